What follows belongs to an exercise in optimizing a design on an open flow for small area; a production flow would make more cautious choices. Where RTL was checked, it was by simulation tests only, not by an equivalence proof against the original. Runs are listed by start time; runs that overlapped did not see each other's results, and the first one shown may already differ from the original design. The series may have gaps, and a smaller design here may also do less where the tests do not look. No functional check of the RTL was part of runs 5 to 8. The flow treats the clock pin as an ideal source, which a real chip does not have. Power figures rest on the tool's default switching activity, not on a simulated workload.

==> design.v <==
`timescale 1ns / 1ps
module counter16(
	input clk,
	input rst,
	input en,
	input [15:0]range,
	output reg [15:0]value
);
	always@(posedge clk or posedge rst) begin
		if(rst) value <= 0;
		else if(en) begin
			if(value == range - 1) value <= 0;
			else value <= value + 1;
		end
	end
endmodule
`timescale 1ns / 1ps
module vga(
	input clk,
	input rst,
	output vgaen,          
	output [8:0]row,
	output [9:0]column,
	input [7:0]color,
	output [2:0]vgaRed,
	output [2:0]vgaGreen,
	output [1:0]vgaBlue,
	output vgaHsync,
	output vgaVsync
);
	parameter CLKF = 25;
	parameter H_SYNC = 96;
	parameter H_BEGIN = 144;
	parameter H_END = 784;
	parameter H_PERIOD = 800;
	parameter V_SYNC = 2;
	parameter V_BEGIN = 31;
	parameter V_END = 511;
	parameter V_PERIOD = 521;
	wire [15:0]clk25;
	counter16 clk25c(clk, rst, 1'b1, 16'd2, clk25);
	assign vgaen = (CLKF == 50) ? 1'b1 : ~clk25[0];
	wire [15:0]hcount16;
	wire [9:0]hcount;
	counter16 hc(clk, rst, vgaen, H_PERIOD, hcount16);
	assign hcount = hcount16[9:0];
	assign vgaHsync = (hcount < H_SYNC) ? 0 : 1;
	assign column = hcount - H_BEGIN;
	wire [15:0]vcount16;
	wire [9:0]vcount;
	counter16 vc(clk, rst, vgaen && (hcount == H_PERIOD - 1), V_PERIOD, vcount16);
	assign vcount = vcount16[9:0];
	assign vgaVsync = (vcount < V_SYNC) ? 0 : 1;
	assign row = vcount - V_BEGIN;
	wire de;
	assign de = (vcount >= V_BEGIN) && (vcount < V_END) && (hcount >= H_BEGIN) && (hcount < H_END);
	assign vgaRed = de ? color[2:0] : 0;
	assign vgaGreen = de ? color[5:3] : 0;
	assign vgaBlue = de ? color[7:6] : 0;
endmodule
`timescale 1ns / 1ps
module mouse #(parameter IDLE_W = 8) (
	input clk,
	input rst,
	input PS2C_act,
	input PS2D,
	output reg [9:0]x,
	output reg [7:0]y,
	output btnl,
	output btnr
);
	reg PS2C;
	always@(posedge clk) PS2C <= PS2C_act;
	reg [7:0]w1;
	reg [7:0]w2;
	reg [7:0]w3;
	reg [7:0]w4;
	reg [IDLE_W-1:0]idlec;
	always@(posedge clk or posedge rst) begin
		if(rst) idlec <= 1;
		else if(~PS2C) idlec <= 1;
		else if(idlec != 0) idlec <= idlec + 1;
	end
	assign idle = (idlec == 0);
	reg oldps2c;
	always@(posedge clk) begin
		oldps2c <= PS2C;
	end
	wire [9:0]newx;
	wire [9:0]newy;
	assign newx = x + {w2[7], w2[7], w2};
	assign newy = {2'b00, y} - {w3[7], w3[7], w3};
	reg [2:0]state;
	reg [8:0]step;
	always@(posedge clk or posedge rst) begin
		if(rst) begin
			w1 <= 0;
			w2 <= 0;
			w3 <= 0;
			w4 <= 0;
			x <= 349;
			y <= 114;
			state <= 7;
			step <= 0;
		end
		else if(idle && PS2C) state <= 0;
		else if(oldps2c & ~PS2C) case(state)
			0: if(~PS2D) begin
					state <= 1;
					step <= 0;
				end
			1: begin
				if(step[3] == 0) w1[step] <= PS2D;
				if(step == 10)	state <= 2;
				if(step == 10) step <= 0;
				else step <= step + 1;
			end
			2: begin
				if(step[3] == 0) w2[step] <= PS2D;
				if(step == 10)	state <= 3;
				if(step == 10) step <= 0;
				else step <= step + 1;
			end
			3: begin
				if(step[3] == 0) w3[step] <= PS2D;
				if(step == 10)	state <= 4;
				if(step == 10) step <= 0;
				else step <= step + 1;
			end
			4: begin
				if(step[3] == 0) w4[step] <= PS2D;
				if(step == 10)	state <= 5;
				if(step == 10) step <= 0;
				else step <= step + 1;
				if(step == 0) begin
					x <= newx > 861 ? 0 : newx > 698 ? 698 : newx;
					y <= (newy > 760) || (newy < 50) ? 50 : newy > 228 ? 228 : newy;
				end
			end
			5: begin
				state <= 6;
			end
			6: begin
				state <= 6;
			end
		endcase
	end
	assign btnl = w1[0];
	assign btnr = w1[1];
endmodule
`timescale 1ns / 1ps
module display(
	input clk,
	input rst,
	input [3:0]num3,
	input [3:0]num2,
	input [3:0]num1,
	input [3:0]num0,
	output reg [3:0]an,
	output reg [6:0]seg
);
	wire [15:0]clk25000;
	counter16 dc(clk, rst, 1'b1, 16'd25000, clk25000);
	reg [1:0]c;
	wire [3:0]num;
	assign num = c[1] ? (c[0] ? num3 : num2) : (c[0] ? num1 : num0);
	always@(posedge clk or posedge rst) begin
		if(rst) begin
			an <= 4'b1110;
			c <= 0;
		end
		else if(clk25000 == 0) begin
			an<={an[2:0],an[3]};
			c<=c+1;
		end
	end
	always@(*) case(num)
		0: seg = 7'b1000000;
		1: seg = 7'b1111001;
		2: seg = 7'b0100100;
		3: seg = 7'b0110000;
		4: seg = 7'b0011001;
		5: seg = 7'b0010010;
		6: seg = 7'b0000010;
		7: seg = 7'b1111000;
		8: seg = 7'b0000000;
		9: seg = 7'b0010000;
		10:seg = 7'b0001000;
		11:seg = 7'b0000011;
		12:seg = 7'b1000110;
		13:seg = 7'b0100001;
		14:seg = 7'b0000110;
		15:seg = 7'b0001110;
	endcase
endmodule
`timescale 1ns / 1ps
module top(
	input clk,
	input rst,
	output [2:0]vgaRed,
	output [2:0]vgaGreen,
	output [1:0]vgaBlue,
	output vgaHsync,
	output vgaVsync,
	output MemOE,
	output MemWR,
	output FlashRp,
	output FlashCS,
	output reg [23:1]MemAdr,
	input [15:0]MemDB,
	input [7:0]sw,
	input [3:0]btn,
	output [7:0]led,
	input PS2C,
	input PS2D,
	output [3:0]an,
	output [6:0]seg
);
	localparam SHOOT_W = 8;    
	localparam RELOAD_W = 13;  
	localparam ENEMY_W = 13;   
	localparam HP_W = 9;       
	parameter E1L = 38;
	parameter E1R = 55;
	parameter E1T = 145;
	parameter E1B = 205;
	parameter E2L = 230;
	parameter E2R = 259;
	parameter E2T = 168;
	parameter E2B = 233;
	parameter E3L = 362;
	parameter E3R = 383;
	parameter E3T = 162;
	parameter E3B = 237;
	parameter E4L = 466;
	parameter E4R = 488;
	parameter E4T = 99;
	parameter E4B = 146;
	wire vgaen;
	wire [8:0]row;
	wire [9:0]column;
	wire [7:0]color;
	vga myvga(clk, rst, vgaen, row, column, color, vgaRed, vgaGreen, vgaBlue, vgaHsync, vgaVsync);
	wire [9:0]x;
	wire [7:0]my;
	wire btnl;
	wire btnr;
	mouse mymouse(clk, rst, PS2C, PS2D, x, my, btnl, btnr);
	reg [3:0]score3;
	reg [3:0]score2;
	reg [3:0]score1;
	reg [3:0]score0;
	display scoredisplay(clk, rst, score3, score2, score1, score0, an, seg);
	reg [6:0]yoffset;
	wire [7:0]y;
	assign y = my - yoffset;
	reg [3:0]ammo;
	assign led = 255 << (8-ammo);
	reg [6:0]hp;
	reg [3:0]enemy;
	wire [10:0]rr;
	wire [10:0]rc;
	assign rr = y - 240 + row;
	assign rc = x - 320 + column;
	assign MemOE = 0;
	assign MemWR = 0;
	assign FlashRp = 1;
	assign FlashCS = 0;
	reg [15:0]cachebg;
	wire picture;
	assign picture = rc < 130 ? enemy[0] : rc < 290 ? enemy[1] : rc < 410 ? enemy[2] : rc < 670 ? enemy[3] : enemy[0];
	always@(posedge clk or posedge rst) begin
		if(rst) begin
			cachebg <= 0;
			MemAdr <= 0;
		end
		else if(vgaen && column[0]) begin
			cachebg <= MemDB;
			MemAdr <= ({picture, 21'd0} | (((y + row) << 11) + ((column + 3) & 11'b01111111111) + x)) >> 1;
		end
	end
	wire [7:0]background;
	assign background = column[0] ? cachebg[15:8] : cachebg[7:0];
	wire [7:0]hud;
	assign hud = ((column == 320 && row >= 237 && row <= 243) || (row == 240 && column >= 317 && column <= 323)) ? 255 :
		((column == 320 && row >= 230 && row <= 250) || (row == 240 && column >= 310 && column <= 330)) ? 0 :
		192;
	wire [7:0]hpdisplay;
	assign hpdisplay = (row >= 465 && row < 475 && column > 5 && column <= 5 + (hp << 1)) ? 7 : 192;
	wire [7:0]ammodisplay;
	assign ammodisplay = (column >= 605 && column < 635 && row < 475 && row >= 475 - (ammo << 4)) ? 8'b00111111 : 192;
	wire [7:0]e1display;
	assign e1display = (enemy[0] && rc >= E1L && rc < E1R && rr >= E1T && rr < E1B) ? 7 : 192;
	wire [7:0]e2display;
	assign e2display = (enemy[1] && rc >= E2L && rc < E2R && rr >= E2T && rr < E2B) ? 7 : 192;
	wire [7:0]e3display;
	assign e3display = (enemy[2] && rc >= E3L && rc < E3R && rr >= E3T && rr < E3B) ? 7 : 192;
	wire [7:0]e4display;
	assign e4display = (enemy[3] && rc >= E4L && rc < E4R && rr >= E4T && rr < E4B) ? 7 : 192;
	wire [7:0]theend;
	assign theend = (hp == 0) ? 7 : 192;
	assign color = (theend != 192) ? theend :
		(hud != 192) ? hud :
		(hpdisplay != 192) ? hpdisplay :
		(ammodisplay != 192) ? ammodisplay :
		background;
	reg [SHOOT_W-1:0]shoot;
	reg lastshoot21;
	reg [SHOOT_W-1:0]offreset;
	reg lastors21;
	reg [RELOAD_W-1:0]reload;
	always@(posedge clk or posedge rst) begin
		if(rst) shoot <= {SHOOT_W{1'b1}};
		else if(btnl) shoot <= shoot + 1;
		else shoot <= {SHOOT_W{1'b1}};
	end
	always@(posedge clk or posedge rst) begin
		if(rst) offreset <= {SHOOT_W{1'b1}};
		else offreset <= offreset + 1;
	end
	always@(posedge clk or posedge rst) begin
		if(rst) lastshoot21 <= 0;
		else lastshoot21 <= shoot[SHOOT_W-1];
	end
	always@(posedge clk or posedge rst) begin
		if(rst) lastors21 <= 0;
		else lastors21 <= offreset[SHOOT_W-1];
	end
	always@(posedge clk or posedge rst) begin
		if(rst) begin
			ammo <= 8;
			reload <= 0;
			yoffset <= 0;
		end
		else begin
			if(&reload) ammo <= 8;
			if(|reload) reload <= reload + 1;
			else if(lastshoot21 & ~(shoot[SHOOT_W-1])) begin
				if(ammo == 1) reload <= 1;
				ammo <= ammo - 1;
			end
			if(~(|reload) && (lastshoot21 & ~(shoot[SHOOT_W-1]))) yoffset <= yoffset + 5;
			else if((lastors21 & ~(offreset[SHOOT_W-1])) && yoffset != 0) yoffset <= yoffset - 1;
		end
	end
	reg [ENEMY_W-1:0]enemytimer;
	wire [3:0]enemycount;
	assign enemycount = {3'b000, enemy[0]} + {3'b000, enemy[1]} + {3'b000, enemy[2]} + {3'b000, enemy[3]};
	always@(posedge clk or posedge rst) begin
		if(rst) enemytimer <= 0;
		else enemytimer <= enemytimer + 1;
	end
	always@(posedge clk or posedge rst) begin
		if(rst) begin
			enemy <= 0;
			hp <= 100;
			score3 <= 0;
			score2 <= 0;
			score1 <= 0;
			score0 <= 0;
		end
		else begin
			if(~(|reload) && (lastshoot21 & ~(shoot[SHOOT_W-1]))) begin
				if(enemy[0] && x >= E1L && x < E1R && y >= E1T && y < E1B) begin
					enemy[0] <= 0;
					if(score0 == 9) begin
						if(score1 == 9) begin
							if(score2 == 9) begin
								score3 <= score3 + 1;
								score2 <= 0;
							end else score2 <= score2 + 1;
							score1 <= 0;
						end else score1 <= score1 + 1;
						score0 <= 0;
					end else score0 <= score0 + 1;
				end
				else if(enemy[1] && x >= E2L && x < E2R && y >= E2T && y < E2B) begin
					enemy[1] <= 0;
					if(score0 == 9) begin
						if(score1 == 9) begin
							if(score2 == 9) begin
								score3 <= score3 + 1;
								score2 <= 0;
							end else score2 <= score2 + 1;
							score1 <= 0;
						end else score1 <= score1 + 1;
						score0 <= 0;
					end else score0 <= score0 + 1;
				end
				else if(enemy[2] && x >= E3L && x < E3R && y >= E3T && y < E3B) begin
					enemy[2] <= 0;
					if(score0 == 9) begin
						if(score1 == 9) begin
							if(score2 == 9) begin
								score3 <= score3 + 1;
								score2 <= 0;
							end else score2 <= score2 + 1;
							score1 <= 0;
						end else score1 <= score1 + 1;
						score0 <= 0;
					end else score0 <= score0 + 1;
				end
				else if(enemy[3] && x >= E4L && x < E4R && y >= E4T && y < E4B) begin
					enemy[3] <= 0;
					if(score0 == 9) begin
						if(score1 == 9) begin
							if(score2 == 9) begin
								score3 <= score3 + 1;
								score2 <= 0;
							end else score2 <= score2 + 1;
							score1 <= 0;
						end else score1 <= score1 + 1;
						score0 <= 0;
					end else score0 <= score0 + 1;
				end
			end
			else if(enemytimer == 0) enemy[{x[0]^hp[0], y[0]^ammo[0]}] <= 1;
			if(enemytimer[HP_W-1:0] == 0) begin
				if(hp < enemycount) hp <= 0;
				else if(~(sw[7]))hp <= hp - enemycount;
			end
		end
	end
endmodule
==> run.sh <==
#!/bin/bash
# synth_recipe.tcl (not shown) runs the flow's synth.tcl, then flattens the netlist and writes it again
# the make line also repeats each setting of config.mk as NAME=value (left out here)
make -C /OpenROAD-flow-scripts/flow DESIGN_CONFIG=/design/flow/config.mk WORK_HOME=/design/flow/orfs CLKGATE_MAP_FILE= SYNTH_SCRIPT=/design/flow/synth_recipe.tcl finish
==> config.mk <==
export PLATFORM = sky130hd
export DESIGN_NAME = top
export DESIGN_NICKNAME = top
export VERILOG_FILES = /design/flow/design.v
export SDC_FILE = /design/flow/constraint.sdc
export NUM_CORES = 4
export LEC_CHECK = 0
export CAP_MARGIN = 20
export CORE_MARGIN = 2
export CORE_UTILIZATION = 40
export SLEW_MARGIN = 20
==> constraint.sdc <==
create_clock -name core_clock -period 10.0 [get_ports {clk}]
set_input_delay 2.0000 -clock core_clock [delete_from_list [all_inputs] [get_ports {clk}]]
set_output_delay 2.0000 -clock core_clock [all_outputs]
set_load 0.01 [all_outputs]
==> impl_metrics.ini, run 1 <==
[setup_path]
path_buf_inv = 2
startpoint_type = flop
path_cells = inv_1 > ha_1 > nand2b_1 > nand2_1 > xor2_2 > ha_1 > nand4_1 > nor3_1 > nor3_1 > or4_1 > o211a_1 > o21a_1 > clkdlybuf4s50_1
critPathArrivalTime_ns = 4.64
cp_slowest_cell = or4_1
crit_type = flop to output port
critPathTopFamily = simple AND/OR/NAND/NOR gates
crit_fanout = 11
crit_path_end_kind = output port
critPathMaxStageDelay_ns = 0.70
required_ns = 8.00

[logic_synthesis]
ys_types = 100
ys_seq_area_share_pct = 37.1
synth_top_area_share_pct = 31.1
synth-seq-cells = 246
avgSynthCellArea_um2 = 9.16
synth_edf_count = 0
synth-warning-count = 7
synthCells = 1821
synthFlopType = dfrtp_1
ys_top_cells_by_area = dfrtp_1 (31%), ha_1 (9.4%), xnor2_1 (5.9%)
synthArstFlopShare_pct = 99.2
yosysTopAreaCell = dfrtp_1
netlist_area_um2 = 16700
synthTopCellsByCount = dfrtp_1 (207), nand2_1 (207), ha_1 (125)

[die]
die_w_um = 208
dieHeight_um = 208
start_util_pct = 40.7
ios = 88
die_area_um2 = 43300
core_um2 = 41000
rows = 74

[drt]
final_antenna_net_count = 0
drt-total-wl_um = 37100
wl_met1_um = 17500
wl_per_cell_um = 15.3
drt-initial-drc-count = 609
drcViolationCount = 0
dr_wl_met2_um = 17400
first_pass_iters = 4
vias_per_cell = 5.34
top_layer_used = met4
vias = 13000
wl_met3_um = 1350

[clocking]
clock_latency_ns = 0.57
h-tree-depth = 1
clock_sinks = 246
cts_tree = built
cts_setup_buffers = 0
cts_made_buffers = 29
cts_root_buf = clkbuf_16
cts_hold_buf = 0
cts_resized = 0
clockBufferDepth = 3
clk_pin_slew_ns = 0.06

[pwr]
p_comb_share_pct = 28.4
p_int_w = 0.00221
p_leak_nw = 8.49
swShare_pct = 32.1
clkPwrFrac_pct = 34.7
p_sw_w = 0.00105
pwr-share-seq_pct = 36.9
power.density_nw_per_um2 = 172
ir_drop_mv = 0.142

[timing]
finalSetupTns_ns = 0
finalHoldViolCount = 0
fmax_ghz = 0.151
whs_ns = 0.416
tightest_slew_ns = 0.974
setup-violations-final = 0
min_period_over_period_pct = 66.4
drv_slew = 0
rsz0062_at_grt = false
relSlewSlack_pct = 35.0
finalClockSkew_ns = 0.0182
min_period_ns = 6.64

[run]
cap_viol_max_count = 0

[placement]
place.detailed.hpwl_um = 27300
io_buffers = 70
globalplace.congestion = 0.849

[global_routing]
grt_pass1_wl_um = 63300
grt_max_degree = 90
grt-ovfl-total = 0
antenna_found_initial = 0
grt_usage_pct = 17.2
grt_pass1_vias = 12700

[status]
status = finished clean

[cells_and_area]
antenna_cells = 0
drive_gt1_share_pct = 9.23
nFillCells = 3861
areaGrowthSynthToFinish_pct = 13.4
final_nets = 2040

[hold_path]
hold_class = flop to flop
## metal layers
layer  global-route usage, %  vias up
met1                    23.3     6194
met2                    29.2      210
li1                        -     6494
met3                    2.38       61
met5                       0        -
met4                    4.27        0
## cells in the final DEF, fill, tap and decap left out, types with 25 or more instances in the layout
cell and instances:
ha_1 125, nor2_1 121, clkdlybuf4s50_1 70, nand3_1 82
xnor2_1 113, nor3_1 41, dfstp_2 37, dfrtp_1 207
xor2_1 66, a21oi_1 70, inv_1 111, nor4_1 25
mux2_2 28, nand2_1 207, and3_1 39, o21ai_0 84
nor2b_1 30, clkbuf_16 29
## state kept, by name, summed over array words and instances (netlist names), 9 cells and up
signal	count
mymouse.step	9
reload	13
cachebg	16
scoredisplay.dc.value	16
myvga.clk25c.value	16
myvga.hc.value	16
enemytimer	13
mymouse.x	10
myvga.vc.value	16
MemAdr	21
## cells by family (layout without fill, tap and decap cells)
group	after synthesis	in the layout	share of synthesized area, %
fa+ha+maj	134	134	10.5
other cells	2	6	0.0450
xor+xnor	181	181	9.60
mux	49	49	3.58
compound gates	330	330	13.4
simple gates	705	705	21.6
buf+inv	174	246	4.14
flops	246	246	37.1
## worst paths after layout
kind	startpoint	endpoint	slack (ns)	cells past startpoint
hold reg to reg	offreset[7]	lastors21	0.42	0
min in group asynchronous	rst	score1[3]	1.92	2
setup reg to reg	myvga.hc.value[4]	MemAdr[21]	5.87	16
max in group asynchronous	rst	mymouse.step[3]	6.59	3
hold / removal	offreset[7]	lastors21	0.42	0
setup / recovery	myvga.hc.value[4]	vgaGreen[1]	3.36	13
## worst reg2reg max path, stage by stage (launching register included)
cell and delay (ns):
dfrtp_1 0.50, inv_1 0.24, ha_1 0.39, xor2_1 0.40, inv_1 0.17, ha_1 0.30
inv_1 0.04, ha_1 0.29, o21ai_0 0.11, a21boi_0 0.18, o22a_1 0.18, xor2_1 0.37
o211ai_1 0.19, mux2i_1 0.18, o211ai_1 0.10, nor4_1 0.28, a21oi_1 0.07
## final cells by class
| cell class | instances | area [um^2] | area share [%] |
|---|---|---|---|
| clock inverter | 18 | 231 | 1.22 |
| multi-input combinational | 1405 | 9810 | 51.9 |
| inverter | 113 | 432 | 2.28 |
| clock buffer | 36 | 802 | 4.24 |
| tap | 532 | 666 | 3.52 |
| sequential | 246 | 6190 | 32.8 |
| timing repair buffer | 79 | 772 | 4.08 |
## power groups by stage
stage / clock [W] / combinational, W / sequential [W]
3_3_place_gp: 0 / 0.000905 / 0.00122
4_1_cts: 0.00117 / 0.000935 / 0.00120
3_5_place_dp: 0 / 0.000926 / 0.00122
5_1_grt: 0.00121 / 0.00105 / 0.00122
2_1_floorplan: 0 / 0.000687 / 0.00118
6_report: 0.00113 / 0.000926 / 0.00120
## through the flow
step	area, um^2	utilization [%]	std cells	setup WS (ns)	total power, W
after CTS	18900	46.1	2429	3.37	0.00331
final	18900	46.1	2429	3.36	0.00326
after global routing	18900	46.1	2429	3.11	0.00347
after global placement	17900	43.6	2375	4.09	0.00212
after detailed placement	17900	43.6	2375	4.00	0.00214
after floorplan	16700	-	1825	1.36	0.00187
==> run 2, diff against run 1 <==
==> design.v (replaced) <==
`timescale 1ns / 1ps
`timescale 1ns / 1ps
module vga(
	input de,
	input [7:0]color,
	output [2:0]vgaRed,
	output [2:0]vgaGreen,
	output [1:0]vgaBlue
);
	assign vgaRed = de ? color[2:0] : 3'd0;
	assign vgaGreen = de ? color[5:3] : 3'd0;
	assign vgaBlue = de ? color[7:6] : 2'd0;
endmodule
`timescale 1ns / 1ps
module mouse #(parameter IDLE_W = 8) (
	input clk,
	input rst,
	input PS2C_act,
	input PS2D,
	output reg [9:0]x,
	output reg [7:0]y,
	output reg btnl
);
	localparam WAIT = 3'd5;
	reg PS2C;
	always@(posedge clk) PS2C <= PS2C_act;
	reg oldps2c;
	always@(posedge clk) oldps2c <= PS2C;
	reg [IDLE_W-1:0]idlec;
	always@(posedge clk or posedge rst) begin
		if(rst) idlec <= 1;
		else if(~PS2C) idlec <= 1;
		else if(idlec != 0) idlec <= idlec + 1;
	end
	wire idle = (idlec == 0);
	reg [2:0]state;
	reg [3:0]step;
	reg [15:0]mv;    
	wire fall = oldps2c & ~PS2C;
	wire inbyte = (state != 0) && (state != WAIT);
	always@(posedge clk)
		if(fall && (state == 2 || state == 3) && ~step[3]) mv <= {PS2D, mv[15:1]};
	always@(posedge clk)
		if(fall && (state == 0 ? ~PS2D : inbyte))
			step <= (state == 0 || step == 10) ? 4'd0 : step + 4'd1;
	wire [10:0]sx = {1'b0, x} + {{3{mv[7]}}, mv[7:0]};
	wire [10:0]sy = {3'b000, y} - {{3{mv[15]}}, mv[15:8]};
	always@(posedge clk or posedge rst) begin
		if(rst) begin
			btnl <= 0;
			x <= 349;
			y <= 114;
			state <= WAIT;
		end
		else if(idle && PS2C) state <= 0;
		else if(fall) begin
			if(state == 0) begin
				if(~PS2D) state <= 1;
			end
			else if(inbyte) begin
				if(state == 1 && step == 0) btnl <= PS2D;
				if(step == 10) state <= state + 3'd1;
				if(state == 4 && step == 0) begin
					x <= sx[10] ? 10'd0 : sx > 698 ? 10'd698 : sx[9:0];
					y <= (sy[10] || sy < 50) ? 8'd50 : sy > 228 ? 8'd228 : sy[7:0];
				end
			end
		end
	end
endmodule
`timescale 1ns / 1ps
module display(
	input [1:0]c,
	input [3:0]num3,
	input [3:0]num2,
	input [3:0]num1,
	input [3:0]num0,
	output [3:0]an,
	output reg [6:0]seg
);
	wire [3:0]num;
	assign num = c[1] ? (c[0] ? num3 : num2) : (c[0] ? num1 : num0);
	assign an = ~(4'b0001 << c);
	always@(*) case(num)
		0: seg = 7'b1000000;
		1: seg = 7'b1111001;
		2: seg = 7'b0100100;
		3: seg = 7'b0110000;
		4: seg = 7'b0011001;
		5: seg = 7'b0010010;
		6: seg = 7'b0000010;
		7: seg = 7'b1111000;
		8: seg = 7'b0000000;
		9: seg = 7'b0010000;
		10:seg = 7'b0001000;
		11:seg = 7'b0000011;
		12:seg = 7'b1000110;
		13:seg = 7'b0100001;
		14:seg = 7'b0000110;
		15:seg = 7'b0001110;
	endcase
endmodule
`timescale 1ns / 1ps
module top(
	input clk,
	input rst,
	output [2:0]vgaRed,
	output [2:0]vgaGreen,
	output [1:0]vgaBlue,
	output vgaHsync,
	output vgaVsync,
	output MemOE,
	output MemWR,
	output FlashRp,
	output FlashCS,
	output [23:1]MemAdr,
	input [15:0]MemDB,
	input [7:0]sw,
	input [3:0]btn,
	output [7:0]led,
	input PS2C,
	input PS2D,
	output [3:0]an,
	output [6:0]seg
);
	parameter E1L = 38;
	parameter E1R = 55;
	parameter E1T = 145;
	parameter E1B = 205;
	parameter E2L = 230;
	parameter E2R = 259;
	parameter E2T = 168;
	parameter E2B = 233;
	parameter E3L = 362;
	parameter E3R = 383;
	parameter E3T = 162;
	parameter E3B = 237;
	parameter E4L = 466;
	parameter E4R = 488;
	parameter E4T = 99;
	parameter E4B = 146;
	localparam [12:0] TOFF = 13'd281;
	localparam [12:0] V_RST = 13'd0 - TOFF;
	reg [12:0]v;
	always@(posedge clk or posedge rst) begin
		if(rst) v <= V_RST;
		else v <= v + 13'd1;
	end
	wire vgaen = v[0];
	reg [4:0]hp5;
	wire [9:0]hc = {hp5, v[5:1]};
	wire lineend = vgaen && hp5 == 5'd20 && v[5:1] == 5'd18;    
	always@(posedge clk or posedge rst) begin
		if(rst) hp5 <= 5'd27;
		else if(lineend) hp5 <= 5'd27;
		else if(v[5:0] == 6'd63) hp5 <= hp5 + 5'd1;
	end
	reg [9:0]rv;
	always@(posedge clk or posedge rst) begin
		if(rst) rv <= 10'd993;
		else if(lineend) rv <= (rv == 10'd489) ? 10'd993 : rv + 10'd1;
	end
	wire [8:0]row = rv[8:0];
	assign vgaHsync = ~(hc >= 10'd883 && hc <= 10'd978);
	assign vgaVsync = ~(rv == 10'd993 || rv == 10'd994);
	wire de = (rv < 10'd480) && (hc >= 10'd3) && (hc <= 10'd642);
	localparam [12:0] V_T1 = 13'd1 - TOFF;
	localparam [12:0] V_T7 = 13'd7 - TOFF;
	wire tick_recoil = (v[7:0] == V_T1[7:0]);      
	wire tick_hp = (v[8:0] == V_RST[8:0]);         
	wire tick_enemy = (v == V_RST);                
	wire tick_digit = (v[2:0] == V_T7[2:0]);       
	wire tick_an0 = (v[2:0] == V_RST[2:0]);        
	wire [9:0]x;
	wire [7:0]my;
	wire btnl;
	mouse mymouse(clk, rst, PS2C, PS2D, x, my, btnl);
	reg [3:0]score3;
	reg [3:0]score2;
	reg [3:0]score1;
	reg [3:0]score0;
	reg [11:0]d;
	reg [1:0]c;
	always@(posedge clk or posedge rst) begin
		if(rst) d <= 0;
		else if(tick_digit) d <= (d == 12'd3124) ? 12'd0 : d + 12'd1;
	end
	always@(posedge clk or posedge rst) begin
		if(rst) c <= 0;
		else if(d == 0 && tick_an0) c <= c + 2'd1;
	end
	display scoredisplay(c, score3, score2, score1, score0, an, seg);
	reg [6:0]yoffset;
	wire [7:0]y;
	assign y = my - {1'b0, yoffset};
	reg [3:0]ammo;
	wire [15:0]ledsh = 16'hff << (4'd8 - ammo);
	assign led = ledsh[7:0];
	reg [6:0]hp4;
	reg [3:0]enemy;
	assign MemOE = 0;
	assign MemWR = 0;
	assign FlashRp = 1;
	assign FlashCS = 0;
	reg [20:1]adr;
	reg pic;
	assign MemAdr = {2'b00, pic, adr};
	reg [15:0]cachebg;
	wire fetch = vgaen && ~v[1];
	wire [9:0]ysum = {2'b00, y} + {1'b0, row};
	wire [9:0]alo = hc[9:1] + x[9:1];           
	wire [10:0]sum = {alo, x[0]};               
	wire picture = (hc[9:2] == 0) ? enemy[0] :
		(sum < 11'd453) ? enemy[0] :
		(sum < 11'd613) ? enemy[1] :
		(sum < 11'd733) ? enemy[2] :
		(sum < 11'd993) ? enemy[3] : enemy[0];
	always@(posedge clk or posedge rst) begin
		if(rst) begin
			adr <= 0;
			pic <= 0;
		end
		else if(fetch) begin
			adr <= {ysum, alo};
			pic <= picture;
		end
	end
	always@(posedge clk) if(fetch) cachebg <= MemDB;
	wire [7:0]background = hc[0] ? cachebg[7:0] : cachebg[15:8];
	wire hud_w = (hc == 10'd323 && rv >= 10'd237 && rv <= 10'd243) ||
		(rv == 10'd240 && hc >= 10'd320 && hc <= 10'd326);
	wire hud_b = (hc == 10'd323 && rv >= 10'd230 && rv <= 10'd250) ||
		(rv == 10'd240 && hc >= 10'd313 && hc <= 10'd333);
	wire hpbar = rv >= 10'd465 && rv < 10'd475 && hc >= 10'd9 && hc <= {hp4, 1'b0};
	wire ammobar = hc >= 10'd608 && hc < 10'd638 && rv < 10'd475 &&
		({1'b0, row} + {2'b00, ammo, 4'b0000}) >= 10'd475;
	wire [7:0]color = (hp4 == 7'd4) ? 8'd7 :
		hud_w ? 8'd255 :
		hud_b ? 8'd0 :
		hpbar ? 8'd7 :
		ammobar ? 8'b00111111 :
		background;
	vga myvga(de, color, vgaRed, vgaGreen, vgaBlue);
	reg [7:0]shoot;
	reg [12:0]reload;
	always@(posedge clk or posedge rst) begin
		if(rst) shoot <= 8'hff;
		else if(btnl) shoot <= shoot + 8'd1;
		else shoot <= 8'hff;
	end
	wire reloading = |reload;
	wire fire = ~reloading && (shoot == 0);
	always@(posedge clk or posedge rst) begin
		if(rst) begin
			ammo <= 8;
			reload <= 0;
			yoffset <= 0;
		end
		else begin
			if(&reload) ammo <= 8;
			if(reloading) reload <= reload + 13'd1;
			else if(shoot == 0) begin
				if(ammo == 1) reload <= 1;
				ammo <= ammo - 4'd1;
			end
			if(fire) yoffset <= yoffset + 7'd5;
			else if(tick_recoil && yoffset != 0) yoffset <= yoffset - 7'd1;
		end
	end
	wire [2:0]enemycount = {2'b00, enemy[0]} + {2'b00, enemy[1]} + {2'b00, enemy[2]} + {2'b00, enemy[3]};
	wire h1 = enemy[0] && x >= E1L && x < E1R && y >= E1T && y < E1B;
	wire h2 = enemy[1] && x >= E2L && x < E2R && y >= E2T && y < E2B;
	wire h3 = enemy[2] && x >= E3L && x < E3R && y >= E3T && y < E3B;
	wire h4 = enemy[3] && x >= E4L && x < E4R && y >= E4T && y < E4B;
	wire hit = h1 | h2 | h3 | h4;
	always@(posedge clk or posedge rst) begin
		if(rst) begin
			enemy <= 0;
			hp4 <= 104;
			score3 <= 0;
			score2 <= 0;
			score1 <= 0;
			score0 <= 0;
		end
		else begin
			if(fire) begin
				if(h1) enemy[0] <= 0;
				else if(h2) enemy[1] <= 0;
				else if(h3) enemy[2] <= 0;
				else if(h4) enemy[3] <= 0;
				if(hit) begin
					if(score0 == 9) begin
						if(score1 == 9) begin
							if(score2 == 9) begin
								score3 <= score3 + 1;
								score2 <= 0;
							end else score2 <= score2 + 1;
							score1 <= 0;
						end else score1 <= score1 + 1;
						score0 <= 0;
					end else score0 <= score0 + 1;
				end
			end
			else if(tick_enemy) enemy[{x[0]^hp4[0], y[0]^ammo[0]}] <= 1;
			if(tick_hp) begin
				if(hp4 < {4'b0000, enemycount} + 7'd4) hp4 <= 4;
				else if(~(sw[7])) hp4 <= hp4 - {4'b0000, enemycount};
			end
		end
	end
endmodule
==> run 2 against run 1 <==
Still clean. Register-to-register slack gained 0.28 ns. Cell area shrank 24%. Non-clock buffer count shrank 7. Wire length shrank 24%. Flip-flop and latch count shrank 56. Critical path type unchanged. Largest cell class unchanged.
==> impl_metrics.ini, run 2 <==
[status]
status = finished clean

[global_routing]
grt_max_degree = 91
grt-ovfl-total = 0
grt_pass1_vias = 9537
grt_pass1_wl_um = 47900
antenna_found_initial = 0
grt_usage_pct = 17.7

[logic_synthesis]
avgSynthCellArea_um2 = 9.78
yosysTopAreaCell = dfrtp_1
synth_most_common_cell = nor2_1
synth-warning-count = 3
synthArstFlopShare_pct = 80.0
synth_top_area_share_pct = 21.1
synthCells = 1297
netlist_area_um2 = 12700
synth-seq-cells = 190
synthFlopType = dfrtp_1
synth_edf_count = 36
ys_top_cells_by_area = dfrtp_1 (21%), ha_1 (10%), dfstp_2 (9.3%)
synthTopCellsByCount = nor2_1 (109), dfrtp_1 (107), ha_1 (104)
ys_seq_area_share_pct = 39.3
ys_types = 101

[timing]
drv_slew = 0
min_period_over_period_pct = 60.7
finalClockSkew_ns = 0.0156
rsz0062_at_grt = false
finalHoldViolCount = 0
finalSetupTns_ns = 0
setup-violations-final = 0
min_period_ns = 6.07
tightest_slew_ns = 0.851
relSlewSlack_pct = 42.5
fmax_ghz = 0.165

[cells_and_area]
areaGrowthSynthToFinish_pct = 12.9
antenna_cells = 0
layout_commonest_cell = nor2_1
drive_gt1_share_pct = 10.3
regMostFlops = adr
final_nets = 1496
largest_reg_flops = 20
reg_top3 = adr: 20 flops, cachebg: 16 flops, mymouse.mv: 16 flops
layout_common_cells = nor2_1 (109), dfrtp_1 (107), ha_1 (103)
layout.cells.non_filler = 1767

[die]
ios = 88
die_area_um2 = 33100
dieHeight_um = 182
die_w_um = 182
start_util_pct = 40.4
core_um2 = 31400
rows = 65

[clocking]
clock_sinks = 190
cts_tree = built
cts_made_buffers = 17
h-tree-depth = 4
cts_hold_buf = 0
clk_pin_slew_ns = 0.08
cts_resized = 0
clock_latency_ns = 0.45
cts_root_buf = clkbuf_16
clockBufferDepth = 2
cts_setup_buffers = 0

[drt]
drt-total-wl_um = 28000
drcViolationCount = 0
vias_per_cell = 5.39
wl_per_cell_um = 15.9
vias = 9517
first_pass_iters = 4
drt-initial-drc-count = 542
final_antenna_net_count = 0

[run]
cap_viol_max_count = 0

[pwr]
clkPwrFrac_pct = 37.6
p_comb_share_pct = 12.9
power.density_nw_per_um2 = 124
ir_drop_mv = 0.144
p_int_w = 0.00130
pwr-share-seq_pct = 49.5
p_leak_nw = 6.03
swShare_pct = 26.9
p_sw_w = 0.000478

[placement]
place.detailed.hpwl_um = 20800
dp_cells = 1735
globalplace.congestion = 0.842
io_buffers = 70

[setup_path]
required_ns = 8.00
crit_type = flop to output port
critPathArrivalTime_ns = 4.07
startpoint_type = flop
crit_fanout = 15
crit_path_end_kind = output port

[hold_path]
hold_class = flop to flop
[run 2: worst paths after layout]
kind | to | slack [ns] | depth (start not counted) | start
worst max-delay path | vgaRed[2] | 3.93 | 8 | rv[4]
worst min-delay path | mymouse.mv[11] | 0.45 | 0 | mymouse.mv[12]
worst max register to register | adr[20] | 6.15 | 13 | mymouse.y[1]
worst min register to register | mymouse.mv[11] | 0.45 | 0 | mymouse.mv[12]
max in group asynchronous | mymouse.state[1] | 6.58 | 3 | rst
min in group asynchronous | adr[18] | 2.10 | 2 | rst
[run 2: power by group through the flow]
stage,Clock [W],Combinational (W),Sequential [W]
2_1_floorplan,0,0.000180,0.000881
3_3_place_gp,0,0.000227,0.000892
3_5_place_dp,0,0.000230,0.000893
4_1_cts,0.000693,0.000232,0.000878
5_1_grt,0.000717,0.000262,0.000885
6_report,0.000667,0.000230,0.000878
[run 2: routing by layer]
metal  share of wire [%]  routed length [um]  vias to the layer above  GRT usage (%)
met5                   0                   0                        -              0
met4                 1.1                 318                        0           4.19
met3                 2.7                 759                       21           2.89
met2                  48               13600                      123           30.5
met1                  48               13400                     4606           23.5
li1                    -                   -                     4767              -
[run 2: logic make-up after synthesis]
group                      synth area share (%)
adders and majority gates                  11.8
and+or+nand+nor                            17.6
buffers and inverters                      4.25
DFF                                        39.3
AOI/OAI and AO/OA                          15.3
muxes                                      4.19
xor gates and xnor gates                   7.52
other                                    0.0592
[run 2: through the flow]
| stage | cell area (um^2) | utilization (%) | worst slack [ns] | hold slack [ns] | power (W) |
|---|---|---|---|---|---|
| floorplan | 12700 | - | 3.98 | 0.358 | 0.00106 |
| global placement | 13700 | 43.8 | 4.11 | 0.431 | 0.00112 |
| detailed placement | 13700 | 43.8 | 4.08 | 0.440 | 0.00112 |
| CTS | 14300 | 45.6 | 3.58 | 0.456 | 0.00180 |
| global route | 14300 | 45.6 | 3.63 | 0.472 | 0.00186 |
| finish | 14300 | 45.6 | 3.93 | 0.450 | 0.00177 |
[run 2: area by class of cell]
class | count | area, um^2
fill | 3017 | 17100
multi-input combinational | 977 | 7210
sequential | 190 | 4980
timing repair buffer | 72 | 716
tap | 402 | 503
clock buffer | 21 | 450
inverter | 94 | 358
clock inverter | 11 | 108
[run 2: worst max-delay path: stages (launching register included)]
cell and delay, ns:
dfrtp_1 0.58, ha_1 0.34, fa_1 0.48, a21oi_1 0.04
or4_1 0.56, a2111oi_2 0.70, nor3_1 0.18, a21oi_1 0.17
clkdlybuf4s50_1 0.57
==> run 3, diff against run 2 <==
--- a/design.v
+++ b/design.v
@@ -21,6 +21,27 @@
 	output reg [7:0]y,
 	output reg btnl
 );
+	function automatic [15:0] addc(input [15:0] a, input [15:0] b, input ci);
+		integer i;
+		reg c;
+		begin
+			c = ci;
+			for(i = 0; i < 16; i = i + 1) begin
+				addc[i] = a[i] ^ b[i] ^ c;
+				c = (a[i] & b[i]) | (c & (a[i] ^ b[i]));
+			end
+		end
+	endfunction
+	function automatic ltu(input [15:0] a, input [15:0] b);
+		integer i;
+		reg br;
+		begin
+			br = 0;
+			for(i = 0; i < 16; i = i + 1)
+				br = (~a[i] & b[i]) | (~(a[i] ^ b[i]) & br);
+			ltu = br;
+		end
+	endfunction
 	localparam WAIT = 3'd5;
 	reg PS2C;
 	always@(posedge clk) PS2C <= PS2C_act;
@@ -43,8 +64,8 @@
 	always@(posedge clk)
 		if(fall && (state == 0 ? ~PS2D : inbyte))
 			step <= (state == 0 || step == 10) ? 4'd0 : step + 4'd1;
-	wire [10:0]sx = {1'b0, x} + {{3{mv[7]}}, mv[7:0]};
-	wire [10:0]sy = {3'b000, y} - {{3{mv[15]}}, mv[15:8]};
+	wire [10:0]sx = addc(x, {{8{mv[7]}}, mv[7:0]}, 1'b0);
+	wire [10:0]sy = addc(y, ~{{8{mv[15]}}, mv[15:8]}, 1'b1);
 	always@(posedge clk or posedge rst) begin
 		if(rst) begin
 			btnl <= 0;
@@ -61,8 +82,8 @@
 				if(state == 1 && step == 0) btnl <= PS2D;
 				if(step == 10) state <= state + 3'd1;
 				if(state == 4 && step == 0) begin
-					x <= sx[10] ? 10'd0 : sx > 698 ? 10'd698 : sx[9:0];
-					y <= (sy[10] || sy < 50) ? 8'd50 : sy > 228 ? 8'd228 : sy[7:0];
+					x <= sx[10] ? 10'd0 : ~ltu(sx, 699) ? 10'd698 : sx[9:0];
+					y <= (sy[10] || ltu(sy, 50)) ? 8'd50 : ~ltu(sy, 229) ? 8'd228 : sy[7:0];
 				end
 			end
 		end
@@ -123,6 +144,27 @@
 	output [3:0]an,
 	output [6:0]seg
 );
+	function automatic [15:0] addc(input [15:0] a, input [15:0] b, input ci);
+		integer i;
+		reg c;
+		begin
+			c = ci;
+			for(i = 0; i < 16; i = i + 1) begin
+				addc[i] = a[i] ^ b[i] ^ c;
+				c = (a[i] & b[i]) | (c & (a[i] ^ b[i]));
+			end
+		end
+	endfunction
+	function automatic ltu(input [15:0] a, input [15:0] b);
+		integer i;
+		reg br;
+		begin
+			br = 0;
+			for(i = 0; i < 16; i = i + 1)
+				br = (~a[i] & b[i]) | (~(a[i] ^ b[i]) & br);
+			ltu = br;
+		end
+	endfunction
 	parameter E1L = 38;
 	parameter E1R = 55;
 	parameter E1T = 145;
@@ -161,9 +203,9 @@
 		else if(lineend) rv <= (rv == 10'd489) ? 10'd993 : rv + 10'd1;
 	end
 	wire [8:0]row = rv[8:0];
-	assign vgaHsync = ~(hc >= 10'd883 && hc <= 10'd978);
+	assign vgaHsync = ~(~ltu(hc, 883) && ltu(hc, 979));
 	assign vgaVsync = ~(rv == 10'd993 || rv == 10'd994);
-	wire de = (rv < 10'd480) && (hc >= 10'd3) && (hc <= 10'd642);
+	wire de = ltu(rv, 480) && ~ltu(hc, 3) && ltu(hc, 643);
 	localparam [12:0] V_T1 = 13'd1 - TOFF;
 	localparam [12:0] V_T7 = 13'd7 - TOFF;
 	wire tick_recoil = (v[7:0] == V_T1[7:0]);      
@@ -179,20 +221,21 @@
 	reg [3:0]score2;
 	reg [3:0]score1;
 	reg [3:0]score0;
-	reg [11:0]d;
+	reg [11:0]e;
 	reg [1:0]c;
+	wire [12:0]einc = addc(e, 0, tick_digit);
 	always@(posedge clk or posedge rst) begin
-		if(rst) d <= 0;
-		else if(tick_digit) d <= (d == 12'd3124) ? 12'd0 : d + 12'd1;
+		if(rst) e <= 12'd4095;
+		else e <= einc[11:0] | (einc[12] ? 12'd971 : 12'd0);
 	end
 	always@(posedge clk or posedge rst) begin
 		if(rst) c <= 0;
-		else if(d == 0 && tick_an0) c <= c + 2'd1;
+		else if((&e) && tick_an0) c <= c + 2'd1;
 	end
 	display scoredisplay(c, score3, score2, score1, score0, an, seg);
 	reg [6:0]yoffset;
 	wire [7:0]y;
-	assign y = my - {1'b0, yoffset};
+	assign y = addc(my, ~{9'd0, yoffset}, 1'b1);
 	reg [3:0]ammo;
 	wire [15:0]ledsh = 16'hff << (4'd8 - ammo);
 	assign led = ledsh[7:0];
@@ -207,14 +250,14 @@
 	assign MemAdr = {2'b00, pic, adr};
 	reg [15:0]cachebg;
 	wire fetch = vgaen && ~v[1];
-	wire [9:0]ysum = {2'b00, y} + {1'b0, row};
-	wire [9:0]alo = hc[9:1] + x[9:1];           
+	wire [9:0]ysum = addc(y, row, 1'b0);
+	wire [9:0]alo = addc(hc[9:1], x[9:1], 1'b0);           
 	wire [10:0]sum = {alo, x[0]};               
 	wire picture = (hc[9:2] == 0) ? enemy[0] :
-		(sum < 11'd453) ? enemy[0] :
-		(sum < 11'd613) ? enemy[1] :
-		(sum < 11'd733) ? enemy[2] :
-		(sum < 11'd993) ? enemy[3] : enemy[0];
+		ltu(sum, 453) ? enemy[0] :
+		ltu(sum, 613) ? enemy[1] :
+		ltu(sum, 733) ? enemy[2] :
+		ltu(sum, 993) ? enemy[3] : enemy[0];
 	always@(posedge clk or posedge rst) begin
 		if(rst) begin
 			adr <= 0;
@@ -227,13 +270,15 @@
 	end
 	always@(posedge clk) if(fetch) cachebg <= MemDB;
 	wire [7:0]background = hc[0] ? cachebg[7:0] : cachebg[15:8];
-	wire hud_w = (hc == 10'd323 && rv >= 10'd237 && rv <= 10'd243) ||
-		(rv == 10'd240 && hc >= 10'd320 && hc <= 10'd326);
-	wire hud_b = (hc == 10'd323 && rv >= 10'd230 && rv <= 10'd250) ||
-		(rv == 10'd240 && hc >= 10'd313 && hc <= 10'd333);
-	wire hpbar = rv >= 10'd465 && rv < 10'd475 && hc >= 10'd9 && hc <= {hp4, 1'b0};
-	wire ammobar = hc >= 10'd608 && hc < 10'd638 && rv < 10'd475 &&
-		({1'b0, row} + {2'b00, ammo, 4'b0000}) >= 10'd475;
+	wire hud_w = (hc == 10'd323 && ~ltu(rv, 237) && ltu(rv, 244)) ||
+		(rv == 10'd240 && ~ltu(hc, 320) && ltu(hc, 327));
+	wire hud_b = (hc == 10'd323 && ~ltu(rv, 230) && ltu(rv, 251)) ||
+		(rv == 10'd240 && ~ltu(hc, 313) && ltu(hc, 334));
+	wire hpbar = ~ltu(rv, 465) && ltu(rv, 475) && ~ltu(hc, 9) && ~ltu({hp4, 1'b0}, hc);
+	wire ammobar = ~ltu(hc, 608) && ltu(hc, 638) && ltu(rv, 475) &&
+		ammo_rows;
+	wire [5:0]ammo_sum = addc(row[8:4], ammo, ~ltu(row[3:0], 11));
+	wire ammo_rows = ammo_sum[5] | (&ammo_sum[4:1]);
 	wire [7:0]color = (hp4 == 7'd4) ? 8'd7 :
 		hud_w ? 8'd255 :
 		hud_b ? 8'd0 :
@@ -243,12 +288,16 @@
 	vga myvga(de, color, vgaRed, vgaGreen, vgaBlue);
 	reg [7:0]shoot;
 	reg [12:0]reload;
+	wire rz12 = (reload[11:0] == 0);
+	wire reloading = ~rz12 | reload[12];
+	wire reload_end = rz12 & reload[12];
+	wire reload_start = (shoot == 0) && (ammo == 1);
+	wire reload_fb = (reload[12] ^ reload[3] ^ reload[2] ^ reload[0] ^ rz12) & (reloading | reload_start);
 	always@(posedge clk or posedge rst) begin
 		if(rst) shoot <= 8'hff;
 		else if(btnl) shoot <= shoot + 8'd1;
 		else shoot <= 8'hff;
 	end
-	wire reloading = |reload;
 	wire fire = ~reloading && (shoot == 0);
 	always@(posedge clk or posedge rst) begin
 		if(rst) begin
@@ -257,22 +306,30 @@
 			yoffset <= 0;
 		end
 		else begin
-			if(&reload) ammo <= 8;
-			if(reloading) reload <= reload + 13'd1;
-			else if(shoot == 0) begin
-				if(ammo == 1) reload <= 1;
-				ammo <= ammo - 4'd1;
-			end
+			if(reload_end) ammo <= 8;
+			reload <= {reload[11:0], reload_fb};
+			if(~reloading && shoot == 0) ammo <= ammo - 4'd1;
 			if(fire) yoffset <= yoffset + 7'd5;
 			else if(tick_recoil && yoffset != 0) yoffset <= yoffset - 7'd1;
 		end
 	end
 	wire [2:0]enemycount = {2'b00, enemy[0]} + {2'b00, enemy[1]} + {2'b00, enemy[2]} + {2'b00, enemy[3]};
-	wire h1 = enemy[0] && x >= E1L && x < E1R && y >= E1T && y < E1B;
-	wire h2 = enemy[1] && x >= E2L && x < E2R && y >= E2T && y < E2B;
-	wire h3 = enemy[2] && x >= E3L && x < E3R && y >= E3T && y < E3B;
-	wire h4 = enemy[3] && x >= E4L && x < E4R && y >= E4T && y < E4B;
+	wire h1 = enemy[0] && ~ltu(x, E1L) && ltu(x, E1R) && ~ltu(y, E1T) && ltu(y, E1B);
+	wire h2 = enemy[1] && ~ltu(x, E2L) && ltu(x, E2R) && ~ltu(y, E2T) && ltu(y, E2B);
+	wire h3 = enemy[2] && ~ltu(x, E3L) && ltu(x, E3R) && ~ltu(y, E3T) && ltu(y, E3B);
+	wire h4 = enemy[3] && ~ltu(x, E4L) && ltu(x, E4R) && ~ltu(y, E4T) && ltu(y, E4B);
 	wire hit = h1 | h2 | h3 | h4;
+	function automatic [3:0] bcdtog(input [3:0] q);
+		bcdtog = {q[0] & (q[3] | (q[2] & q[1])), q[1] & q[0], q[0] & ~q[3], 1'b1};
+	endfunction
+	wire sc_c0 = fire & hit;
+	wire sc_c1 = sc_c0 & score0[3] & score0[0];
+	wire sc_c2 = sc_c1 & score1[3] & score1[0];
+	wire sc_c3 = sc_c2 & score2[3] & score2[0];
+	wire [3:0]sc_t0 = sc_c0 ? bcdtog(score0) : 4'd0;
+	wire [3:0]sc_t1 = sc_c1 ? bcdtog(score1) : 4'd0;
+	wire [3:0]sc_t2 = sc_c2 ? bcdtog(score2) : 4'd0;
+	wire [3:0]sc_t3 = sc_c3 ? {&score3[2:0], &score3[1:0], score3[0], 1'b1} : 4'd0;
 	always@(posedge clk or posedge rst) begin
 		if(rst) begin
 			enemy <= 0;
@@ -283,28 +340,20 @@
 			score0 <= 0;
 		end
 		else begin
+			score0 <= score0 ^ sc_t0;
+			score1 <= score1 ^ sc_t1;
+			score2 <= score2 ^ sc_t2;
+			score3 <= score3 ^ sc_t3;
 			if(fire) begin
 				if(h1) enemy[0] <= 0;
 				else if(h2) enemy[1] <= 0;
 				else if(h3) enemy[2] <= 0;
 				else if(h4) enemy[3] <= 0;
-				if(hit) begin
-					if(score0 == 9) begin
-						if(score1 == 9) begin
-							if(score2 == 9) begin
-								score3 <= score3 + 1;
-								score2 <= 0;
-							end else score2 <= score2 + 1;
-							score1 <= 0;
-						end else score1 <= score1 + 1;
-						score0 <= 0;
-					end else score0 <= score0 + 1;
-				end
 			end
 			else if(tick_enemy) enemy[{x[0]^hp4[0], y[0]^ammo[0]}] <= 1;
 			if(tick_hp) begin
-				if(hp4 < {4'b0000, enemycount} + 7'd4) hp4 <= 4;
-				else if(~(sw[7])) hp4 <= hp4 - {4'b0000, enemycount};
+				if(ltu(hp4, enemycount + 7'd4)) hp4 <= 4;
+				else if(~(sw[7])) hp4 <= addc(hp4, ~{13'd0, enemycount}, 1'b1);
 			end
 		end
 	end
==> run 3 against run 2 <==
Power is 14% higher. Sequential share of layout area is 3.8 points higher. Sequential power is 4.9% higher. Clock skew is 0.0073 ns lower. Non-clock buffer count stayed put. Critical path depth is 9 higher. Critical endpoint is now vgaGreen[0]. Cell area is 9.6% lower. Worst hold slack worse by 0.070 ns.
==> impl_metrics.ini, run 3 <==
[status]
status = finished clean

[timing]
fmax_ghz = 0.156
min_period_over_period_pct = 64.2
setup-violations-final = 0
relSlewSlack_pct = 32.0
finalHoldViolCount = 0
rsz0062_at_grt = false
finalSetupTns_ns = 0
tightest_slew_ns = 1.02
drv_slew = 0
whs_ns = 0.380
min_period_ns = 6.42
finalClockSkew_ns = 0.00832

[clocking]
cts_made_buffers = 17
h-tree-depth = 4
clock_sinks = 190
clock_latency_ns = 0.44
clk_pin_slew_ns = 0.07
cts_hold_buf = 0
cts_root_buf = clkbuf_16
cts_tree = built
clockBufferDepth = 2
cts_setup_buffers = 0
cts_resized = 0

[cells_and_area]
largest_reg_flops = 20
multi_input_area_um2 = 5650
reg_top3 = adr: 20 flops, cachebg: 16 flops, mymouse.mv: 16 flops
final_nets = 1265
final_util_pct = 46.6
antenna_cells = 0
layout_commonest_cell = inv_1
regMostFlops = adr
nFillCells = 2630
areaGrowthSynthToFinish_pct = 14.9
layout.cells.non_filler = 1498
layout_common_cells = inv_1 (126), dfrtp_1 (95), nand2_1 (86)
regArea_um2 = 5000
drive_gt1_share_pct = 12.0

[pwr]
ir_drop_mv = 0.126
p_total_w = 0.00202
p_leak_nw = 5.62
power.density_nw_per_um2 = 156

[logic_synthesis]
synthArstFlopShare_pct = 80.0
synth_edf_count = 36
synthTopCellsByCount = inv_1 (127), dfrtp_1 (95), nand2_1 (86)
ys_seq_area_share_pct = 44.3
yosysTopAreaCell = dfrtp_1
synth_top_area_share_pct = 21.1
synth-seq-cells = 190
netlist_area_um2 = 11300
ys_top_cells_by_area = dfrtp_1 (21%), dfstp_2 (13%), edfxtp_1 (9.6%)
synth_most_common_cell = inv_1
ys_types = 80
synthCells = 1050
synthFlopType = dfrtp_1
synth-warning-count = 3
avgSynthCellArea_um2 = 10.7

[global_routing]
grt-ovfl-total = 0
antenna_found_initial = 0
grt_pass1_vias = 7661
grt_pass1_wl_um = 39000
grt_max_degree = 83
grt_usage_pct = 16.6

[setup_path]
crit_type = flop to output port
critPathArrivalTime_ns = 4.42
required_ns = 8.00
startpoint_type = flop
rrSetupSlack_ns = 4.69
crit_fanout = 6
crit_path_end_kind = output port
r2r_end = mymouse.x[0]
cp_slowest_cell = dfstp_2
ff2ff_path_depth = 14
r2r-start = mymouse.x[0]
path_cells = ha_1 > inv_1 > ha_1 > inv_1 > a31oi_1 > fa_1 > fa_1 > inv_1 > fa_1 > ha_1 > a31oi_1 > a2111oi_2 > a211oi_1 > nor2_1 > nand2_1 > a21oi_1 > clkdlybuf4s50_1
critPathMaxStageDelay_ns = 0.60

[hold_path]
min_to = reload[7]
hold_class = flop to flop
min-delay-start = reload[6]
whs_path_depth = 0

[placement]
place.detailed.hpwl_um = 17000
dp_cells = 1466
io_buffers = 70
globalplace.congestion = 0.831

[die]
core_um2 = 27800
die_w_um = 172
rows = 61
die_area_um2 = 29500
start_util_pct = 40.6
dieHeight_um = 172
ios = 88

[drt]
drcViolationCount = 0
first_pass_iters = 5
wl_per_cell_um = 15.3
vias = 7600
drt-initial-drc-count = 566
final_antenna_net_count = 0
drt-total-wl_um = 22900
vias_per_cell = 5.07

[run]
cap_viol_max_count = 0
==> run 3: how the worst max path moves through the flow <==
stage,from,endpoint,slack (ns),cells after the start
4_1_cts,rv[0],vgaGreen[0],3.55,17
3_5_place_dp,rv[0],vgaGreen[0],4.03,17
6_report,rv[0],vgaGreen[0],3.58,17
5_1_grt,rv[1],vgaGreen[0],3.32,17
2_1_floorplan,rst,adr[10],4.00,1
3_3_place_gp,rv[0],vgaGreen[2],4.08,17
==> run 3: area by class of cell <==
class	count	share of cell area, %
Multi-Input combinational cell	697	43.6
Clock inverter	13	1.45
Sequential cell	190	38.6
Timing Repair Buffer	72	5.53
Tap cell	378	3.65
Inverter	129	3.78
Clock buffer	19	3.42
==> run 3: kinds of logic after synthesis <==
logic type	Yosys count	synth area share, %
AND/OR/NAND/NOR	302	13.9
adder cells (fa/ha/maj)	126	16.9
multiplexers	41	4.34
flip-flops	190	44.3
XOR/XNOR	61	4.74
AO/OA/AOI/OAI	161	9.86
buffers and inverters	167	5.86
other	2	0.0666
==> run 3: routing by layer <==
metal  wire length (um)  up-vias  GRT usage, %  share of wire [%]
met5                  0        -             0                  0
met2              10400       97          26.1                 45
met4                205        0          4.02               0.90
li1                   -     3718             -                  -
met3                617       15          3.14                2.7
met1              11600     3770          23.9                 51
==> run 3: through the flow <==
| step | setup slack [ns] | cell area, um^2 |
|---|---|---|
| floorplan | 4.00 | 11300 |
| global placement | 4.08 | 12300 |
| detailed placement | 4.03 | 12300 |
| CTS | 3.55 | 12900 |
| global route | 3.32 | 12900 |
| finish | 3.58 | 12900 |
==> run 3: power breakdown <==
| group | total [W] | leakage, nW | internal, W | switching [W] |
|---|---|---|---|---|
| clock network | 0.000730 | 0.302 | 0.000427 | 0.000303 |
| registers | 0.000921 | 2.19 | 0.000863 | 0.0000580 |
| logic | 0.000367 | 3.12 | 0.000165 | 0.000202 |
| total | 0.00202 | 5.62 | 0.00146 | 0.000562 |
==> run 3: worst max-delay path, delay by kind of cell, from the launching register on <==
| kind | cells | cell delay, ns |
|---|---|---|
| AND/OR/NAND/NOR | 2 | 0.18 |
| flip-flops | 1 | 0.60 |
| AO/OA/AOI/OAI | 5 | 1.06 |
| buffers and inverters | 4 | 0.76 |
| adder cells (fa/ha/maj) | 6 | 1.39 |
==> run 4, diff against run 3 <==
==> flow/run.sh (new file) <==
#!/bin/bash
# Standard ORFS layout; the only change is the cell used for the port
# buffers (buf_1 instead of the default pick).
set -euo pipefail
bash standard.sh BUFFER_PORTS_ARGS="-buffer_cell sky130_fd_sc_hd__buf_1" finish > make_finish.log 2>&1
==> standard.sh (new file) <==
#!/bin/bash
# synth_recipe.tcl (not shown) runs the flow's synth.tcl, then flattens the netlist and writes it again
# the make line also repeats each setting of config.mk as NAME=value (left out here)
make -C /OpenROAD-flow-scripts/flow DESIGN_CONFIG=/design/flow/config.mk WORK_HOME=/design/flow/orfs CLKGATE_MAP_FILE= SYNTH_SCRIPT=/design/flow/synth_recipe.tcl "${@:-finish}"
--- a/config.mk
+++ b/config.mk
@@ -8,4 +8,5 @@
 export CAP_MARGIN = 20
 export CORE_MARGIN = 2
 export CORE_UTILIZATION = 40
+export CTS_BUF_LIST = sky130_fd_sc_hd__clkbuf_8
 export SLEW_MARGIN = 20
removed: run.sh
==> run 4 against run 3 <==
Core utilization is 2.2 points lower. Synthesized area unchanged. Critical endpoint unchanged. Worst hold slack worse by 0.0052 ns. Highest routed layer unchanged.
==> impl_metrics.ini, run 4 <==
[status]
status = finished clean

[run]
cap_viol_max_count = 0

[cells_and_area]
nFillCells = 2725
layout_common_cells = inv_1 (127), dfrtp_1 (95), nand2_1 (86)
regMostFlops = adr
areaGrowthSynthToFinish_pct = 9.51
antenna_cells = 0
layout_commonest_cell = inv_1
final_nets = 1265
regArea_um2 = 5000
layout.cells.non_filler = 1498
largest_reg_flops = 20
drive_gt1_share_pct = 12.1
multi_input_area_um2 = 5650
reg_top3 = adr: 20 flops, cachebg: 16 flops, mymouse.mv: 16 flops

[die]
start_util_pct = 40.6
die_w_um = 172
dieHeight_um = 172
rows = 61
ios = 88
die_area_um2 = 29500
core_um2 = 27800

[logic_synthesis]
synth-seq-cells = 190
synthCells = 1050
synth_top_area_share_pct = 21.1
netlist_area_um2 = 11300
synth_edf_count = 36
avgSynthCellArea_um2 = 10.7
yosysTopAreaCell = dfrtp_1
synthFlopType = dfrtp_1
synth_most_common_cell = inv_1
ys_top_cells_by_area = dfrtp_1 (21%), dfstp_2 (13%), edfxtp_1 (9.6%)
synthTopCellsByCount = inv_1 (127), dfrtp_1 (95), nand2_1 (86)
synthArstFlopShare_pct = 80.0
ys_types = 80
ys_seq_area_share_pct = 44.3
synth-warning-count = 3

[timing]
relSlewSlack_pct = 29.6
whs_ns = 0.375
fmax_ghz = 0.162
rsz0062_at_grt = false
min_period_over_period_pct = 61.9
finalHoldViolCount = 0
tightest_slew_ns = 1.06
setup-violations-final = 0
drv_slew = 0
finalSetupTns_ns = 0
min_period_ns = 6.19
finalClockSkew_ns = 0.0154

[drt]
wl_per_cell_um = 15.1
final_antenna_net_count = 0
vias = 7611
drt-total-wl_um = 22600
drcViolationCount = 0
drt-initial-drc-count = 566
vias_per_cell = 5.08
first_pass_iters = 5

[setup_path]
required_ns = 8.00
path_buf_inv = 4
critPathTopFamily = adder cells
crit_type = flop to output port
path_cells = ha_1 > inv_1 > ha_1 > inv_1 > a31oi_1 > fa_1 > fa_1 > inv_1 > fa_1 > ha_1 > a31oi_1 > a2111oi_2 > a211oi_1 > nor2_1 > nand2_1 > a21oi_1 > buf_1
cp_slowest_cell = a2111oi_2
critPathMaxStageDelay_ns = 0.62
crit_path_end_kind = output port
crit_fanout = 6
startpoint_type = flop
critPathArrivalTime_ns = 4.19

[hold_path]
hold_class = flop to flop

[placement]
place.detailed.hpwl_um = 16600
dp_cells = 1466
io_buffers = 70
globalplace.congestion = 0.838

[clocking]
h-tree-depth = 4
cts_resized = 0
cts_tree = built
clock_latency_ns = 0.48
clock_sinks = 190
cts_hold_buf = 0
clockBufferDepth = 2
clk_pin_slew_ns = 0.10
cts_made_buffers = 17
cts_setup_buffers = 0
cts_root_buf = clkbuf_8

[pwr]
pwr-share-seq_pct = 49.6
ir_drop_mv = 0.151
power.density_nw_per_um2 = 150
p_leak_nw = 5.36
p_comb_share_pct = 18.9
p_sw_w = 0.000545
p_int_w = 0.00131
clkPwrFrac_pct = 31.5
swShare_pct = 29.3

[global_routing]
grt_pass1_vias = 7519
grt_pass1_wl_um = 38500
grt-ovfl-total = 0
antenna_found_initial = 0
grt_usage_pct = 16.4
grt_max_degree = 92
run 4: cell counts after synthesis:
Identical to the previous run, type by type.
run 4: final timing paths:
check / startpoint / endpoint / slack, ns / depth (start not counted)
max: rv[0] / vgaGreen[0] / 3.81 / 17
min: reload[1] / reload[2] / 0.38 / 0
max reg2reg: mymouse.x[0] / mymouse.x[8] / 4.60 / 14
min reg2reg: reload[1] / reload[2] / 0.38 / 0
max in group asynchronous: rst / adr[1] / 7.03 / 3
min in group asynchronous: rst / reload[7] / 1.65 / 2
run 4: cells by family (layout without fill, tap and decap cells):
| logic type | Yosys count | after routing | share of synthesized area (%) |
|---|---|---|---|
| muxes | 41 | 41 | 4.34 |
| buffers and inverters | 167 | 233 | 5.86 |
| xor gates and xnor gates | 61 | 61 | 4.74 |
| and+or+nand+nor | 302 | 302 | 13.9 |
| adders and majority gates | 126 | 126 | 16.9 |
| other | 2 | 6 | 0.0666 |
| DFF | 190 | 190 | 44.3 |
| AOI/OAI and AO/OA | 161 | 161 | 9.86 |
run 4: per-layer routing:
metal / up-vias / routed length (um) / track usage, %
met1: 3735 / 11200 / 23.4
met5: - / 0 / 0
met3: 22 / 815 / 2.98
met4: 0 / 303 / 4.68
met2: 141 / 10300 / 25.7
li1: 3713 / - / -
run 4: final cells by class:
| cell class | instances | share of cell area, % |
|---|---|---|
| Multi-Input combinational cell | 697 | 45.7 |
| Clock inverter | 14 | 1.75 |
| Timing Repair Buffer | 72 | 2.25 |
| Inverter | 129 | 3.96 |
| Sequential cell | 190 | 40.5 |
| Clock buffer | 18 | 2.01 |
| Tap cell | 378 | 3.83 |
run 4: worst register-to-register path, stage by stage, from the launching register on:
cell and delay (ns):
dfstp_2 0.65, ha_1 0.18, inv_1 0.06, fa_1 0.44
fa_1 0.46, fa_1 0.46, fa_1 0.46, fa_1 0.46
fa_1 0.42, inv_1 0.09, fa_1 0.21, fa_1 0.43
o21ai_0 0.49, nand2b_1 0.24, o31ai_1 0.29
run 4: per-stage QoR:
step                setup slack (ns)  total power, W  utilization, %  area (um^2)
global placement                4.38         0.00128            42.7        11900
CTS                             3.80         0.00188            44.4        12300
finish                          3.81         0.00186            44.4        12300
detailed placement              4.35         0.00129            42.7        11900
global route                    3.56         0.00197            44.4        12300
floorplan                       4.00         0.00119               -        11300
run 4: power by group through the flow:
stage,logic [W],registers [W],clock network (W)
floorplan,0.000267,0.000921,0
global placement,0.000344,0.000935,0
detailed placement,0.000351,0.000936,0
CTS,0.000356,0.000922,0.000605
global route,0.000407,0.000932,0.000635
finish,0.000351,0.000921,0.000586
==> run 5, diff against run 4 <==
--- a/design.v
+++ b/design.v
@@ -12,7 +12,7 @@
 	assign vgaBlue = de ? color[7:6] : 2'd0;
 endmodule
 `timescale 1ns / 1ps
-module mouse #(parameter IDLE_W = 8) (
+module mouse(
 	input clk,
 	input rst,
 	input PS2C_act,
@@ -47,13 +47,14 @@
 	always@(posedge clk) PS2C <= PS2C_act;
 	reg oldps2c;
 	always@(posedge clk) oldps2c <= PS2C;
-	reg [IDLE_W-1:0]idlec;
+	reg [7:0]idlec;
+	wire iz7 = (idlec[6:0] == 0);
+	wire idle = iz7 & ~idlec[7];
 	always@(posedge clk or posedge rst) begin
 		if(rst) idlec <= 1;
 		else if(~PS2C) idlec <= 1;
-		else if(idlec != 0) idlec <= idlec + 1;
+		else idlec <= {idlec[6:0], (idlec[7] ^ idlec[5] ^ idlec[4] ^ idlec[3]) & ~iz7};
 	end
-	wire idle = (idlec == 0);
 	reg [2:0]state;
 	reg [3:0]step;
 	reg [15:0]mv;    
@@ -287,18 +288,19 @@
 		background;
 	vga myvga(de, color, vgaRed, vgaGreen, vgaBlue);
 	reg [7:0]shoot;
+	wire shot = (shoot == 8'hfe);
 	reg [12:0]reload;
 	wire rz12 = (reload[11:0] == 0);
 	wire reloading = ~rz12 | reload[12];
 	wire reload_end = rz12 & reload[12];
-	wire reload_start = (shoot == 0) && (ammo == 1);
+	wire reload_start = shot && (ammo == 1);
 	wire reload_fb = (reload[12] ^ reload[3] ^ reload[2] ^ reload[0] ^ rz12) & (reloading | reload_start);
 	always@(posedge clk or posedge rst) begin
 		if(rst) shoot <= 8'hff;
-		else if(btnl) shoot <= shoot + 8'd1;
+		else if(btnl) shoot <= {shoot[6:0], shoot[7] ^ shoot[5] ^ shoot[4] ^ shoot[3] ^ (shoot[6:0] == 0)};
 		else shoot <= 8'hff;
 	end
-	wire fire = ~reloading && (shoot == 0);
+	wire fire = ~reloading && shot;
 	always@(posedge clk or posedge rst) begin
 		if(rst) begin
 			ammo <= 8;
@@ -308,7 +310,7 @@
 		else begin
 			if(reload_end) ammo <= 8;
 			reload <= {reload[11:0], reload_fb};
-			if(~reloading && shoot == 0) ammo <= ammo - 4'd1;
+			if(fire) ammo <= ammo - 4'd1;
 			if(fire) yoffset <= yoffset + 7'd5;
 			else if(tick_recoil && yoffset != 0) yoffset <= yoffset - 7'd1;
 		end
==> flow/run.sh (replaced) <==
#!/bin/bash
# Standard ORFS layout with buf_1 port buffers and a clock tree of clkbuf_8
# without dummy loads.
set -euo pipefail
bash standard.sh BUFFER_PORTS_ARGS="-buffer_cell sky130_fd_sc_hd__buf_1" \
  CTS_ARGS="-sink_clustering_enable -repair_clock_nets -buf_list sky130_fd_sc_hd__clkbuf_8 -dont_use_dummy_load" \
  finish > make_finish.log 2>&1
--- a/config.mk
+++ b/config.mk
@@ -8,5 +8,4 @@
 export CAP_MARGIN = 20
 export CORE_MARGIN = 2
 export CORE_UTILIZATION = 40
-export CTS_BUF_LIST = sky130_fd_sc_hd__clkbuf_8
 export SLEW_MARGIN = 20
==> run 5 against run 4 <==
Still clean on timing, DRC and antenna. Worst setup slack improved by 0.13 ns. Power rose by 0.67%. Clock power fell by 33%. Synthesized area fell by 1.8%. Cell count fell by 1.5%. Critical path type unchanged. Critical endpoint is now vgaRed[0]. Largest cell class unchanged.
==> impl_metrics.ini, run 5 <==
[setup_path]
r2r-start = mymouse.x[0]
critPathArrivalTime_ns = 4.05
r2r_end = mymouse.x[6]
critPathTopFamily = adder cells
rrSetupSlack_ns = 4.78
startpoint_type = flop
required_ns = 8.00
crit_type = flop to output port
ff2ff_path_depth = 14
crit_path_end_kind = output port
path_buf_inv = 4
path_depth = 16
crit_fanout = 6
cp_slowest_cell = dfstp_2
path_cells = ha_1 > inv_1 > ha_1 > inv_1 > a31oi_1 > fa_1 > fa_1 > inv_1 > fa_1 > a31oi_1 > nor2_1 > o221ai_1 > nand3_1 > a21oi_1 > a21oi_1 > buf_1
critPathMaxStageDelay_ns = 0.59

[timing]
relSlewSlack_pct = 39.8
min_period_ns = 6.05
drv_slew = 0
min_period_over_period_pct = 60.5
setup-violations-final = 0
tightest_slew_ns = 0.902
finalSetupTns_ns = 0
rsz0062_at_grt = false
finalClockSkew_ns = 0.0338
finalHoldViolCount = 0
whs_ns = 0.390
fmax_ghz = 0.165

[pwr]
power.density_nw_per_um2 = 157
p_comb_share_pct = 27.1
swShare_pct = 33.7
p_int_w = 0.00124
clkPwrFrac_pct = 21.1
p_total_w = 0.00187
p_leak_nw = 5.05
pwr-share-seq_pct = 51.8
p_sw_w = 0.000630
ir_drop_mv = 0.105

[clocking]
cts_hold_buf = 0
cts_made_buffers = 17
cts_tree = built
cts_setup_buffers = 0
clock_latency_ns = 0.48
cts_root_buf = clkbuf_8
cts_resized = 0
h-tree-depth = 4
clock_sinks = 190
clk_pin_slew_ns = 0.11
clockBufferDepth = 2

[cells_and_area]
layout_common_cells = inv_1 (109), dfrtp_1 (95), nand2_1 (92)
reg_top3 = adr: 20 flops, cachebg: 16 flops, mymouse.mv: 16 flops
final_nets = 1259
regMostFlops = adr
antenna_cells = 0
areaGrowthSynthToFinish_pct = 7.91
layout_commonest_cell = inv_1
finalInstanceArea_um2 = 11900
layout.cells.non_filler = 1475
drive_gt1_share_pct = 11.9
largest_reg_flops = 20

[logic_synthesis]
ys_seq_area_share_pct = 45.1
netlist_area_um2 = 11100
synthFlopType = dfrtp_1
ys_types = 74
synth_most_common_cell = inv_1
synthArstFlopShare_pct = 80.0
synth_edf_count = 36
synth-seq-cells = 190
avgSynthCellArea_um2 = 10.7
synth-warning-count = 3
yosysTopAreaCell = dfrtp_1
synthCells = 1039
synthTopCellsByCount = inv_1 (110), dfrtp_1 (95), nand2_1 (92)
synth_top_area_share_pct = 21.5
ys_top_cells_by_area = dfrtp_1 (21%), dfstp_2 (14%), edfxtp_1 (9.8%)

[placement]
globalplace.congestion = 0.909
place_area_um2 = 11700
dp_cells = 1458
place.detailed.hpwl_um = 17100
io_buffers = 70

[global_routing]
grt_usage_pct = 16.7
grt_pass1_vias = 7481
grt_pass1_wl_um = 38100
antenna_found_initial = 0
grt-ovfl-total = 0
grt_max_degree = 58

[run]
cap_viol_max_count = 0

[drt]
drt-total-wl_um = 22600
dr_wl_met2_um = 10700
drt-initial-drc-count = 425
top_layer_used = met4
vias_per_cell = 5.14
final_antenna_net_count = 0
drcViolationCount = 0
wl_met1_um = 10700
first_pass_iters = 4
vias = 7583
wl_per_cell_um = 15.3
wl_met3_um = 786

[status]
status = finished clean

[die]
die_area_um2 = 29000
rows = 60
start_util_pct = 40.9
core_um2 = 27100
dieHeight_um = 170
die_w_um = 170
ios = 88

[hold_path]
whs_path_depth = 0
hold_class = flop to flop
min-delay-start = reload[1]
min_to = reload[2]
==> run 5: changes by cell type after synthesis, sizes merged, moves of 6 or more <==
cell,previous run,this run
nor2,44,60
nand2,86,92
nor2b,12,6
a21oi,37,50
o21ai,28,38
mux2i,23,9
nand2b,10,17
clkbuf,28,22
inv,128,113
nor4,13,20
xnor2,46,37
mux2,13,19
a31oi,6,14
==> run 5: power groups by stage <==
stage               registers [W]  logic [W]  clock network [W]
global placement         0.000983   0.000504                  0
CTS                      0.000971   0.000515           0.000408
global route             0.000985   0.000580           0.000439
finish                   0.000969   0.000507           0.000394
floorplan                0.000964   0.000383                  0
detailed placement       0.000985   0.000513                  0
==> run 5: how the worst max path moves through the flow <==
| stage | slack [ns] | endpoint | from |
|---|---|---|---|
| finish | 3.95 | vgaRed[0] | rv[0] |
| global route | 3.68 | vgaRed[0] | rv[0] |
| CTS | 3.89 | vgaRed[0] | rv[0] |
| detailed placement | 4.40 | vgaRed[0] | rv[0] |
| global placement | 4.41 | vgaRed[0] | rv[0] |
| floorplan | 4.00 | adr[10] | rst |
==> run 5: layout make-up <==
cell class,instances,area (um^2)
flip-flops and latches,190,5000
clock buffers,17,234
fillers,2617,15200
well taps,372,465
inverters,113,429
multi-input cells,706,5510
repair buffers,77,315
==> run 5: worst reg2reg max path, delay by kind of cell, from the launching register on <==
family                   cells  cell delay [ns]
adder cells (fa/ha/maj)      9             3.51
flip-flops                   1             0.65
AO/OA/AOI/OAI                2             0.64
AND/OR/NAND/NOR              1             0.17
buffers and inverters        2             0.13
==> run 5: per-stage QoR <==
step | utilization [%] | setup slack, ns
2_1_floorplan | - | 4.00
3_3_place_gp | 43.2 | 4.41
3_5_place_dp | 43.2 | 4.40
4_1_cts | 44.1 | 3.89
5_1_grt | 44.1 | 3.68
6_report | 44.1 | 3.95
==> run 5: kinds of logic (layout without fill, tap and decap cells) <==
| kind of cell | count (synthesis) | count (layout) | share of synthesized area, % |
|---|---|---|---|
| XOR/XNOR | 53 | 53 | 4.26 |
| flip-flops | 190 | 190 | 45.1 |
| other | 2 | 6 | 0.0678 |
| multiplexers | 32 | 32 | 3.56 |
| AND/OR/NAND/NOR | 319 | 319 | 14.7 |
| adder cells (fa/ha/maj) | 122 | 122 | 16.8 |
| buffers and inverters | 147 | 207 | 5.33 |
| AO/OA/AOI/OAI | 174 | 174 | 10.2 |
==> run 5: metal layers <==
| metal | up-vias | GRT usage, % |
|---|---|---|
| met3 | 33 | 2.95 |
| met4 | 0 | 5.80 |
| li1 | 3705 | - |
| met2 | 135 | 26.8 |
| met1 | 3710 | 22.8 |
| met5 | - | 0 |
==> run 6, diff against run 5 <==
--- a/design.v
+++ b/design.v
@@ -208,12 +208,9 @@
 	assign vgaVsync = ~(rv == 10'd993 || rv == 10'd994);
 	wire de = ltu(rv, 480) && ~ltu(hc, 3) && ltu(hc, 643);
 	localparam [12:0] V_T1 = 13'd1 - TOFF;
-	localparam [12:0] V_T7 = 13'd7 - TOFF;
 	wire tick_recoil = (v[7:0] == V_T1[7:0]);      
 	wire tick_hp = (v[8:0] == V_RST[8:0]);         
 	wire tick_enemy = (v == V_RST);                
-	wire tick_digit = (v[2:0] == V_T7[2:0]);       
-	wire tick_an0 = (v[2:0] == V_RST[2:0]);        
 	wire [9:0]x;
 	wire [7:0]my;
 	wire btnl;
@@ -222,16 +219,17 @@
 	reg [3:0]score2;
 	reg [3:0]score1;
 	reg [3:0]score0;
-	reg [11:0]e;
-	reg [1:0]c;
-	wire [12:0]einc = addc(e, 0, tick_digit);
+	localparam [14:0] DL_END = 15'd21978;
+	reg [14:0]dl;
+	wire dl_end = (dl == DL_END);
 	always@(posedge clk or posedge rst) begin
-		if(rst) e <= 12'd4095;
-		else e <= einc[11:0] | (einc[12] ? 12'd971 : 12'd0);
+		if(rst) dl <= DL_END;
+		else dl <= {dl[13:0], dl[14] ^ dl[13] ^ dl_end};
 	end
+	reg [1:0]c;
 	always@(posedge clk or posedge rst) begin
 		if(rst) c <= 0;
-		else if((&e) && tick_an0) c <= c + 2'd1;
+		else if(dl_end) c <= c + 2'd1;
 	end
 	display scoredisplay(c, score3, score2, score1, score0, an, seg);
 	reg [6:0]yoffset;
==> flow/run.sh (replaced) <==
#!/bin/bash
# Standard ORFS layout with buf_1 port buffers and a clock tree without
# dummy loads.
set -euo pipefail
bash standard.sh BUFFER_PORTS_ARGS="-buffer_cell sky130_fd_sc_hd__buf_1" \
  CTS_ARGS="-sink_clustering_enable -repair_clock_nets -buf_list sky130_fd_sc_hd__clkbuf_8 -sink_clustering_size 24 -sink_clustering_max_diameter 80 -dont_use_dummy_load" \
  finish > make_finish.log 2>&1
==> run 6 against run 5 <==
Still clean on timing, DRC and antenna. Synthesized area decreased by 0.78%. Worst hold slack worse by 0.033 ns. Power is 3.1% lower. First-iteration DRC count decreased by 1.2%. Combinational power decreased by 7.3%. Via count is 4.1% lower. Sequential share of layout area increased by 1.1 points. Clock skew fell by 0.0012 ns. Core utilization shrank 0.29 points.
==> impl_metrics.ini, run 6 <==
[drt]
wl_per_cell_um = 15.9
drt-initial-drc-count = 420
vias = 7272
drt-total-wl_um = 22300
drcViolationCount = 0
vias_per_cell = 5.19
first_pass_iters = 5
final_antenna_net_count = 0

[hold_path]
whs_path_depth = 0
hold_class = flop to flop

[timing]
finalClockSkew_ns = 0.0326
min_period_ns = 6.63
drv_slew = 0
finalSetupTns_ns = 0
min_period_over_period_pct = 66.3
fmax_ghz = 0.151
setup-violations-final = 0
finalHoldViolCount = 0
tightest_slew_ns = 1.07
relSlewSlack_pct = 29.0
rsz0062_at_grt = false

[clocking]
cts_root_buf = clkbuf_8
cts_tree = built
clockBufferDepth = 2
cts_hold_buf = 0
cts_made_buffers = 17
cts_resized = 0
cts_setup_buffers = 0
h-tree-depth = 4
clock_sinks = 193
clock_latency_ns = 0.46
clk_pin_slew_ns = 0.10

[setup_path]
r2r-start = mymouse.x[0]
critPathArrivalTime_ns = 4.63
rrSetupSlack_ns = 4.63
crit_path_end_kind = output port
ff2ff_path_depth = 14
r2r_end = mymouse.x[6]
crit_fanout = 7
critPathCapture = vgaRed[2]
required_ns = 8.00
crit_type = flop to output port
crit_start = rv[0]
startpoint_type = flop

[placement]
globalplace.congestion = 0.816
place.detailed.hpwl_um = 16600
io_buffers = 70

[logic_synthesis]
yosysTopAreaCell = dfrtp_1
ys_seq_area_share_pct = 46.1
synth_top_area_share_pct = 23.0
synthCells = 996
synth_most_common_cell = inv_1
netlist_area_um2 = 11000
synth-warning-count = 3
avgSynthCellArea_um2 = 11.0
synthFlopType = dfrtp_1
ys_top_cells_by_area = dfrtp_1 (23%), dfstp_2 (13%), edfxtp_1 (9.8%)
synthArstFlopShare_pct = 80.3
ys_types = 89
synthTopCellsByCount = inv_1 (120), dfrtp_1 (101), nand2_1 (70)
synth_edf_count = 36
synth-seq-cells = 193

[cells_and_area]
layout_commonest_cell = inv_1
final_nets = 1201
layout_common_cells = inv_1 (119), dfrtp_1 (101), nand2_1 (70), buf_1 (70), ha_1 (61)
antenna_cells = 0
areaGrowthSynthToFinish_pct = 7.44
largest_reg_flops = 20
nFillCells = 2554
drive_gt1_share_pct = 11.5
regMostFlops = adr
reg_top3 = adr: 20 flops, cachebg: 16 flops, mymouse.mv: 16 flops

[die]
die_area_um2 = 28800
start_util_pct = 40.8
dieHeight_um = 170
die_w_um = 170
ios = 88
core_um2 = 27000
rows = 60

[run]
cap_viol_max_count = 0

[pwr]
ir_drop_mv = 0.162
p_total_w = 0.00181
p_leak_nw = 4.97
power.density_nw_per_um2 = 154

[global_routing]
grt-ovfl-total = 0
grt_usage_pct = 16.5
antenna_found_initial = 0
grt_max_degree = 83
grt_pass1_wl_um = 38000
grt_pass1_vias = 7344

[status]
status = finished clean
run 6: cell type report:
class                           instances  area, um^2  share of cell area (%)
Tap cell                              341         427                    3.61
Clock buffer                           17         234                    1.98
Multi-Input combinational cell        655        5310                    45.0
Inverter                              122         465                    3.94
Timing Repair Buffer                   74         297                    2.51
Sequential cell                       193        5070                    42.9
run 6: report_power, final:
part | switching, W | internal, W | total [W]
Clock | 0.000239 | 0.000151 | 0.000390
Combinational | 0.000285 | 0.000184 | 0.000470
Sequential | 0.0000717 | 0.000882 | 0.000954
run 6: kinds of logic (layout without fill, tap and decap cells):
family | after synthesis | count (layout) | synth area share [%]
AOI/OAI and AO/OA | 168 | 168 | 10.5
adders and majority gates | 106 | 106 | 15.1
DFF | 193 | 193 | 46.1
muxes | 37 | 37 | 4.00
other | 2 | 6 | 0.0684
and+or+nand+nor | 283 | 283 | 14.1
buffers and inverters | 152 | 213 | 5.73
xor gates and xnor gates | 55 | 55 | 4.45
run 6: stage by stage:
step	instance area, um^2	setup slack, ns	utilization (%)	hold WS [ns]	cells
6_report	11800	3.37	43.8	0.357	1402
5_1_grt	11800	3.07	43.8	0.366	1402
4_1_cts	11800	3.36	43.8	0.359	1402
3_5_place_dp	11600	3.86	42.9	0.354	1385
3_3_place_gp	11600	3.92	42.9	0.352	1385
2_1_floorplan	11000	3.91	-	0.348	1000
run 6: worst min path at each step:
stage	slack (ns)	start	end
finish	0.36	dl[9]	dl[10]
global route	0.37	dl[9]	dl[10]
CTS	0.36	dl[9]	dl[10]
detailed placement	0.35	dl[7]	dl[8]
global placement	0.35	dl[5]	dl[6]
floorplan	0.35	dl[5]	dl[6]
run 6: critical path: stages (launching register included):
cell and delay (ns):
dfstp_2 0.60, ha_1 0.28, inv_1 0.07, ha_1 0.18, inv_1 0.07, a31oi_1 0.11, fa_1 0.40, fa_1 0.36
inv_1 0.07, fa_1 0.18, ha_1 0.12, nor4bb_1 0.38, o211ai_1 0.14, a211oi_1 0.56, inv_1 0.13, and4_4 0.24
a21oi_1 0.15, buf_1 0.17
run 6: metal layers:
layer  track usage, %  vias to the layer above  routed length [um]  share of wire, %
met4             4.24                        0                 265               1.2
met5                0                        -                   0                 0
li1                 -                     3547                   -                 -
met1             24.0                     3565               11100                50
met2             25.6                      142               10100                45
met3             3.03                       18                 845               3.8
==> run 7, diff against run 6 <==
==> flow/run.sh (replaced) <==
#!/bin/bash
# Standard ORFS layout with buf_1 port buffers and a clock tree without
# dummy loads.
set -euo pipefail
bash standard.sh BUFFER_PORTS_ARGS="-buffer_cell sky130_fd_sc_hd__buf_1" \
  CTS_ARGS="-sink_clustering_enable -repair_clock_nets -buf_list sky130_fd_sc_hd__clkbuf_16 -sink_clustering_size 48 -sink_clustering_max_diameter 120 -dont_use_dummy_load" \
  finish > make_finish.log 2>&1
==> run 7 against run 6 <==
Synthesized cell count unchanged. Worst setup slack better by 0.055 ns. Cell count unchanged. First-iteration DRC count down 1.7%. Combinational power about the same. Sequential share of layout area down 0.69 points. Fmax up 0.84%. Sequential power about the same. Non-clock buffer count unchanged. Core utilization up 0.71 points.
==> impl_metrics.ini, run 7 <==
[status]
status = finished clean

[cells_and_area]
largest_reg_flops = 20
layout_common_cells = inv_1 (119), dfrtp_1 (101), nand2_1 (70), buf_1 (70), ha_1 (61)
areaGrowthSynthToFinish_pct = 9.18
regMostFlops = adr
final_nets = 1201
regArea_um2 = 5070
finalInstanceArea_um2 = 12000
antenna_cells = 0
nFillCells = 2525
drive_gt1_share_pct = 11.5
reg_top3 = adr: 20 flops, cachebg: 16 flops, mymouse.mv: 16 flops
layout_commonest_cell = inv_1
multi_input_area_um2 = 5310

[timing]
tightest_slew_ns = 1.07
min_period_over_period_pct = 65.7
finalClockSkew_ns = 0.0223
min_period_ns = 6.57
relSlewSlack_pct = 28.8
finalSetupTns_ns = 0
finalHoldViolCount = 0
rsz0062_at_grt = false
fmax_ghz = 0.152
drv_slew = 0
setup-violations-final = 0

[pwr]
ir_drop_mv = 0.162
p_leak_nw = 5.06
power.density_nw_per_um2 = 165

[clocking]
h-tree-depth = 4
clockBufferDepth = 2
clk_pin_slew_ns = 0.07
cts_made_buffers = 17
cts_tree = built
cts_setup_buffers = 0
cts_hold_buf = 0
clock_latency_ns = 0.43
cts_resized = 0
cts_root_buf = clkbuf_16
clock_sinks = 193

[setup_path]
crit_type = flop to output port
r2r-start = mymouse.x[0]
critPathArrivalTime_ns = 4.57
ff2ff_path_depth = 14
required_ns = 8.00
crit_start = rv[0]
crit_fanout = 7
startpoint_type = flop
rrSetupSlack_ns = 4.70
crit_path_end_kind = output port

[die]
dieHeight_um = 170
start_util_pct = 40.8
core_um2 = 27000
ios = 88
rows = 60
die_area_um2 = 28800
die_w_um = 170

[logic_synthesis]
synthTopCellsByCount = inv_1 (120), dfrtp_1 (101), nand2_1 (70)
ys_seq_area_share_pct = 46.1
synthCells = 996
ys_types = 89
synth_most_common_cell = inv_1
synthArstFlopShare_pct = 80.3
synthFlopType = dfrtp_1
yosysTopAreaCell = dfrtp_1
synth-warning-count = 3
netlist_area_um2 = 11000
avgSynthCellArea_um2 = 11.0
synth-seq-cells = 193
synth_top_area_share_pct = 23.0
ys_top_cells_by_area = dfrtp_1 (23%), dfstp_2 (13%), edfxtp_1 (9.8%)
synth_edf_count = 36

[run]
cap_viol_max_count = 0

[global_routing]
grt_usage_pct = 16.6
grt_max_degree = 83
grt-ovfl-total = 0
grt_pass1_vias = 7357
grt_pass1_wl_um = 38100
antenna_found_initial = 0

[drt]
vias = 7269
final_antenna_net_count = 0
wl_per_cell_um = 15.9
drt-initial-drc-count = 413
first_pass_iters = 5
drt-total-wl_um = 22300
vias_per_cell = 5.18
drcViolationCount = 0

[hold_path]
whs_path_depth = 0
min-delay-start = dl[9]
hold_class = flop to flop

[placement]
globalplace.congestion = 0.816
place.detailed.hpwl_um = 16600
place_area_um2 = 11600
io_buffers = 70
==> run 7: cell counts after synthesis <==
No cell type changed its count.
==> run 7: report_power, final <==
group          switching [W]  internal [W]  total (W)
sequential         0.0000713      0.000883   0.000954
combinational       0.000286      0.000185   0.000470
clock               0.000259      0.000296   0.000555
total               0.000616       0.00136    0.00198
==> run 7: kinds of logic after synthesis <==
logic type,Yosys count,synth area share [%]
XOR/XNOR,55,4.45
buffers and inverters,152,5.73
other,2,0.0684
AO/OA/AOI/OAI,168,10.5
AND/OR/NAND/NOR,283,14.1
flip-flops,193,46.1
multiplexers,37,4.00
adder cells (fa/ha/maj),106,15.1
==> run 7: worst paths after layout <==
check,end
worst max-delay path,vgaRed[2]
worst min-delay path,dl[10]
worst max register to register,mymouse.x[6]
worst min register to register,dl[10]
max in group asynchronous,mymouse.y[7]
min in group asynchronous,mymouse.state[1]
==> run 7: through the flow <==
| step | setup slack (ns) | cells | utilization, % | power (W) | hold slack (ns) |
|---|---|---|---|---|---|
| floorplan | 3.91 | 1000 | - | 0.00129 | 0.348 |
| global placement | 3.92 | 1385 | 42.9 | 0.00143 | 0.352 |
| detailed placement | 3.86 | 1385 | 42.9 | 0.00144 | 0.354 |
| CTS | 3.40 | 1402 | 44.5 | 0.00201 | 0.365 |
| global route | 3.12 | 1402 | 44.5 | 0.00211 | 0.373 |
| finish | 3.43 | 1402 | 44.5 | 0.00198 | 0.361 |
==> run 7: layer usage <==
layer / vias up / wire length, um / GRT usage, %
met3: 19 / 893 / 3.24
met4: 0 / 269 / 3.90
li1: 3547 / - / -
met1: 3539 / 11000 / 24.0
met2: 164 / 10200 / 25.9
met5: - / 0 / 0
==> run 7: critical path: stages, from the launching register on <==
cell      delay (ns)
dfstp_2         0.59
ha_1            0.27
inv_1           0.07
ha_1            0.18
inv_1           0.07
a31oi_1         0.11
fa_1            0.40
fa_1            0.36
inv_1           0.07
fa_1            0.18
ha_1            0.12
nor4bb_1        0.38
o211ai_1        0.14
a211oi_1        0.55
inv_1           0.13
and4_4          0.23
a21oi_1         0.15
buf_1           0.17
==> run 7: area by class of cell <==
| class | instances | area share, % |
|---|---|---|
| sequential | 193 | 42.2 |
| timing repair buffer | 74 | 2.47 |
| inverter | 122 | 3.88 |
| tap | 341 | 3.56 |
| multi-input combinational | 655 | 44.3 |
| clock buffer | 17 | 3.55 |
==> run 8, diff against run 7 <==
==> flow/run.sh (replaced) <==
#!/bin/bash
# Layout flow: the standard ORFS flow (standard.sh) with
#  - synthesis: the standard script (synth_recipe.tcl) with full-adder
#    extraction off and an area-oriented ABC script (flow/area.abc);
#    registers are mapped exactly as in the standard synthesis;
#  - port buffers: buf_1;
#  - clock tree: clkbuf_8, no dummy loads.
# Each ORFS step logs to orfs/logs/; make's own output goes to make_*.log.
set -euo pipefail
W=$(pwd)
bash standard.sh SYNTH_SCRIPT="$W/flow/synth.tcl" ADDER_MAP_FILE= \
  BUFFER_PORTS_ARGS="-buffer_cell sky130_fd_sc_hd__buf_1" \
  CTS_ARGS="-sink_clustering_enable -repair_clock_nets -buf_list sky130_fd_sc_hd__clkbuf_8 -dont_use_dummy_load" \
  finish > make_finish.log 2>&1
==> flow/area.abc (new file) <==
strash
&get -n
&deepsyn -T 30
&put
dch -f
amap
topo
dnsize -c
==> flow/synth.tcl (new file) <==
# The standard synthesis script, with ABC run on flow/area.abc instead
# of ORFS's speed script.
set ::area_abc [file join [file dirname [file normalize [info script]]] area.abc]
proc abc {args} {
  set i [lsearch $args -script]
  if {$i >= 0} { lset args [expr {$i + 1}] $::area_abc }
  yosys abc {*}$args
}
source [file join [file dirname [file dirname [file normalize [info script]]]] synth_recipe.tcl]
==> run 8 against run 7 <==
Sequential power increased by 2.7%. Still clean on timing, DRC and antenna. Cell area decreased by 12%. Cell count increased by 8.9%. Synthesized area decreased by 12%. Highest routed layer unchanged. Sequential share of layout area increased by 5.5 points. First-iteration DRC count increased by 57%.
==> impl_metrics.ini, run 8 <==
[logic_synthesis]
avgSynthCellArea_um2 = 8.67
synthTopCellsByCount = nor2_1 (207), clkinv_1 (140), nand2_1 (111)
synthFlopType = dfrtp_1
synth_top_area_share_pct = 26.1
ys_top_cells_by_area = dfrtp_1 (26%), dfstp_2 (15%), edfxtp_1 (11%)
ys_seq_area_share_pct = 52.3
netlist_area_um2 = 9690
synth-warning-count = 3
yosysTopAreaCell = dfrtp_1
synthArstFlopShare_pct = 80.3
ys_types = 53
synthCells = 1118
synth_most_common_cell = nor2_1
synth-seq-cells = 193
synth_edf_count = 36

[global_routing]
grt-ovfl-total = 0
grt_pass1_wl_um = 38100
grt_pass1_vias = 7624
grt_max_degree = 95
grt_usage_pct = 18.2
antenna_found_initial = 0

[timing]
fmax_ghz = 0.186
min_period_over_period_pct = 53.8
setup-violations-final = 0
finalHoldViolCount = 0
rsz0062_at_grt = false
finalClockSkew_ns = 0.0431
whs_ns = 0.337
finalSetupTns_ns = 0
drv_slew = 0
relSlewSlack_pct = 43.5
min_period_ns = 5.38
tightest_slew_ns = 0.848
worst_slack_ns = 4.62

[placement]
place.detailed.hpwl_um = 17100
pre_cts_slack_ns = 4.77
globalplace.congestion = 0.904
io_buffers = 70

[cells_and_area]
areaGrowthSynthToFinish_pct = 9.50
regMostFlops = adr
drive_gt1_share_pct = 6.71
antenna_cells = 0
final_nets = 1242
largest_reg_flops = 20
layout_common_cells = nor2_1 (206), clkinv_1 (139), nand2_1 (111)
reg_top3 = adr: 20 flops, cachebg: 16 flops, mymouse.mv: 16 flops
layout_commonest_cell = nor2_1

[hold_path]
hold_class = flop to flop
min-delay-start = dl[6]

[setup_path]
startpoint_type = flop
critPathMaxStageDelay_ns = 0.64
crit_type = flop to flop
crit_start = yoffset[0]
critPathArrivalTime_ns = 5.78
crit_top_cell = nand2_1
crit_path_end_kind = flop
path_buf_inv = 2
critPathTopFamily = simple AND/OR/NAND/NOR gates
required_ns = 10.41
cp_slowest_cell = a21oi_1
r2r-start = yoffset[0]
crit_fanout = 8

[die]
start_util_pct = 41.0
ios = 88
die_area_um2 = 25500
die_w_um = 160
core_um2 = 23600
dieHeight_um = 160
rows = 56

[status]
status = finished clean

[drt]
drcViolationCount = 0
wl_per_cell_um = 14.9
vias_per_cell = 5.32
vias = 8118
final_antenna_net_count = 0
drt-total-wl_um = 22700
drt-initial-drc-count = 650
first_pass_iters = 5

[clocking]
cts_made_buffers = 17
clock_latency_ns = 0.47
clk_pin_slew_ns = 0.11
h-tree-depth = 4
cts_tree = built
clockBufferDepth = 2
cts_setup_buffers = 0
cts_resized = 0
clock_sinks = 193
cts_root_buf = clkbuf_8
cts_hold_buf = 0

[run]
cap_viol_max_count = 0

[pwr]
ir_drop_mv = 0.107
p_leak_nw = 4.06
power.density_nw_per_um2 = 198
run 8: cell type report:
cell class / count / area (um^2)
fill: 2382 / 13000
sequential: 193 / 5070
multi-input combinational: 782 / 4070
inverter: 140 / 531
tap: 319 / 399
timing repair buffer: 76 / 308
clock buffer: 17 / 234
run 8: power breakdown:
group / switching (W) / total (W) / internal, W / leakage [nW]
sequential: 0.0000705 / 0.000980 / 0.000909 / 2.27
clock: 0.000244 / 0.000395 / 0.000151 / 0.122
combinational: 0.000459 / 0.000722 / 0.000263 / 1.67
total: 0.000773 / 0.00210 / 0.00132 / 4.06
run 8: path summary, 6_finish.rpt:
kind	slack, ns	end	depth (start not counted)
max in group asynchronous	6.96	yoffset[5]	3
min in group asynchronous	1.72	hp4[4]	2
hold reg to reg	0.34	dl[7]	0
hold / removal	0.34	dl[7]	0
setup reg to reg	4.62	score3[3]	27
setup / recovery	4.62	score3[3]	27
run 8: logic make-up after synthesis:
kind of cell	after synthesis	share of synthesized area [%]
buf+inv	147	5.96
simple gates	454	20.5
flops	193	52.3
other cells	2	0.0775
xor+xnor	1	0.0904
compound gates	321	21.0
run 8: layer usage:
| layer | up-vias | part of all wire [%] | global-route usage, % |
|---|---|---|---|
| li1 | 4125 | - | - |
| met1 | 3817 | 49 | 26.0 |
| met2 | 152 | 45 | 28.9 |
| met3 | 24 | 4.4 | 3.32 |
| met4 | 0 | 1.5 | 4.42 |
| met5 | - | 0 | 0 |
run 8: through the flow:
stage               cells  instance area (um^2)  util (%)  power, W
floorplan            1122                  9710         -   0.00151
global placement     1510                 10400      44.0   0.00171
detailed placement   1510                 10400      44.0   0.00172
CTS                  1527                 10600      44.9   0.00212
global route         1527                 10600      44.9   0.00225
finish               1527                 10600      44.9   0.00210
==> run 9, diff against run 8 <==
--- a/design.v
+++ b/design.v
@@ -278,12 +278,17 @@
 		ammo_rows;
 	wire [5:0]ammo_sum = addc(row[8:4], ammo, ~ltu(row[3:0], 11));
 	wire ammo_rows = ammo_sum[5] | (&ammo_sum[4:1]);
-	wire [7:0]color = (hp4 == 7'd4) ? 8'd7 :
-		hud_w ? 8'd255 :
-		hud_b ? 8'd0 :
-		hpbar ? 8'd7 :
-		ammobar ? 8'b00111111 :
-		background;
+	wire theend = (hp4 == 7'd4);
+	wire c_r1 = theend | hud_w | (~hud_b & (hpbar | ammobar));
+	wire c_rb = ~hud_b;
+	wire c_g1 = ~theend & (hud_w | (~hud_b & ~hpbar & ammobar));
+	wire c_gb = ~theend & ~hud_b & ~hpbar;
+	wire c_b1 = ~theend & hud_w;
+	wire c_bb = ~theend & ~hud_b & ~hpbar & ~ammobar;
+	wire [7:0]color;
+	assign color[2:0] = {3{c_r1}} | ({3{c_rb}} & background[2:0]);
+	assign color[5:3] = {3{c_g1}} | ({3{c_gb}} & background[5:3]);
+	assign color[7:6] = {2{c_b1}} | ({2{c_bb}} & background[7:6]);
 	vga myvga(de, color, vgaRed, vgaGreen, vgaBlue);
 	reg [7:0]shoot;
 	wire shot = (shoot == 8'hfe);
==> run 9 against run 8 <==
Clock power down 2%. Non-clock buffer count down 2. Sequential power up 2%. Worst hold slack better by 0.011 ns. Via count down 0.64%. Sequential share of layout area up 0.23 points. Combinational power down 9.4%. Cell count down 1.6%. Wire length down 0.77%. Critical endpoint is now vgaGreen[0]. Largest cell class unchanged.
==> impl_metrics.ini, run 9 <==
[setup_path]
r2r_end = score3[3]
crit_path_end_kind = output port
crit_fanout = 7
path_buf_inv = 3
critPathCapture = vgaGreen[0]
critPathArrivalTime_ns = 3.59
critPathMaxStageDelay_ns = 0.47
critPathTopFamily = simple AND/OR/NAND/NOR gates
startpoint_type = flop
required_ns = 8.00
r2r-start = mymouse.y[1]
ff2ff_path_depth = 29
crit_type = flop to output port
crit_start = v[4]
path_cells = clkinv_1 > nand2_1 > nor2_1 > clkinv_1 > o41a_1 > a2111oi_0 > o21ai_0 > or2_0 > nor2_1 > and3_1 > a311o_1 > buf_1
path_depth = 12
cp_slowest_cell = dfrtp_1
rrSetupSlack_ns = 4.56

[drt]
drcViolationCount = 0
vias_per_cell = 5.37
drt-total-wl_um = 22500
first_pass_iters = 5
drt-initial-drc-count = 512
vias = 8066
final_antenna_net_count = 0
wl_per_cell_um = 15.0

[clocking]
clock_sinks = 193
clk_pin_slew_ns = 0.10
clock_latency_ns = 0.47
h-tree-depth = 4
cts_resized = 0
clockBufferDepth = 2
cts_root_buf = clkbuf_8
cts_setup_buffers = 0
cts_tree = built
cts_made_buffers = 17
cts_hold_buf = 0

[die]
dieHeight_um = 159
start_util_pct = 40.9
ios = 88
core_um2 = 23600
rows = 56
die_w_um = 159
die_area_um2 = 25400

[cells_and_area]
regMostFlops = adr
antenna_cells = 0
reg_top3 = adr: 20 flops, cachebg: 16 flops, mymouse.mv: 16 flops
areaGrowthSynthToFinish_pct = 9.45
final_nets = 1217
layout_common_cells = nor2_1 (183), clkinv_1 (139), nand2_1 (104)
regArea_um2 = 5070
multi_input_area_um2 = 4040
drive_gt1_share_pct = 6.68
finalInstanceArea_um2 = 10600
largest_reg_flops = 20
layout.cells.non_filler = 1502
layout_commonest_cell = nor2_1
nFillCells = 2373

[pwr]
power.density_nw_per_um2 = 193
p_total_w = 0.00204
ir_drop_mv = 0.0852
p_leak_nw = 3.97

[logic_synthesis]
synth-warning-count = 3
ys_seq_area_share_pct = 52.5
synth_most_common_cell = nor2_1
synthFlopType = dfrtp_1
netlist_area_um2 = 9650
synth_top_area_share_pct = 26.2
ys_top_cells_by_area = dfrtp_1 (26%), dfstp_2 (15%), edfxtp_1 (11%)
synthCells = 1095
yosysTopAreaCell = dfrtp_1
synthArstFlopShare_pct = 80.3
synthTopCellsByCount = nor2_1 (184), clkinv_1 (140), nand2_1 (104)
synth-seq-cells = 193
ys_types = 54
synth_edf_count = 36
avgSynthCellArea_um2 = 8.81

[timing]
finalHoldViolCount = 0
setup-violations-final = 0
finalSetupTns_ns = 0
finalClockSkew_ns = 0.0480
drv_slew = 0
tightest_slew_ns = 0.984
rsz0062_at_grt = false
fmax_ghz = 0.179
min_period_over_period_pct = 55.9
relSlewSlack_pct = 33.8
min_period_ns = 5.59

[placement]
globalplace.congestion = 0.915
place.detailed.hpwl_um = 17100
dp_cells = 1485
place_area_um2 = 10300
io_buffers = 70

[global_routing]
grt_usage_pct = 18.3
grt.met1_usage_pct = 25.7
grt_pass1_vias = 7495
grt_max_degree = 108
antenna_found_initial = 0
grtUsageMet3_pct = 3.54
met2_usage_pct = 28.8
grt-busiest-layer = met2
grt-ovfl-total = 0
grt_pass1_wl_um = 38000

[status]
status = finished clean

[hold_path]
whs_path_depth = 0
hold_class = flop to flop

[run]
cap_viol_max_count = 0
[run 9: worst reg2reg max path: cells and delay by family, from the launching register on]
kind / cells / cell delay [ns]
AO/OA/AOI/OAI: 10 / 1.81
buffers and inverters: 2 / 0.45
flip-flops: 1 / 0.57
AND/OR/NAND/NOR: 17 / 2.57
[run 9: worst min-delay path by stage]
stage                          start    endpoint  slack (ns)
after floorplan           reload[10]  reload[11]        0.35
after global placement         dl[0]       dl[1]        0.35
after detailed placement   reload[6]   reload[7]        0.36
after CTS                      dl[3]       dl[4]        0.34
after global routing           dl[3]       dl[4]        0.34
final                          dl[3]       dl[4]        0.35
[run 9: final cells by class]
class                      instances  area share [%]
multi-input combinational        759            38.2
inverter                         140            5.02
timing repair buffer              74            2.77
tap                              319            3.78
sequential                       193            48.0
clock buffer                      17            2.22
[run 9: metal layers]
metal / part of all wire (%) / up-vias
li1: - / 4084
met1: 49 / 3785
met2: 45 / 178
met3: 4.2 / 19
met4: 1.5 / 0
met5: 0 / -
[run 9: through the flow]
step           utilization, %  hold WS [ns]  setup slack [ns]
4_1_cts                  44.7         0.344              4.21
3_3_place_gp             43.7         0.350              4.63
2_1_floorplan               -         0.346              5.31
3_5_place_dp             43.7         0.357              4.61
5_1_grt                  44.7         0.339              3.97
6_report                 44.7         0.349              4.41
[run 9: cells by family (layout without fill, tap and decap cells)]
group,after synthesis,count (layout),synth area share [%]
AND/OR/NAND/NOR,419,419,19.3
AO/OA/AOI/OAI,334,334,22.1
flip-flops,193,193,52.5
buffers and inverters,147,231,5.99
other,2,6,0.0778
[run 9: power by group]
group	switching [W]	total, W	internal, W
clock	0.000236	0.000387	0.000151
combinational	0.000420	0.000654	0.000234
sequential	0.0000780	0.000997	0.000919
total	0.000734	0.00204	0.00130
==> run 10, diff against run 9 <==
--- a/config.mk
+++ b/config.mk
@@ -7,5 +7,6 @@
 export LEC_CHECK = 0
 export CAP_MARGIN = 20
 export CORE_MARGIN = 2
-export CORE_UTILIZATION = 40
+export CORE_UTILIZATION = 70
+export PLACE_DENSITY = 0.8
 export SLEW_MARGIN = 20
==> run 10 against run 9 <==
Highest routed layer unchanged. First-iteration DRC count up 32%. Register-to-register slack worse by 0.08 ns. Fmax down 1.9%. Synthesized area unchanged. Combinational power up 1%. Still clean on timing, DRC and antenna. Power up 0.36%. Synthesized cell count unchanged.
==> impl_metrics.ini, run 10 <==
[status]
status = finished clean

[timing]
relSlewSlack_pct = 38.7
tightest_slew_ns = 0.916
fmax_ghz = 0.175
min_period_over_period_pct = 57.0
finalSetupTns_ns = 0
finalHoldViolCount = 0
min_period_ns = 5.70
setup-violations-final = 0
drv_slew = 0
rsz0062_at_grt = false
finalClockSkew_ns = 0.0309

[clocking]
cts_resized = 0
cts_hold_buf = 0
cts_tree = built
clk_pin_slew_ns = 0.10
cts_setup_buffers = 0
cts_made_buffers = 17
clock_latency_ns = 0.49
clockBufferDepth = 2
cts_root_buf = clkbuf_8
h-tree-depth = 4
clock_sinks = 193

[global_routing]
grt_usage_pct = 30.5
grt_pass1_wl_um = 35200
antenna_found_initial = 0
grt_pass1_vias = 7455
grt_max_degree = 87
grt-ovfl-total = 0

[hold_path]
whs_path_depth = 0
hold_class = flop to flop
min_to = dl[4]
min-delay-start = dl[3]

[setup_path]
crit_path_end_kind = output port
startpoint_type = flop
rrSetupSlack_ns = 4.48
required_ns = 8.00
crit_type = flop to output port
ff2ff_path_depth = 29
r2r-start = mymouse.y[1]
crit_fanout = 7
r2r_end = score3[3]
critPathArrivalTime_ns = 3.70

[logic_synthesis]
avgSynthCellArea_um2 = 8.81
synth-seq-cells = 193
synth_most_common_cell = nor2_1
ys_seq_area_share_pct = 52.5
ys_top_cells_by_area = dfrtp_1 (26%), dfstp_2 (15%), edfxtp_1 (11%)
synthTopCellsByCount = nor2_1 (184), clkinv_1 (140), nand2_1 (104)
synthArstFlopShare_pct = 80.3
synth-warning-count = 3
ys_types = 54
synth_top_area_share_pct = 26.2
synthCells = 1095
yosysTopAreaCell = dfrtp_1
synth_edf_count = 36
synthFlopType = dfrtp_1
netlist_area_um2 = 9650

[pwr]
power.density_nw_per_um2 = 197
ir_drop_mv = 0.153
p_leak_nw = 3.97

[drt]
vias = 8353
drt-initial-drc-count = 677
final_antenna_net_count = 0
wl_per_cell_um = 15.9
drt-total-wl_um = 21600
first_pass_iters = 5
drcViolationCount = 0
vias_per_cell = 6.15

[cells_and_area]
largest_reg_flops = 20
antenna_cells = 0
nFillCells = 968
final_nets = 1217
reg_top3 = adr: 20 flops, cachebg: 16 flops, mymouse.mv: 16 flops
layout_common_cells = nor2_1 (183), clkinv_1 (139), nand2_1 (104)
drive_gt1_share_pct = 6.68
areaGrowthSynthToFinish_pct = 7.55
regMostFlops = adr
layout_commonest_cell = nor2_1
final_util_pct = 77.8

[die]
core_um2 = 13300
ios = 88
dieHeight_um = 121
start_util_pct = 72.3
die_w_um = 121
die_area_um2 = 14700
rows = 42

[placement]
place.detailed.hpwl_um = 16100
globalplace.congestion = 0.933
io_buffers = 70

[run]
cap_viol_max_count = 0
==> run 10: layer usage <==
metal	routed length [um]	vias up	GRT usage, %
met5	0	-	0
li1	-	4071	-
met1	9850	3959	43.9
met4	359	0	9.70
met2	9950	279	47.8
met3	1410	44	5.12
==> run 10: area by class of cell <==
class / instances / area (um^2) / area share (%)
clock buffers: 17 / 234 / 2.25
inverters: 140 / 531 / 5.11
multi-input cells: 759 / 4030 / 38.9
flip-flops and latches: 193 / 5070 / 48.8
well taps: 176 / 220 / 2.12
repair buffers: 74 / 293 / 2.82
==> run 10: power by group <==
part	switching, W	internal (W)	leakage [nW]
sequential	0.0000771	0.000919	2.27
clock	0.000235	0.000150	0.122
combinational	0.000430	0.000234	1.58
total	0.000742	0.00130	3.97
==> run 10: per-stage QoR <==
stage	cells	area [um^2]	power (W)	worst slack, ns	hold slack, ns
after floorplan	1099	9670	0.00148	5.31	0.346
after global placement	1342	10100	0.00164	4.83	0.348
after detailed placement	1342	10100	0.00166	4.61	0.357
after CTS	1359	10400	0.00204	4.20	0.353
after global routing	1359	10400	0.00217	3.83	0.364
final	1359	10400	0.00205	4.30	0.354
==> run 10: logic make-up (layout without fill, tap and decap cells) <==
logic type	Yosys count	in the layout	synth area share [%]
other	2	6	0.0778
AO/OA/AOI/OAI	334	334	22.1
flip-flops	193	193	52.5
buffers and inverters	147	231	5.99
AND/OR/NAND/NOR	419	419	19.3
==> run 10: worst max-delay path by stage <==
stage,startpoint,end,depth (start not counted)
3_5_place_dp,mymouse.y[1],score3[3],29
5_1_grt,mymouse.y[1],score3[3],29
6_report,v[4],vgaGreen[0],12
3_3_place_gp,mymouse.y[1],score3[3],29
2_1_floorplan,rst,adr[10],1
4_1_cts,rv[0],vgaGreen[0],10
==> run 10: worst max-delay path: stages (launching register included) <==
cell and delay, ns:
dfrtp_1 0.47, clkinv_1 0.19, nand2_1 0.11, nor2_1 0.18
clkinv_1 0.16, o41a_1 0.34, a2111oi_0 0.26, o21ai_0 0.24
or2_0 0.32, nand2b_1 0.21, o21ai_0 0.39, a311o_1 0.19
buf_1 0.15
==> run 11, diff against run 10 <==
--- a/design.v
+++ b/design.v
@@ -182,7 +182,7 @@
 	parameter E4R = 488;
 	parameter E4T = 99;
 	parameter E4B = 146;
-	localparam [12:0] TOFF = 13'd281;
+	localparam [12:0] TOFF = 13'd8153;
 	localparam [12:0] V_RST = 13'd0 - TOFF;
 	reg [12:0]v;
 	always@(posedge clk or posedge rst) begin
@@ -291,7 +291,7 @@
 	assign color[7:6] = {2{c_b1}} | ({2{c_bb}} & background[7:6]);
 	vga myvga(de, color, vgaRed, vgaGreen, vgaBlue);
 	reg [7:0]shoot;
-	wire shot = (shoot == 8'hfe);
+	wire shot = (shoot == 8'h01);
 	reg [12:0]reload;
 	wire rz12 = (reload[11:0] == 0);
 	wire reloading = ~rz12 | reload[12];
@@ -299,9 +299,9 @@
 	wire reload_start = shot && (ammo == 1);
 	wire reload_fb = (reload[12] ^ reload[3] ^ reload[2] ^ reload[0] ^ rz12) & (reloading | reload_start);
 	always@(posedge clk or posedge rst) begin
-		if(rst) shoot <= 8'hff;
+		if(rst) shoot <= 8'h00;
 		else if(btnl) shoot <= {shoot[6:0], shoot[7] ^ shoot[5] ^ shoot[4] ^ shoot[3] ^ (shoot[6:0] == 0)};
-		else shoot <= 8'hff;
+		else shoot <= 8'h00;
 	end
 	wire fire = ~reloading && shot;
 	always@(posedge clk or posedge rst) begin
--- a/flow/run.sh
+++ b/flow/run.sh
@@ -10,5 +10,5 @@
 W=$(pwd)
 bash standard.sh SYNTH_SCRIPT="$W/flow/synth.tcl" ADDER_MAP_FILE= \
   BUFFER_PORTS_ARGS="-buffer_cell sky130_fd_sc_hd__buf_1" \
-  CTS_ARGS="-sink_clustering_enable -repair_clock_nets -buf_list sky130_fd_sc_hd__clkbuf_8 -dont_use_dummy_load" \
+  CTS_ARGS="-sink_clustering_enable -repair_clock_nets -buf_list {sky130_fd_sc_hd__clkbuf_4 sky130_fd_sc_hd__clkbuf_8} -dont_use_dummy_load" \
   finish > make_finish.log 2>&1
--- a/config.mk
+++ b/config.mk
@@ -7,6 +7,5 @@
 export LEC_CHECK = 0
 export CAP_MARGIN = 20
 export CORE_MARGIN = 2
-export CORE_UTILIZATION = 70
-export PLACE_DENSITY = 0.8
+export CORE_UTILIZATION = 40
 export SLEW_MARGIN = 20
==> run 11 against run 10 <==
Combinational power shrank 2%. Non-clock buffer count grew 1. Sequential share of layout area shrank 0.91 points. Synthesized cell count grew 1.2%. Core utilization shrank 33 points. Die area grew 72%. Wire length grew 5.0%. Critical path type is now flop to flop. Largest power group unchanged.
==> impl_metrics.ini, run 11 <==
[status]
status = finished clean

[setup_path]
required_ns = 10.41
crit_fanout = 9
critPathArrivalTime_ns = 6.49
startpoint_type = flop
crit_type = flop to flop
crit_path_end_kind = flop

[clocking]
cts_resized = 0
cts_root_buf = clkbuf_8
clockBufferDepth = 2
clock_sinks = 193
cts_hold_buf = 0
cts_made_buffers = 17
cts_setup_buffers = 0
cts_tree = built
clock_latency_ns = 0.50
h-tree-depth = 4
clk_pin_slew_ns = 0.12

[global_routing]
grt_usage_pct = 18.3
grt-ovfl-total = 0
grt_pass1_wl_um = 37900
grt_pass1_vias = 7542
antenna_found_initial = 0
grt_max_degree = 86

[cells_and_area]
reg_top3 = adr: 20 flops, cachebg: 16 flops, mymouse.mv: 16 flops
final_util_pct = 44.8
regMostFlops = adr
largest_reg_flops = 20
layout_common_cells = nor2_1 (203), clkinv_1 (145), dfrtp_1 (115)
layout_commonest_cell = nor2_1
layout.cells.non_filler = 1516
antenna_cells = 0
drive_gt1_share_pct = 5.51
final_nets = 1231
areaGrowthSynthToFinish_pct = 9.55

[logic_synthesis]
ys_seq_area_share_pct = 52.5
synthTopCellsByCount = nor2_1 (204), clkinv_1 (146), dfrtp_1 (115)
ys_top_cells_by_area = dfrtp_1 (30%), edfxtp_1 (11%), dfstp_2 (11%)
synth-warning-count = 3
yosysTopAreaCell = dfrtp_1
synth_edf_count = 36
synth_top_area_share_pct = 29.9
synthFlopType = dfrtp_1
avgSynthCellArea_um2 = 8.68
netlist_area_um2 = 9620
synthCells = 1108
synthArstFlopShare_pct = 80.3
synth-seq-cells = 193
synth_most_common_cell = nor2_1
ys_types = 50

[run]
cap_viol_max_count = 0

[timing]
finalHoldViolCount = 0
finalSetupTns_ns = 0
min_period_ns = 6.08
rsz0062_at_grt = false
relSlewSlack_pct = 36.4
drv_slew = 0
tightest_slew_ns = 0.944
finalClockSkew_ns = 0.0566
min_period_over_period_pct = 60.8
fmax_ghz = 0.164
setup-violations-final = 0

[drt]
first_pass_iters = 5
wl_per_cell_um = 14.9
vias_per_cell = 5.35
final_antenna_net_count = 0
vias = 8110
drt-initial-drc-count = 576
drt-total-wl_um = 22600
drcViolationCount = 0

[placement]
globalplace.congestion = 0.915
place.detailed.hpwl_um = 16900
dp_cells = 1499
io_buffers = 70

[pwr]
power.density_nw_per_um2 = 195
p_leak_nw = 4.00
ir_drop_mv = 0.151

[die]
core_um2 = 23500
die_area_um2 = 25300
die_w_um = 159
rows = 56
ios = 88
start_util_pct = 40.9
dieHeight_um = 159

[hold_path]
hold_class = flop to flop
[run 11: where the power goes]
part           internal [W]  switching (W)
combinational      0.000222       0.000430
sequential         0.000920      0.0000932
clock              0.000151       0.000243
total               0.00129       0.000765
[run 11: per-stage QoR]
step           worst slack [ns]  instance area (um^2)  power (W)  hold slack [ns]
4_1_cts                    3.92                 10500    0.00207            0.361
3_5_place_dp               4.00                 10300    0.00167            0.353
3_3_place_gp               4.04                 10300    0.00166            0.351
2_1_floorplan              5.29                  9640    0.00149            0.346
6_report                   3.92                 10500    0.00206            0.366
5_1_grt                    3.23                 10500    0.00221            0.371
[run 11: per-layer routing]
layer	part of all wire (%)	vias up	GRT usage (%)
met5	0	-	0
met4	1.6	0	5.50
met3	4.5	25	3.46
met2	44	184	28.4
met1	49	3814	26.1
li1	-	4087	-
[run 11: cell families (layout without fill, tap and decap cells)]
kind of cell / after synthesis / count (layout) / share of synthesized area (%)
compound gates: 333 / 333 / 21.8
buf+inv: 153 / 238 / 6.24
flops: 193 / 193 / 52.5
other cells: 2 / 6 / 0.0781
simple gates: 427 / 427 / 19.4
[run 11: worst paths after layout]
| check | to | start | slack (ns) | cells past startpoint |
|---|---|---|---|---|
| min | dl[12] | dl[11] | 0.37 | 0 |
| max in group asynchronous | enemy[3] | rst | 6.86 | 3 |
| min reg2reg | dl[12] | dl[11] | 0.37 | 0 |
| min in group asynchronous | shoot[5] | rst | 1.62 | 2 |
| max reg2reg | score3[3] | shoot[5] | 3.92 | 25 |
| max | score3[3] | shoot[5] | 3.92 | 25 |
[run 11: worst max-delay path, cell delays in order (launching register included)]
cell and delay [ns]:
dfrtp_1 0.35, clkinv_1 0.08, o21ai_0 0.24, nor2_1 0.06, a221oi_1 0.25, nor2b_1 0.22
a21oi_1 0.12, nor4_1 0.68, nor2b_1 0.67, clkinv_1 0.44, nor4_1 0.37, a31oi_1 0.11
a2111oi_0 0.45, or4_1 0.27, nand2_1 0.12, nor2_1 0.21, nand2_1 0.13, nor2_1 0.19
nand2_1 0.14, nor2_1 0.19, nand2_1 0.11, nor2_1 0.14, clkinv_1 0.09, nor2_1 0.16
nor2_1 0.06, a21oi_1 0.11
[run 11: area by class of cell]
cell class	instances	area, um^2
fillers	2376	13000
flip-flops and latches	193	5050
multi-input cells	766	4000
inverters	146	553
well taps	319	399
repair buffers	75	300
clock buffers	17	234
==> run 12, diff against run 11 <==
--- a/flow/run.sh
+++ b/flow/run.sh
@@ -10,5 +10,5 @@
 W=$(pwd)
 bash standard.sh SYNTH_SCRIPT="$W/flow/synth.tcl" ADDER_MAP_FILE= \
   BUFFER_PORTS_ARGS="-buffer_cell sky130_fd_sc_hd__buf_1" \
-  CTS_ARGS="-sink_clustering_enable -repair_clock_nets -buf_list {sky130_fd_sc_hd__clkbuf_4 sky130_fd_sc_hd__clkbuf_8} -dont_use_dummy_load" \
+  CTS_ARGS="-sink_clustering_enable -repair_clock_nets -buf_list sky130_fd_sc_hd__clkbuf_8 -dont_use_dummy_load" \
   finish > make_finish.log 2>&1
==> run 12 against run 11 <==
Flip-flop and latch count is the same. Combinational power barely moved. Clock power hardly changed. Critical endpoint unchanged. Largest power group unchanged. Highest routed layer unchanged.
==> impl_metrics.ini, run 12 <==
[status]
status = finished clean

[clocking]
cts_root_buf = clkbuf_8
clk_pin_slew_ns = 0.12
cts_tree = built
clock_latency_ns = 0.50
cts_made_buffers = 17
h-tree-depth = 4
cts_hold_buf = 0
cts_resized = 0
cts_setup_buffers = 0
clock_sinks = 193
clockBufferDepth = 2

[global_routing]
grt_pass1_vias = 7542
grt_usage_pct = 18.3
grt_max_degree = 86
grt-ovfl-total = 0
grt_pass1_wl_um = 37900
antenna_found_initial = 0

[logic_synthesis]
netlist_area_um2 = 9620
synthArstFlopShare_pct = 80.3
yosysTopAreaCell = dfrtp_1
synth_most_common_cell = nor2_1
synth_top_area_share_pct = 29.9
synthTopCellsByCount = nor2_1 (204), clkinv_1 (146), dfrtp_1 (115)
synthFlopType = dfrtp_1
synth-seq-cells = 193
synth_edf_count = 36
ys_top_cells_by_area = dfrtp_1 (30%), edfxtp_1 (11%), dfstp_2 (11%)
avgSynthCellArea_um2 = 8.68
synthCells = 1108
ys_seq_area_share_pct = 52.5
synth-warning-count = 3
ys_types = 50

[timing]
min_period_over_period_pct = 60.8
drv_slew = 0
relSlewSlack_pct = 36.4
tightest_slew_ns = 0.944
min_period_ns = 6.08
finalHoldViolCount = 0
fmax_ghz = 0.164
worst_slack_ns = 3.92
finalSetupTns_ns = 0
setup-violations-final = 0
rsz0062_at_grt = false
whs_ns = 0.366
finalClockSkew_ns = 0.0566

[cells_and_area]
antenna_cells = 0
drive_gt1_share_pct = 5.51
regMostFlops = adr
areaGrowthSynthToFinish_pct = 9.55
largest_reg_flops = 20
final_nets = 1231
final_util_pct = 44.8
layout_commonest_cell = nor2_1
reg_top3 = adr: 20 flops, cachebg: 16 flops, mymouse.mv: 16 flops
layout_common_cells = nor2_1 (203), clkinv_1 (145), dfrtp_1 (115)

[pwr]
p_comb_share_pct = 31.7
pwr-share-seq_pct = 49.2
clkPwrFrac_pct = 19.1
ir_drop_mv = 0.151
power.density_nw_per_um2 = 195
p_sw_w = 0.000765
swShare_pct = 37.2
p_int_w = 0.00129
p_leak_nw = 4.00

[die]
ios = 88
dieHeight_um = 159
core_um2 = 23500
die_area_um2 = 25300
die_w_um = 159
start_util_pct = 40.9
rows = 56

[hold_path]
whs_path_depth = 0
hold_class = flop to flop

[setup_path]
startpoint_type = flop
critPathMaxStageDelay_ns = 0.68
critPathArrivalTime_ns = 6.49
ff2ff_path_depth = 25
crit_type = flop to flop
cp_slowest_cell = nor4_1
crit_top_cell = nor2_1
crit_fanout = 9
crit_path_end_kind = flop
required_ns = 10.41

[drt]
vias_per_cell = 5.35
drcViolationCount = 0
final_antenna_net_count = 0
vias = 8110
drt-initial-drc-count = 576
wl_per_cell_um = 14.9
first_pass_iters = 5
drt-total-wl_um = 22600

[run]
cap_viol_max_count = 0

[placement]
pre_cts_slack_ns = 4.00
io_buffers = 70
place.detailed.hpwl_um = 16900
globalplace.congestion = 0.915
## run 12: cell counts in the layout (fill, tap and decap cells not counted)
No cell type changed its count.
## run 12: critical path, delay by kind of cell (launching register included)
family / cells / cell delay [ns]
simple gates: 16 / 3.72
compound gates: 6 / 1.28
buf+inv: 3 / 0.61
flops: 1 / 0.35
## run 12: kinds of logic (layout without fill, tap and decap cells)
| logic type | after synthesis | after routing | share of synthesized area, % |
|---|---|---|---|
| AO/OA/AOI/OAI | 333 | 333 | 21.8 |
| buffers and inverters | 153 | 238 | 6.24 |
| flip-flops | 193 | 193 | 52.5 |
| other | 2 | 6 | 0.0781 |
| AND/OR/NAND/NOR | 427 | 427 | 19.4 |
## run 12: stage by stage
stage                     cell area [um^2]  power (W)  instances
after detailed placement             10300    0.00167       1499
after global routing                 10500    0.00221       1516
final                                10500    0.00206       1516
after CTS                            10500    0.00207       1516
after floorplan                       9640    0.00149       1112
after global placement               10300    0.00166       1499
## run 12: per-layer routing
layer / share of wire, % / GRT usage, % / vias up
li1: - / - / 4087
met1: 49 / 26.1 / 3814
met2: 44 / 28.4 / 184
met3: 4.5 / 3.46 / 25
met4: 1.6 / 5.50 / 0
met5: 0 / 0 / -
## run 12: final timing paths
kind	start	endpoint	slack, ns
min reg2reg	dl[11]	dl[12]	0.37
min in group asynchronous	rst	shoot[5]	1.62
max reg2reg	shoot[5]	score3[3]	3.92
max in group asynchronous	rst	enemy[3]	6.86
max	shoot[5]	score3[3]	3.92
min	dl[11]	dl[12]	0.37
## run 12: power by group through the flow
stage / Sequential [W] / Combinational, W / Clock, W
floorplan: 0.00101 / 0.000478 / 0
global placement: 0.00103 / 0.000638 / 0
detailed placement: 0.00103 / 0.000644 / 0
CTS: 0.00101 / 0.000650 / 0.000410
global route: 0.00103 / 0.000743 / 0.000440
finish: 0.00101 / 0.000652 / 0.000393
## run 12: final cells by class
cell class	instances	area, um^2
fill	2376	13000
sequential	193	5050
multi-input combinational	766	4000
timing repair buffer	75	300
tap	319	399
clock buffer	17	234
inverter	146	553
==> run 13, diff against run 12 <==
--- a/config.mk
+++ b/config.mk
@@ -5,7 +5,8 @@
 export SDC_FILE = /design/flow/constraint.sdc
 export NUM_CORES = 4
 export LEC_CHECK = 0
-export CAP_MARGIN = 20
+export CAP_MARGIN = 0
 export CORE_MARGIN = 2
 export CORE_UTILIZATION = 40
-export SLEW_MARGIN = 20
+export GPL_TIMING_DRIVEN = 0
+export SLEW_MARGIN = 0
==> run 13 against run 12 <==
Cell area increased by 0.98%. Flip-flop and latch count unchanged. Combinational power increased by 0.6%. Worst hold slack worse by 0.027 ns. Cell count increased by 0.46%. Critical endpoint unchanged. First-iteration DRC count grew 39%. Largest power group unchanged. Die area unchanged. Synthesized area stayed put. Still clean on timing, DRC and antenna.
==> impl_metrics.ini, run 13 <==
[logic_synthesis]
yosysTopAreaCell = dfrtp_1
synth_most_common_cell = nor2_1
synthArstFlopShare_pct = 80.3
synth-warning-count = 3
synthTopCellsByCount = nor2_1 (204), clkinv_1 (146), dfrtp_1 (115)
ys_top_cells_by_area = dfrtp_1 (30%), edfxtp_1 (11%), dfstp_2 (11%)
synthCells = 1108
ys_types = 50
synth_top_area_share_pct = 29.9
synthFlopType = dfrtp_1
ys_seq_area_share_pct = 52.5
synth-seq-cells = 193
synth_edf_count = 36
avgSynthCellArea_um2 = 8.68
netlist_area_um2 = 9620

[placement]
io_buffers = 70
globalplace.congestion = 0.874
place.detailed.hpwl_um = 17300

[timing]
min_period_ns = 6.22
fmax_ghz = 0.161
min_period_over_period_pct = 62.2
relSlewSlack_pct = 33.8
tightest_slew_ns = 0.982
finalHoldViolCount = 0
setup-violations-final = 0
finalSetupTns_ns = 0
finalClockSkew_ns = 0.0507
drv_slew = 0
rsz0062_at_grt = false

[cells_and_area]
final_nets = 1238
areaGrowthSynthToFinish_pct = 10.6
layout_commonest_cell = nor2_1
antenna_cells = 0
drive_gt1_share_pct = 6.06
layout_common_cells = nor2_1 (203), clkinv_1 (145), dfrtp_1 (115)
reg_top3 = adr: 20 flops, cachebg: 16 flops, mymouse.mv: 16 flops
largest_reg_flops = 20
regMostFlops = adr

[die]
core_um2 = 23500
die_area_um2 = 25300
dieHeight_um = 159
rows = 56
ios = 88
start_util_pct = 40.9
die_w_um = 159

[setup_path]
critPathTopFamily = simple AND/OR/NAND/NOR gates
cp_slowest_cell = nor4_1
crit_top_cell = nor2_1
required_ns = 10.39
startpoint_type = flop
rrSetupSlack_ns = 3.78
path_buf_inv = 3
crit_path_end_kind = flop
crit_fanout = 9
crit_type = flop to flop
critPathArrivalTime_ns = 6.61
critPathMaxStageDelay_ns = 0.72

[clocking]
cts_made_buffers = 17
clk_pin_slew_ns = 0.12
cts_tree = built
clockBufferDepth = 2
h-tree-depth = 4
cts_setup_buffers = 0
clock_latency_ns = 0.48
cts_root_buf = clkbuf_8
clock_sinks = 193
cts_resized = 0
cts_hold_buf = 0

[drt]
wl_per_cell_um = 15.1
drt-initial-drc-count = 801
first_pass_iters = 5
drcViolationCount = 0
vias = 8097
drt-total-wl_um = 22900
vias_per_cell = 5.32
final_antenna_net_count = 0

[pwr]
power.density_nw_per_um2 = 194
ir_drop_mv = 0.177
p_total_w = 0.00206
p_leak_nw = 4.05

[global_routing]
grt_pass1_vias = 7656
grt_max_degree = 98
grt_usage_pct = 18.4
grt-ovfl-total = 0
grt_pass1_wl_um = 38100
antenna_found_initial = 0

[status]
status = finished clean

[hold_path]
hold_class = flop to flop

[run]
cap_viol_max_count = 0
[run 13: final timing paths]
kind                                from         end  depth (start not counted)
worst max-delay path            shoot[5]   score3[3]                         25
worst min-delay path               dl[7]       dl[8]                          0
worst max register to register  shoot[5]   score3[3]                         25
worst min register to register     dl[7]       dl[8]                          0
max in group asynchronous            rst      hp4[5]                          3
min in group asynchronous            rst  reload[10]                          2
[run 13: logic make-up (layout without fill, tap and decap cells)]
logic type / count (synthesis) / in the layout / synth area share [%]
AO/OA/AOI/OAI: 333 / 333 / 21.8
buffers and inverters: 153 / 245 / 6.24
flip-flops: 193 / 193 / 52.5
other: 2 / 6 / 0.0781
AND/OR/NAND/NOR: 427 / 427 / 19.4
[run 13: report_power, final]
group / total, W / switching (W) / internal (W)
Clock: 0.000397 / 0.000246 / 0.000151
Sequential: 0.00101 / 0.0000900 / 0.000920
Combinational: 0.000656 / 0.000429 / 0.000227
Total: 0.00206 / 0.000765 / 0.00130
[run 13: worst reg2reg max path, stage by stage, from the launching register on]
cell and delay [ns]:
dfrtp_1 0.35, clkinv_1 0.08, o21ai_0 0.25, nor2_1 0.07, a221oi_1 0.26, nor2b_1 0.21, a21oi_1 0.09, nor4_1 0.72
nor2b_1 0.70, clkinv_1 0.42, nor4_1 0.36, a31oi_1 0.12, a2111oi_0 0.54, or4_1 0.27, nand2_1 0.13, nor2_1 0.23
nand2_1 0.14, nor2_1 0.18, nand2_1 0.13, nor2_1 0.18, nand2_1 0.12, nor2_1 0.14, clkinv_1 0.11, nor2_1 0.16
nor2_1 0.06, a21oi_1 0.12
[run 13: final cells by class]
cell class,instances,area (um^2)
fill,2364,12900
sequential,193,5050
multi-input combinational,766,4000
inverter,146,553
tap,319,399
timing repair buffer,75,352
clock buffer,17,234
buffer,7,52.6
[run 13: through the flow]
stage	hold slack (ns)	setup slack [ns]	std cells	utilization, %	instance area, um^2
global placement	0.352	3.83	1501	43.7	10300
CTS	0.336	3.74	1523	45.2	10600
finish	0.340	3.78	1523	45.2	10600
floorplan	0.346	5.29	1112	-	9640
detailed placement	0.355	3.79	1506	44.2	10400
global route	0.346	2.88	1523	45.2	10600
[run 13: layer usage]
layer | wire length, um | up-vias | global-route usage (%)
met3 | 938 | 13 | 3.36
met5 | 0 | - | 0
met1 | 11600 | 3796 | 27.2
met4 | 184 | 0 | 4.38
li1 | - | 4102 | -
met2 | 10200 | 186 | 28.3
==> run 14, diff against run 13 <==
--- a/flow/run.sh
+++ b/flow/run.sh
@@ -10,5 +10,5 @@
 W=$(pwd)
 bash standard.sh SYNTH_SCRIPT="$W/flow/synth.tcl" ADDER_MAP_FILE= \
   BUFFER_PORTS_ARGS="-buffer_cell sky130_fd_sc_hd__buf_1" \
-  CTS_ARGS="-sink_clustering_enable -repair_clock_nets -buf_list sky130_fd_sc_hd__clkbuf_8 -dont_use_dummy_load" \
+  CTS_ARGS="-sink_clustering_enable -repair_clock_nets -buf_list sky130_fd_sc_hd__clkbuf_8 -root_buf sky130_fd_sc_hd__clkbuf_16 -sink_clustering_levels 1 -dont_use_dummy_load" \
   finish > make_finish.log 2>&1
==> config.mk (replaced) <==
export PLATFORM = sky130hd
export DESIGN_NAME = top
export DESIGN_NICKNAME = top
export VERILOG_FILES = /design/flow/design.v
export SDC_FILE = /design/flow/constraint.sdc
export NUM_CORES = 4
export LEC_CHECK = 0
export CAP_MARGIN = 20
export CORE_MARGIN = 2
export CORE_UTILIZATION = 40
export SLEW_MARGIN = 20
==> run 14 against run 13 <==
Power is 0.26% higher. Still clean. Synthesized area stayed put. Core utilization is 0.39 points lower. Cell area is 0.87% lower. Clock skew is 0.0054 ns higher. Synthesized cell count stayed put. Sequential share of layout area is 0.42 points higher. Critical path depth stayed put.
==> impl_metrics.ini, run 14 <==
[pwr]
power.density_nw_per_um2 = 196
p_leak_nw = 4.00
ir_drop_mv = 0.151

[cells_and_area]
drive_gt1_share_pct = 5.51
reg_top3 = adr: 20 flops, cachebg: 16 flops, mymouse.mv: 16 flops
areaGrowthSynthToFinish_pct = 9.66
antenna_cells = 0
regMostFlops = adr
layout_commonest_cell = nor2_1
regArea_um2 = 5050
layout_common_cells = nor2_1 (203), clkinv_1 (145), dfrtp_1 (115)
multi_input_area_um2 = 4000
nFillCells = 2375
largest_reg_flops = 20
layout.cells.non_filler = 1516
final_nets = 1231

[drt]
wl_per_cell_um = 14.9
drt-initial-drc-count = 546
final_antenna_net_count = 0
vias_per_cell = 5.35
drcViolationCount = 0
vias = 8104
first_pass_iters = 5
drt-total-wl_um = 22600

[die]
dieHeight_um = 159
rows = 56
ios = 88
die_w_um = 159
start_util_pct = 40.9
core_um2 = 23500
die_area_um2 = 25300

[timing]
rsz0062_at_grt = false
setup-violations-final = 0
drv_slew = 0
finalHoldViolCount = 0
relSlewSlack_pct = 36.4
tightest_slew_ns = 0.943
whs_ns = 0.366
fmax_ghz = 0.165
worst_slack_ns = 3.93
finalClockSkew_ns = 0.0561
min_period_over_period_pct = 60.7
min_period_ns = 6.07
finalSetupTns_ns = 0

[setup_path]
crit_fanout = 9
crit_type = flop to flop
critPathArrivalTime_ns = 6.40
startpoint_type = flop
crit_path_end_kind = flop
required_ns = 10.32

[clocking]
clk_pin_slew_ns = 0.12
cts_hold_buf = 0
cts_made_buffers = 17
cts_root_buf = clkbuf_16
cts_setup_buffers = 0
clock_latency_ns = 0.42
clockBufferDepth = 2
cts_tree = built
h-tree-depth = 4
clock_sinks = 193
cts_resized = 0

[logic_synthesis]
synth_xor_area_share_pct = 0
synth_compound_area_share_pct = 21.8
synth_most_common_cell = nor2_1
synth-seq-cells = 193
synth_mux_area_share_pct = 0
synthCells = 1108
ys_seq_area_share_pct = 52.5
ys_types = 50
synthTopCellsByCount = nor2_1 (204), clkinv_1 (146), dfrtp_1 (115)
synthArstFlopShare_pct = 80.3
ys_top_cells_by_area = dfrtp_1 (30%), edfxtp_1 (11%), dfstp_2 (11%)
yosys.area_share.simple_pct = 19.4
synth_top_family_by_area = compound AO/OA/AOI/OAI gates
yosysTopAreaCell = dfrtp_1
synth-warning-count = 3
synth_top_area_share_pct = 29.9
avgSynthCellArea_um2 = 8.68
synth_edf_count = 36
synthFlopType = dfrtp_1
netlist_area_um2 = 9620
synth_adder_area_share_pct = 0

[global_routing]
grt_max_degree = 86
grt-busiest-layer = met2
grt_pass1_wl_um = 37900
grt_pass1_vias = 7542
antenna_found_initial = 0
grtUsageMet3_pct = 3.39
grt-ovfl-total = 0
grt.met1_usage_pct = 26.1
met2_usage_pct = 28.4
grt_usage_pct = 18.3

[placement]
io_buffers = 70
globalplace.congestion = 0.915
place.detailed.hpwl_um = 16900
dp_cells = 1499
pre_cts_slack_ns = 4.00

[hold_path]
hold_class = flop to flop

[status]
status = finished clean

[run]
cap_viol_max_count = 0
run 14: per-stage QoR:
| step | instance area [um^2] | util (%) | total power (W) |
|---|---|---|---|
| after floorplan | 9640 | - | 0.00149 |
| after global placement | 10300 | 43.8 | 0.00166 |
| after detailed placement | 10300 | 43.8 | 0.00167 |
| after CTS | 10600 | 44.8 | 0.00208 |
| after global routing | 10600 | 44.8 | 0.00222 |
| final | 10600 | 44.8 | 0.00207 |
run 14: final cells by class:
| class | count | share of cell area, % |
|---|---|---|
| Multi-Input combinational cell | 766 | 37.9 |
| Sequential cell | 193 | 47.9 |
| Clock buffer | 17 | 2.32 |
| Inverter | 146 | 5.24 |
| Timing Repair Buffer | 75 | 2.85 |
| Tap cell | 319 | 3.78 |
run 14: path summary, 6_finish.rpt:
| check | to | cells past startpoint | slack (ns) | start |
|---|---|---|---|---|
| max | score3[3] | 25 | 3.93 | shoot[5] |
| min | dl[12] | 0 | 0.37 | dl[11] |
| max reg2reg | score3[3] | 25 | 3.93 | shoot[5] |
| min reg2reg | dl[12] | 0 | 0.37 | dl[11] |
| max in group asynchronous | enemy[3] | 3 | 6.77 | rst |
| min in group asynchronous | shoot[5] | 2 | 1.69 | rst |
run 14: metal layers:
layer	vias to the layer above	wire length, um
li1	4091	-
met1	3774	11100
met2	216	10000
met3	23	1120
met4	0	369
met5	-	0
run 14: cell families (layout without fill, tap and decap cells):
family / Yosys count / count (layout)
DFF: 193 / 193
and+or+nand+nor: 427 / 427
AOI/OAI and AO/OA: 333 / 333
other: 2 / 6
buffers and inverters: 153 / 238
run 14: worst max-delay path, stage by stage, from the launching register on:
cell,delay (ns)
dfrtp_1,0.35
clkinv_1,0.08
o21ai_0,0.24
nor2_1,0.06
a221oi_1,0.25
nor2b_1,0.22
a21oi_1,0.12
nor4_1,0.67
nor2b_1,0.66
clkinv_1,0.43
nor4_1,0.37
a31oi_1,0.12
a2111oi_0,0.45
or4_1,0.28
nand2_1,0.13
nor2_1,0.21
nand2_1,0.13
nor2_1,0.19
nand2_1,0.14
nor2_1,0.19
nand2_1,0.11
nor2_1,0.14
clkinv_1,0.09
nor2_1,0.16
nor2_1,0.06
a21oi_1,0.11
run 14: where the power goes:
group          leakage (nW)  switching, W  total (W)  internal [W]
Sequential             2.28     0.0000924    0.00101      0.000920
Clock                 0.127      0.000242   0.000404      0.000162
Combinational          1.59      0.000430   0.000652      0.000222
Total                  4.00      0.000764    0.00207       0.00130
==> run 15, diff against run 14 <==
--- a/flow/run.sh
+++ b/flow/run.sh
@@ -10,5 +10,5 @@
 W=$(pwd)
 bash standard.sh SYNTH_SCRIPT="$W/flow/synth.tcl" ADDER_MAP_FILE= \
   BUFFER_PORTS_ARGS="-buffer_cell sky130_fd_sc_hd__buf_1" \
-  CTS_ARGS="-sink_clustering_enable -repair_clock_nets -buf_list sky130_fd_sc_hd__clkbuf_8 -root_buf sky130_fd_sc_hd__clkbuf_16 -sink_clustering_levels 1 -dont_use_dummy_load" \
+  CTS_ARGS="-sink_clustering_enable -repair_clock_nets -buf_list sky130_fd_sc_hd__clkbuf_8 -sink_clustering_size 12 -sink_clustering_max_diameter 50 -dont_use_dummy_load" \
   finish > make_finish.log 2>&1
==> run 15 against run 14 <==
Clock power down 3%. Worst hold slack about the same. Cell area decreased by 0.11%. Via count about the same. Combinational power is essentially flat. Power fell by 0.48%. Non-clock buffer count did not move. Fmax is 0.12% lower. Cell count did not move. Die area is the same. Worst setup slack got worse by 0.0075 ns. Critical path type unchanged. Critical endpoint unchanged.
==> impl_metrics.ini, run 15 <==
[status]
status = finished clean

[clocking]
cts_root_buf = clkbuf_8
cts_made_buffers = 17
cts_resized = 0
cts_setup_buffers = 0
clockBufferDepth = 2
clk_pin_slew_ns = 0.12
clock_sinks = 193
h-tree-depth = 4
cts_tree = built
clock_latency_ns = 0.50
cts_hold_buf = 0

[placement]
io_buffers = 70
dp_cells = 1499
globalplace.congestion = 0.915
place.detailed.hpwl_um = 16900
pre_cts_slack_ns = 4.00

[logic_synthesis]
synthCells = 1108
ys_seq_area_share_pct = 52.5
synth_top_area_share_pct = 29.9
synthArstFlopShare_pct = 80.3
synthTopCellsByCount = nor2_1 (204), clkinv_1 (146), dfrtp_1 (115)
synth_most_common_cell = nor2_1
synth-warning-count = 3
yosysTopAreaCell = dfrtp_1
synthFlopType = dfrtp_1
avgSynthCellArea_um2 = 8.68
netlist_area_um2 = 9620
ys_types = 50
synth-seq-cells = 193
synth_edf_count = 36
ys_top_cells_by_area = dfrtp_1 (30%), edfxtp_1 (11%), dfstp_2 (11%)

[setup_path]
crit_path_end_kind = flop
crit_fanout = 9
startpoint_type = flop
crit_type = flop to flop
critPathMaxStageDelay_ns = 0.68
required_ns = 10.41
cp_slowest_cell = nor4_1
critPathArrivalTime_ns = 6.49
crit_top_cell = nor2_1
ff2ff_path_depth = 25

[cells_and_area]
layout.cells.non_filler = 1516
layout_common_cells = nor2_1 (203), clkinv_1 (145), dfrtp_1 (115)
reg_top3 = adr: 20 flops, cachebg: 16 flops, mymouse.mv: 16 flops
layout_commonest_cell = nor2_1
areaGrowthSynthToFinish_pct = 9.55
largest_reg_flops = 20
regMostFlops = adr
final_nets = 1231
antenna_cells = 0
drive_gt1_share_pct = 5.51

[die]
die_area_um2 = 25300
dieHeight_um = 159
die_w_um = 159
ios = 88
start_util_pct = 40.9
rows = 56
core_um2 = 23500

[timing]
worst_slack_ns = 3.92
whs_ns = 0.366
fmax_ghz = 0.164
finalSetupTns_ns = 0
drv_slew = 0
finalHoldViolCount = 0
tightest_slew_ns = 0.944
setup-violations-final = 0
min_period_ns = 6.08
finalClockSkew_ns = 0.0566
relSlewSlack_pct = 36.4
rsz0062_at_grt = false
min_period_over_period_pct = 60.8

[pwr]
swShare_pct = 37.2
p_sw_w = 0.000765
clkPwrFrac_pct = 19.1
ir_drop_mv = 0.151
p_leak_nw = 4.00
p_comb_share_pct = 31.7
power.density_nw_per_um2 = 195
pwr-share-seq_pct = 49.2
p_int_w = 0.00129

[drt]
wl_per_cell_um = 14.9
final_antenna_net_count = 0
vias = 8110
drt-total-wl_um = 22600
drt-initial-drc-count = 576
vias_per_cell = 5.35
first_pass_iters = 5
drcViolationCount = 0

[hold_path]
whs_path_depth = 0
hold_class = flop to flop

[global_routing]
grt_usage_pct = 18.3
grt_max_degree = 86
grt_pass1_vias = 7542
grt_pass1_wl_um = 37900
grt-ovfl-total = 0
antenna_found_initial = 0

[run]
cap_viol_max_count = 0
[run 15: changes by cell type in the layout (fill, tap and decap cells not counted)]
| cell | previous run | this run |
|---|---|---|
| clkbuf_8 | 16 | 17 |
| clkbuf_16 | 1 | 0 |
[run 15: critical path, delay by kind of cell, from the launching register on]
kind                   cells  cell delay [ns]
AND/OR/NAND/NOR           16             3.72
AO/OA/AOI/OAI              6             1.28
buffers and inverters      3             0.61
flip-flops                 1             0.35
[run 15: power by group through the flow]
| stage | sequential [W] | clock, W | combinational [W] |
|---|---|---|---|
| 6_report | 0.00101 | 0.000393 | 0.000652 |
| 4_1_cts | 0.00101 | 0.000410 | 0.000650 |
| 3_5_place_dp | 0.00103 | 0 | 0.000644 |
| 3_3_place_gp | 0.00103 | 0 | 0.000638 |
| 2_1_floorplan | 0.00101 | 0 | 0.000478 |
| 5_1_grt | 0.00103 | 0.000440 | 0.000743 |
[run 15: cell type report]
class,instances,area (um^2)
clock buffer,17,234
tap,319,399
multi-input combinational,766,4000
timing repair buffer,75,300
sequential,193,5050
inverter,146,553
fill,2376,13000
[run 15: final timing paths]
| path | start | slack [ns] | to |
|---|---|---|---|
| setup reg to reg | shoot[5] | 3.92 | score3[3] |
| hold / removal | dl[11] | 0.37 | dl[12] |
| min in group asynchronous | rst | 1.62 | shoot[5] |
| hold reg to reg | dl[11] | 0.37 | dl[12] |
| setup / recovery | shoot[5] | 3.92 | score3[3] |
| max in group asynchronous | rst | 6.86 | enemy[3] |
[run 15: cells by family after synthesis]
logic type	synth area share, %
other cells	0.0781
buf+inv	6.24
flops	52.5
compound gates	21.8
simple gates	19.4
[run 15: routing by layer]
| layer | up-vias | part of all wire, % | global-route usage [%] |
|---|---|---|---|
| li1 | 4087 | - | - |
| met1 | 3814 | 49 | 26.1 |
| met2 | 184 | 44 | 28.4 |
| met3 | 25 | 4.5 | 3.46 |
| met4 | 0 | 1.6 | 5.50 |
| met5 | - | 0 | 0 |
[run 15: stage by stage]
step / area [um^2] / total power, W / utilization, %
global route: 10500 / 0.00221 / 44.8
global placement: 10300 / 0.00166 / 43.8
CTS: 10500 / 0.00207 / 44.8
detailed placement: 10300 / 0.00167 / 43.8
floorplan: 9640 / 0.00149 / -
finish: 10500 / 0.00206 / 44.8
==> run 16, diff against run 15 <==
==> flow/run.sh (replaced) <==
#!/bin/bash
# Layout flow: the standard ORFS flow (standard.sh) with
#  - synthesis: the standard script (synth_recipe.tcl) with full-adder
#    extraction off and an area-oriented ABC script (flow/area.abc);
#    registers are mapped exactly as in the standard synthesis;
#  - port buffers: buf_1;
#  - clock tree: clkbuf_8, no dummy loads; after CTS, a clock buffer with
#    more than 15 loads becomes clkbuf_16 (flow/post_cts.tcl).
# Each ORFS step logs to orfs/logs/; make's own output goes to make_*.log.
set -euo pipefail
W=$(pwd)
bash standard.sh SYNTH_SCRIPT="$W/flow/synth.tcl" ADDER_MAP_FILE= \
  BUFFER_PORTS_ARGS="-buffer_cell sky130_fd_sc_hd__buf_1" \
  CTS_ARGS="-sink_clustering_enable -repair_clock_nets -buf_list sky130_fd_sc_hd__clkbuf_8 -dont_use_dummy_load" \
  POST_CTS_TCL="$W/flow/post_cts.tcl" \
  finish > make_finish.log 2>&1
==> flow/post_cts.tcl (new file) <==
# After CTS: a clock buffer that drives more than 15 pins is given the
# stronger clkbuf_16, to keep the slew at the flip-flop clock pins low.
set db [ord::get_db]
set big [$db findMaster sky130_fd_sc_hd__clkbuf_16]
set n 0
foreach inst [[ord::get_db_block] getInsts] {
  if {[[$inst getMaster] getName] ne "sky130_fd_sc_hd__clkbuf_8"} { continue }
  set out [$inst findITerm X]
  set net [$out getNet]
  if {$net eq "NULL"} { continue }
  set loads [expr {[llength [$net getITerms]] - 1}]
  if {$loads > 15} {
    $inst swapMaster $big
    incr n
  }
}
puts "post_cts: upsized $n clock buffers"
if {$n > 0} {
  detailed_placement
  check_placement -verbose
  estimate_parasitics -placement
}
==> run 16 against run 15 <==
Critical endpoint unchanged. Cell count is the same. Global-route usage hardly changed. Largest power group unchanged. Fmax rose by 0.84%.
==> impl_metrics.ini, run 16 <==
[status]
status = finished clean

[drt]
final_antenna_net_count = 0
vias = 8058
drt-initial-drc-count = 555
drcViolationCount = 0
wl_per_cell_um = 14.9
drt-total-wl_um = 22600
vias_per_cell = 5.32
first_pass_iters = 5

[cells_and_area]
areaGrowthSynthToFinish_pct = 9.90
reg_top3 = adr: 20 flops, cachebg: 16 flops, mymouse.mv: 16 flops
final_nets = 1231
antenna_cells = 0
layout_commonest_cell = nor2_1
regMostFlops = adr
drive_gt1_share_pct = 5.51
layout_common_cells = nor2_1 (203), clkinv_1 (145), dfrtp_1 (115)
largest_reg_flops = 20
nFillCells = 2375

[timing]
relSlewSlack_pct = 39.7
rsz0062_at_grt = false
finalHoldViolCount = 0
min_period_ns = 6.03
drv_slew = 0
whs_ns = 0.366
finalClockSkew_ns = 0.0301
finalSetupTns_ns = 0
setup-violations-final = 0
fmax_ghz = 0.166
min_period_over_period_pct = 60.3
tightest_slew_ns = 0.904

[setup_path]
crit_type = flop to flop
crit_path_end_kind = flop
r2r-start = shoot[4]
critPathArrivalTime_ns = 6.36
rrSetupSlack_ns = 3.97
r2r_end = score3[3]
ff2ff_path_depth = 25
crit_fanout = 9
required_ns = 10.33
startpoint_type = flop

[global_routing]
grt_pass1_vias = 7552
grt-ovfl-total = 0
grt_max_degree = 86
grt_pass1_wl_um = 37900
antenna_found_initial = 0
grt_usage_pct = 18.3

[pwr]
power.density_nw_per_um2 = 197
ir_drop_mv = 0.151
p_sw_w = 0.000765
clkPwrFrac_pct = 20.3
p_comb_share_pct = 31.2
swShare_pct = 36.7
pwr-share-seq_pct = 48.5
p_int_w = 0.00132
p_leak_nw = 4.01

[logic_synthesis]
ys_seq_area_share_pct = 52.5
synthFlopType = dfrtp_1
synthCells = 1108
synthArstFlopShare_pct = 80.3
synth_edf_count = 36
synth_top_area_share_pct = 29.9
ys_types = 50
synthTopCellsByCount = nor2_1 (204), clkinv_1 (146), dfrtp_1 (115)
ys_top_cells_by_area = dfrtp_1 (30%), edfxtp_1 (11%), dfstp_2 (11%)
synth_most_common_cell = nor2_1
synth-seq-cells = 193
yosysTopAreaCell = dfrtp_1
netlist_area_um2 = 9620
avgSynthCellArea_um2 = 8.68
synth-warning-count = 3

[hold_path]
min_to = dl[12]
whs_path_depth = 0
min-delay-start = dl[11]
hold_class = flop to flop

[die]
core_um2 = 23500
ios = 88
dieHeight_um = 159
die_w_um = 159
rows = 56
start_util_pct = 40.9
die_area_um2 = 25300

[run]
cap_viol_max_count = 0

[clocking]
clock_sinks = 193
clk_pin_slew_ns = 0.09
cts_tree = built
clock_latency_ns = 0.40

[placement]
place.detailed.hpwl_um = 16900
io_buffers = 70
globalplace.congestion = 0.915
==> run 16: changes by cell type in the layout (fill, tap and decap cells not counted) <==
cell / before / now
clkbuf_8: 17 / 14
clkbuf_16: 0 / 3
==> run 16: kinds of logic after synthesis <==
family	Yosys count	synth area share, %
buf+inv	153	6.24
other cells	2	0.0781
flops	193	52.5
simple gates	427	19.4
compound gates	333	21.8
==> run 16: how the worst max path moves through the flow <==
stage	start	to	cells after the start
floorplan	rst	adr[10]	1
global placement	shoot[4]	score3[3]	25
detailed placement	shoot[5]	score3[3]	25
global route	shoot[4]	score3[3]	25
finish	shoot[4]	score3[3]	25
==> run 16: metal layers <==
metal	vias up	global-route usage, %	share of wire, %
met5	-	0	0
met4	0	5.74	1.7
met3	25	3.39	5.0
met2	199	28.5	44
met1	3741	26.1	49
li1	4093	-	-
==> run 16: area by class of cell <==
cell class,count,area [um^2],area share (%)
flip-flops and latches,193,5050,47.8
repair buffers,75,300,2.84
clock buffers,17,268,2.53
inverters,146,553,5.23
well taps,319,399,3.78
multi-input cells,766,4000,37.9
==> run 16: critical path: stages (launching register included) <==
cell	delay (ns)
dfrtp_1	0.35
clkinv_1	0.09
nand2_1	0.09
o21ai_0	0.11
a221oi_1	0.35
nor2b_1	0.22
a21oi_1	0.12
nor4_1	0.66
nor2b_1	0.66
clkinv_1	0.44
nor4_1	0.38
a31oi_1	0.11
a2111oi_0	0.45
or4_1	0.28
nand2_1	0.13
nor2_1	0.22
nand2_1	0.13
nor2_1	0.19
nand2_1	0.14
nor2_1	0.19
nand2_1	0.11
nor2_1	0.14
clkinv_1	0.09
nor2_1	0.16
nor2_1	0.06
a21oi_1	0.11
==> run 16: metrics by stage <==
step,instances,utilization (%),area (um^2),total power (W),setup WS [ns]
global route,1516,44.9,10600,0.00224,3.26
detailed placement,1499,43.8,10300,0.00167,4.00
floorplan,1112,-,9640,0.00149,5.29
global placement,1499,43.8,10300,0.00166,4.04
finish,1516,44.9,10600,0.00209,3.97
==> run 16: power groups by stage <==
stage	Clock (W)	Combinational (W)	Sequential (W)
global placement	0	0.000638	0.00103
floorplan	0	0.000478	0.00101
finish	0.000423	0.000651	0.00101
global route	0.000469	0.000743	0.00103
detailed placement	0	0.000644	0.00103
==> run 17, diff against run 16 <==
--- a/design.v
+++ b/design.v
@@ -298,9 +298,8 @@
 	wire reload_end = rz12 & reload[12];
 	wire reload_start = shot && (ammo == 1);
 	wire reload_fb = (reload[12] ^ reload[3] ^ reload[2] ^ reload[0] ^ rz12) & (reloading | reload_start);
-	always@(posedge clk or posedge rst) begin
-		if(rst) shoot <= 8'h00;
-		else if(btnl) shoot <= {shoot[6:0], shoot[7] ^ shoot[5] ^ shoot[4] ^ shoot[3] ^ (shoot[6:0] == 0)};
+	always@(posedge clk) begin
+		if(btnl) shoot <= {shoot[6:0], shoot[7] ^ shoot[5] ^ shoot[4] ^ shoot[3] ^ (shoot[6:0] == 0)};
 		else shoot <= 8'h00;
 	end
 	wire fire = ~reloading && shot;
==> run 17 against run 16 <==
Still clean. Flip-flop and latch count unchanged. Die area fell by 0.42%. Worst setup slack better by 0.44 ns. Clock skew shrank 0.012 ns. Critical path depth increased by 3. Wire length down 1.9%. Cell area shrank 0.45%. Combinational power increased by 25%. Register-to-register slack improved by 0.44 ns. Cell count fell by 0.13%. Global-route usage down 0.29 points. Via count shrank 0.26%. Critical path type unchanged. Largest power group unchanged.
==> impl_metrics.ini, run 17 <==
[drt]
first_pass_iters = 6
final_antenna_net_count = 0
drt-total-wl_um = 22200
drt-initial-drc-count = 554
vias_per_cell = 5.31
drcViolationCount = 0
wl_per_cell_um = 14.6
vias = 8037

[placement]
place.detailed.hpwl_um = 16700
pre_cts_slack_ns = 4.51
dp_cells = 1497
globalplace.congestion = 0.916
io_buffers = 70

[setup_path]
crit_path_end_kind = flop
cp_slowest_cell = o21ai_0
startpoint_type = flop
critPathArrivalTime_ns = 5.90
required_ns = 10.31
crit_type = flop to flop
crit_fanout = 6
crit_top_cell = nand2_1
critPathMaxStageDelay_ns = 0.62

[clocking]
clock_sinks = 193
clk_pin_slew_ns = 0.08
cts_tree = built
clock_latency_ns = 0.39

[cells_and_area]
layout.cells.non_filler = 1514
final_nets = 1229
drive_gt1_share_pct = 5.36
reg_top3 = adr: 20 flops, cachebg: 16 flops, mymouse.mv: 16 flops
layout_commonest_cell = nor2_1
areaGrowthSynthToFinish_pct = 9.87
antenna_cells = 0
nFillCells = 2313
regMostFlops = adr
layout_common_cells = nor2_1 (185), clkinv_1 (166), dfrtp_1 (107)
largest_reg_flops = 20
final_util_pct = 44.8

[global_routing]
grt_pass1_vias = 7495
antenna_found_initial = 0
grt_usage_pct = 18.0
grt_max_degree = 95
grt-ovfl-total = 0
grt_pass1_wl_um = 37300

[timing]
rsz0062_at_grt = false
finalSetupTns_ns = 0
tightest_slew_ns = 1.12
finalHoldViolCount = 0
finalClockSkew_ns = 0.0181
fmax_ghz = 0.179
worst_slack_ns = 4.40
min_period_ns = 5.60
min_period_over_period_pct = 56.0
relSlewSlack_pct = 25.0
drv_slew = 0
setup-violations-final = 0

[logic_synthesis]
yosysTopAreaCell = dfrtp_1
avgSynthCellArea_um2 = 8.65
synth-warning-count = 3
synthTopCellsByCount = nor2_1 (186), clkinv_1 (167), dfrtp_1 (107)
synthCells = 1107
synthFlopType = dfrtp_1
ys_top_cells_by_area = dfrtp_1 (28%), edfxtp_1 (11%), dfstp_2 (11%)
synth_top_area_share_pct = 28.0
synth-seq-cells = 193
synth_edf_count = 36
ys_types = 47
synth_most_common_cell = nor2_1
netlist_area_um2 = 9580
ys_seq_area_share_pct = 52.3
synthArstFlopShare_pct = 76.2

[run]
cap_viol_max_count = 0

[die]
die_w_um = 159
die_area_um2 = 25200
ios = 88
core_um2 = 23500
rows = 56
dieHeight_um = 159
start_util_pct = 40.8

[pwr]
p_leak_nw = 3.98
power.density_nw_per_um2 = 217
ir_drop_mv = 0.0942

[hold_path]
hold_class = flop to flop

[status]
status = finished clean
==> run 17: changes by cell type after synthesis, moves of 8 or more <==
cell / before / now
nand3_1: 15 / 23
o21a_1: 26 / 17
nand2_1: 108 / 92
o22a_1: 12 / 4
clkinv_1: 146 / 167
o22ai_1: 29 / 41
dfrtp_1: 115 / 107
nor2_1: 204 / 186
dfxtp_1: 2 / 10
==> run 17: path summary, 6_finish.rpt <==
| kind | startpoint | end | slack, ns | depth (start not counted) |
|---|---|---|---|---|
| max | mymouse.y[1] | score3[3] | 4.40 | 28 |
| min | reload[10] | reload[11] | 0.37 | 0 |
| max reg2reg | mymouse.y[1] | score3[3] | 4.40 | 28 |
| min reg2reg | reload[10] | reload[11] | 0.37 | 0 |
| max in group asynchronous | rst | rv[1] | 6.96 | 3 |
| min in group asynchronous | rst | mymouse.idlec[2] | 1.80 | 2 |
==> run 17: logic make-up after synthesis <==
family	after synthesis	synth area share [%]
AO/OA/AOI/OAI	336	22.0
other	2	0.0784
AND/OR/NAND/NOR	402	18.6
buffers and inverters	174	7.09
flip-flops	193	52.3
==> run 17: power by group <==
group          internal [W]  switching (W)  total [W]
clock network      0.000187       0.000248   0.000435
registers          0.000936       0.000102    0.00104
logic              0.000287       0.000527   0.000814
==> run 17: area by class of cell <==
type	instances	area, um^2	area share [%]
flip-flops and latches	193	5010	47.6
multi-input cells	744	3910	37.2
inverters	167	632	6.00
well taps	319	399	3.79
repair buffers	74	293	2.78
clock buffers	17	279	2.65
==> run 17: through the flow <==
step	power, W	instance area (um^2)	hold slack [ns]
after floorplan	0.00163	9590	0.346
after global placement	0.00185	10200	0.350
after detailed placement	0.00186	10200	0.354
after global routing	0.00246	10500	0.375
final	0.00229	10500	0.367
==> run 17: critical path, delay by kind of cell, from the launching register on <==
kind	cells	cell delay (ns)
AO/OA/AOI/OAI	9	1.52
buffers and inverters	3	0.61
flip-flops	1	0.55
AND/OR/NAND/NOR	16	2.84
==> run 17: routing by layer <==
layer	track usage, %	wire length (um)	vias up
met5	0	0	-
met4	6.30	559	0
met3	2.77	935	28
met2	28.9	9980	199
met1	25.0	10700	3722
li1	-	-	4088
==> run 18, diff against run 17 <==
--- a/design.v
+++ b/design.v
@@ -17,8 +17,8 @@
 	input rst,
 	input PS2C_act,
 	input PS2D,
-	output reg [9:0]x,
-	output reg [7:0]y,
+	output [9:0]x,
+	output [7:0]y,
 	output reg btnl
 );
 	function automatic [15:0] addc(input [15:0] a, input [15:0] b, input ci);
@@ -47,15 +47,21 @@
 	always@(posedge clk) PS2C <= PS2C_act;
 	reg oldps2c;
 	always@(posedge clk) oldps2c <= PS2C;
-	reg [7:0]idlec;
+	reg [9:0]x_q;
+	reg [7:0]y_q;
+	assign x = x_q ^ 10'd349;
+	assign y = y_q ^ 8'd114;
+	reg [7:0]idlec_q;
+	wire [7:0]idlec = idlec_q ^ 8'd1;
 	wire iz7 = (idlec[6:0] == 0);
 	wire idle = iz7 & ~idlec[7];
 	always@(posedge clk or posedge rst) begin
-		if(rst) idlec <= 1;
-		else if(~PS2C) idlec <= 1;
-		else idlec <= {idlec[6:0], (idlec[7] ^ idlec[5] ^ idlec[4] ^ idlec[3]) & ~iz7};
+		if(rst) idlec_q <= 0;
+		else if(~PS2C) idlec_q <= 0;
+		else idlec_q <= {idlec[6:0], (idlec[7] ^ idlec[5] ^ idlec[4] ^ idlec[3]) & ~iz7} ^ 8'd1;
 	end
-	reg [2:0]state;
+	reg [2:0]state_q;
+	wire [2:0]state = state_q ^ WAIT;
 	reg [3:0]step;
 	reg [15:0]mv;    
 	wire fall = oldps2c & ~PS2C;
@@ -70,21 +76,21 @@
 	always@(posedge clk or posedge rst) begin
 		if(rst) begin
 			btnl <= 0;
-			x <= 349;
-			y <= 114;
-			state <= WAIT;
+			x_q <= 0;
+			y_q <= 0;
+			state_q <= 0;
 		end
-		else if(idle && PS2C) state <= 0;
+		else if(idle && PS2C) state_q <= WAIT;
 		else if(fall) begin
 			if(state == 0) begin
-				if(~PS2D) state <= 1;
+				if(~PS2D) state_q <= 3'd1 ^ WAIT;
 			end
 			else if(inbyte) begin
 				if(state == 1 && step == 0) btnl <= PS2D;
-				if(step == 10) state <= state + 3'd1;
+				if(step == 10) state_q <= (state + 3'd1) ^ WAIT;
 				if(state == 4 && step == 0) begin
-					x <= sx[10] ? 10'd0 : ~ltu(sx, 699) ? 10'd698 : sx[9:0];
-					y <= (sy[10] || ltu(sy, 50)) ? 8'd50 : ~ltu(sy, 229) ? 8'd228 : sy[7:0];
+					x_q <= (sx[10] ? 10'd0 : ~ltu(sx, 699) ? 10'd698 : sx[9:0]) ^ 10'd349;
+					y_q <= ((sy[10] || ltu(sy, 50)) ? 8'd50 : ~ltu(sy, 229) ? 8'd228 : sy[7:0]) ^ 8'd114;
 				end
 			end
 		end
@@ -184,24 +190,27 @@
 	parameter E4B = 146;
 	localparam [12:0] TOFF = 13'd8153;
 	localparam [12:0] V_RST = 13'd0 - TOFF;
-	reg [12:0]v;
+	reg [12:0]v_q;
+	wire [12:0]v = v_q ^ V_RST;
 	always@(posedge clk or posedge rst) begin
-		if(rst) v <= V_RST;
-		else v <= v + 13'd1;
+		if(rst) v_q <= 0;
+		else v_q <= (v + 13'd1) ^ V_RST;
 	end
 	wire vgaen = v[0];
-	reg [4:0]hp5;
+	reg [4:0]hp5_q;
+	wire [4:0]hp5 = hp5_q ^ 5'd27;
 	wire [9:0]hc = {hp5, v[5:1]};
 	wire lineend = vgaen && hp5 == 5'd20 && v[5:1] == 5'd18;    
 	always@(posedge clk or posedge rst) begin
-		if(rst) hp5 <= 5'd27;
-		else if(lineend) hp5 <= 5'd27;
-		else if(v[5:0] == 6'd63) hp5 <= hp5 + 5'd1;
+		if(rst) hp5_q <= 0;
+		else if(lineend) hp5_q <= 0;
+		else if(v[5:0] == 6'd63) hp5_q <= (hp5 + 5'd1) ^ 5'd27;
 	end
-	reg [9:0]rv;
+	reg [9:0]rv_q;
+	wire [9:0]rv = rv_q ^ 10'd993;
 	always@(posedge clk or posedge rst) begin
-		if(rst) rv <= 10'd993;
-		else if(lineend) rv <= (rv == 10'd489) ? 10'd993 : rv + 10'd1;
+		if(rst) rv_q <= 0;
+		else if(lineend) rv_q <= (rv == 10'd489) ? 10'd0 : (rv + 10'd1) ^ 10'd993;
 	end
 	wire [8:0]row = rv[8:0];
 	assign vgaHsync = ~(~ltu(hc, 883) && ltu(hc, 979));
@@ -220,11 +229,12 @@
 	reg [3:0]score1;
 	reg [3:0]score0;
 	localparam [14:0] DL_END = 15'd21978;
-	reg [14:0]dl;
-	wire dl_end = (dl == DL_END);
+	reg [14:0]dl_q;
+	wire [14:0]dl = dl_q ^ DL_END;
+	wire dl_end = (dl_q == 0);
 	always@(posedge clk or posedge rst) begin
-		if(rst) dl <= DL_END;
-		else dl <= {dl[13:0], dl[14] ^ dl[13] ^ dl_end};
+		if(rst) dl_q <= 0;
+		else dl_q <= {dl[13:0], dl[14] ^ dl[13] ^ dl_end} ^ DL_END;
 	end
 	reg [1:0]c;
 	always@(posedge clk or posedge rst) begin
@@ -235,10 +245,12 @@
 	reg [6:0]yoffset;
 	wire [7:0]y;
 	assign y = addc(my, ~{9'd0, yoffset}, 1'b1);
-	reg [3:0]ammo;
+	reg [3:0]ammo_q;
+	wire [3:0]ammo = ammo_q ^ 4'd8;
 	wire [15:0]ledsh = 16'hff << (4'd8 - ammo);
 	assign led = ledsh[7:0];
-	reg [6:0]hp4;
+	reg [6:0]hp4_q;
+	wire [6:0]hp4 = hp4_q ^ 7'd104;
 	reg [3:0]enemy;
 	assign MemOE = 0;
 	assign MemWR = 0;
@@ -305,14 +317,14 @@
 	wire fire = ~reloading && shot;
 	always@(posedge clk or posedge rst) begin
 		if(rst) begin
-			ammo <= 8;
+			ammo_q <= 0;
 			reload <= 0;
 			yoffset <= 0;
 		end
 		else begin
-			if(reload_end) ammo <= 8;
+			if(reload_end) ammo_q <= 0;
 			reload <= {reload[11:0], reload_fb};
-			if(fire) ammo <= ammo - 4'd1;
+			if(fire) ammo_q <= (ammo - 4'd1) ^ 4'd8;
 			if(fire) yoffset <= yoffset + 7'd5;
 			else if(tick_recoil && yoffset != 0) yoffset <= yoffset - 7'd1;
 		end
@@ -337,7 +349,7 @@
 	always@(posedge clk or posedge rst) begin
 		if(rst) begin
 			enemy <= 0;
-			hp4 <= 104;
+			hp4_q <= 0;
 			score3 <= 0;
 			score2 <= 0;
 			score1 <= 0;
@@ -356,8 +368,8 @@
 			end
 			else if(tick_enemy) enemy[{x[0]^hp4[0], y[0]^ammo[0]}] <= 1;
 			if(tick_hp) begin
-				if(ltu(hp4, enemycount + 7'd4)) hp4 <= 4;
-				else if(~(sw[7])) hp4 <= addc(hp4, ~{13'd0, enemycount}, 1'b1);
+				if(ltu(hp4, enemycount + 7'd4)) hp4_q <= 7'd4 ^ 7'd104;
+				else if(~(sw[7])) hp4_q <= addc(hp4, ~{13'd0, enemycount}, 1'b1) ^ 7'd104;
 			end
 		end
 	end
--- a/flow/run.sh
+++ b/flow/run.sh
@@ -1,8 +1,9 @@
 #!/bin/bash
 # Layout flow: the standard ORFS flow (standard.sh) with
 #  - synthesis: the standard script (synth_recipe.tcl) with full-adder
-#    extraction off and an area-oriented ABC script (flow/area.abc);
-#    registers are mapped exactly as in the standard synthesis;
+#    extraction off and area-oriented ABC scripts (flow/synth.tcl,
+#    flow/area*.abc); registers are mapped exactly as in the standard
+#    synthesis;
 #  - port buffers: buf_1;
 #  - clock tree: clkbuf_8, no dummy loads; after CTS, a clock buffer with
 #    more than 15 loads becomes clkbuf_16 (flow/post_cts.tcl).
==> flow/area1.abc (new file) <==
strash
&get -n
&deepsyn -T 25 -S 1
&put
dch -f
amap
topo
dnsize -c
==> flow/area2.abc (new file) <==
strash
&get -n
&deepsyn -T 25 -S 2
&put
dch -f
amap
topo
dnsize -c
==> flow/area3.abc (new file) <==
strash
&get -n
&deepsyn -T 25 -S 3
&put
dch -f
amap
topo
dnsize -c
==> flow/area4.abc (new file) <==
strash
&get -n
&deepsyn -T 25 -S 4
&put
dch -f
amap
topo
dnsize -c
==> flow/synth.tcl (replaced) <==
# The standard synthesis script (synth_recipe.tcl), with ABC run on an
# area-oriented script instead of ORFS's speed script. The area script's
# &deepsyn is randomised: it is run with seeds 1..4 and the smallest
# mapping is kept. Registers are untouched (ABC maps only the logic).
set ::area_abc_dir [file dirname [file normalize [info script]]]
proc abc {args} {
  set i [lsearch $args -script]
  set lib [lindex $args [expr {[lsearch $args -liberty] + 1}]]
  set tmp $::env(OBJECTS_DIR)/abc_area_stat.txt
  design -save my_pre_abc
  set best_area 1e30
  foreach seed {1 2 3 4} {
    design -load my_pre_abc
    set a $args
    lset a [expr {$i + 1}] $::area_abc_dir/area$seed.abc
    yosys abc {*}$a
    tee -q -o $tmp stat -liberty $lib
    set f [open $tmp r]
    set area 1e30
    regexp {Chip area for module[^:]*:\s*([0-9.]+)} [read $f] -> area
    close $f
    puts "area script seed $seed: $area"
    if {$area < $best_area} {
      set best_area $area
      design -save my_best_abc
    }
  }
  design -load my_best_abc
  puts "area script: kept $best_area"
}
source [file join [file dirname $::area_abc_dir] synth_recipe.tcl]
removed: flow/area.abc
==> run 18 against run 17 <==
Still clean. Cell count increased by 0.20%. Die area down 0.40%. Worst setup slack better by 0.12 ns. Synthesized area shrank 0.40%. Critical path type unchanged. Critical endpoint unchanged.
==> impl_metrics.ini, run 18 <==
[logic_synthesis]
synth_most_common_cell = nor2_1
synth_edf_count = 36
ys_top_cells_by_area = dfrtp_1 (39%), edfxtp_1 (11%), nor2_1 (8.2%)
synthArstFlopShare_pct = 76.2
ys_seq_area_share_pct = 52.0
synthFlopType = dfrtp_1
ys_types = 46
yosysTopAreaCell = dfrtp_1
synth-warning-count = 3
synth-seq-cells = 193
netlist_area_um2 = 9540
synth_top_area_share_pct = 38.6
avgSynthCellArea_um2 = 8.59
synthCells = 1111
synthTopCellsByCount = nor2_1 (208), clkinv_1 (149), dfrtp_1 (147)

[drt]
vias = 8025
first_pass_iters = 5
final_antenna_net_count = 0
drt-total-wl_um = 23100
drcViolationCount = 0
wl_per_cell_um = 15.2
vias_per_cell = 5.29
drt-initial-drc-count = 640

[timing]
min_period_ns = 5.48
rsz0062_at_grt = false
relSlewSlack_pct = 38.6
finalClockSkew_ns = 0.0384
finalHoldViolCount = 0
fmax_ghz = 0.183
min_period_over_period_pct = 54.8
drv_slew = 0
setup-violations-final = 0
finalSetupTns_ns = 0
tightest_slew_ns = 0.911
worst_slack_ns = 4.52

[die]
die_area_um2 = 25100
start_util_pct = 40.6
dieHeight_um = 158
die_w_um = 158
core_um2 = 23500
rows = 56
ios = 88

[setup_path]
crit_type = flop to flop
crit_fanout = 5
crit_top_cell = nand2_1
rrSetupSlack_ns = 4.52
critPathArrivalTime_ns = 5.82
critPathMaxStageDelay_ns = 0.48
required_ns = 10.34
startpoint_type = flop
crit_path_end_kind = flop
cp_slowest_cell = a2111oi_0

[global_routing]
antenna_found_initial = 0
grt-ovfl-total = 0
grt_usage_pct = 19.1
grt_pass1_vias = 7409
grt_max_degree = 83
grt_pass1_wl_um = 37700

[cells_and_area]
final_nets = 1232
nFillCells = 2347
layout_commonest_cell = nor2_1
final_util_pct = 44.7
regMostFlops = adr
reg_top3 = adr: 20 flops, cachebg: 16 flops, mymouse.mv: 16 flops
areaGrowthSynthToFinish_pct = 10.1
drive_gt1_share_pct = 2.00
layout_common_cells = nor2_1 (207), clkinv_1 (148), dfrtp_1 (147)
antenna_cells = 0
finalInstanceArea_um2 = 10500
largest_reg_flops = 20

[clocking]
clock_latency_ns = 0.41
cts_tree = built
clk_pin_slew_ns = 0.10
clock_sinks = 193

[pwr]
p_total_w = 0.00194
power.density_nw_per_um2 = 185
ir_drop_mv = 0.155
p_leak_nw = 4.14

[status]
status = finished clean

[placement]
io_buffers = 70
globalplace.congestion = 0.892
place.detailed.hpwl_um = 17400
place_area_um2 = 10200
pre_cts_slack_ns = 4.55

[run]
cap_viol_max_count = 0

[hold_path]
hold_class = flop to flop
[run 18: cell types whose count changed after synthesis, sizes merged, moves of 8 or more]
cell and change:
o22ai -9, dfrtp +40, clkinv -18, nor2 +22, nand3 -9, dfstp -40, or2 -8
[run 18: worst paths after layout]
kind / startpoint / depth (start not counted) / endpoint
max in group asynchronous: rst / 3 / mymouse.state_q[0]
min in group asynchronous: rst / 2 / score3[0]
hold / removal: reload[4] / 0 / reload[5]
setup / recovery: mymouse.y_q[1] / 28 / score3[3]
setup reg to reg: mymouse.y_q[1] / 28 / score3[3]
hold reg to reg: reload[4] / 0 / reload[5]
[run 18: metal layers]
layer	global-route usage [%]	up-vias	wire (um)
met5	0	-	0
met2	28.9	169	10200
met4	5.23	0	319
met1	27.8	3725	11500
met3	4.03	22	1090
li1	-	4109	-
[run 18: logic make-up (layout without fill, tap and decap cells)]
logic type / count (synthesis) / after routing / share of synthesized area (%)
AO/OA/AOI/OAI: 334 / 334 / 22.0
buffers and inverters: 156 / 239 / 6.41
flip-flops: 193 / 193 / 52.0
other: 2 / 6 / 0.0787
AND/OR/NAND/NOR: 426 / 426 / 19.5
[run 18: critical path: cells and delay by family (launching register included)]
kind	cells	cell delay, ns
compound gates	10	2.05
buf+inv	3	0.51
flops	1	0.41
simple gates	15	2.48
[run 18: metrics by stage]
stage | hold WS (ns) | std cells
after global routing | 0.380 | 1517
final | 0.359 | 1517
after floorplan | 0.346 | 1115
after global placement | 0.351 | 1500
after detailed placement | 0.356 | 1500
[run 18: final cells by class]
class | count | area (um^2) | area share [%]
inverters | 149 | 564 | 5.37
multi-input cells | 766 | 4000 | 38.1
well taps | 319 | 399 | 3.80
clock buffers | 17 | 290 | 2.76
repair buffers | 73 | 285 | 2.72
flip-flops and latches | 193 | 4960 | 47.2
[run 18: power breakdown]
part / internal, W / leakage [nW] / switching [W]
clock: 0.000196 / 0.148 / 0.000250
sequential: 0.000877 / 2.27 / 0.0000646
combinational: 0.000190 / 1.72 / 0.000363
total: 0.00126 / 4.14 / 0.000678
==> run 19, diff against run 18 <==
--- a/design.v
+++ b/design.v
@@ -325,8 +325,7 @@
 			if(reload_end) ammo_q <= 0;
 			reload <= {reload[11:0], reload_fb};
 			if(fire) ammo_q <= (ammo - 4'd1) ^ 4'd8;
-			if(fire) yoffset <= yoffset + 7'd5;
-			else if(tick_recoil && yoffset != 0) yoffset <= yoffset - 7'd1;
+			yoffset <= addc(yoffset, fire ? 7'd5 : {7{tick_recoil && yoffset != 0}}, 1'b0);
 		end
 	end
 	wire [2:0]enemycount = {2'b00, enemy[0]} + {2'b00, enemy[1]} + {2'b00, enemy[2]} + {2'b00, enemy[3]};
==> run 19 against run 18 <==
Synthesized cell count decreased by 2.3%. Count of clock-buffer cells in the layout stayed put. Critical path depth is 13 lower. Flip-flop and latch count unchanged. Clock power shrank 2%. Clock skew down 0.011 ns. Core utilization hardly changed. Power grew 16%. Largest cell class unchanged. Die area fell by 0.67%. Cell area is 0.49% lower. Synthesized area fell by 0.70%. Highest routed layer unchanged. Global-route usage is 0.73 points lower.
==> impl_metrics.ini, run 19 <==
[clocking]
clock_sinks = 193
cts_tree = built
clk_pin_slew_ns = 0.07
clock_latency_ns = 0.40

[run]
cap_viol_max_count = 0

[logic_synthesis]
synth_top_area_share_pct = 38.8
ys_types = 50
synth-warning-count = 3
netlist_area_um2 = 9470
avgSynthCellArea_um2 = 8.72
synth_most_common_cell = nor2_1
synthTopCellsByCount = nor2_1 (207), dfrtp_1 (147), clkinv_1 (145)
yosysTopAreaCell = dfrtp_1
synth-seq-cells = 193
synth_edf_count = 36
synthCells = 1086
synthFlopType = dfrtp_1
synthArstFlopShare_pct = 76.2
ys_seq_area_share_pct = 52.4
ys_top_cells_by_area = dfrtp_1 (39%), edfxtp_1 (11%), nor2_1 (8.2%)

[setup_path]
critPathArrivalTime_ns = 3.46
required_ns = 8.00
startpoint_type = flop
crit_path_end_kind = output port
crit_type = flop to output port
rrSetupSlack_ns = 4.93
crit_fanout = 5

[cells_and_area]
final_nets = 1209
final_util_pct = 44.8
antenna_cells = 0
areaGrowthSynthToFinish_pct = 10.3
drive_gt1_share_pct = 2.21
regArea_um2 = 4960
layout_commonest_cell = nor2_1
reg_top3 = adr: 20 flops, cachebg: 16 flops, mymouse.mv: 16 flops
multi_input_area_um2 = 3950
nFillCells = 2292
largest_reg_flops = 20
regMostFlops = adr
layout_common_cells = nor2_1 (206), dfrtp_1 (147), clkinv_1 (144)
layout.cells.non_filler = 1494

[timing]
rsz0062_at_grt = false
min_period_ns = 5.46
setup-violations-final = 0
fmax_ghz = 0.183
whs_ns = 0.367
relSlewSlack_pct = 45.9
tightest_slew_ns = 0.811
finalHoldViolCount = 0
drv_slew = 0
finalClockSkew_ns = 0.0270
finalSetupTns_ns = 0
min_period_over_period_pct = 54.6

[pwr]
ir_drop_mv = 0.103
p_leak_nw = 4.10
p_int_w = 0.00138
pwr-share-seq_pct = 44.8
power.density_nw_per_um2 = 215
p_sw_w = 0.000861
clkPwrFrac_pct = 19.4
swShare_pct = 38.4
p_comb_share_pct = 35.8

[placement]
globalplace.congestion = 0.876
dp_cells = 1477
io_buffers = 70
place.detailed.hpwl_um = 16800

[drt]
drt-initial-drc-count = 532
vias = 7961
drt-total-wl_um = 22100
wl_per_cell_um = 14.8
first_pass_iters = 5
final_antenna_net_count = 0
drcViolationCount = 0
vias_per_cell = 5.33

[die]
dieHeight_um = 158
die_w_um = 158
core_um2 = 23300
ios = 88
start_util_pct = 40.6
die_area_um2 = 24900
rows = 56

[global_routing]
grt_max_degree = 87
grt-ovfl-total = 0
grt_pass1_vias = 7428
antenna_found_initial = 0
grt_pass1_wl_um = 36300
grt_usage_pct = 18.4

[status]
status = finished clean

[hold_path]
hold_class = flop to flop
[run 19: cell count changes in the layout (fill, tap and decap cells not counted), sizes merged, moves of 3 or more]
cell,previous run,this run
o221ai,8,14
o221a,0,5
nand4,9,4
o211ai,8,4
o32ai,3,6
clkinv,148,144
o22a,7,3
o21ai,99,82
a21oi,76,68
nor3,32,35
a311oi,0,3
[run 19: layout make-up]
| type | count | share of cell area, % |
|---|---|---|
| Clock buffer | 17 | 2.78 |
| Inverter | 145 | 5.26 |
| Sequential cell | 193 | 47.5 |
| Timing Repair Buffer | 75 | 2.87 |
| Multi-Input combinational cell | 745 | 37.8 |
| Tap cell | 319 | 3.82 |
[run 19: through the flow]
step | worst slack (ns) | total power (W) | cell area (um^2)
2_1_floorplan | 5.40 | 0.00160 | 9490
3_3_place_gp | 5.00 | 0.00181 | 10200
3_5_place_dp | 4.93 | 0.00182 | 10200
5_1_grt | 4.13 | 0.00242 | 10400
6_report | 4.54 | 0.00224 | 10400
[run 19: layer usage]
layer  part of all wire [%]  global-route usage, %  vias up
met4                    1.8                   5.54        0
met5                      0                      0        -
li1                       -                      -     4046
met1                     48                   25.0     3702
met2                     46                   29.6      183
met3                    4.8                   3.64       30
[run 19: logic make-up after synthesis]
group,count (synthesis),share of synthesized area [%]
compound gates,321,22.1
buf+inv,152,6.30
flops,193,52.4
other cells,2,0.0793
simple gates,418,19.1
[run 19: path summary, 6_finish.rpt]
kind	start	end	depth (start not counted)
max	rv_q[1]	vgaBlue[0]	15
min	reload[6]	reload[7]	0
max reg2reg	mymouse.y_q[1]	score3[3]	22
min reg2reg	reload[6]	reload[7]	0
max in group asynchronous	rst	mymouse.y_q[7]	3
min in group asynchronous	rst	dl_q[9]	2
[run 19: worst max-delay path, stage by stage (launching register included)]
cell      delay, ns
dfrtp_1        0.41
clkinv_1       0.12
o21ai_0        0.25
nand2_1        0.13
nor2_1         0.18
o22ai_1        0.17
nor3_1         0.29
nor3_1         0.08
nor3_1         0.18
a21oi_1        0.06
nor3_1         0.32
o31ai_1        0.23
nor2b_1        0.20
o221a_1        0.12
or2_0          0.21
buf_1          0.13
[run 19: power by group through the flow]
| stage | sequential, W | combinational, W | clock [W] |
|---|---|---|---|
| after floorplan | 0.00100 | 0.000594 | 0 |
| after global placement | 0.00102 | 0.000789 | 0 |
| after detailed placement | 0.00102 | 0.000800 | 0 |
| after global routing | 0.00102 | 0.000920 | 0.000481 |
| final | 0.00100 | 0.000803 | 0.000435 |
==> run 20, diff against run 19 <==
--- a/flow/run.sh
+++ b/flow/run.sh
@@ -12,6 +12,6 @@
 W=$(pwd)
 bash standard.sh SYNTH_SCRIPT="$W/flow/synth.tcl" ADDER_MAP_FILE= \
   BUFFER_PORTS_ARGS="-buffer_cell sky130_fd_sc_hd__buf_1" \
-  CTS_ARGS="-sink_clustering_enable -repair_clock_nets -buf_list sky130_fd_sc_hd__clkbuf_8 -dont_use_dummy_load" \
+  CTS_ARGS="-repair_clock_nets -buf_list sky130_fd_sc_hd__clkbuf_8 -dont_use_dummy_load" \
   POST_CTS_TCL="$W/flow/post_cts.tcl" \
   finish > make_finish.log 2>&1
==> run 20 against run 19 <==
Still clean on timing, DRC and antenna. Cell area did not move. Fmax did not move. Clock power barely moved. Cell count did not move. Non-clock buffer count did not move. Count of clock-buffer cells in the layout did not move. Sequential power barely moved. Synthesized area did not move. Core utilization did not move. Register-to-register slack barely moved. Synthesized cell count did not move. Critical endpoint unchanged. Largest power group unchanged.
==> impl_metrics.ini, run 20 <==
[clocking]
clk_pin_slew_ns = 0.07
cts_tree = built
clock_latency_ns = 0.40
clock_sinks = 193

[hold_path]
min_to = reload[7]
whs_path_depth = 0
hold_class = flop to flop
min-delay-start = reload[6]

[run]
cap_viol_max_count = 0

[drt]
drcViolationCount = 0
first_pass_iters = 5
wl_per_cell_um = 14.8
drt-initial-drc-count = 532
vias_per_cell = 5.33
drt-total-wl_um = 22100
vias = 7961
final_antenna_net_count = 0

[cells_and_area]
layout_common_cells = nor2_1 (206), dfrtp_1 (147), clkinv_1 (144)
drive_gt1_share_pct = 2.21
layout.cells.non_filler = 1494
layout_commonest_cell = nor2_1
reg_top3 = adr: 20 flops, cachebg: 16 flops, mymouse.mv: 16 flops
regMostFlops = adr
areaGrowthSynthToFinish_pct = 10.3
final_nets = 1209
largest_reg_flops = 20
nFillCells = 2292
multi_input_area_um2 = 3950
regArea_um2 = 4960
finalInstanceArea_um2 = 10400
antenna_cells = 0

[setup_path]
crit_path_end_kind = output port
crit_top_cell = nor3_1
path_cells = clkinv_1 > o21ai_0 > nand2_1 > nor2_1 > o22ai_1 > nor3_1 > nor3_1 > nor3_1 > a21oi_1 > nor3_1 > o31ai_1 > nor2b_1 > o221a_1 > or2_0 > buf_1
critPathMaxStageDelay_ns = 0.41
crit_fanout = 5
r2r-start = mymouse.y_q[1]
cp_slowest_cell = dfrtp_1
ff2ff_path_depth = 22
required_ns = 8.00
critPathArrivalTime_ns = 3.46
r2r_end = score3[3]
rrSetupSlack_ns = 4.93
startpoint_type = flop
crit_type = flop to output port

[placement]
place.detailed.hpwl_um = 16800
pre_cts_slack_ns = 4.93
place_area_um2 = 10200
globalplace.congestion = 0.876
dp_cells = 1477
io_buffers = 70

[pwr]
p_leak_nw = 4.10
power.density_nw_per_um2 = 215
ir_drop_mv = 0.103

[timing]
drv_slew = 0
setup-violations-final = 0
tightest_slew_ns = 0.811
finalSetupTns_ns = 0
rsz0062_at_grt = false
worst_slack_ns = 4.54
min_period_ns = 5.46
relSlewSlack_pct = 45.9
finalHoldViolCount = 0
fmax_ghz = 0.183
finalClockSkew_ns = 0.0270
min_period_over_period_pct = 54.6

[logic_synthesis]
synth-warning-count = 3
synth_most_common_cell = nor2_1
ys_seq_area_share_pct = 52.4
synthCells = 1086
synth_top_area_share_pct = 38.8
synth_edf_count = 36
netlist_area_um2 = 9470
avgSynthCellArea_um2 = 8.72
synthArstFlopShare_pct = 76.2
synthTopCellsByCount = nor2_1 (207), dfrtp_1 (147), clkinv_1 (145)
ys_top_cells_by_area = dfrtp_1 (39%), edfxtp_1 (11%), nor2_1 (8.2%)
synth-seq-cells = 193
yosysTopAreaCell = dfrtp_1
synthFlopType = dfrtp_1
ys_types = 50

[die]
core_um2 = 23300
dieHeight_um = 158
start_util_pct = 40.6
rows = 56
die_w_um = 158
ios = 88
die_area_um2 = 24900

[global_routing]
antenna_found_initial = 0
grt_max_degree = 87
grt_pass1_wl_um = 36300
grt_pass1_vias = 7428
grt-ovfl-total = 0
grt_usage_pct = 18.4

[status]
status = finished clean
-- run 20: kinds of logic after synthesis --
logic type,after synthesis,share of synthesized area [%]
other cells,2,0.0793
compound gates,321,22.1
flops,193,52.4
simple gates,418,19.1
buf+inv,152,6.30
-- run 20: metal layers --
metal / GRT usage [%] / vias up / wire length (um)
li1: - / 4046 / -
met4: 5.54 / 0 / 408
met1: 25.0 / 3702 / 10600
met3: 3.64 / 30 / 1060
met5: 0 / - / 0
met2: 29.6 / 183 / 10100
-- run 20: worst max-delay path by stage --
stage,from,to,slack [ns],depth (start not counted)
global placement,mymouse.y_q[1],score3[3],5.00,22
global route,rv_q[1],vgaRed[0],4.13,14
finish,rv_q[1],vgaBlue[0],4.54,15
floorplan,rst,adr[10],5.40,1
detailed placement,mymouse.y_q[1],score3[3],4.93,22
-- run 20: cell type report --
class                   instances  area share, %
flip-flops and latches        193           47.5
multi-input cells             745           37.8
inverters                     145           5.26
well taps                     319           3.82
repair buffers                 75           2.87
clock buffers                  17           2.78
-- run 20: worst max-delay path, delay by kind of cell, from the launching register on --
family	cells	cell delay [ns]
AND/OR/NAND/NOR	8	1.59
AO/OA/AOI/OAI	5	0.83
flip-flops	1	0.41
buffers and inverters	2	0.25
-- run 20: power breakdown --
group,switching [W],total [W],internal (W)
Combinational,0.000526,0.000803,0.000277
Clock,0.000240,0.000435,0.000196
Sequential,0.0000953,0.00100,0.000910
-- run 20: per-stage QoR --
stage / total power [W] / util, % / hold slack [ns]
after floorplan: 0.00160 / - / 0.346
after global placement: 0.00181 / 43.5 / 0.351
after detailed placement: 0.00182 / 43.5 / 0.352
after global routing: 0.00242 / 44.8 / 0.375
final: 0.00224 / 44.8 / 0.367
==> run 21, diff against run 20 <==
--- a/flow/run.sh
+++ b/flow/run.sh
@@ -12,6 +12,6 @@
 W=$(pwd)
 bash standard.sh SYNTH_SCRIPT="$W/flow/synth.tcl" ADDER_MAP_FILE= \
   BUFFER_PORTS_ARGS="-buffer_cell sky130_fd_sc_hd__buf_1" \
-  CTS_ARGS="-repair_clock_nets -buf_list sky130_fd_sc_hd__clkbuf_8 -dont_use_dummy_load" \
+  CTS_ARGS="-sink_clustering_enable -repair_clock_nets -buf_list sky130_fd_sc_hd__clkbuf_16 -sink_clustering_size 30 -sink_clustering_max_diameter 100 -sink_clustering_levels 1 -dont_use_dummy_load" \
   POST_CTS_TCL="$W/flow/post_cts.tcl" \
   finish > make_finish.log 2>&1
==> run 21 against run 20 <==
Synthesized cell count unchanged. Largest power group unchanged. Global-route usage increased by 0.066 points. Fmax fell by 1.0%. Still clean.
==> impl_metrics.ini, run 21 <==
[status]
status = finished clean

[logic_synthesis]
synth_edf_count = 36
ys_top_cells_by_area = dfrtp_1 (39%), edfxtp_1 (11%), nor2_1 (8.2%)
avgSynthCellArea_um2 = 8.72
synthArstFlopShare_pct = 76.2
synth-warning-count = 3
synthTopCellsByCount = nor2_1 (207), dfrtp_1 (147), clkinv_1 (145)
yosysTopAreaCell = dfrtp_1
synth_most_common_cell = nor2_1
yosys.area_share.simple_pct = 19.1
synth_mux_area_share_pct = 0
ys_types = 50
synth_xor_area_share_pct = 0
synth_top_family_by_area = compound AO/OA/AOI/OAI gates
synth_top_area_share_pct = 38.8
synth_adder_area_share_pct = 0
synthFlopType = dfrtp_1
synth_compound_area_share_pct = 22.1
ys_seq_area_share_pct = 52.4
synthCells = 1086
netlist_area_um2 = 9470
synth-seq-cells = 193

[die]
start_util_pct = 40.6
ios = 88
dieHeight_um = 158
rows = 56
die_area_um2 = 24900
core_um2 = 23300
die_w_um = 158

[timing]
setup-violations-final = 0
relSlewSlack_pct = 46.0
finalSetupTns_ns = 0
min_period_over_period_pct = 55.2
whs_ns = 0.353
finalClockSkew_ns = 0.0281
fmax_ghz = 0.181
tightest_slew_ns = 0.810
min_period_ns = 5.52
rsz0062_at_grt = false
finalHoldViolCount = 0
drv_slew = 0

[cells_and_area]
largest_reg_flops = 20
layout_commonest_cell = nor2_1
reg_top3 = adr: 20 flops, cachebg: 16 flops, mymouse.mv: 16 flops
final_nets = 1209
areaGrowthSynthToFinish_pct = 11.7
antenna_cells = 0
drive_gt1_share_pct = 2.21
layout_common_cells = nor2_1 (206), dfrtp_1 (147), clkinv_1 (144)
finalInstanceArea_um2 = 10600
regMostFlops = adr

[hold_path]
hold_class = flop to flop

[global_routing]
grt-ovfl-total = 0
antenna_found_initial = 0
grt_pass1_wl_um = 36500
grt_pass1_vias = 7450
grt_usage_pct = 18.4
grt_max_degree = 87

[setup_path]
critPathMaxStageDelay_ns = 0.41
crit_type = flop to output port
path_cells = clkinv_1 > o21ai_0 > nand2_1 > nor2_1 > o22ai_1 > nor3_1 > nor3_1 > nor3_1 > a21oi_1 > nor3_1 > o31ai_1 > a31oi_1 > a221o_1 > buf_1
startpoint_type = flop
crit_fanout = 5
critPathArrivalTime_ns = 3.52
crit_top_cell = nor3_1
cp_slowest_cell = dfrtp_1
crit_path_end_kind = output port
critPathTopFamily = compound AO/OA/AOI/OAI gates
required_ns = 8.00
path_buf_inv = 2

[drt]
first_pass_iters = 5
vias_per_cell = 5.37
vias = 8016
wl_per_cell_um = 14.9
drcViolationCount = 0
drt-total-wl_um = 22200
final_antenna_net_count = 0
drt-initial-drc-count = 515

[pwr]
ir_drop_mv = 0.128
p_leak_nw = 4.16
power.density_nw_per_um2 = 223

[clocking]
clock_latency_ns = 0.44
clk_pin_slew_ns = 0.08
clock_sinks = 193
cts_tree = built

[placement]
io_buffers = 70
place_area_um2 = 10200
globalplace.congestion = 0.876
place.detailed.hpwl_um = 16800

[run]
cap_viol_max_count = 0
-- run 21: cell counts after synthesis --
Identical to the previous run, type by type.
-- run 21: kinds of logic (layout without fill, tap and decap cells) --
| family | after synthesis | after routing |
|---|---|---|
| AO/OA/AOI/OAI | 321 | 321 |
| buffers and inverters | 152 | 237 |
| flip-flops | 193 | 193 |
| other | 2 | 6 |
| AND/OR/NAND/NOR | 418 | 418 |
-- run 21: final timing paths --
path                                      from        endpoint  slack (ns)  cells past startpoint
worst min register to register         dl_q[3]         dl_q[4]        0.35                      0
worst max-delay path                   rv_q[1]       vgaRed[1]        4.48                     14
worst max register to register  mymouse.y_q[1]       score3[3]        4.91                     22
min in group asynchronous                  rst        dl_q[13]        1.70                      2
worst min-delay path                   dl_q[3]         dl_q[4]        0.35                      0
max in group asynchronous                  rst  mymouse.x_q[7]        6.93                      3
-- run 21: layout make-up --
class,count,area (um^2)
clock buffer,17,425
fill,2276,12700
inverter,145,549
multi-input combinational,745,3950
sequential,193,4960
tap,319,399
timing repair buffer,75,300
-- run 21: routing by layer --
| layer | vias to the layer above | global-route usage, % | wire, um |
|---|---|---|---|
| li1 | 4044 | - | - |
| met3 | 31 | 3.61 | 1020 |
| met2 | 182 | 29.7 | 10100 |
| met4 | 0 | 5.97 | 468 |
| met5 | - | 0 | 0 |
| met1 | 3759 | 25.0 | 10700 |
-- run 21: report_power, final --
part / switching, W / internal (W) / total [W]
registers: 0.0000953 / 0.000911 / 0.00101
logic: 0.000526 / 0.000277 / 0.000803
clock network: 0.000256 / 0.000296 / 0.000552
-- run 21: stage by stage --
step	power [W]	std cells	util (%)	setup slack [ns]
6_report	0.00236	1494	45.4	4.48
5_1_grt	0.00254	1494	45.4	4.12
3_5_place_dp	0.00182	1477	43.5	4.93
3_3_place_gp	0.00181	1477	43.5	5.00
2_1_floorplan	0.00160	1090	-	5.40
-- run 21: worst register-to-register path, stage by stage, from the launching register on --
cell and delay [ns]:
dfrtp_1 0.42, clkinv_1 0.11, a22oi_1 0.11, a22oi_1 0.23
nand2_1 0.10, o21a_1 0.12, nand2_1 0.07, o21ai_0 0.09
o21ai_0 0.57, clkinv_1 0.24, o21ai_0 0.36, nor3_1 0.13
a2111oi_0 0.64, or4_1 0.27, nand2_1 0.12, nor2b_1 0.21
nand2_1 0.14, nor2b_1 0.30, and3_1 0.25, and2_0 0.20
and3_1 0.22, nor2_1 0.05, a21oi_1 0.10

==> separate check: timing with driven ports <==
In the flow no input, the clock included, has a driving cell. The finished layouts below were timed again as built, in two steps.
Step 1 assumes that a clkbuf_16 drives the clock port and a buf_2 every other input.
Step 2 adds t to the input delays and takes it off the output delays; t is the mean of the earliest and latest rising clock arrival at the registers after step 1. Input paths then give back, and output paths get back, about the clock's delay inside the block.
a / b / c = no drivers / after step 1 / after step 2; a / b = the first two.
run | t, ns | setup WS [ns] | hold slack, ns | worst data-port slew with drivers (ns) | cell pins on the clock port's net
run 1 | 0.617 | 3.359 / 3.303 / 3.920 | 0.416 / 0.416 / 0.416 | 0.05 | 1
run 2 | 0.489 | 3.933 / 3.882 / 4.371 | 0.450 / 0.450 / 0.450 | 0.05 | 1
run 3 | 0.480 | 3.576 / 3.529 / 4.009 | 0.380 / 0.380 / 0.380 | 0.05 | 1
run 4 | 0.520 | 3.814 / 3.773 / 4.293 | 0.375 / 0.375 / 0.375 | 0.04 | 1
run 5 | 0.512 | 3.949 / 3.904 / 4.416 | 0.390 / 0.390 / 0.390 | 0.04 | 1
run 6 | 0.487 | 3.373 / 3.333 / 3.819 | 0.357 / 0.357 / 0.357 | 0.04 | 1
run 7 | 0.466 | 3.429 / 3.381 / 3.847 | 0.361 / 0.361 / 0.361 | 0.04 | 1
run 8 | 0.490 | 4.623 / 4.584 / 4.623 | 0.337 / 0.337 / 0.337 | 0.04 | 1
run 9 | 0.486 | 4.406 / 4.366 / 4.561 | 0.349 / 0.349 / 0.349 | 0.04 | 1
run 10 | 0.511 | 4.297 / 4.257 / 4.477 | 0.354 / 0.354 / 0.354 | 0.04 | 1
run 11 | 0.516 | 3.919 / 3.919 / 3.919 | 0.366 / 0.366 / 0.366 | 0.05 | 1
run 12 | 0.516 | 3.919 / 3.919 / 3.919 | 0.366 / 0.366 / 0.366 | 0.05 | 1
run 13 | 0.502 | 3.776 / 3.776 / 3.776 | 0.340 / 0.340 / 0.340 | 0.06 | 1
run 14 | 0.440 | 3.926 / 3.926 / 3.926 | 0.366 / 0.366 / 0.366 | 0.05 | 1
run 15 | 0.516 | 3.919 / 3.919 / 3.919 | 0.366 / 0.366 / 0.366 | 0.05 | 1
run 16 | 0.435 | 3.969 / 3.969 / 3.969 | 0.366 / 0.366 / 0.366 | 0.05 | 1
run 17 | 0.425 | 4.405 / 4.405 / 4.405 | 0.367 / 0.367 / 0.367 | 0.04 | 1
run 18 | 0.433 | 4.524 / 4.524 / 4.524 | 0.359 / 0.359 / 0.359 | 0.05 | 1
run 19 | 0.429 | 4.536 / 4.491 / 4.920 | 0.367 / 0.367 / 0.367 | 0.04 | 1
run 20 | 0.429 | 4.536 / 4.491 / 4.920 | 0.367 / 0.367 / 0.367 | 0.04 | 1
run 21 | 0.472 | 4.479 / 4.430 / 4.902 | 0.353 / 0.353 / 0.353 | 0.04 | 1
After both steps every run listed still meets setup and hold.
